From an optimization exercise on the open Yosys and OpenROAD flow, aimed at small area, a short achievable clock period and few clock cycles per item; shortcuts taken in it are not production practice. RTL that was checked went through simulation tests only; none was proved equivalent to the original. Order is by start time. A run may have started before the one above it ended, and the first run may already hold edits. The series may have gaps, and a smaller design here may also do less where the tests do not look. Only the layout flow was run in run 1; the RTL was not checked for function there.

File: design/flow/config.mk
export PLATFORM = sky130hd
export DESIGN_NAME = gcd
export DESIGN_NICKNAME = gcd
export VERILOG_FILES = /design/flow/design.v
export SDC_FILE = /design/flow/constraint.sdc
export NUM_CORES = 4
export LEC_CHECK = 0
export CAP_MARGIN = 20
export CORE_MARGIN = 2
export CORE_UTILIZATION = 40
export PLACE_DENSITY = 0.6
export SLEW_MARGIN = 20
File: design/flow/constraint.sdc
create_clock -name core_clock -period 4.0 [get_ports {clk}]
set_input_delay 0.8000 -clock core_clock [delete_from_list [all_inputs] [get_ports {clk}]]
set_output_delay 0.8000 -clock core_clock [all_outputs]
set_load 0.01 [all_outputs]
File: design/flow/design.v
module gcd(
      input [31:0]      a_in,      
      input [31:0]      b_in,      
      input             start,     
      input             reset_n,   
      input             clk,       
      output reg [31:0] result,    
      output reg      done        
      );
      reg [31:0] tempA;        
      reg [31:0] tempB;        
      reg [31:0] aIn;          
      reg [31:0] bIn;          
      reg [31:0] tempANext, tempBNext, aInNext, bInNext, resultNext;
      reg        doneNext;
      enum logic [2:0] {       
            IDLE = 3'b00,
            TEST = 3'b01,
            SUBTRACT = 3'b10,
            SWAP = 3'b11
      } presentState, nextState;
      always_ff @(posedge clk, negedge reset_n) begin
            if (!reset_n) begin
                  presentState <= IDLE;
                  done <= 1'b0;
            end
            else begin
                  presentState <= nextState;
                  done <= doneNext;
            end
      end
      always_ff @(posedge clk) begin
            tempA <= tempANext;
            tempB <= tempBNext;
            aIn <= aInNext;
            bIn <= bInNext;
            result <= resultNext;
      end
      always_comb begin
            tempANext = tempA;
            tempBNext = tempB;
            aInNext = aIn;
            bInNext = bIn;
            resultNext = result;
            doneNext = done;
            nextState = presentState;
            case (presentState)
                  IDLE: begin
                        if (start) begin 
                              aInNext = a_in;
                              bInNext = b_in;
                              doneNext = 1'b0;
                              nextState = TEST;
                        end
                        else 
                              nextState = IDLE;
                  end
                  TEST: begin
                        if (aIn < bIn) begin 
                              tempANext = aIn;
                              tempBNext = bIn;
                              nextState = SWAP;
                        end
                        else if (aIn == 32'd0) begin 
                              resultNext = bIn;
                              doneNext = 1'b1;
                              nextState = IDLE;
                        end
                        else if (bIn == 32'd0) begin 
                              resultNext = aIn;
                              doneNext = 1'b1;
                              nextState = IDLE;
                        end
                        else 
                              nextState = SUBTRACT;
                  end
                  SUBTRACT: begin 
                        aInNext = aIn - bIn;
                        nextState = TEST;
                  end
                  SWAP: begin 
                        aInNext = tempB;
                        bInNext = tempA;
                        nextState = SUBTRACT;
                  end
                  default: nextState = IDLE;
            endcase
      end
endmodule
File: design/flow/run.sh
#!/bin/bash
# synth_recipe.tcl (not shown) runs the flow's synth.tcl, then flattens the netlist and writes it again
# the make line also repeats each setting of config.mk as NAME=value (left out here)
make -C /OpenROAD-flow-scripts/flow DESIGN_CONFIG=/design/flow/config.mk WORK_HOME=/design/flow/orfs CLKGATE_MAP_FILE= SYNTH_SCRIPT=/design/flow/synth_recipe.tcl finish
==> results.txt, run 1 <==
share of layout cells above drive strength 1=6.79%; hpwl dp=13900 µm; Synth-to-Final Area Change=22.0%; hold crit path type=register to register; ant diodes=0; Synth Register Bits=163; initial antenna violation count=0; setup bufs post-CTS=0; skew final=0.0101 ns; CP Data Arrival Time=3.62 ns; CTS clk-pin slew, worst paths=0.07 ns; root buffer cell=clkbuf_16; clock sinks=163; GR Util All Layers=20.3%; via count=5908; htree depth=4; RSZ-0062 raised after global routing=no; number of distinct library cells after synthesis=58; vias per inst=5.40; Filler cells=1775; most frequent cells in the layout=160 x edfxtp_1, 130 x nand2_1, 99 x clkdlybuf4s50_1; Final Hold Fails=0; First-pass DRT Iterations=7; Post-Syn Area=8160 µm²; final setup fails=0; global-route wire length before repair=33600 µm; IO buf count=99; CP endpoint kind=register; Core Area=20100 µm²; Die Wd=147 µm; Crit Path Category=register to register; setup TNS=0 ns; count of hold-fix buffers inserted at cts=0; final net count=913; Die Span Y=147 µm; Cells after Synth=714; max-slew violation count=0; largest net degree at the start of global routing=65; RePlAce Congestion=0.921; Worst Max-Slew Pin Slew=0.791 ns; Num CTS Buffers=17; clock latency (worst-skew pair)=0.43 ns; CTS tree=yes; most common cell after layout, fill and taps aside=edfxtp_1; final global-route overflow total=0; worst path required time=4.11 ns; DR WL/cell=19.3 µm; critical path startpoint category=register; met3 GRT Util=4.60%; GRT busiest layer=met2; status=complete, no violations; Row Count=52; Async S/R FF share, synth=1.84%; normalized max-slew margin=47.3%; syn nets=814; f_max=0.285 GHz; R2R Setup Slk=0.49 ns; met2 GRT Util=33.4%; YS warnings=1; syn avg cell area=11.4 µm²; sequential area share after synthesis=59.8%; most common flop cell mapped by yosys=edfxtp_1; Clock Path Buffers=2; Initial Util=40.6%; DRC Markers=0; final period utilization=87.7%; Top Ports=100; Die Footprint=21600 µm²; final WL=21100 µm; worst-path fanout max=32; EDFF count, synth=160; met1 Track Usage GR=27.4%; Initial DRC Count=609; minimum clock period=3.51 ns; vias in the first global route=6051; Antenna Nets Post-Route=0; # Max-Cap Violations=0; Resized cells post-CTS=0
[sequential cells by signal (all words and copies together) (netlist names)]
signal        flops
bIn              32
presentState      2
tempB            32
result           32
done              1
tempA            32
aIn              32
[area by class of cell]
cell class	instances	area [µm²]	area share (%)
clock buffers	21	440	4.42
clock inverters	10	63.8	0.641
inverters	41	154	1.55
multi-input cells	480	2960	29.7
flip-flops and latches	163	4880	49.0
well taps	270	338	3.39
repair buffers	110	1120	11.3
[synth_stat cells (2+ instances only)]
master,n,area [µm²]
nor4_1,16,100
o21ai_0,13,65.1
o2111ai_1,2,17.5
clkbuf_8,4,55.1
inv_1,41,154
a31o_2,3,26.3
a21oi_1,55,275
a22oi_1,2,15.0
a31oi_1,10,62.6
ha_1,32,400
a21o_1,49,368
a221o_1,5,50.1
buf_4,3,22.5
nor2b_1,6,37.5
nand3_1,4,20.0
dfrtp_1,3,75.1
xnor2_1,16,140
a31o_1,2,17.5
o31ai_1,4,30.0
xor2_1,10,87.6
a211oi_1,3,22.5
and3_1,4,25.0
buf_6,2,22.5
clkbuf_1,17,63.8
o21a_1,3,22.5
o21bai_1,3,22.5
nand2_1,130,488
mux2i_1,4,40.0
buf_1,3,11.3
nor2_1,55,206
nand4_1,10,62.6
and2_2,2,15.0
o21ai_1,4,20.0
o311a_1,2,20.0
and2_1,2,12.5
mux2_2,2,22.5
a41oi_1,2,17.5
or3_1,4,25.0
nand2b_1,4,25.0
edfxtp_1,160,4800
[cell families after synthesis]
kind of cell | Yosys count | share of synthesized area (%)
simple gates | 241 | 12.9
buf+inv | 71 | 4.09
compound gates | 174 | 14.5
mux | 6 | 0.767
fa+ha+maj | 33 | 5.15
xor+xnor | 26 | 2.79
flops | 163 | 59.8
[through the flow]
step	setup WS [ns]	hold WS (ns)	cells	cell area, µm²	util (%)
after global placement	0.608	0.472	1064	9450	47.0
final	0.491	0.506	1095	9960	49.5
after detailed placement	0.485	0.495	1064	9450	47.0
after global routing	0.213	0.516	1095	9960	49.5
after CTS	0.463	0.504	1095	9960	49.5
after floorplan	0.238	0.451	714	8160	-
[worst max-delay path, stage by stage, from the launching register on]
cell and delay [ns]:
edfxtp_1 0.38, inv_1 0.08, ha_1 0.23, fa_1 0.41, nand2b_1 0.18, a21oi_1 0.21, o31ai_1 0.15, a2111oi_2 0.44
o21ai_1 0.13, nand2_1 0.14, o2bb2ai_1 0.18, o31a_1 0.19, and3_2 0.22, buf_12 0.24
[worst paths after layout]
kind,start,cells after the start,end
setup / recovery,aIn[0]$_DFFE_PP_,13,result[5]$_DFFE_PP_
hold / removal,aIn[0]$_DFFE_PP_,0,tempA[0]$_DFFE_PP_
setup reg to reg,aIn[0]$_DFFE_PP_,13,result[5]$_DFFE_PP_
hold reg to reg,aIn[0]$_DFFE_PP_,0,tempA[0]$_DFFE_PP_
max in group asynchronous,reset_n,1,presentState[1]$_DFF_PN0_
min in group asynchronous,reset_n,1,done$_DFFE_PN0P_
[layer usage]
metal	wire (µm)	part of all wire, %
met1	9660	46
met2	10300	49
met3	897	4.3
met4	257	1.2
met5	0	0
Power of run 1 is not shown: the default activity estimate is doubtful for this run.
==> inputs of run 2 (changes only) <==
==> design/flow/design.v (replaced) <==
module gcd(
      input [31:0]      a_in,
      input [31:0]      b_in,
      input             start,
      input             reset_n,
      input             clk,
      output [31:0]     result,
      output            done
      );
      reg [31:0] a, b;
      reg        busy;       
      wire [31:0] t  = a ~^ b;         
      wire [31:0] pg = a | ~b;         
      wire [31:0] gg = a & ~b;         
      reg  [31:0] G, P;                
      integer lv, i;
      always @* begin
            G = gg;
            P = pg;
            for (lv = 0; lv < 5; lv = lv + 1)
                  for (i = 0; i < 32; i = i + 1)
                        if (i[lv]) begin
                              G[i] = G[i] | (P[i] & G[((i >> lv) << lv) - 1]);
                              P[i] = P[i] & P[((i >> lv) << lv) - 1];
                        end
      end
      wire [32:0] c0 = {G, 1'b0};         
      wire [32:0] c1 = {G | P, 1'b1};     
      wire [31:0] dab = t ^ c1[31:0];     
      wire [31:0] dba = ~(t ^ c0[31:0]);  
      wire a_gt = c0[32];                 
      wire b_gt = ~c1[32];                
      wire eq = &t;
      assign done = busy & (eq | ~|a | ~|b);
      assign result = a | b;
      wire [31:0] u = a | b;
      reg  [31:0] below;                
      always @* begin
            below = {u[30:0], 1'b0};
            for (lv = 0; lv < 5; lv = lv + 1)
                  for (i = 31; i >= 0; i = i - 1)
                        if (i >= (1 << lv))
                              below[i] = below[i] | below[i - (1 << lv)];
      end
      wire [31:0] lo = u & ~below;
      wire [31:0] x  = a ^ b;
      wire ak = |(a & lo);                           
      wire bk = |(b & lo);                           
      wire x1 = |({1'b0, x[31:1]} & lo);             
      wire x2 = |({2'b0, x[31:2]} & lo);             
      wire sub = ak & bk;
      wire a_step = ~ak | (bk & a_gt);
      wire b_step = ~bk | (ak & b_gt);
      wire [1:0] sh = x1 ? 2'd0 : x2 ? 2'd1 : 2'd2;   
      reg [31:0] a_nx, b_nx;
      always @* begin
            if (!sub)
                  a_nx = {1'b0, a[31:1]};
            else case (sh)
                  2'd0: a_nx = {1'b0, dab[31:1]};
                  2'd1: a_nx = {2'b0, dab[31:2]};
                  default: a_nx = {3'b0, dab[31:3]};
            endcase
            if (!sub)
                  b_nx = {1'b0, b[31:1]};
            else case (sh)
                  2'd0: b_nx = {1'b0, dba[31:1]};
                  2'd1: b_nx = {2'b0, dba[31:2]};
                  default: b_nx = {3'b0, dba[31:3]};
            endcase
      end
      always @(posedge clk, negedge reset_n) begin
            if (!reset_n)
                  busy <= 1'b0;
            else if (start)
                  busy <= 1'b1;
      end
      always @(posedge clk) begin
            if (start) begin
                  a <= a_in;
                  b <= b_in;
            end
            else begin
                  if (a_step) a <= a_nx;
                  if (b_step) b <= b_nx;
            end
      end
endmodule
--- a/design/flow/config.mk
+++ b/design/flow/config.mk
@@ -10,3 +10,4 @@
 export CORE_UTILIZATION = 40
 export PLACE_DENSITY = 0.6
+export SETUP_SLACK_MARGIN = 0.5
 export SLEW_MARGIN = 20
==> results.txt, run 2 <==
status=complete, no violations; Die Wd=159 µm; R2R cell count=15; Synth area leaders=edfxtp_1 20%, ha_1 12%, inv_1 5.0%; most common flop cell mapped by yosys=edfxtp_1; normalized max-slew margin=55.1%; skew final=0.0120 ns; RePlAce Congestion=0.995; GR Util All Layers=32.6%; DRC Markers=0; most common cell after layout, fill and taps aside=buf_4; area leader, netlist=edfxtp_1; Hold Path Origin=busy$_DFFE_PN0P_; # Max-Cap Violations=0; Synth Register Bits=65; EDFF count, synth=64; WHS Path Cells=1; max-slew violation count=0; syn nets=1396; final net count=1634; biggest regs=a: 32 flops, b: 32 flops, busy: 1 flops; clock sinks=65; minimum clock period=3.58 ns; Die Footprint=25400 µm²; count of hold-fix buffers inserted at cts=0; htree depth=3; number of distinct library cells after synthesis=97; CP endpoint kind=register; Synth top cells by count=130 x inv_1, 96 x ha_1, 96 x nand2_1, 79 x nor2_1, 70 x a21oi_1; Yosys top cell area share=19.9%; root buffer cell=clkbuf_16; via count=11293; clock latency (worst-skew pair)=0.36 ns; Initial Util=40.9%; YS warnings=1; Core Area=23600 µm²; Clock Path Buffers=2; global-route wire length before repair=64100 µm; most numerous cell in the Yosys netlist=inv_1; Row Count=56; Num CTS Buffers=9; worst-path fanout max=5; DR WL/cell=24.8 µm; Async S/R FF share, synth=1.54%; RSZ-0062 raised after global routing=yes; Top Ports=100; Synth-to-Final Area Change=41.5%; worst r2r src=b[0]$_DFFE_PP_; CTS clk-pin slew, worst paths=0.07 ns; initial antenna violation count=0; IO buf count=99; Final Hold Fails=0; Antenna Nets Post-Route=0; Crit Path Category=register to register; hold crit path type=register to register; most frequent cells in the layout=154 x buf_4, 110 x inv_1, 98 x clkdlybuf4s50_1; final period utilization=89.5%; f_max=0.279 GHz; vias per inst=6.31; syn avg cell area=7.87 µm²; worst setup path startpoint=b[0]$_DFFE_PP_; worst path required time=4.18 ns; share of layout cells above drive strength 1=26.9%; Die Span Y=159 µm; Cells after Synth=1228; Initial DRC Count=1642; critical path startpoint category=register; Worst Max-Slew Pin Slew=0.666 ns; CP Data Arrival Time=3.76 ns; setup TNS=0 ns; Post-Syn Area=9660 µm²; vias in the first global route=10633; ant diodes=0; final setup fails=0; sequential area share after synthesis=20.1%; hpwl dp=32400 µm; First-pass DRT Iterations=8; CTS tree=yes; largest net degree at the start of global routing=45; final WL=44400 µm; final global-route overflow total=0
==> run 2: critical path, cell delays in order (launching register included) <==
cell and delay [ns]:
edfxtp_1 0.42, inv_2 0.10, ha_4 0.12, inv_2 0.03, fa_2 0.35, or3_4 0.36, a31oi_4 0.18, o31a_1 0.34
buf_6 0.19, nor3_4 0.06, fa_2 0.39, o21ai_2 0.09, xor2_2 0.11, mux2_4 0.29, a211o_1 0.30, o311ai_2 0.06
==> run 2: kinds of logic after synthesis <==
logic type      after synthesis  share of synthesized area, %
compound gates              355                          25.7
xor+xnor                     45                          4.08
fa+ha+maj                   101                          13.5
buf+inv                     197                          8.79
flops                        65                          20.1
mux                          42                          4.43
simple gates                423                          23.4
==> run 2: final timing paths <==
check	endpoint	slack, ns
max	a[14]$_DFFE_PP_	0.42
max reg2reg	a[14]$_DFFE_PP_	0.42
min reg2reg	busy$_DFFE_PN0P_	0.47
max in group asynchronous	busy$_DFFE_PN0P_	3.32
min in group asynchronous	busy$_DFFE_PN0P_	0.59
min	busy$_DFFE_PN0P_	0.47
==> run 2: repair_timing <==
action / 4_1_cts / 5_1_grt
cloned: 1 / 7
pin swaps: 17 / 33
setup buffers: 37 / 42
gates resized for setup: 87 / 139
setup endpoints to repair: 127 / 126
==> run 2: layer usage <==
layer	track usage (%)	share of wire, %
met1	43.0	40
met2	52.2	45
met3	6.77	11
met4	13.2	4.8
met5	0	0
==> run 2: metrics by stage <==
stage	utilization [%]	setup WS [ns]	cell area, µm²	cells	hold slack [ns]
floorplan	-	0.583	9670	1228	0.437
global placement	49.2	0.0313	11600	1687	0.454
detailed placement	49.2	0.121	11600	1687	0.457
CTS	53.3	0.490	12600	1741	0.470
global route	57.9	0.307	13700	1790	0.499
finish	57.9	0.420	13700	1790	0.467
==> run 2: cell type report <==
type,instances,area (µm²)
Fill cell,2204,9940
Sequential cell,65,1950
Clock inverter,6,35.0
Tap cell,319,399
Inverter,131,502
Timing Repair Buffer,293,2830
Multi-Input combinational cell,966,7730
Clock buffer,10,229
Testbench counts for the RTL of run 2, summed over its fixed seeds: cycles 13,892, items 1,600.
Power of run 2 is not shown: default switching activity piles up to over one toggle a cycle in this logic, so the estimate is an artifact.
==> inputs of run 3 (changes only) <==
--- a/design/flow/config.mk
+++ b/design/flow/config.mk
@@ -10,4 +10,3 @@
 export CORE_UTILIZATION = 40
 export PLACE_DENSITY = 0.6
-export SETUP_SLACK_MARGIN = 0.5
 export SLEW_MARGIN = 20
==> results.txt, run 3 <==
status=complete, no violations; area leader, netlist=edfxtp_1; final net count=1584; Post-Syn Area=9660 µm²; Worst path slowest cell=or4b_1; RePlAce Congestion=0.982; setup TNS=0 ns; Crit Path Category=register to register; initial antenna violation count=1; R2R Setup Slk=0.11 ns; critical path startpoint category=register; Top Ports=100; GR Util All Layers=32.0%; CP Data Arrival Time=3.97 ns; WHS Path Cells=1; final critical-path setup slack=0.108 ns; final WL=42100 µm; multi-input logic area=6920 µm²; global-route wire length before repair=63100 µm; largest net degree at the start of global routing=43; Synth Register Bits=65; final global-route overflow total=0; syn avg cell area=7.87 µm²; skew final=0.0131 ns; Setup crit end=a[27]$_DFFE_PP_; clock sinks=65; worst path required time=4.07 ns; EDFF count, synth=64; worst r2r src=a[6]$_DFFE_PP_; count of hold-fix buffers inserted at cts=0; DR WL/cell=24.2 µm; First-pass DRT Iterations=6; vias per inst=6.20; CTS tree=yes; Cell Chain, Critical Path=inv_1, ha_1, or4_1, or4b_1, nand3b_1, nor3_4, o311ai_1, xor2_1, buf_4, nand2_1, o211ai_1, a31oi_1; pre-CTS WS=-0.0714 ns; R2R cell count=12; minimum clock period=3.89 ns; final setup fails=0; max-slew violation count=0; Initial Util=40.9%; share of layout cells above drive strength 1=15.0%; YS warnings=1; Filler cells=2351; Register Area=1950 µm²; DRC Markers=0; IO buf count=99; biggest regs=a: 32 flops, b: 32 flops, busy: 1 flops; hpwl dp=33200 µm; # Max-Cap Violations=0; Synth-to-Final Area Change=26.8%; most numerous cell in the Yosys netlist=inv_1; Final Hold Fails=0; Die Span Y=159 µm; Placed Instances=1724; Worst Max-Slew Pin Slew=0.908 ns; root buffer cell=clkbuf_16; via count=10794; Initial DRC Count=1049; CP endpoint kind=register; syn nets=1396; clock latency (worst-skew pair)=0.36 ns; final period utilization=97.3%; Cells after Synth=1228; Antenna Nets Post-Route=0; Non-Filler Instances=1740; Async S/R FF share, synth=1.54%; sequential area share after synthesis=20.1%; Yosys top cell area share=19.9%; Synth area leaders=edfxtp_1 20%, ha_1 12%, inv_1 5.0%; hold crit path type=register to register; Crit path largest cell delay=0.67 ns; Num CTS Buffers=9; most frequent cells in the layout=134 x buf_4, 130 x inv_1, 98 x clkdlybuf4s50_1; CTS clk-pin slew, worst paths=0.06 ns; ant diodes=0; Die Footprint=25400 µm²; normalized max-slew margin=39.0%; htree depth=3; vias in the first global route=10396; Row Count=56; most common flop cell mapped by yosys=edfxtp_1; Synth top cells by count=130 x inv_1, 96 x ha_1, 96 x nand2_1, 79 x nor2_1, 70 x a21oi_1; worst setup path startpoint=a[6]$_DFFE_PP_; Die Wd=159 µm; worst-path fanout max=7; f_max=0.257 GHz; number of distinct library cells after synthesis=97; Crit Reg-Reg Endpoint=a[27]$_DFFE_PP_; Clock Path Buffers=2; most common cell after layout, fill and taps aside=buf_4; Core Area=23600 µm²
-- run 3: cell counts after synthesis --
Identical to the previous run, type by type.
-- run 3: how the worst min path moves through the flow --
stage	to	from	slack, ns
finish	busy$_DFFE_PN0P_	busy$_DFFE_PN0P_	0.47
global route	busy$_DFFE_PN0P_	busy$_DFFE_PN0P_	0.49
CTS	busy$_DFFE_PN0P_	busy$_DFFE_PN0P_	0.47
detailed placement	busy$_DFFE_PN0P_	busy$_DFFE_PN0P_	0.45
global placement	busy$_DFFE_PN0P_	busy$_DFFE_PN0P_	0.46
floorplan	busy$_DFFE_PN0P_	busy$_DFFE_PN0P_	0.44
-- run 3: timing repair --
action	CTS	global route
endpoints found under the setup margin	5	25
hold endpoints to repair	0	0
resized for setup	1	12
buffers inserted	0	0
-- run 3: logic make-up after synthesis --
| logic type | Yosys count | synth area share (%) |
|---|---|---|
| adders and majority gates | 101 | 13.5 |
| AOI/OAI and AO/OA | 355 | 25.7 |
| buffers and inverters | 197 | 8.79 |
| muxes | 42 | 4.43 |
| xor gates and xnor gates | 45 | 4.08 |
| and+or+nand+nor | 423 | 23.4 |
| DFF | 65 | 20.1 |
-- run 3: through the flow --
step,util [%],hold slack [ns],cell area [µm²]
2_1_floorplan,-,0.437,9660
3_3_place_gp,50.4,0.456,11900
3_5_place_dp,50.4,0.454,11900
4_1_cts,51.7,0.473,12200
5_1_grt,51.9,0.487,12200
6_report,51.9,0.473,12200
-- run 3: layout make-up --
class	count	area share [%]
clock inverters	7	0.582
clock buffers	9	1.84
well taps	319	3.26
repair buffers	243	17.9
flip-flops and latches	65	15.9
inverters	131	4.01
multi-input cells	966	56.5
-- run 3: routing by layer --
metal  wire length, µm  vias up  track usage [%]  part of all wire [%]
met5                 0        -                0                     0
met4              1110        0             11.2                   2.6
met3              3360       79             4.66                   8.0
met2             19500      584             53.1                    46
met1             18100     5183             42.6                    43
li1                  -     4948                -                     -
-- run 3: critical path, delay by kind of cell, from the launching register on --
kind	cells	cell delay, ns
AOI/OAI and AO/OA	3	0.62
adders and majority gates	1	0.24
buffers and inverters	2	0.28
xor gates and xnor gates	1	0.27
and+or+nand+nor	5	1.75
DFF	1	0.43
Power of run 3 is left out for the same reason.
==> inputs of run 4 (changes only) <==
--- a/design/flow/design.v
+++ b/design/flow/design.v
@@ -10,12 +10,13 @@
       reg [31:0] a, b;
       reg        busy;       
-      wire [31:0] t  = a ~^ b;         
-      wire [31:0] pg = a | ~b;         
-      wire [31:0] gg = a & ~b;         
+      wire [31:0] x  = a ^ b;
+      wire [31:0] n  = a & b;
+      wire [31:0] t  = ~x;             
+      wire [31:0] gg = a & x;          
       reg  [31:0] G, P;                
       integer lv, i;
       always @* begin
             G = gg;
-            P = pg;
+            P = t;
             for (lv = 0; lv < 5; lv = lv + 1)
                   for (i = 0; i < 32; i = i + 1)
@@ -34,15 +35,14 @@
       assign done = busy & (eq | ~|a | ~|b);
       assign result = a | b;
-      wire [31:0] u = a | b;
+      wire [31:0] u = x | n;           
       reg  [31:0] below;                
       always @* begin
             below = {u[30:0], 1'b0};
             for (lv = 0; lv < 5; lv = lv + 1)
-                  for (i = 31; i >= 0; i = i - 1)
-                        if (i >= (1 << lv))
-                              below[i] = below[i] | below[i - (1 << lv)];
+                  for (i = 0; i < 32; i = i + 1)
+                        if (i[lv])
+                              below[i] = below[i] | below[((i >> lv) << lv) - 1];
       end
-      wire [31:0] lo = u & ~below;
-      wire [31:0] x  = a ^ b;
+      wire [31:0] lo = ~below;         
       wire ak = |(a & lo);                           
       wire bk = |(b & lo);                           
==> results.txt, run 4 <==
Synth area leaders=edfxtp_1 24%, ha_1 7.6%, a21oi_1 7.2%; Synth top cells by count=121 x nand2_1, 115 x a21oi_1, 107 x inv_1, 75 x o21ai_0, 64 x edfxtp_1; syn avg cell area=7.51 µm²; most common cell after layout, fill and taps aside=nand2_1; top layer in use=met4; vias in the first global route=8668; area leader, netlist=edfxtp_1; Worst Max-Slew Pin Slew=0.844 ns; Design Area, Final=10100 µm²; final period utilization=97.8%; initial antenna violation count=0; critical path's top delay family=compound AO/OA/AOI/OAI gates; worst setup path startpoint=b[11]$_DFFE_PP_; number of distinct library cells after synthesis=75; hpwl dp=25200 µm; DRC Markers=0; most common flop cell mapped by yosys=edfxtp_1; Post-Syn Area=8040 µm²; Initial Util=41.1%; final critical-path setup slack=0.0886 ns; Final Hold Fails=0; R2R Setup Slk=0.09 ns; RePlAce Congestion=0.982; Cells after Synth=1071; clock sinks=65; Crit Reg-Reg Endpoint=a[28]$_DFFE_PP_; Yosys top cell area share=23.9%; share of layout cells above drive strength 1=11.3%; Crit Path Category=register to register; f_max=0.256 GHz; pre-CTS WS=0.155 ns; global-route wire length before repair=51200 µm; EDFF count, synth=64; GR Util All Layers=30.9%; critical path startpoint category=register; Initial DRC Count=1140; Async S/R FF share, synth=1.54%; met3 routed WL=3250 µm; final WL=33100 µm; most frequent cells in the layout=121 x nand2_1, 115 x a21oi_1, 107 x inv_1; Clock Path Buffers=2; worst-path fanout max=11; YS warnings=1; Cell Chain, Critical Path=inv_1, ha_1, buf_4, mux2_2, a221o_1, a211o_4, o2111a_1, or2_0, buf_4, o31ai_4, xnor2_1, o31ai_2, o21ai_1; syn nets=1187; htree depth=3; CTS tree=yes; status=complete, no violations; multi-input logic area=5460 µm²; max-slew violation count=0; Row Count=51; DR WL met2=14400 µm; # Max-Cap Violations=0; Num CTS Buffers=9; Worst path slowest cell=edfxtp_1; final net count=1311; ant diodes=0; skew final=0.00801 ns; final global-route overflow total=0; largest net degree at the start of global routing=54; minimum clock period=3.91 ns; Top Ports=100; clock latency (worst-skew pair)=0.36 ns; most numerous cell in the Yosys netlist=nand2_1; final setup fails=0; biggest regs=a: 32 flops, b: 32 flops, busy: 1 flops; vias per inst=6.23; Core Area=19600 µm²; Hold Path Origin=busy$_DFFE_PN0P_; worst path required time=4.10 ns; hold crit path type=register to register; CTS clk-pin slew, worst paths=0.06 ns; IO buf count=99; Antenna Nets Post-Route=0; WHS Path Cells=1; Die Wd=146 µm; CP endpoint kind=register; normalized max-slew margin=43.5%; Crit path largest cell delay=0.40 ns; R2R cell count=13; RSZ-0062 raised after global routing=yes; Die Footprint=21300 µm²; Register Area=1950 µm²; Filler cells=2009; final core occ=51.8%; root buffer cell=clkbuf_16; DR WL/cell=22.6 µm; Synth-to-Final Area Change=26.1%; DRT met1 WL=14400 µm; final hold slack=0.476 ns; Setup crit end=a[28]$_DFFE_PP_; worst path bufs/invs=3; CP Data Arrival Time=4.01 ns; sequential area share after synthesis=24.2%; Synth Register Bits=65; setup bufs post-CTS=0; via count=9129; Die Span Y=146 µm; First-pass DRT Iterations=6; worst r2r src=b[11]$_DFFE_PP_; placed cell area=9790 µm²; most frequent CP cell=buf_4; Crit path depth=13
run 4: cell types whose count changed in the layout (fill, tap and decap cells not counted), moves of 21 or more:
cell     change
buf_4       -49
a21oi_1     +45
ha_1        -42
nor3_1      -27
nand2_1     +25
inv_1       -23
o21ai_1     -21
run 4: how the worst min path moves through the flow:
stage	to	slack, ns
floorplan	busy$_DFFE_PN0P_	0.44
detailed placement	busy$_DFFE_PN0P_	0.47
finish	busy$_DFFE_PN0P_	0.48
global route	busy$_DFFE_PN0P_	0.50
global placement	busy$_DFFE_PN0P_	0.47
CTS	busy$_DFFE_PN0P_	0.48
run 4: metrics by stage:
| step | instances | TNS, ns |
|---|---|---|
| floorplan | 1071 | 0 |
| global placement | 1449 | 0 |
| detailed placement | 1449 | 0 |
| CTS | 1465 | 0 |
| global route | 1465 | -0.223 |
| finish | 1465 | 0 |
run 4: area by class of cell:
cell class	count	area share, %
inverter	109	4.03
clock inverter	6	0.814
clock buffer	10	2.26
timing repair buffer	187	16.7
sequential	65	19.2
tap	265	3.27
multi-input combinational	823	53.8
run 4: cells by family (layout without fill, tap and decap cells):
kind of cell / count (synthesis) / count (layout) / synth area share, %
AO/OA/AOI/OAI: 383 / 383 / 31.1
AND/OR/NAND/NOR: 297 / 297 / 17.3
buffers and inverters: 183 / 312 / 8.87
flip-flops: 65 / 65 / 24.2
XOR/XNOR: 62 / 62 / 6.75
adder cells (fa/ha/maj): 49 / 49 / 7.62
multiplexers: 32 / 32 / 4.22
run 4: per-layer routing:
layer  vias up  global-route usage [%]
li1       4185                       -
met1      4330                    43.5
met2       546                    47.0
met3        68                    5.96
met4         0                    11.0
met5         -                       0
run 4: what timing repair did:
action,CTS,global route
hold buffers,0,0
gates cloned,0,0
resized for setup,4,4
setup endpoints to repair,1,21
pin swaps,1,3
Testbench counts for the RTL of run 4, summed over its fixed seeds: cycles 13,892, items 1,600.
Power of run 4 is left out for the same reason.
==> inputs of run 5 (changes only) <==
--- a/design/flow/config.mk
+++ b/design/flow/config.mk
@@ -10,3 +10,4 @@
 export CORE_UTILIZATION = 40
 export PLACE_DENSITY = 0.6
+export SETUP_SLACK_MARGIN = 0.3
 export SLEW_MARGIN = 20
==> results.txt, run 5 <==
area leader, netlist=edfxtp_1; RePlAce Congestion=1.01; Die Footprint=21300 µm²; most common flop cell mapped by yosys=edfxtp_1; worst path required time=4.09 ns; syn avg cell area=7.51 µm²; Final Hold Fails=0; Synth area leaders=edfxtp_1 24%, ha_1 7.6%, a21oi_1 7.2%; count of hold-fix buffers inserted at cts=0; vias in the first global route=8704; multi-input logic area=5710 µm²; CTS tree=yes; most frequent cells in the layout=121 x nand2_1, 115 x buf_4, 113 x a21oi_1; Post-Syn Area=8040 µm²; initial antenna violation count=1; max-slew violation count=0; Initial Util=41.1%; share of layout cells above drive strength 1=18.1%; YS warnings=1; global-route wire length before repair=51700 µm; ant diodes=0; status=complete, no violations; root buffer cell=clkbuf_16; Die Wd=146 µm; Yosys top cell area share=23.9%; number of distinct library cells after synthesis=75; minimum clock period=3.83 ns; # Max-Cap Violations=0; Initial DRC Count=1219; Synth top cells by count=121 x nand2_1, 115 x a21oi_1, 107 x inv_1, 75 x o21ai_0, 64 x edfxtp_1; Top Ports=100; htree depth=3; RSZ-0062 raised after global routing=yes; clock sinks=65; IO buf count=99; setup TNS=0 ns; DR WL/cell=23.0 µm; Placed Instances=1450; DRC Markers=0; final setup fails=0; worst r2r src=b[3]$_DFFE_PP_; critical path's top delay family=buffers and inverters; Synth-to-Final Area Change=34.7%; Async S/R FF share, synth=1.54%; Hold Path Origin=busy$_DFFE_PN0P_; Register Area=1950 µm²; f_max=0.261 GHz; Clock Path Buffers=2; Cells after Synth=1071; Filler cells=1852; worst setup path startpoint=b[3]$_DFFE_PP_; R2R cell count=22; biggest regs=a: 32 flops, b: 32 flops, busy: 1 flops; critical path startpoint category=register; Non-Filler Instances=1512; most numerous cell in the Yosys netlist=nand2_1; Core Area=19600 µm²; hold crit path type=register to register; Hold Path End=busy$_DFFE_PN0P_; vias per inst=6.18; Synth Register Bits=65; Worst Max-Slew Pin Slew=0.760 ns; Row Count=51; final net count=1358; Cell Chain, Critical Path=inv_1, ha_4, nor4_4, and3_4, or3b_4, nor3_4, buf_4, buf_6, buf_6, buf_6, buf_6, buf_6, buf_6, buf_6, buf_6, buf_6, buf_6, buf_6, o31ai_4, xnor2_2, a221oi_2, a21oi_1; First-pass DRT Iterations=6; WHS Path Cells=1; Worst path slowest cell=edfxtp_1; final global-route overflow total=0; GR Util All Layers=31.4%; Die Span Y=146 µm; hpwl dp=25300 µm; largest net degree at the start of global routing=36; worst path bufs/invs=13; via count=9339; final period utilization=95.7%; EDFF count, synth=64; most frequent CP cell=buf_6; Num CTS Buffers=9; R2R Setup Slk=0.17 ns; Crit Reg-Reg Endpoint=a[29]$_DFFE_PP_; CP endpoint kind=register; final WL=34800 µm; most common cell after layout, fill and taps aside=nand2_1; clock latency (worst-skew pair)=0.36 ns; sequential area share after synthesis=24.2%; normalized max-slew margin=48.9%; worst-path fanout max=4; CTS clk-pin slew, worst paths=0.06 ns; Antenna Nets Post-Route=0; skew final=0.0130 ns; Crit Path Category=register to register; syn nets=1187; Crit path largest cell delay=0.45 ns; CP Data Arrival Time=3.92 ns
## run 5: cell counts after synthesis
Identical to the previous run, type by type.
## run 5: logic make-up (layout without fill, tap and decap cells)
logic type,Yosys count,count (layout),share of synthesized area (%)
fa+ha+maj,49,49,7.62
xor+xnor,62,62,6.75
mux,32,32,4.22
buf+inv,183,358,8.87
flops,65,65,24.2
compound gates,383,383,31.1
simple gates,297,298,17.3
## run 5: layout make-up
class	instances	share of cell area, %
sequential	65	18.0
timing repair buffer	233	19.7
inverter	109	3.78
clock buffer	14	2.44
multi-input combinational	824	52.7
clock inverter	2	0.346
tap	265	3.06
## run 5: layer usage
layer	GRT usage [%]	vias to the layer above	part of all wire, %	wire, µm
li1	-	4286	-	-
met1	45.2	4413	44	15500
met2	47.5	564	44	15300
met3	5.71	74	8.8	3080
met4	9.90	2	2.7	936
met5	0	-	0.037	13
## run 5: repair_timing
action / 4_1_cts / 5_1_grt
pin swaps: 14 / 18
gates resized for setup: 36 / 39
buffers inserted: 23 / 21
endpoints found under the setup margin: 36 / 125
cloned: 0 / 2
## run 5: how the worst max path moves through the flow
stage,to,slack [ns],depth (start not counted)
6_report,a[29]$_DFFE_PP_,0.17,22
5_1_grt,a[29]$_DFFE_PP_,0.07,22
4_1_cts,a[29]$_DFFE_PP_,0.23,23
3_5_place_dp,done,0.13,10
3_3_place_gp,done,0.18,10
2_1_floorplan,b[0]$_DFFE_PP_,0.33,12
## run 5: per-stage QoR
stage	utilization [%]	hold slack (ns)	instance area, µm²	setup slack, ns
finish	55.3	0.471	10800	0.170
global route	55.3	0.500	10800	0.0705
CTS	53.4	0.472	10500	0.225
detailed placement	50.2	0.461	9830	0.134
global placement	50.2	0.454	9830	0.178
floorplan	-	0.437	8060	0.330
Power of run 5 is left out for the same reason.
==> inputs of run 6 (changes only) <==
==> design/flow/flow/run.sh (new file) <==
#!/bin/bash
cp standard.sh standard_sh.log
export BUFFER_PORTS_ARGS="-buffer_cell sky130_fd_sc_hd__buf_1"
bash standard.sh > standard.log 2>&1
==> design/flow/standard.sh (new file) <==
#!/bin/bash
# synth_recipe.tcl (not shown) runs the flow's synth.tcl, then flattens the netlist and writes it again
# the make line also repeats each setting of config.mk as NAME=value (left out here)
make -C /OpenROAD-flow-scripts/flow DESIGN_CONFIG=/design/flow/config.mk WORK_HOME=/design/flow/orfs CLKGATE_MAP_FILE= SYNTH_SCRIPT=/design/flow/synth_recipe.tcl "${@:-finish}"
--- a/design/flow/config.mk
+++ b/design/flow/config.mk
@@ -10,4 +10,3 @@
 export CORE_UTILIZATION = 40
 export PLACE_DENSITY = 0.6
-export SETUP_SLACK_MARGIN = 0.3
 export SLEW_MARGIN = 20
removed: design/flow/run.sh
==> results.txt, run 6 <==
IO buf count=99; worst path bufs/invs=2; syn nets=1187; worst-path fanout max=9; Antenna Nets Post-Route=0; Initial Util=41.1%; largest net degree at the start of global routing=48; Synth Area in XOR/XNOR=6.75%; count of hold-fix buffers inserted at cts=0; Row Count=51; CTS clk-pin slew, worst paths=0.06 ns; RePlAce Congestion=1.02; Num CTS Buffers=9; hpwl dp=24600 µm; hold crit path type=input pin to asynchronous set/reset pin; CP endpoint kind=register; final WL=32400 µm; vias per inst=6.26; final net count=1297; Die Footprint=21300 µm²; biggest regs=a: 32 flops, b: 32 flops, busy: 1 flops; Crit Path Category=register to register; main combinational cell family by area after synthesis=compound AO/OA/AOI/OAI gates; area leader, netlist=edfxtp_1; mux cell area share after synthesis=4.22%; status=complete, no violations; Placed Instances=1434; compound-cell area share of the yosys netlist=31.1%; Clock Path Buffers=2; placed cell area=9090 µm²; CP Data Arrival Time=4.00 ns; simple-gate share of the synthesized area=17.3%; # Max-Cap Violations=0; Cell Chain, Critical Path=inv_1, ha_1, mux2_2, a221o_1, a211o_4, o2111a_1, or2_0, buf_4, o31ai_4, xnor2_1, o31ai_2, o21ai_1; CTS tree=yes; Yosys top cell area share=23.9%; minimum clock period=3.90 ns; root buffer cell=clkbuf_16; ant diodes=0; share of layout cells above drive strength 1=10.5%; Synth area leaders=edfxtp_1 24%, ha_1 7.6%, a21oi_1 7.2%; YS warnings=1; Worst Max-Slew Pin Slew=0.809 ns; GR Util All Layers=29.8%; Async S/R FF share, synth=1.54%; f_max=0.256 GHz; htree depth=3; global-route wire length before repair=49500 µm; DR WL/cell=22.3 µm; via count=9078; Non-Filler Instances=1451; worst setup path startpoint=a[11]$_DFFE_PP_; worst r2r src=a[11]$_DFFE_PP_; max-slew violation count=0; DRC Markers=0; met3 routed WL=3050 µm; final setup fails=0; Top Ports=100; normalized max-slew margin=45.9%; Synth top cells by count=121 x nand2_1, 115 x a21oi_1, 107 x inv_1, 75 x o21ai_0, 64 x edfxtp_1; vias in the first global route=8395; top layer in use=met4; initial antenna violation count=0; DRT met1 WL=14200 µm; First-pass DRT Iterations=5; most frequent cells in the layout=121 x nand2_1, 115 x a21oi_1, 107 x inv_1; clock latency (worst-skew pair)=0.36 ns; Final Hold Fails=0; EDFF count, synth=64; number of distinct library cells after synthesis=75; final critical-path setup slack=0.0963 ns; DR WL met2=14000 µm; Core Area=19600 µm²; most common flop cell mapped by yosys=edfxtp_1; final hold slack=0.189 ns; critical path's top delay family=compound AO/OA/AOI/OAI gates; Die Span Y=146 µm; final global-route overflow total=0; Crit path largest cell delay=0.43 ns; final period utilization=97.6%; critical path startpoint category=register; Synth-to-Final Area Change=17.0%; Post-Syn Area=8040 µm²; Cells after Synth=1071; clock sinks=65; worst path required time=4.10 ns; most numerous cell in the Yosys netlist=nand2_1; Design Area, Final=9410 µm²; Initial DRC Count=1229; post-synthesis adder-cell area fraction=7.62%; pre-CTS WS=0.158 ns; most common cell after layout, fill and taps aside=nand2_1; Worst path slowest cell=edfxtp_1; skew final=0.00825 ns; sequential area share after synthesis=24.2%; Synth Register Bits=65; syn avg cell area=7.51 µm²; Die Wd=146 µm; RSZ-0062 raised after global routing=yes
[run 6: cell counts after synthesis]
Identical to the previous run, type by type.
[run 6: stage by stage]
step | util, % | TNS (ns)
floorplan | - | 0
global placement | 46.4 | 0
detailed placement | 46.4 | 0
CTS | 47.9 | 0
global route | 48.0 | -0.0434
finish | 48.0 | 0
[run 6: kinds of logic after synthesis]
family / after synthesis
buf+inv: 183
xor+xnor: 62
mux: 32
compound gates: 383
flops: 65
fa+ha+maj: 49
simple gates: 297
[run 6: timing repair]
item	4_1_cts	5_1_grt
setup endpoints to repair	1	2
pin swaps	0	1
gates resized for setup	2	7
buffers inserted	1	0
[run 6: area by class of cell]
cell class,instances,area (µm²)
tap,265,332
inverter,109,409
multi-input combinational,823,5470
timing repair buffer,173,993
sequential,65,1950
clock buffer,10,229
clock inverter,6,35.0
fill,2061,10200
[run 6: layer usage]
| metal | track usage (%) | up-vias |
|---|---|---|
| met2 | 44.5 | 525 |
| met4 | 12.2 | 0 |
| met5 | 0 | - |
| met3 | 4.67 | 75 |
| met1 | 42.8 | 4316 |
| li1 | - | 4162 |
[run 6: worst paths after layout]
| kind | to | slack [ns] | depth (start not counted) |
|---|---|---|---|
| worst min-delay path | busy$_DFFE_PN0P_ | 0.19 | 1 |
| min in group core_clock | busy$_DFFE_PN0P_ | 0.47 | 1 |
| worst max register to register | a[28]$_DFFE_PP_ | 0.1 | 12 |
| max in group asynchronous | busy$_DFFE_PN0P_ | 3.72 | 1 |
| worst min register to register | busy$_DFFE_PN0P_ | 0.47 | 1 |
| worst max-delay path | a[28]$_DFFE_PP_ | 0.1 | 12 |
Power of run 6 is left out for the same reason.
==> inputs of run 7 (changes only) <==
--- a/design/flow/config.mk
+++ b/design/flow/config.mk
@@ -9,4 +9,5 @@
 export CORE_MARGIN = 2
 export CORE_UTILIZATION = 40
+export CTS_BUF_LIST = sky130_fd_sc_hd__clkbuf_8
 export PLACE_DENSITY = 0.6
 export SLEW_MARGIN = 20
==> results.txt, run 7 <==
Worst Max-Slew Pin Slew=0.811 ns; area leader, netlist=edfxtp_1; DRC Markers=0; biggest regs=a: 32 flops, b: 32 flops, busy: 1 flops; Die Wd=146 µm; final period utilization=97.3%; Num CTS Buffers=9; Initial DRC Count=1247; Die Span Y=146 µm; CP Data Arrival Time=4.02 ns; Register Area=1950 µm²; status=complete, no violations; Setup crit end=a[28]$_DFFE_PP_; final WL=32500 µm; hpwl dp=24600 µm; worst setup path startpoint=a[11]$_DFFE_PP_; syn avg cell area=7.51 µm²; # Max-Cap Violations=0; R2R Setup Slk=0.11 ns; skew final=0.00995 ns; vias in the first global route=8414; Core Area=19600 µm²; final net count=1302; via count=9017; IO buf count=99; Yosys top cell area share=23.9%; most common flop cell mapped by yosys=edfxtp_1; Row Count=51; clock sinks=65; placed cell area=9090 µm²; minimum clock period=3.89 ns; EDFF count, synth=64; critical path startpoint category=register; Crit Reg-Reg Endpoint=a[28]$_DFFE_PP_; Design Area, Final=9370 µm²; Die Footprint=21300 µm²; Antenna Nets Post-Route=0; sequential area share after synthesis=24.2%; Clock Path Buffers=2; Synth top cells by count=121 x nand2_1, 115 x a21oi_1, 107 x inv_1, 75 x o21ai_0, 64 x edfxtp_1; vias per inst=6.19; setup TNS=0 ns; Placed Instances=1434; most common cell after layout, fill and taps aside=nand2_1; Post-Syn Area=8040 µm²; global-route wire length before repair=49400 µm; Cells after Synth=1071; CTS clk-pin slew, worst paths=0.09 ns; Top Ports=100; GR Util All Layers=29.8%; number of distinct library cells after synthesis=75; CTS tree=yes; worst path required time=4.13 ns; worst r2r src=a[11]$_DFFE_PP_; most numerous cell in the Yosys netlist=nand2_1; Synth area leaders=edfxtp_1 24%, ha_1 7.6%, a21oi_1 7.2%; DR WL/cell=22.3 µm; largest net degree at the start of global routing=48; f_max=0.257 GHz; multi-input logic area=5490 µm²; Filler cells=2079; hold crit path type=input pin to asynchronous set/reset pin; Non-Filler Instances=1456; most frequent cells in the layout=121 x nand2_1, 115 x a21oi_1, 108 x inv_1; final global-route overflow total=0; final setup fails=0; root buffer cell=clkbuf_8; clock latency (worst-skew pair)=0.39 ns; worst-path fanout max=9; Initial Util=41.1%; syn nets=1187; CP endpoint kind=register; Synth Register Bits=65; normalized max-slew margin=45.4%; RePlAce Congestion=1.02; Synth-to-Final Area Change=16.5%; share of layout cells above drive strength 1=11.3%; initial antenna violation count=0; First-pass DRT Iterations=6; Async S/R FF share, synth=1.54%; R2R cell count=12; Crit Path Category=register to register; max-slew violation count=0; ant diodes=0; YS warnings=1; htree depth=3; Final Hold Fails=0
## run 7: cell counts after synthesis
Identical to the previous run, type by type.
## run 7: repair_timing
action | 4_1_cts | 5_1_grt
endpoints found under the setup margin | 1 | 2
gates resized for setup | 2 | 12
setup buffers | 1 | 5
pin swaps | 0 | 1
hold buffers | 0 | 0
## run 7: cell type report
type / instances / share of cell area (%)
Inverter: 109 / 4.37
Timing Repair Buffer: 178 / 11.0
Tap cell: 265 / 3.54
Clock inverter: 7 / 0.414
Multi-Input combinational cell: 823 / 58.6
Clock buffer: 9 / 1.32
Sequential cell: 65 / 20.8
## run 7: worst min path at each step
stage / depth (start not counted) / slack, ns / endpoint
after floorplan: 1 / 0.44 / busy$_DFFE_PN0P_
after global placement: 1 / 0.46 / busy$_DFFE_PN0P_
after detailed placement: 1 / 0.46 / busy$_DFFE_PN0P_
after CTS: 1 / 0.15 / busy$_DFFE_PN0P_
after global routing: 1 / 0.16 / busy$_DFFE_PN0P_
final: 1 / 0.16 / busy$_DFFE_PN0P_
## run 7: metrics by stage
stage                     util, %  hold slack, ns  setup slack, ns
after floorplan                 -           0.437            0.108
after global placement       46.4           0.457            0.144
final                        47.8           0.156            0.109
after detailed placement     46.4           0.459            0.158
after global routing         47.8           0.157          -0.0102
after CTS                    47.4           0.149          0.00885
## run 7: routing by layer
| metal | GRT usage [%] | vias to the layer above | wire length, µm |
|---|---|---|---|
| met2 | 44.2 | 538 | 13700 |
| met5 | 0 | - | 0 |
| met3 | 5.11 | 89 | 3270 |
| li1 | - | 4175 | - |
| met4 | 13.0 | 0 | 1290 |
| met1 | 42.2 | 4215 | 14200 |
## run 7: logic make-up after synthesis
family                   Yosys count  share of synthesized area (%)
AO/OA/AOI/OAI                    383                           31.1
AND/OR/NAND/NOR                  297                           17.3
buffers and inverters            183                           8.87
flip-flops                        65                           24.2
XOR/XNOR                          62                           6.75
adder cells (fa/ha/maj)           49                           7.62
multiplexers                      32                           4.22
## run 7: worst max-delay path, cell delays in order (launching register included)
cell and delay, ns:
edfxtp_1 0.42, inv_1 0.09, ha_2 0.41, mux2_2 0.37, a221o_1 0.40, a211o_4 0.40, o2111a_1 0.28, or2_0 0.24
buf_4 0.18, o31ai_4 0.17, xnor2_1 0.17, o31ai_2 0.37, o21ai_1 0.12
Power of run 7 is left out for the same reason.
==> inputs of run 8 (changes only) <==
==> design/flow/flow/run.sh (replaced) <==
#!/bin/bash
cp standard.sh standard_sh.log
export BUFFER_PORTS_ARGS="-buffer_cell sky130_fd_sc_hd__buf_1"
export RECOVER_POWER=100
bash standard.sh > standard.log 2>&1
==> results.txt, run 8 <==
Num CTS Buffers=9; DR WL met2=13800 µm; Synth Register Bits=65; IO buf count=99; root buffer cell=clkbuf_8; Top Ports=100; max-slew violation count=43; normalized max-slew margin=-39.3%; Design Area, Final=9320 µm²; SO Viols=capacitance limit, slew limit; clock sinks=65; hpwl dp=24600 µm; syn avg cell area=7.51 µm²; CTS clk-pin slew, worst paths=0.09 ns; Worst Max-Slew Pin Slew=2.09 ns; number of distinct library cells after synthesis=75; R2R Setup Slk=0.1 ns; GR Util All Layers=29.8%; share of layout cells above drive strength 1=10.4%; Synth area leaders=edfxtp_1 24%, ha_1 7.6%, a21oi_1 7.2%; Crit Reg-Reg Endpoint=a[28]$_DFFE_PP_; most common cell after layout, fill and taps aside=nand2_1; final global-route overflow total=0; skew final=0.0119 ns; Antenna Nets Post-Route=0; ant diodes=0; final net count=1302; global-route wire length before repair=49400 µm; critical path startpoint category=register; Yosys top cell area share=23.9%; # Max-Cap Violations=1; syn nets=1187; minimum clock period=3.90 ns; vias in the first global route=8414; Placed Instances=1434; final WL=32400 µm; First-pass DRT Iterations=7; Initial DRC Count=1098; Core Area=19600 µm²; Final Hold Fails=0; CP endpoint kind=register; worst setup path startpoint=a[11]$_DFFE_PP_; R2R cell count=12; placed cell area=9090 µm²; worst-path fanout max=9; Row Count=51; CTS tree=yes; status=failed layout checks; htree depth=3; Filler cells=2089; DR WL/cell=22.3 µm; multi-input logic area=5490 µm²; most numerous cell in the Yosys netlist=nand2_1; worst r2r src=a[11]$_DFFE_PP_; EDFF count, synth=64; worst path required time=4.13 ns; Non-Filler Instances=1456; YS warnings=1; Die Footprint=21300 µm²; Die Wd=146 µm; final core occ=47.6%; Post-Syn Area=8040 µm²; f_max=0.256 GHz; Cells after Synth=1071; RePlAce Congestion=1.02; area leader, netlist=edfxtp_1; final period utilization=97.6%; top layer in use=met4; final setup fails=0; largest net degree at the start of global routing=48; DRT met1 WL=14200 µm; final hold slack=0.158 ns; vias per inst=6.25; Async S/R FF share, synth=1.54%; most frequent cells in the layout=121 x nand2_1, 115 x a21oi_1, 108 x inv_1; DRC Markers=0; Synth-to-Final Area Change=15.9%; clock latency (worst-skew pair)=0.39 ns; met3 routed WL=3160 µm; Die Span Y=146 µm; Setup crit end=a[28]$_DFFE_PP_; biggest regs=a: 32 flops, b: 32 flops, busy: 1 flops; CP Data Arrival Time=4.03 ns; sequential area share after synthesis=24.2%; Initial Util=41.1%; Register Area=1950 µm²; via count=9095; most common flop cell mapped by yosys=edfxtp_1; Clock Path Buffers=2; Synth top cells by count=121 x nand2_1, 115 x a21oi_1, 107 x inv_1, 75 x o21ai_0, 64 x edfxtp_1; hold crit path type=input pin to asynchronous set/reset pin; initial antenna violation count=0; Crit Path Category=register to register
## run 8: worst min path at each step
stage | cells after the start | start | to | slack, ns
2_1_floorplan | 1 | busy$_DFFE_PN0P_ | busy$_DFFE_PN0P_ | 0.44
3_3_place_gp | 1 | busy$_DFFE_PN0P_ | busy$_DFFE_PN0P_ | 0.46
3_5_place_dp | 1 | busy$_DFFE_PN0P_ | busy$_DFFE_PN0P_ | 0.46
4_1_cts | 1 | reset_n | busy$_DFFE_PN0P_ | 0.15
5_1_grt | 1 | reset_n | busy$_DFFE_PN0P_ | 0.16
6_report | 1 | reset_n | busy$_DFFE_PN0P_ | 0.16
## run 8: kinds of logic after synthesis
logic type / count (synthesis) / synth area share (%)
xor gates and xnor gates: 62 / 6.75
and+or+nand+nor: 297 / 17.3
adders and majority gates: 49 / 7.62
buffers and inverters: 183 / 8.87
DFF: 65 / 24.2
muxes: 32 / 4.22
AOI/OAI and AO/OA: 383 / 31.1
## run 8: through the flow
step,setup TNS [ns],worst slack (ns)
3_5_place_dp,0,0.158
4_1_cts,0,0.00885
6_report,0,0.0968
3_3_place_gp,0,0.144
5_1_grt,-0.0531,-0.0147
2_1_floorplan,0,0.108
## run 8: final cells by class
class	count	share of cell area [%]
Inverter	109	4.39
Tap cell	265	3.56
Sequential cell	65	20.9
Multi-Input combinational cell	823	58.9
Timing Repair Buffer	178	10.6
Clock inverter	7	0.416
Clock buffer	9	1.33
## run 8: timing repair
action,4_1_cts,5_1_grt
hold endpoints to repair,0,0
hold buffers,0,0
pin swaps,0,1
setup endpoints to repair,1,2
setup buffers,1,5
resized for setup,2,12
## run 8: critical path: stages (launching register included)
cell	delay, ns
edfxtp_1	0.42
inv_1	0.09
ha_2	0.41
mux2_1	0.37
a221o_1	0.40
a211o_4	0.40
o2111a_1	0.29
or2_0	0.24
buf_4	0.17
o31ai_4	0.17
xnor2_1	0.17
o31ai_2	0.38
o21ai_1	0.12
## run 8: routing by layer
| metal | vias up | track usage [%] |
|---|---|---|
| met5 | - | 0 |
| met4 | 0 | 13.0 |
| met3 | 90 | 5.11 |
| met2 | 555 | 44.2 |
| met1 | 4278 | 42.2 |
| li1 | 4172 | - |
Power of run 8 is left out for the same reason.
==> inputs of run 9 (changes only) <==
==> design/flow/flow/run.sh (replaced) <==
#!/bin/bash
cp standard.sh standard_sh.log
export BUFFER_PORTS_ARGS="-buffer_cell sky130_fd_sc_hd__buf_1"
bash standard.sh > standard.log 2>&1
--- a/design/flow/config.mk
+++ b/design/flow/config.mk
@@ -8,6 +8,6 @@
 export CAP_MARGIN = 20
 export CORE_MARGIN = 2
-export CORE_UTILIZATION = 40
+export CORE_UTILIZATION = 65
 export CTS_BUF_LIST = sky130_fd_sc_hd__clkbuf_8
-export PLACE_DENSITY = 0.6
+export PLACE_DENSITY = 0.75
 export SLEW_MARGIN = 20
==> results.txt, run 9 <==
First-pass DRT Iterations=8; skew final=0.0153 ns; most common cell after layout, fill and taps aside=nand2_1; sequential area share after synthesis=24.2%; number of distinct library cells after synthesis=75; worst-path fanout max=6; met2 GRT Util=68.6%; root buffer cell=clkbuf_8; final net count=1287; CTS tree=yes; f_max=0.254 GHz; vias in the first global route=8615; count of hold-fix buffers inserted at cts=0; final critical-path setup slack=0.0643 ns; GR Util All Layers=46.6%; Crit path largest cell delay=0.52 ns; Final Hold Fails=0; # Max-Cap Violations=0; syn nets=1187; Post-Syn Area=8040 µm²; Synth area leaders=edfxtp_1 24%, ha_1 7.6%, a21oi_1 7.2%; DRC Markers=0; Yosys top cell area share=23.9%; final hold slack=0.170 ns; worst path required time=3.20 ns; CP endpoint kind=output port; status=complete, no violations; R2R Setup Slk=0.12 ns; share of layout cells above drive strength 1=10.1%; CP Data Arrival Time=3.14 ns; Worst path slowest cell=or3b_2; Core Area=12100 µm²; Cells after Synth=1071; Async S/R FF share, synth=1.54%; syn avg cell area=7.51 µm²; Synth-to-Final Area Change=13.5%; IO buf count=99; max-slew violation count=0; final WL=31000 µm; Synth top cells by count=121 x nand2_1, 115 x a21oi_1, 107 x inv_1, 75 x o21ai_0, 64 x edfxtp_1; Antenna Nets Post-Route=0; final period utilization=98.4%; CTS clk-pin slew, worst paths=0.09 ns; Crit Reg-Reg Endpoint=b[15]$_DFFE_PP_; via count=9458; hpwl dp=23100 µm; YS warnings=1; Worst Max-Slew Pin Slew=0.881 ns; worst r2r src=b[8]$_DFFE_PP_; GRT busiest layer=met2; EDFF count, synth=64; biggest regs=a: 32 flops, b: 32 flops, busy: 1 flops; RePlAce Congestion=1.10; pre-CTS WS=0.159 ns; critical path startpoint category=register; Die Span Y=115 µm; clock sinks=65; Filler cells=918; clock latency (worst-skew pair)=0.39 ns; htree depth=3; global-route wire length before repair=47100 µm; Initial DRC Count=1907; Die Footprint=13300 µm²; RSZ-0062 raised after global routing=yes; most numerous cell in the Yosys netlist=nand2_1; Initial Util=66.7%; final core occ=75.7%; minimum clock period=3.94 ns; largest net degree at the start of global routing=59; met3 GRT Util=13.4%; most frequent cells in the layout=121 x nand2_1, 115 x a21oi_1, 109 x inv_1; vias per inst=7.04; initial antenna violation count=0; setup TNS=0 ns; Top Ports=100; Synth Register Bits=65; Crit Path Category=register to output port; Row Count=40; area leader, netlist=edfxtp_1; ant diodes=0; Clock Path Buffers=2; Die Wd=115 µm; most common flop cell mapped by yosys=edfxtp_1; Cell Chain, Critical Path=inv_1, ha_2, nor4_2, buf_4, and3_1, or3b_2, nor3_2, and3_4, o21a_1, clkbuf_2; normalized max-slew margin=40.9%; Num CTS Buffers=9; met1 Track Usage GR=62.2%; hold crit path type=input pin to asynchronous set/reset pin; final global-route overflow total=0; R2R cell count=11; final setup fails=0; DR WL/cell=23.0 µm
-- run 9: what timing repair did --
item                                    4_1_cts  5_1_grt
cloned                                        0        0
endpoints found under the setup margin        1       48
buffers inserted                              1        6
hold endpoints to repair                      0        0
resized for setup                             4       10
pin swaps                                     0        2
-- run 9: how the worst max path moves through the flow --
stage | startpoint | end | slack [ns] | cells after the start
final | b[10]$_DFFE_PP_ | done | 0.06 | 10
after global routing | b[10]$_DFFE_PP_ | done | -0.02 | 10
after CTS | a[11]$_DFFE_PP_ | done | 0.0002 | 10
after detailed placement | a[13]$_DFFE_PP_ | b[14]$_DFFE_PP_ | 0.16 | 12
after global placement | a[13]$_DFFE_PP_ | a[28]$_DFFE_PP_ | 0.21 | 12
after floorplan | a[9]$_DFFE_PP_ | b[0]$_DFFE_PP_ | 0.11 | 12
-- run 9: per-stage QoR --
stage                     cell area [µm²]  cells
after CTS                            9050   1338
after global placement               8850   1321
after detailed placement             8850   1321
after floorplan                      8050   1071
after global routing                 9130   1344
final                                9130   1344
-- run 9: final cells by class --
type | instances | area (µm²) | share of cell area, %
clock inverters | 5 | 22.5 | 0.247
inverters | 109 | 409 | 4.48
clock buffers | 11 | 151 | 1.66
multi-input cells | 823 | 5470 | 59.9
flip-flops and latches | 65 | 1950 | 21.3
repair buffers | 163 | 917 | 10.0
well taps | 168 | 210 | 2.30
-- run 9: layer usage --
| layer | vias up | wire length (µm) |
|---|---|---|
| li1 | 4152 | - |
| met1 | 4231 | 11500 |
| met2 | 897 | 13000 |
| met3 | 178 | 4690 |
| met4 | 0 | 1780 |
| met5 | - | 0 |
-- run 9: logic make-up after synthesis --
logic type | count (synthesis) | share of synthesized area, %
AOI/OAI and AO/OA | 383 | 31.1
xor gates and xnor gates | 62 | 6.75
buffers and inverters | 183 | 8.87
adders and majority gates | 49 | 7.62
DFF | 65 | 24.2
and+or+nand+nor | 297 | 17.3
muxes | 32 | 4.22
-- run 9: worst max-delay path, delay by kind of cell, from the launching register on --
kind                     cells  cell delay (ns)
adder cells (fa/ha/maj)      1             0.34
AO/OA/AOI/OAI                1             0.14
buffers and inverters        3             0.42
flip-flops                   1             0.42
AND/OR/NAND/NOR              5             1.42
Power of run 9 is left out for the same reason.
==> inputs of run 10 (changes only) <==
--- a/design/flow/config.mk
+++ b/design/flow/config.mk
@@ -8,6 +8,6 @@
 export CAP_MARGIN = 20
 export CORE_MARGIN = 2
-export CORE_UTILIZATION = 65
+export CORE_UTILIZATION = 55
 export CTS_BUF_LIST = sky130_fd_sc_hd__clkbuf_8
-export PLACE_DENSITY = 0.75
+export PLACE_DENSITY = 0.65
 export SLEW_MARGIN = 20
==> results.txt, run 10 <==
simple-gate share of the synthesized area=17.3%; main combinational cell family by area after synthesis=compound AO/OA/AOI/OAI gates; CTS tree=yes; # Max-Cap Violations=0; most numerous cell in the Yosys netlist=nand2_1; DR WL/cell=23.3 µm; final net count=1297; CP endpoint kind=output port; syn nets=1187; initial antenna violation count=1; share of layout cells above drive strength 1=10.5%; YS warnings=1; Cells after Synth=1071; worst r2r src=a[1]$_DFFE_PP_; clock sinks=65; Synth Register Bits=65; hpwl dp=23700 µm; IO buf count=99; mux cell area share after synthesis=4.22%; f_max=0.257 GHz; Final Hold Fails=0; Initial DRC Count=1169; final core occ=63.9%; EDFF count, synth=64; Die Wd=125 µm; DRC Markers=0; Initial Util=55.8%; most frequent cells in the layout=121 x nand2_1, 115 x a21oi_1, 110 x inv_1; count of hold-fix buffers inserted at cts=0; post-synthesis adder-cell area fraction=7.62%; pre-CTS WS=0.0620 ns; vias in the first global route=8430; minimum clock period=3.88 ns; Synth top cells by count=121 x nand2_1, 115 x a21oi_1, 107 x inv_1, 75 x o21ai_0, 64 x edfxtp_1; final period utilization=97.1%; sequential area share after synthesis=24.2%; global-route wire length before repair=48100 µm; Synth area leaders=edfxtp_1 24%, ha_1 7.6%, a21oi_1 7.2%; CTS clk-pin slew, worst paths=0.08 ns; final global-route overflow total=0; Filler cells=1345; Antenna Nets Post-Route=0; Die Footprint=15600 µm²; clock latency (worst-skew pair)=0.39 ns; number of distinct library cells after synthesis=75; worst setup path startpoint=a[11]$_DFFE_PP_; Synth Area in XOR/XNOR=6.75%; Core Area=14400 µm²; via count=9261; biggest regs=a: 32 flops, b: 32 flops, busy: 1 flops; max-slew violation count=0; Yosys top cell area share=23.9%; Synth-to-Final Area Change=14.7%; CP Data Arrival Time=3.08 ns; Crit Reg-Reg Endpoint=b[14]$_DFFE_PP_; RePlAce Congestion=1.02; root buffer cell=clkbuf_8; normalized max-slew margin=34.5%; status=complete, no violations; Die Span Y=125 µm; final critical-path setup slack=0.116 ns; R2R Setup Slk=0.14 ns; R2R cell count=13; htree depth=3; Crit Path Category=register to output port; Row Count=44; compound-cell area share of the yosys netlist=31.1%; critical path startpoint category=register; syn avg cell area=7.51 µm²; GR Util All Layers=39.4%; setup TNS=0 ns; Async S/R FF share, synth=1.54%; final WL=31900 µm; Num CTS Buffers=9; final setup fails=0; First-pass DRT Iterations=6; most common flop cell mapped by yosys=edfxtp_1; hold crit path type=input pin to asynchronous set/reset pin; Worst Max-Slew Pin Slew=0.983 ns; Setup crit end=done; area leader, netlist=edfxtp_1; ant diodes=0; worst-path fanout max=11; largest net degree at the start of global routing=57; Clock Path Buffers=2; Top Ports=100; most common cell after layout, fill and taps aside=nand2_1; vias per inst=6.76; Post-Syn Area=8040 µm²; worst path required time=3.20 ns; skew final=0.0168 ns
-- run 10: cell counts after synthesis --
Identical to the previous run, type by type.
-- run 10: final cells by class --
| class | count | area [µm²] | share of cell area (%) |
|---|---|---|---|
| multi-input cells | 824 | 5490 | 59.5 |
| well taps | 184 | 230 | 2.50 |
| inverters | 109 | 409 | 4.44 |
| clock buffers | 10 | 138 | 1.49 |
| clock inverters | 6 | 51.3 | 0.556 |
| repair buffers | 172 | 961 | 10.4 |
| flip-flops and latches | 65 | 1950 | 21.1 |
-- run 10: metrics by stage --
stage / area [µm²] / cells / hold WS [ns]
3_3_place_gp: 8910 / 1345 / 0.452
3_5_place_dp: 8910 / 1345 / 0.464
2_1_floorplan: 8050 / 1071 / 0.437
4_1_cts: 9160 / 1365 / 0.172
6_report: 9220 / 1370 / 0.174
5_1_grt: 9220 / 1370 / 0.174
-- run 10: worst max-delay path, cell delays in order, from the launching register on --
cell      delay, ns
edfxtp_1       0.44
inv_1          0.10
ha_1           0.25
buf_4          0.19
nor4_2         0.26
buf_4          0.16
and3_1         0.21
or3b_4         0.43
nor3_4         0.15
and3_4         0.23
o21a_1         0.12
buf_1          0.15
-- run 10: layer usage --
| layer | global-route usage (%) | routed length [µm] | up-vias |
|---|---|---|---|
| met5 | 0 | 7 | - |
| met4 | 18.2 | 1580 | 2 |
| met3 | 8.52 | 3940 | 140 |
| met2 | 59.0 | 13500 | 674 |
| met1 | 54.4 | 12800 | 4278 |
| li1 | - | - | 4167 |
-- run 10: cells by family after synthesis --
| kind of cell | count (synthesis) |
|---|---|
| xor+xnor | 62 |
| simple gates | 297 |
| buf+inv | 183 |
| mux | 32 |
| compound gates | 383 |
| fa+ha+maj | 49 |
| flops | 65 |
-- run 10: worst min path at each step --
stage / startpoint / endpoint / slack (ns) / cells past startpoint
after floorplan: busy$_DFFE_PN0P_ / busy$_DFFE_PN0P_ / 0.44 / 1
after CTS: reset_n / busy$_DFFE_PN0P_ / 0.17 / 1
final: reset_n / busy$_DFFE_PN0P_ / 0.17 / 1
after global routing: reset_n / busy$_DFFE_PN0P_ / 0.17 / 1
after global placement: busy$_DFFE_PN0P_ / busy$_DFFE_PN0P_ / 0.45 / 1
after detailed placement: busy$_DFFE_PN0P_ / busy$_DFFE_PN0P_ / 0.46 / 1
-- run 10: timing repair --
action	4_1_cts	5_1_grt
buffers inserted	4	4
gates cloned	0	1
pin swaps	1	4
gates resized for setup	5	9
endpoints found under the setup margin	1	54
Power of run 10 is left out for the same reason.
==> inputs of run 11 (changes only) <==
==> design/flow/flow/run.sh (replaced) <==
#!/bin/bash
set -e
cp standard.sh standard_sh.log
rm -rf scripts
cp -r "$FLOW_HOME/scripts" scripts
cp flow/abc_speed.script scripts/abc_speed.script
export BUFFER_PORTS_ARGS="-buffer_cell sky130_fd_sc_hd__buf_1"
bash standard.sh SCRIPTS_DIR="$PWD/scripts" finish > standard.log 2>&1
==> design/flow/flow/abc_speed.script (new file) <==
&get -n
&st
&dch
&nf
&st
&syn2
&if -g -K 6
&synch2
&nf
&st
&dch
&nf -R 1000
&put
buffer -c
topo
stime -c
upsize -c
dnsize -c
--- a/design/flow/config.mk
+++ b/design/flow/config.mk
@@ -8,6 +8,6 @@
 export CAP_MARGIN = 20
 export CORE_MARGIN = 2
-export CORE_UTILIZATION = 55
+export CORE_UTILIZATION = 65
 export CTS_BUF_LIST = sky130_fd_sc_hd__clkbuf_8
-export PLACE_DENSITY = 0.65
+export PLACE_DENSITY = 0.75
 export SLEW_MARGIN = 20
==> results.txt, run 11 <==
skew final=0.0177 ns; syn avg cell area=7.70 µm²; CTS tree=yes; DRC Markers=0; CTS clk-pin slew, worst paths=0.08 ns; max-slew violation count=0; global-route wire length before repair=44400 µm; RePlAce Congestion=1.08; number of distinct library cells after synthesis=66; EDFF count, synth=64; largest net degree at the start of global routing=105; final setup fails=11; main combinational cell family by area after synthesis=compound AO/OA/AOI/OAI gates; status=failed layout checks; critical path's top delay family=compound AO/OA/AOI/OAI gates; htree depth=3; Crit Path Category=register to register; # Max-Cap Violations=0; most frequent CP cell=a21oi_2; Worst Max-Slew Pin Slew=1.06 ns; CP Data Arrival Time=4.11 ns; Core Area=11300 µm²; Die Wd=111 µm; worst-path fanout max=6; Worst path slowest cell=edfxtp_1; count of hold-fix buffers inserted at cts=0; Row Count=39; Synth area leaders=edfxtp_1 26%, ha_1 8.3%, a21oi_1 7.4%; First-pass DRT Iterations=9; DR WL/cell=22.9 µm; final critical-path setup slack=-0.00941 ns; Num CTS Buffers=9; hpwl dp=20900 µm; f_max=0.249 GHz; Filler cells=770; Cells after Synth=964; Clock Path Buffers=2; Register Area=1950 µm²; final period utilization=100%; Die Span Y=111 µm; CP endpoint kind=register; GR Util All Layers=45.2%; Synth Register Bits=65; Synth top cells by count=110 x a21oi_1, 95 x inv_1, 79 x nand2_1, 68 x nor2_1, 64 x edfxtp_1; minimum clock period=4.01 ns; Yosys top cell area share=25.9%; Post-Syn Area=7420 µm²; IO buf count=99; most frequent cells in the layout=107 x a21oi_1, 104 x buf_4, 98 x buf_1; most numerous cell in the Yosys netlist=a21oi_1; R2R Setup Slk=-0.009 ns; critical path startpoint category=register; via count=8941; Synth-to-Final Area Change=23.4%; Initial Util=65.9%; share of layout cells above drive strength 1=18.2%; worst path bufs/invs=3; Synth Area in XOR/XNOR=6.71%; most common flop cell mapped by yosys=edfxtp_1; biggest regs=a: 32 flops, b: 32 flops, busy: 1 flops; compound-cell area share of the yosys netlist=31.9%; final net count=1233; vias per inst=7.07; root buffer cell=clkbuf_8; Final Hold Fails=0; hold crit path type=input pin to asynchronous set/reset pin; syn nets=1080; Initial DRC Count=1437; SO Viols=setup timing; worst path required time=4.10 ns; final global-route overflow total=0; multi-input logic area=5100 µm²; Cell Chain, Critical Path=inv_2, ha_4, mux2i_4, o31ai_1, a21oi_4, o21ai_2, a21oi_2, nor2_2, or3_4, nand4_4, nand3_4, a221o_1, a211oi_2, a21oi_2, o311ai_4, buf_6, clkbuf_16; normalized max-slew margin=29.4%; Antenna Nets Post-Route=0; Async S/R FF share, synth=1.54%; simple-gate share of the synthesized area=14.8%; clock latency (worst-skew pair)=0.39 ns; RSZ-0062 raised after global routing=yes; post-synthesis adder-cell area fraction=8.26%; vias in the first global route=8408; Die Footprint=12300 µm²; final core occ=81.3%; Top Ports=100; clock sinks=65; final WL=28900 µm; most common cell after layout, fill and taps aside=a21oi_1; area leader, netlist=edfxtp_1; Crit path largest cell delay=0.41 ns; mux cell area share after synthesis=2.86%; sequential area share after synthesis=26.2%; initial antenna violation count=0; YS warnings=1
-- run 11: changes by cell type in the layout (fill, tap and decap cells not counted), sizes merged, moves of 9 or more --
cell,change
buf,+42
nand2,-41
a221oi,+17
a31oi,-16
o21ai,+11
a22o,+10
nand3,-10
o22ai,+10
mux2,-9
-- run 11: cell families (layout without fill, tap and decap cells) --
| family | Yosys count | in the layout |
|---|---|---|
| AO/OA/AOI/OAI | 366 | 366 |
| buffers and inverters | 175 | 332 |
| flip-flops | 65 | 65 |
| AND/OR/NAND/NOR | 233 | 233 |
| other | 0 | 1 |
| XOR/XNOR | 56 | 56 |
| adder cells (fa/ha/maj) | 49 | 49 |
| multiplexers | 20 | 20 |
-- run 11: repair_timing --
action,CTS,global route
buffers inserted,7,19
endpoints found under the setup margin,46,95
pin swaps,5,16
gates cloned,1,1
gates resized for setup,17,54
-- run 11: routing by layer --
metal	global-route usage [%]	vias to the layer above	wire length [µm]
li1	-	3843	-
met1	58.9	4041	10500
met2	69.7	864	12400
met3	11.6	193	4180
met4	23.1	0	1910
met5	0	-	0
-- run 11: area by class of cell --
type / instances / area share [%]
flip-flops and latches: 65 / 21.2
clock inverters: 6 / 0.560
diodes: 1 / 0.0273
repair buffers: 215 / 15.0
clock buffers: 9 / 1.35
inverters: 102 / 4.18
multi-input cells: 724 / 55.7
well taps: 143 / 1.95
-- run 11: worst paths after layout --
check,startpoint,to,depth (start not counted)
setup / recovery,b[5]$_DFFE_PP_,b[6]$_DFFE_PP_,17
hold / removal,reset_n,busy$_DFFE_PN0P_,1
max in group asynchronous,reset_n,busy$_DFFE_PN0P_,1
min in group core_clock,busy$_DFFE_PN0P_,busy$_DFFE_PN0P_,1
hold reg to reg,busy$_DFFE_PN0P_,busy$_DFFE_PN0P_,1
setup reg to reg,b[5]$_DFFE_PP_,b[6]$_DFFE_PP_,17
-- run 11: through the flow --
step / setup TNS [ns] / worst slack, ns / cells / hold slack [ns] / cell area, µm²
4_1_cts: 0 / 0.0163 / 1244 / 0.166 / 8760
2_1_floorplan: -8.30 / -0.259 / 964 / 0.437 / 7460
6_report: -0.0389 / -0.00941 / 1265 / 0.174 / 9170
3_3_place_gp: -6.10 / -0.218 / 1221 / 0.453 / 8440
5_1_grt: -3.00 / -0.111 / 1264 / 0.185 / 9160
3_5_place_dp: -6.46 / -0.209 / 1221 / 0.470 / 8440
Power of run 11 is left out for the same reason.
==> inputs of run 12 (changes only) <==
==> design/flow/flow/abc_speed.script (replaced) <==
&get -n
&st
&dch
&nf -R 1000
&put
buffer -c
topo
stime -c
upsize -c
dnsize -c
==> results.txt, run 12 <==
status=complete, no violations; global-route wire length before repair=42800 µm; GR Util All Layers=43.3%; vias in the first global route=8122; Die Footprint=12600 µm²; worst-path fanout max=13; Antenna Nets Post-Route=0; Crit path largest cell delay=0.46 ns; First-pass DRT Iterations=9; final WL=27900 µm; initial antenna violation count=0; compound-cell area share of the yosys netlist=29.0%; Cells after Synth=994; Initial Util=66.6%; CTS tree=yes; Top Ports=100; Initial DRC Count=1510; DR WL/cell=22.3 µm; mux cell area share after synthesis=2.14%; biggest regs=a: 32 flops, b: 32 flops, busy: 1 flops; via count=8651; final period utilization=97.4%; main combinational cell family by area after synthesis=compound AO/OA/AOI/OAI gates; largest net degree at the start of global routing=69; Worst Max-Slew Pin Slew=1.10 ns; clock sinks=65; area leader, netlist=edfxtp_1; Core Area=11400 µm²; share of layout cells above drive strength 1=13.1%; f_max=0.257 GHz; skew final=0.0132 ns; worst path bufs/invs=3; Worst path slowest cell=ha_1; most common flop cell mapped by yosys=edfxtp_1; final net count=1222; Async S/R FF share, synth=1.54%; Die Wd=112 µm; sequential area share after synthesis=25.6%; CTS clk-pin slew, worst paths=0.08 ns; ant diodes=0; Row Count=39; max-slew violation count=0; Post-Syn Area=7600 µm²; post-synthesis adder-cell area fraction=8.06%; Filler cells=842; number of distinct library cells after synthesis=70; root buffer cell=clkbuf_8; Crit Path Category=register to output port; normalized max-slew margin=26.0%; hold crit path type=input pin to asynchronous set/reset pin; hpwl dp=20700 µm; EDFF count, synth=64; final global-route overflow total=0; simple-gate share of the synthesized area=17.7%; Synth area leaders=edfxtp_1 25%, ha_1 8.1%, o22ai_1 6.9%; Synth top cells by count=110 x inv_1, 101 x nand2_1, 84 x o22ai_1, 82 x o21ai_1, 64 x edfxtp_1; Die Span Y=112 µm; minimum clock period=3.89 ns; multi-input logic area=4970 µm²; Synth Area in XOR/XNOR=6.45%; syn nets=1110; final core occ=78.0%; most numerous cell in the Yosys netlist=inv_1; Register Area=1950 µm²; most common cell after layout, fill and taps aside=inv_1; vias per inst=6.90; Final Hold Fails=0; Synth-to-Final Area Change=17.1%; clock latency (worst-skew pair)=0.38 ns; most frequent cells in the layout=107 x inv_1, 100 x nand2_1, 98 x buf_1; final setup fails=0; RePlAce Congestion=1.09; htree depth=3; IO buf count=99; CP Data Arrival Time=3.09 ns; YS warnings=1; # Max-Cap Violations=0; syn avg cell area=7.65 µm²; worst path required time=3.20 ns; critical path startpoint category=register; Yosys top cell area share=25.3%; critical path's top delay family=simple AND/OR/NAND/NOR gates; Clock Path Buffers=2; DRC Markers=0; Synth Register Bits=65; CP endpoint kind=output port; Num CTS Buffers=9; Cell Chain, Critical Path=inv_1, ha_1, nor4_4, nand2_2, or3_1, nor2_1, buf_6, and3_1, o31a_1, buf_1
-- run 12: changes by cell type in the layout (fill, tap and decap cells not counted), sizes merged, moves of 11 or more --
cell and change:
nor2 -15, o21ai +39, inv +12, o22ai +67, a221oi -16, nand2 +22, a2bb2oi -11, a21oi -79
buf -31
-- run 12: kinds of logic after synthesis --
group	Yosys count
compound gates	347
mux	16
simple gates	265
buf+inv	196
xor+xnor	56
flops	65
fa+ha+maj	49
-- run 12: worst paths after layout --
check	endpoint	slack, ns	startpoint	cells after the start
max	done	0.11	a[7]$_DFFE_PP_	10
min	busy$_DFFE_PN0P_	0.18	reset_n	1
max reg2reg	b[17]$_DFFE_PP_	0.12	b[0]$_DFFE_PP_	17
min reg2reg	busy$_DFFE_PN0P_	0.54	busy$_DFFE_PN0P_	1
max in group asynchronous	busy$_DFFE_PN0P_	3.72	reset_n	1
min in group core_clock	busy$_DFFE_PN0P_	0.54	busy$_DFFE_PN0P_	1
-- run 12: layout make-up --
type	count	area share (%)
sequential	65	21.9
clock buffer	9	1.39
inverter	113	4.82
clock inverter	7	1.50
timing repair buffer	183	12.6
multi-input combinational	734	55.8
tap	143	2.01
-- run 12: metrics by stage --
| step | TNS (ns) | hold WS, ns | cell area [µm²] | std cells | worst slack (ns) |
|---|---|---|---|---|---|
| floorplan | 0 | 0.437 | 7670 | 994 | 0.00570 |
| global placement | 0 | 0.483 | 8440 | 1224 | 0.156 |
| detailed placement | 0 | 0.506 | 8440 | 1224 | 0.140 |
| CTS | 0 | 0.178 | 8730 | 1241 | 0.00345 |
| global route | -0.00796 | 0.181 | 8910 | 1254 | -0.00457 |
| finish | 0 | 0.180 | 8910 | 1254 | 0.105 |
-- run 12: worst reg2reg max path, cell delays in order (launching register included) --
cell      delay (ns)
edfxtp_1        0.42
inv_2           0.08
ha_4            0.19
inv_4           0.09
nor3_4          0.05
buf_4           0.14
a32oi_1         0.17
nand2_1         0.11
a221oi_2        0.25
nand3_1         0.14
a221oi_1        0.38
nand4_1         0.26
or3b_4          0.47
or2_4           0.29
buf_12          0.18
o221ai_1        0.20
o22ai_1         0.10
o21ai_1         0.19
-- run 12: repair_timing --
item,in CTS,in global routing
pin swaps,1,7
gates cloned,0,1
resized for setup,3,16
setup buffers,1,12
endpoints found under the setup margin,1,71
hold buffers,0,0
-- run 12: metal layers --
layer  global-route usage, %  routed length, µm  vias to the layer above
met5                       0                  0                        -
met4                    17.6               1120                        0
met3                    9.40               3920                      108
met2                    66.5              12300                      738
met1                    59.6              10600                     3925
li1                        -                  -                     3880
Power of run 12 is left out for the same reason.
==> inputs of run 13 (changes only) <==
--- a/design/flow/config.mk
+++ b/design/flow/config.mk
@@ -10,4 +10,6 @@
 export CORE_UTILIZATION = 65
 export CTS_BUF_LIST = sky130_fd_sc_hd__clkbuf_8
+export CTS_CLUSTER_DIAMETER = 100
+export CTS_CLUSTER_SIZE = 40
 export PLACE_DENSITY = 0.75
 export SLEW_MARGIN = 20
==> results.txt, run 13 <==
share of layout cells above drive strength 1=13.1%; CP Data Arrival Time=3.09 ns; status=complete, no violations; met3 GRT Util=9.40%; Die Footprint=12600 µm²; Worst Max-Slew Pin Slew=1.10 ns; simple-gate share of the synthesized area=17.7%; First-pass DRT Iterations=9; sequential area share after synthesis=25.6%; ant diodes=0; syn nets=1110; Post-Syn Area=7600 µm²; most common cell after layout, fill and taps aside=inv_1; most numerous cell in the Yosys netlist=inv_1; RePlAce Congestion=1.09; most common flop cell mapped by yosys=edfxtp_1; root buffer cell=clkbuf_8; max-slew violation count=0; clock sinks=65; clock latency (worst-skew pair)=0.38 ns; syn avg cell area=7.65 µm²; skew final=0.0132 ns; Design Area, Final=8910 µm²; final setup fails=0; CTS clk-pin slew, worst paths=0.08 ns; Cells after Synth=994; # Max-Cap Violations=0; IO buf count=99; worst-path fanout max=13; post-synthesis adder-cell area fraction=8.06%; via count=8651; worst path required time=3.20 ns; Synth Area in XOR/XNOR=6.45%; Row Count=39; biggest regs=a: 32 flops, b: 32 flops, busy: 1 flops; compound-cell area share of the yosys netlist=29.0%; R2R Setup Slk=0.12 ns; Synth top cells by count=110 x inv_1, 101 x nand2_1, 84 x o22ai_1, 82 x o21ai_1, 64 x edfxtp_1; global-route wire length before repair=42800 µm; mux cell area share after synthesis=2.14%; Synth Register Bits=65; Initial Util=66.6%; Die Span Y=112 µm; hold crit path type=input pin to asynchronous set/reset pin; CTS tree=yes; DRC Markers=0; hpwl dp=20700 µm; DR WL/cell=22.3 µm; YS warnings=1; final global-route overflow total=0; minimum clock period=3.89 ns; most frequent cells in the layout=107 x inv_1, 100 x nand2_1, 98 x buf_1; main combinational cell family by area after synthesis=compound AO/OA/AOI/OAI gates; critical path startpoint category=register; Core Area=11400 µm²; GR Util All Layers=43.3%; Filler cells=842; met1 Track Usage GR=59.6%; placed cell area=8440 µm²; area leader, netlist=edfxtp_1; Initial DRC Count=1510; Register Area=1950 µm²; Die Wd=112 µm; Clock Path Buffers=2; Final Hold Fails=0; Async S/R FF share, synth=1.54%; GRT busiest layer=met2; met2 GRT Util=66.5%; count of hold-fix buffers inserted at cts=0; Antenna Nets Post-Route=0; largest net degree at the start of global routing=69; multi-input logic area=4970 µm²; final net count=1222; f_max=0.257 GHz; CP endpoint kind=output port; vias in the first global route=8122; Top Ports=100; vias per inst=6.90; number of distinct library cells after synthesis=70; Synth area leaders=edfxtp_1 25%, ha_1 8.1%, o22ai_1 6.9%; Num CTS Buffers=9; normalized max-slew margin=26.0%; final WL=27900 µm; htree depth=3; final period utilization=97.4%; Crit Path Category=register to output port; Yosys top cell area share=25.3%; initial antenna violation count=0; Synth-to-Final Area Change=17.1%; EDFF count, synth=64
run 13: metal layers:
| metal | vias to the layer above | wire length, µm |
|---|---|---|
| li1 | 3880 | - |
| met1 | 3925 | 10600 |
| met2 | 738 | 12300 |
| met3 | 108 | 3920 |
| met4 | 0 | 1120 |
| met5 | - | 0 |
run 13: worst paths after layout:
path                                    endpoint  depth (start not counted)             start
worst max-delay path                        done                         10    a[7]$_DFFE_PP_
worst min-delay path            busy$_DFFE_PN0P_                          1           reset_n
worst max register to register   b[17]$_DFFE_PP_                         17    b[0]$_DFFE_PP_
worst min register to register  busy$_DFFE_PN0P_                          1  busy$_DFFE_PN0P_
max in group asynchronous       busy$_DFFE_PN0P_                          1           reset_n
min in group core_clock         busy$_DFFE_PN0P_                          1  busy$_DFFE_PN0P_
run 13: logic make-up (layout without fill, tap and decap cells):
family	after synthesis	after routing
AND/OR/NAND/NOR	265	266
XOR/XNOR	56	56
AO/OA/AOI/OAI	347	347
multiplexers	16	16
adder cells (fa/ha/maj)	49	49
flip-flops	65	65
buffers and inverters	196	312
run 13: timing repair:
item,in CTS,in global routing
endpoints found under the hold margin,0,0
pin swaps,1,7
gates cloned,0,1
gates resized for setup,3,16
setup buffers,1,12
endpoints found under the setup margin,1,71
run 13: metrics by stage:
step	util [%]	setup WS [ns]	hold WS (ns)	TNS, ns	cells
2_1_floorplan	-	0.00570	0.437	0	994
3_3_place_gp	74.0	0.156	0.483	0	1224
3_5_place_dp	74.0	0.140	0.506	0	1224
4_1_cts	76.5	0.00345	0.178	0	1241
5_1_grt	78.0	-0.00457	0.181	-0.00796	1254
6_report	78.0	0.105	0.180	0	1254
run 13: final cells by class:
| class | count | area share (%) |
|---|---|---|
| clock inverters | 7 | 1.50 |
| repair buffers | 183 | 12.6 |
| multi-input cells | 734 | 55.8 |
| well taps | 143 | 2.01 |
| inverters | 113 | 4.82 |
| clock buffers | 9 | 1.39 |
| flip-flops and latches | 65 | 21.9 |
run 13: worst max-delay path: stages, from the launching register on:
cell,delay (ns)
edfxtp_1,0.45
inv_1,0.07
ha_1,0.46
nor4_4,0.30
nand2_2,0.13
or3_1,0.42
nor2_1,0.15
buf_6,0.20
and3_1,0.20
o31a_1,0.17
buf_1,0.17
Power of run 13 is left out for the same reason.
==> inputs of run 14 (changes only) <==
--- a/design/flow/design.v
+++ b/design/flow/design.v
@@ -8,5 +8,7 @@
       output            done
       );
-      reg [31:0] a, b;
+      reg [31:0] na, nb;     
+      wire [31:0] a = ~na;
+      wire [31:0] b = ~nb;
       reg        busy;       
       wire [31:0] x  = a ^ b;
@@ -78,10 +80,10 @@
       always @(posedge clk) begin
             if (start) begin
-                  a <= a_in;
-                  b <= b_in;
+                  na <= ~a_in;
+                  nb <= ~b_in;
             end
             else begin
-                  if (a_step) a <= a_nx;
-                  if (b_step) b <= b_nx;
+                  if (a_step) na <= ~a_nx;
+                  if (b_step) nb <= ~b_nx;
             end
       end
==> design/flow/flow/run.sh (replaced) <==
#!/bin/bash
cp standard.sh standard_sh.log
export BUFFER_PORTS_ARGS="-buffer_cell sky130_fd_sc_hd__buf_1"
bash standard.sh > standard.log 2>&1
--- a/design/flow/config.mk
+++ b/design/flow/config.mk
@@ -10,6 +10,4 @@
 export CORE_UTILIZATION = 65
 export CTS_BUF_LIST = sky130_fd_sc_hd__clkbuf_8
-export CTS_CLUSTER_DIAMETER = 100
-export CTS_CLUSTER_SIZE = 40
 export PLACE_DENSITY = 0.75
 export SLEW_MARGIN = 20
removed: design/flow/flow/abc_speed.script
==> results.txt, run 14 <==
status=complete, no violations; YS warnings=1; Crit Path Category=register to output port; initial antenna violation count=0; final WL=32400 µm; Final Hold Fails=0; Post-Syn Area=8520 µm²; critical path's top delay family=simple AND/OR/NAND/NOR gates; vias per inst=7.21; htree depth=3; DR WL/cell=23.3 µm; worst path bufs/invs=2; final hold slack=0.160 ns; Synth top cells by count=103 x nand2_1, 83 x o21ai_0, 82 x nor2_1, 65 x inv_1, 64 x edfxtp_1; max-slew violation count=0; final period utilization=96.6%; critical path startpoint category=register; Synth area leaders=edfxtp_1 23%, ha_1 7.2%, o21ai_0 4.9%; final setup fails=0; Worst Max-Slew Pin Slew=0.783 ns; normalized max-slew margin=47.6%; CP endpoint kind=output port; setup bufs post-CTS=0; root buffer cell=clkbuf_8; RePlAce Congestion=1.03; Num CTS Buffers=9; final core occ=75.3%; sequential area share after synthesis=22.8%; Die Footprint=14000 µm²; DRC Markers=0; # Max-Cap Violations=0; final net count=1332; minimum clock period=3.87 ns; Cells after Synth=1109; First-pass DRT Iterations=7; syn nets=1225; Synth-to-Final Area Change=12.4%; ant diodes=0; Async S/R FF share, synth=1.54%; most numerous cell in the Yosys netlist=nand2_1; worst-path fanout max=9; number of distinct library cells after synthesis=90; hold crit path type=input pin to asynchronous set/reset pin; CP Data Arrival Time=3.07 ns; Synth Register Bits=65; Worst path slowest cell=edfxtp_1; clock sinks=65; share of layout cells above drive strength 1=11.1%; post-synthesis adder-cell area fraction=7.19%; most common cell after layout, fill and taps aside=nand2_1; mux cell area share after synthesis=2.51%; most common flop cell mapped by yosys=edfxtp_1; EDFF count, synth=64; GR Util All Layers=45.8%; Die Wd=119 µm; main combinational cell family by area after synthesis=compound AO/OA/AOI/OAI gates; Cell Chain, Critical Path=ha_1, buf_4, nor4bb_2, and3_1, and2_1, and3b_1, nand4b_1, a21boi_0, buf_1; compound-cell area share of the yosys netlist=31.5%; Synth Area in XOR/XNOR=5.04%; Initial Util=67.0%; simple-gate share of the synthesized area=23.7%; CTS tree=yes; count of hold-fix buffers inserted at cts=0; syn avg cell area=7.68 µm²; most frequent cells in the layout=103 x nand2_1, 98 x buf_1, 82 x o21ai_0; setup TNS=0 ns; largest net degree at the start of global routing=55; global-route wire length before repair=50600 µm; clock latency (worst-skew pair)=0.40 ns; Initial DRC Count=1639; Antenna Nets Post-Route=0; final critical-path setup slack=0.134 ns; area leader, netlist=edfxtp_1; worst path required time=3.20 ns; hpwl dp=24200 µm; Core Area=12700 µm²; vias in the first global route=9327; RSZ-0062 raised after global routing=no; IO buf count=99; CTS clk-pin slew, worst paths=0.09 ns; skew final=0.0124 ns; Clock Path Buffers=2; via count=10049; final global-route overflow total=0; Row Count=41; f_max=0.259 GHz; Resized cells post-CTS=0; Die Span Y=119 µm; Top Ports=100; Yosys top cell area share=22.6%; pre-CTS WS=0.0573 ns; Crit path largest cell delay=0.51 ns; biggest regs=na: 32 flops, nb: 32 flops, busy: 1 flops
==> run 14: cell count changes in the layout (fill, tap and decap cells not counted), sizes merged, moves of 16 or more <==
cell,previous run,this run
a211oi,0,25
a21oi,35,59
a31oi,5,31
inv,114,67
nand2b,2,24
nand3,21,37
nor2,53,85
o211ai,4,21
o21ai,129,91
o22ai,84,18
xor2,35,19
==> run 14: per-layer routing <==
metal | track usage, % | share of wire (%) | vias up
met5 | 0 | 0 | -
met4 | 26.4 | 6.3 | 0
met3 | 8.78 | 14 | 183
met2 | 71.6 | 44 | 854
met1 | 59.2 | 36 | 4582
li1 | - | - | 4430
==> run 14: cell type report <==
| type | instances | area, µm² |
|---|---|---|
| inverter | 66 | 248 |
| timing repair buffer | 170 | 976 |
| clock inverter | 5 | 22.5 |
| fill | 1069 | 3150 |
| multi-input combinational | 904 | 6020 |
| sequential | 65 | 1950 |
| tap | 172 | 215 |
| clock buffer | 11 | 151 |
==> run 14: final timing paths <==
path	startpoint	endpoint	slack, ns	cells after the start
setup / recovery	na[17]$_DFFE_PP_	done	0.13	9
hold / removal	reset_n	busy$_DFFE_PN0P_	0.16	1
setup reg to reg	nb[22]$_DFFE_PP_	nb[16]$_DFFE_PP_	0.15	11
hold reg to reg	busy$_DFFE_PN0P_	busy$_DFFE_PN0P_	0.48	1
max in group asynchronous	reset_n	busy$_DFFE_PN0P_	3.74	1
min in group core_clock	busy$_DFFE_PN0P_	busy$_DFFE_PN0P_	0.48	1
==> run 14: worst register-to-register path: stages, from the launching register on <==
cell	delay (ns)
edfxtp_1	0.55
ha_1	0.34
nor2b_1	0.19
o21ai_0	0.09
a2111oi_0	0.53
a21oi_1	0.20
a211oi_1	0.44
or3_1	0.28
buf_12	0.28
nor2_1	0.20
a221oi_1	0.37
o22ai_1	0.13
==> run 14: kinds of logic after synthesis <==
| kind of cell | after synthesis |
|---|---|
| compound gates | 394 |
| flops | 65 |
| xor+xnor | 49 |
| simple gates | 392 |
| buf+inv | 140 |
| mux | 20 |
| fa+ha+maj | 49 |
==> run 14: metrics by stage <==
step / cell area [µm²] / std cells
finish: 9580 / 1393
global route: 9580 / 1393
CTS: 9540 / 1393
detailed placement: 9370 / 1377
global placement: 9340 / 1376
floorplan: 8530 / 1109
Testbench counts for the RTL of run 14, summed over its fixed seeds: cycles 13,892, items 1,600.
Power of run 14 is left out for the same reason.
==> inputs of run 15 (changes only) <==
==> design/flow/flow/run.sh (replaced) <==
#!/bin/bash
set -e
cp standard.sh standard_sh.log
rm -rf scripts
cp -r "$FLOW_HOME/scripts" scripts
cp flow/abc_speed.script scripts/abc_speed.script
export BUFFER_PORTS_ARGS="-buffer_cell sky130_fd_sc_hd__buf_1"
bash standard.sh SCRIPTS_DIR="$PWD/scripts" finish > standard.log 2>&1
==> design/flow/flow/abc_speed.script (new file) <==
&get -n
&st
&dch
&nf -R 1000
&put
buffer -c
topo
stime -c
upsize -c
dnsize -c
--- a/design/flow/config.mk
+++ b/design/flow/config.mk
@@ -11,3 +11,4 @@
 export CTS_BUF_LIST = sky130_fd_sc_hd__clkbuf_8
 export PLACE_DENSITY = 0.75
+export SETUP_SLACK_MARGIN = 0.05
 export SLEW_MARGIN = 20
==> results.txt, run 15 <==
YS warnings=1; sequential area share after synthesis=25.9%; clock sinks=65; Yosys top cell area share=25.6%; IO buf count=99; Final Hold Fails=0; minimum clock period=3.91 ns; Filler cells=852; Worst path slowest cell=edfxtp_1; vias per inst=7.22; worst-path fanout max=7; final core occ=75.4%; final WL=27800 µm; Async S/R FF share, synth=1.54%; final period utilization=97.9%; Synth top cells by count=87 x nand2_1, 87 x o22ai_1, 64 x edfxtp_1, 58 x o21ai_1, 56 x o21ai_0; Crit Path Category=register to output port; most frequent cells in the layout=99 x buf_1, 87 x o22ai_1, 86 x nand2_1; syn nets=1049; worst path required time=3.20 ns; Synth-to-Final Area Change=14.0%; critical path's top delay family=simple AND/OR/NAND/NOR gates; hold crit path type=input pin to asynchronous set/reset pin; most common cell after layout, fill and taps aside=buf_1; final net count=1152; First-pass DRT Iterations=8; number of distinct library cells after synthesis=75; biggest regs=na: 32 flops, nb: 32 flops, busy: 1 flops; vias in the first global route=7997; Placed Instances=1143; Worst Max-Slew Pin Slew=0.661 ns; EDFF count, synth=64; status=complete, no violations; Cells after Synth=933; f_max=0.255 GHz; Synth area leaders=edfxtp_1 26%, ha_1 8.2%, o22ai_1 7.2%; count of hold-fix buffers inserted at cts=0; worst path bufs/invs=2; root buffer cell=clkbuf_8; Die Wd=112 µm; CP endpoint kind=output port; final hold slack=0.174 ns; via count=8546; Top Ports=100; most common flop cell mapped by yosys=edfxtp_1; setup TNS=0 ns; Antenna Nets Post-Route=0; Cell Chain, Critical Path=inv_1, ha_2, nand2b_1, nor2_1, and3_1, and3_2, nand2_1, or3_1, a21boi_1, buf_1; RSZ-0062 raised after global routing=yes; CTS tree=yes; Core Area=11400 µm²; final global-route overflow total=0; normalized max-slew margin=55.9%; final setup fails=0; Die Span Y=112 µm; RePlAce Congestion=1.05; syn avg cell area=8.06 µm²; skew final=0.00980 ns; share of layout cells above drive strength 1=14.0%; critical path startpoint category=register; Post-Syn Area=7520 µm²; Initial Util=66.1%; Num CTS Buffers=9; htree depth=3; DR WL/cell=23.5 µm; Crit path largest cell delay=0.47 ns; DRC Markers=0; CP Data Arrival Time=3.11 ns; # Max-Cap Violations=0; GR Util All Layers=42.1%; Synth Register Bits=65; clock latency (worst-skew pair)=0.38 ns; initial antenna violation count=1; Row Count=39; Initial DRC Count=1227; Die Footprint=12400 µm²; max-slew violation count=0; Non-Filler Instances=1183; area leader, netlist=edfxtp_1; CTS clk-pin slew, worst paths=0.08 ns; hpwl dp=19900 µm; global-route wire length before repair=41500 µm; largest net degree at the start of global routing=58; Clock Path Buffers=2; ant diodes=0
run 15: changes by cell type in the layout (fill, tap and decap cells not counted), sizes merged, moves of 12 or more:
cell    previous run  this run
a211oi            25        13
a21boi            14         2
a21oi             59        46
a31oi             31        10
nand2            105        89
nand2b            24         7
nor2              85        52
nor3              24         9
o21ai             91       115
o22ai             18        87
o31ai             19         1
run 15: path summary, 6_finish.rpt:
path / from / endpoint / slack [ns] / depth (start not counted)
max: na[8]$_DFFE_PP_ / done / 0.09 / 10
min: reset_n / busy$_DFFE_PN0P_ / 0.17 / 1
max reg2reg: na[0]$_DFFE_PP_ / na[17]$_DFFE_PP_ / 0.12 / 18
min reg2reg: busy$_DFFE_PN0P_ / busy$_DFFE_PN0P_ / 0.49 / 1
max in group asynchronous: reset_n / busy$_DFFE_PN0P_ / 3.72 / 1
min in group core_clock: busy$_DFFE_PN0P_ / busy$_DFFE_PN0P_ / 0.49 / 1
run 15: stage by stage:
step	cell area, µm²	setup WS, ns
after CTS	8340	0.0665
after global placement	8120	0.175
after detailed placement	8120	0.133
final	8570	0.0852
after floorplan	7660	-0.232
after global routing	8570	0.0174
run 15: timing repair:
item	4_1_cts	5_1_grt
endpoints found under the setup margin	1	60
resized for setup	3	22
pin swaps	0	7
cloned	0	2
setup buffers	5	18
run 15: logic make-up (layout without fill, tap and decap cells):
logic type	Yosys count	count (layout)	share of synthesized area (%)
xor gates and xnor gates	50	50	5.83
muxes	28	28	3.76
buffers and inverters	130	235	8.67
and+or+nand+nor	259	261	18.3
adders and majority gates	49	49	8.16
AOI/OAI and AO/OA	352	352	29.4
DFF	65	65	25.9
run 15: area by class of cell:
type / count / area [µm²] / share of cell area (%)
timing repair buffer: 160 / 905 / 10.6
tap: 143 / 179 / 2.09
clock buffer: 9 / 124 / 1.45
inverter: 60 / 228 / 2.66
multi-input combinational: 740 / 5140 / 59.9
sequential: 65 / 1950 / 22.7
clock inverter: 6 / 51.3 / 0.599
run 15: metal layers:
metal	GRT usage (%)	wire, µm
met1	55.3	10500
met2	66.8	12100
met3	8.27	3710
met4	20.6	1490
met5	0	0
run 15: worst reg2reg max path: cells and delay by family (launching register included):
family / cells / cell delay [ns]
adder cells (fa/ha/maj): 1 / 0.18
AO/OA/AOI/OAI: 5 / 0.86
AND/OR/NAND/NOR: 10 / 1.78
buffers and inverters: 2 / 0.39
flip-flops: 1 / 0.40
Power of run 15 is left out for the same reason.
==> inputs of run 16 (changes only) <==
--- a/design/flow/config.mk
+++ b/design/flow/config.mk
@@ -11,4 +11,4 @@
 export CTS_BUF_LIST = sky130_fd_sc_hd__clkbuf_8
 export PLACE_DENSITY = 0.75
-export SETUP_SLACK_MARGIN = 0.05
+export SETUP_SLACK_MARGIN = 0.1
 export SLEW_MARGIN = 20
==> results.txt, run 16 <==
Post-Syn Area=7520 µm²; worst r2r src=na[16]$_DFFE_PP_; Cells after Synth=933; Initial DRC Count=1319; largest net degree at the start of global routing=58; Final Hold Fails=0; DR WL/cell=23.5 µm; f_max=0.260 GHz; final net count=1154; share of layout cells above drive strength 1=14.6%; Num CTS Buffers=9; status=complete, no violations; hpwl dp=19900 µm; area leader, netlist=edfxtp_1; Synth Register Bits=65; CP Data Arrival Time=3.96 ns; Clock Path Buffers=2; Cell Chain, Critical Path=ha_2, inv_2, nor4_4, and3_4, and3_4, nand4_1, nor2_4, buf_4, nand2b_1, o221ai_1, nor4_1, nand3_1, and2_4, inv_2, a21oi_1, o211ai_1, o211ai_1, o21ai_1; number of distinct library cells after synthesis=75; vias per inst=7.22; # Max-Cap Violations=0; Crit path largest cell delay=0.48 ns; count of hold-fix buffers inserted at cts=0; Synth top cells by count=87 x nand2_1, 87 x o22ai_1, 64 x edfxtp_1, 58 x o21ai_1, 56 x o21ai_0; Row Count=39; most common flop cell mapped by yosys=edfxtp_1; most common cell after layout, fill and taps aside=buf_1; hold crit path type=input pin to asynchronous set/reset pin; biggest regs=na: 32 flops, nb: 32 flops, busy: 1 flops; Synth area leaders=edfxtp_1 26%, ha_1 8.2%, o22ai_1 7.2%; RSZ-0062 raised after global routing=yes; Synth-to-Final Area Change=14.6%; EDFF count, synth=64; CP endpoint kind=register; Non-Filler Instances=1185; Die Span Y=112 µm; most frequent cells in the layout=99 x buf_1, 86 x nand2_1, 85 x o22ai_1; Initial Util=66.1%; Die Wd=112 µm; max-slew violation count=0; Crit Path Category=register to register; Filler cells=852; Core Area=11400 µm²; minimum clock period=3.85 ns; final critical-path setup slack=0.151 ns; Placed Instances=1143; syn avg cell area=8.06 µm²; Worst Max-Slew Pin Slew=0.677 ns; GR Util All Layers=42.3%; CTS clk-pin slew, worst paths=0.07 ns; ant diodes=0; skew final=0.00788 ns; syn nets=1049; final WL=27900 µm; R2R Setup Slk=0.15 ns; final core occ=75.8%; normalized max-slew margin=54.9%; R2R cell count=18; YS warnings=1; final setup fails=0; vias in the first global route=8009; sequential area share after synthesis=25.9%; Antenna Nets Post-Route=0; Yosys top cell area share=25.6%; worst path required time=4.11 ns; Die Footprint=12400 µm²; DRC Markers=0; clock latency (worst-skew pair)=0.37 ns; Async S/R FF share, synth=1.54%; RePlAce Congestion=1.05; Worst path slowest cell=edfxtp_1; htree depth=3; root buffer cell=clkbuf_8; final period utilization=96.2%; initial antenna violation count=1; Crit Reg-Reg Endpoint=na[17]$_DFFE_PP_; global-route wire length before repair=41600 µm; critical path startpoint category=register; pre-CTS WS=0.133 ns; final global-route overflow total=0; CTS tree=yes; via count=8561; IO buf count=99; worst-path fanout max=16; First-pass DRT Iterations=6; clock sinks=65; Top Ports=100
[run 16: cell types whose count changed in the layout (fill, tap and decap cells not counted), sizes merged]
cell	before	now
buf	160	162
[run 16: logic make-up (layout without fill, tap and decap cells)]
family                   after synthesis  count (layout)  synth area share (%)
AO/OA/AOI/OAI                        352             352                  29.4
AND/OR/NAND/NOR                      259             261                  18.3
buffers and inverters                130             237                  8.67
flip-flops                            65              65                  25.9
XOR/XNOR                              50              50                  5.83
adder cells (fa/ha/maj)               49              49                  8.16
multiplexers                          28              28                  3.76
[run 16: layout make-up]
cell class              instances  area, µm²  area share [%]
flip-flops and latches         65       1950            22.6
well taps                     143        179            2.08
repair buffers                162        920            10.7
inverters                      60        228            2.64
multi-input cells             740       5170            60.0
clock buffers                   9        124            1.44
clock inverters                 6       51.3           0.595
[run 16: repair_timing]
item	in CTS	in global routing
endpoints found under the setup margin	1	83
gates resized for setup	5	25
gates cloned	0	2
pin swaps	0	8
buffers inserted	6	19
[run 16: worst max path at each step]
stage / start / to
2_1_floorplan: nb[2]$_DFFE_PP_ / nb[0]$_DFFE_PP_
3_3_place_gp: na[16]$_DFFE_PP_ / nb[6]$_DFFE_PP_
3_5_place_dp: na[16]$_DFFE_PP_ / nb[6]$_DFFE_PP_
4_1_cts: na[16]$_DFFE_PP_ / nb[6]$_DFFE_PP_
5_1_grt: na[16]$_DFFE_PP_ / na[12]$_DFFE_PP_
6_report: na[16]$_DFFE_PP_ / na[17]$_DFFE_PP_
[run 16: per-layer routing]
layer  global-route usage (%)  vias up  wire (µm)
met5                        0        -          0
li1                         -     3756          -
met1                     55.6     3887      10500
met4                     20.6        0       1530
met2                     67.1      744      12200
met3                     8.22      174       3590
[run 16: critical path, delay by kind of cell, from the launching register on]
| family | cells | cell delay (ns) |
|---|---|---|
| AOI/OAI and AO/OA | 5 | 0.65 |
| adders and majority gates | 1 | 0.26 |
| buffers and inverters | 3 | 0.43 |
| DFF | 1 | 0.48 |
| and+or+nand+nor | 9 | 1.75 |
[run 16: through the flow]
step | setup TNS [ns] | hold WS (ns) | instance area [µm²]
final | 0 | 0.180 | 8610
after global routing | 0 | 0.184 | 8610
after CTS | 0 | 0.177 | 8350
after detailed placement | 0 | 0.472 | 8120
after global placement | 0 | 0.443 | 8120
after floorplan | -7.42 | 0.429 | 7660
Power of run 16 is left out for the same reason.
==> inputs of run 17 (changes only) <==
==> design/flow/flow/abc_speed.script (replaced) <==
&get -n
&st
&dch
&nf -R 1000
&st
&dch
&nf -R 1000
&put
buffer -c
topo
stime -c
upsize -c
dnsize -c
==> results.txt, run 17 <==
clock latency (worst-skew pair)=0.37 ns; Synth area leaders=edfxtp_1 26%, ha_1 8.3%, o22ai_1 7.7%; max-slew violation count=0; htree depth=3; largest net degree at the start of global routing=62; Synth Register Bits=65; Synth top cells by count=92 x o21ai_0, 90 x o22ai_1, 67 x nand2_1, 64 x edfxtp_1, 62 x inv_1; hold crit path type=input pin to asynchronous set/reset pin; Die Span Y=110 µm; CTS clk-pin slew, worst paths=0.08 ns; IO buf count=99; First-pass DRT Iterations=7; Post-Syn Area=7360 µm²; final net count=1173; global-route wire length before repair=43100 µm; clock sinks=65; Final Hold Fails=0; RSZ-0062 raised after global routing=yes; Synth-to-Final Area Change=18.6%; final core occ=79.8%; met2 GRT Util=65.8%; RePlAce Congestion=1.11; share of layout cells above drive strength 1=15.6%; Clock Path Buffers=2; syn avg cell area=7.94 µm²; final global-route overflow total=0; worst path required time=3.20 ns; status=failed layout checks; minimum clock period=4.09 ns; number of distinct library cells after synthesis=80; pre-CTS WS=-0.0470 ns; Die Wd=110 µm; vias per inst=7.50; final setup fails=1; Num CTS Buffers=9; final critical-path setup slack=-0.0906 ns; biggest regs=na: 32 flops, nb: 32 flops, busy: 1 flops; final period utilization=102%; DR WL/cell=23.5 µm; Register Area=1950 µm²; f_max=0.244 GHz; most frequent CP cell=nand2_1; most common cell after layout, fill and taps aside=buf_1; Crit Path Category=register to output port; worst-path fanout max=5; GR Util All Layers=43.5%; Core Area=10900 µm²; Initial Util=67.3%; CP endpoint kind=output port; sequential area share after synthesis=26.5%; CTS tree=yes; met1 Track Usage GR=59.0%; root buffer cell=clkbuf_8; placed cell area=8160 µm²; Initial DRC Count=1828; Worst path slowest cell=edfxtp_1; vias in the first global route=8177; Cell Chain, Critical Path=buf_4, ha_1, nor2b_4, nand2_1, nor2_4, nand2_1, nor2_2, nand3_2, nor4_4, buf_4, nand2_1, or3_1, a21boi_1, buf_2; DRC Markers=0; Cells after Synth=927; SO Viols=setup timing; Crit path largest cell delay=0.41 ns; Row Count=38; syn nets=1043; Design Area, Final=8730 µm²; hpwl dp=19700 µm; # Max-Cap Violations=0; Die Footprint=12200 µm²; EDFF count, synth=64; Yosys top cell area share=26.1%; Worst Max-Slew Pin Slew=0.911 ns; Antenna Nets Post-Route=0; area leader, netlist=edfxtp_1; ant diodes=0; normalized max-slew margin=39.3%; CP Data Arrival Time=3.29 ns; Async S/R FF share, synth=1.54%; most common flop cell mapped by yosys=edfxtp_1; initial antenna violation count=0; skew final=0.0137 ns; multi-input logic area=5080 µm²; final WL=28200 µm; Filler cells=773; most numerous cell in the Yosys netlist=o21ai_0; most frequent cells in the layout=98 x buf_1, 89 x o22ai_1, 89 x o21ai_0; met3 GRT Util=9.71%; critical path startpoint category=register; via count=9018; Top Ports=100; YS warnings=1; R2R cell count=13; GRT busiest layer=met2
[run 17: changes by cell type after synthesis, moves of 8 or more]
cell	delta
a211oi_1	+14
nor2_1	+17
buf_2	-8
o211ai_1	-14
nand3_1	-9
nand2_1	-20
o21ai_0	+36
a22oi_1	-10
mux2i_1	-19
o221ai_1	+15
clkbuf_1	+12
o21ai_1	-30
xnor2_1	-10
[run 17: final cells by class]
type	instances	area share, %
flip-flops and latches	65	22.3
well taps	140	2.01
clock buffers	9	1.42
inverters	67	2.88
multi-input cells	736	58.2
clock inverters	7	0.616
repair buffers	178	12.6
[run 17: final timing paths]
kind	startpoint	end	slack, ns
worst max-delay path	nb[16]$_DFFE_PP_	done	-0.09
max in group asynchronous	reset_n	busy$_DFFE_PN0P_	3.73
min in group core_clock	busy$_DFFE_PN0P_	busy$_DFFE_PN0P_	0.50
worst min-delay path	reset_n	busy$_DFFE_PN0P_	0.18
worst max register to register	na[15]$_DFFE_PP_	nb[20]$_DFFE_PP_	0.15
worst min register to register	busy$_DFFE_PN0P_	busy$_DFFE_PN0P_	0.50
[run 17: repair_timing]
item | in CTS | in global routing
setup buffers | 5 | 10
cloned | 2 | 2
pin swaps | 6 | 10
gates resized for setup | 12 | 30
hold buffers | 0 | 0
setup endpoints to repair | 46 | 126
[run 17: through the flow]
step                      TNS (ns)  instances  hold WS, ns
after floorplan                  0        927        0.429
after global placement     -0.0445       1166        0.446
after detailed placement    -0.111       1167        0.474
after CTS                        0       1190        0.183
after global routing        -0.211       1202        0.190
final                      -0.0906       1202        0.176
[run 17: kinds of logic after synthesis]
kind of cell	synth area share, %
AOI/OAI and AO/OA	33.3
and+or+nand+nor	18.8
buffers and inverters	7.67
DFF	26.5
adders and majority gates	8.33
xor gates and xnor gates	4.40
muxes	1.11
[run 17: worst max-delay path, delay by kind of cell (launching register included)]
kind            cells  cell delay [ns]
fa+ha+maj           1             0.29
buf+inv             3             0.50
flops               1             0.41
simple gates        9             1.54
compound gates      1             0.17
[run 17: metal layers]
metal	share of wire (%)	vias up
li1	-	3841
met1	36	4083
met2	42	893
met3	16	201
met4	6.0	0
met5	0	-
Power of run 17 is left out for the same reason.
==> inputs of run 18 (changes only) <==
--- a/design/flow/design.v
+++ b/design/flow/design.v
@@ -38,17 +38,27 @@
       assign result = a | b;
       wire [31:0] u = x | n;           
-      reg  [31:0] below;                
+      reg  [31:0] any, va, vb, v1, v2;
+      integer w;
       always @* begin
-            below = {u[30:0], 1'b0};
-            for (lv = 0; lv < 5; lv = lv + 1)
-                  for (i = 0; i < 32; i = i + 1)
-                        if (i[lv])
-                              below[i] = below[i] | below[((i >> lv) << lv) - 1];
+            any = u;
+            va = a;
+            vb = b;
+            v1 = {1'b0, x[31:1]};
+            v2 = {2'b0, x[31:2]};
+            for (lv = 0; lv < 5; lv = lv + 1) begin
+                  w = 1 << lv;
+                  for (i = 0; i < 32; i = i + 2 * (1 << lv)) begin
+                        va[i] = va[i] | (~any[i] & va[i + w]);
+                        vb[i] = vb[i] | (~any[i] & vb[i + w]);
+                        v1[i] = v1[i] | (~any[i] & v1[i + w]);
+                        v2[i] = v2[i] | (~any[i] & v2[i + w]);
+                        any[i] = any[i] | any[i + w];
+                  end
+            end
       end
-      wire [31:0] lo = ~below;         
-      wire ak = |(a & lo);                           
-      wire bk = |(b & lo);                           
-      wire x1 = |({1'b0, x[31:1]} & lo);             
-      wire x2 = |({2'b0, x[31:2]} & lo);             
+      wire ak = va[0];                 
+      wire bk = vb[0];                 
+      wire x1 = v1[0];                 
+      wire x2 = v2[0];                 
       wire sub = ak & bk;
       wire a_step = ~ak | (bk & a_gt);
==> design/flow/flow/abc_speed.script (replaced) <==
&get -n
&st
&dch
&nf -R 1000
&put
buffer -c
topo
stime -c
upsize -c
dnsize -c
==> results.txt, run 18 <==
status=complete, no violations; count of hold-fix buffers inserted at cts=0; Synth Register Bits=65; GR Util All Layers=38.3%; critical path startpoint category=register; syn nets=1097; CTS tree=yes; root buffer cell=clkbuf_8; f_max=0.260 GHz; Worst Max-Slew Pin Slew=0.931 ns; vias in the first global route=7460; normalized max-slew margin=38.0%; most common flop cell mapped by yosys=edfxtp_1; max-slew violation count=0; syn avg cell area=8.07 µm²; IO buf count=99; final net count=1194; minimum clock period=3.85 ns; Yosys top cell area share=24.8%; Initial Util=67.2%; sequential area share after synthesis=25.1%; Post-Syn Area=7740 µm²; number of distinct library cells after synthesis=67; share of layout cells above drive strength 1=10.4%; biggest regs=na: 32 flops, nb: 32 flops, busy: 1 flops; Synth-to-Final Area Change=12.4%; worst-path fanout max=6; Die Span Y=113 µm; Core Area=11500 µm²; final hold slack=0.170 ns; DRC Markers=0; most numerous cell in the Yosys netlist=nand2_1; clock sinks=65; Die Wd=113 µm; DR WL/cell=20.3 µm; global-route wire length before repair=38700 µm; most common cell after layout, fill and taps aside=buf_1; worst path required time=3.20 ns; via count=8004; final critical-path setup slack=0.153 ns; Filler cells=913; ant diodes=0; Crit Path Category=register to output port; vias per inst=6.65; Top Ports=100; multi-input logic area=5260 µm²; Die Footprint=12800 µm²; pre-CTS WS=0.177 ns; First-pass DRT Iterations=16; final period utilization=96.2%; final global-route overflow total=0; Clock Path Buffers=2; RePlAce Congestion=1.07; Register Area=1950 µm²; RSZ-0062 raised after global routing=yes; Cells after Synth=959; Final Hold Fails=0; EDFF count, synth=64; Synth area leaders=edfxtp_1 25%, ha_1 11%, mux2i_1 9.4%; hpwl dp=18100 µm; # Max-Cap Violations=0; final WL=24500 µm; CTS clk-pin slew, worst paths=0.08 ns; skew final=0.0126 ns; largest net degree at the start of global routing=54; Synth top cells by count=93 x nand2_1, 73 x mux2i_1, 71 x ha_1, 69 x inv_1; area leader, netlist=edfxtp_1; htree depth=3; initial antenna violation count=0; clock latency (worst-skew pair)=0.39 ns; Num CTS Buffers=9; CP Data Arrival Time=3.05 ns; most frequent cells in the layout=98 x buf_1, 93 x nand2_1, 73 x mux2i_1; CP endpoint kind=output port; final setup fails=0; hold crit path type=input pin to asynchronous set/reset pin; Row Count=39; YS warnings=1; Initial DRC Count=980; Async S/R FF share, synth=1.54%; Antenna Nets Post-Route=0
run 18: stage by stage:
step	setup TNS (ns)	utilization (%)	cell area, µm²	std cells
2_1_floorplan	0	-	7740	959
3_3_place_gp	0	72.0	8290	1173
3_5_place_dp	0	72.0	8290	1173
4_1_cts	0	74.4	8570	1194
5_1_grt	-0.00255	75.6	8700	1204
6_report	0	75.6	8700	1204
run 18: critical path, cell delays in order, from the launching register on:
cell	delay, ns
edfxtp_1	0.52
ha_1	0.33
nor2b_1	0.20
nand2_1	0.10
nor2_1	0.16
buf_4	0.16
nand3_1	0.15
nor2_2	0.20
nand2_1	0.14
nor3_4	0.16
nand3b_1	0.14
a21boi_0	0.20
buf_1	0.17
run 18: final timing paths:
check	from	end	slack [ns]	cells past startpoint
setup / recovery	nb[0]$_DFFE_PP_	done	0.15	12
setup reg to reg	na[2]$_DFFE_PP_	na[24]$_DFFE_PP_	0.22	16
hold reg to reg	busy$_DFFE_PN0P_	busy$_DFFE_PN0P_	0.48	1
max in group asynchronous	reset_n	busy$_DFFE_PN0P_	3.73	1
min in group core_clock	busy$_DFFE_PN0P_	busy$_DFFE_PN0P_	0.48	1
hold / removal	reset_n	busy$_DFFE_PN0P_	0.17	1
run 18: cell families (layout without fill, tap and decap cells):
| logic type | after synthesis | count (layout) | synth area share, % |
|---|---|---|---|
| multiplexers | 73 | 73 | 9.44 |
| AND/OR/NAND/NOR | 256 | 256 | 16.1 |
| adder cells (fa/ha/maj) | 71 | 71 | 11.5 |
| AO/OA/AOI/OAI | 305 | 305 | 24.0 |
| XOR/XNOR | 51 | 51 | 5.77 |
| buffers and inverters | 138 | 240 | 8.05 |
| flip-flops | 65 | 65 | 25.1 |
run 18: per-layer routing:
layer,global-route usage [%],up-vias,part of all wire (%)
met1,49.2,3667,39
met5,1.57,-,0
met3,5.03,113,9.7
met4,17.6,0,4.1
met2,64.1,512,47
li1,-,3712,-
run 18: final cells by class:
type                    instances  share of cell area [%]
clock buffers                  13                    2.06
flip-flops and latches         65                    22.4
inverters                      72                    3.11
well taps                     143                    2.06
repair buffers                152                    9.50
multi-input cells             756                    60.5
clock inverters                 3                   0.446
run 18: what timing repair did:
action,in CTS,in global routing
resized for setup,6,14
endpoints found under the setup margin,1,105
pin swaps,2,2
setup buffers,5,10
Testbench counts for the RTL of run 18, summed over its fixed seeds: cycles 13,892, items 1,600.
Power of run 18 is left out for the same reason.
==> inputs of run 19 (changes only) <==
==> design/flow/flow/abc_speed.script (replaced) <==
&get -n
&st
&dch
&nf -R 1000
&st
&dch
&nf -R 1000
&put
buffer -c
topo
stime -c
upsize -c
dnsize -c
==> results.txt, run 19 <==
sequential area share after synthesis=26.0%; Initial Util=66.2%; clock latency (worst-skew pair)=0.38 ns; Non-Filler Instances=1181; status=complete, no violations; vias per inst=6.99; CP Data Arrival Time=3.04 ns; Die Footprint=12400 µm²; Core Area=11300 µm²; Die Wd=111 µm; area leader, netlist=edfxtp_1; most common flop cell mapped by yosys=edfxtp_1; worst path required time=3.20 ns; largest net degree at the start of global routing=71; EDFF count, synth=64; Synth-to-Final Area Change=14.2%; ant diodes=0; Cells after Synth=931; Worst path slowest cell=edfxtp_1; root buffer cell=clkbuf_8; most numerous cell in the Yosys netlist=o21ai_0; GR Util All Layers=41.1%; Synth top cells by count=126 x o21ai_0, 77 x inv_1, 74 x a21oi_1, 71 x ha_1; Worst Max-Slew Pin Slew=0.912 ns; global-route wire length before repair=41200 µm; syn avg cell area=8.06 µm²; max-slew violation count=0; clock sinks=65; First-pass DRT Iterations=8; minimum clock period=3.84 ns; syn nets=1069; Clock Path Buffers=2; final net count=1171; share of layout cells above drive strength 1=11.7%; final WL=25700 µm; Crit Reg-Reg Endpoint=na[18]$_DFFE_PP_; RSZ-0062 raised after global routing=yes; hold crit path type=input pin to asynchronous set/reset pin; CP endpoint kind=output port; most frequent cells in the layout=126 x o21ai_0, 98 x buf_1, 77 x inv_1; biggest regs=na: 32 flops, nb: 32 flops, busy: 1 flops; Placed Instances=1157; critical path startpoint category=register; final period utilization=96.1%; Top Ports=100; Crit path largest cell delay=0.41 ns; CTS tree=yes; via count=8254; htree depth=3; Synth Register Bits=65; IO buf count=99; Antenna Nets Post-Route=0; DR WL/cell=21.8 µm; normalized max-slew margin=39.2%; R2R Setup Slk=0.25 ns; Post-Syn Area=7500 µm²; YS warnings=1; worst-path fanout max=5; count of hold-fix buffers inserted at cts=0; most common cell after layout, fill and taps aside=o21ai_0; # Max-Cap Violations=0; Yosys top cell area share=25.6%; f_max=0.260 GHz; Row Count=39; Cell Chain, Critical Path=ha_1, nor2b_2, nand2_2, nor2_4, nand2_1, nor2_4, and3_4, nand2_4, nor4_4, and3_4, nand3b_1, a21boi_0, buf_2; skew final=0.0114 ns; worst r2r src=nb[16]$_DFFE_PP_; Crit Path Category=register to output port; final setup fails=0; RePlAce Congestion=1.04; Final Hold Fails=0; final global-route overflow total=0; initial antenna violation count=0; Filler cells=826; R2R cell count=13; Async S/R FF share, synth=1.54%; CTS clk-pin slew, worst paths=0.07 ns; Synth area leaders=edfxtp_1 26%, ha_1 12%, o21ai_0 8.4%; Initial DRC Count=1337; number of distinct library cells after synthesis=75; hpwl dp=18900 µm; Die Span Y=111 µm; vias in the first global route=7945; Num CTS Buffers=9; DRC Markers=0
run 19: cell count changes after synthesis, moves of 10 or more:
cell	before	now
a21oi_1	60	74
a22oi_1	26	3
a31oi_1	18	8
clkbuf_1	30	40
mux2i_1	73	16
nand2_1	93	64
nand3_1	40	12
o21ai_0	64	126
o21ai_1	40	3
o221ai_1	3	55
run 19: final cells by class:
| cell class | instances | area, µm² | share of cell area, % |
|---|---|---|---|
| clock buffers | 9 | 124 | 1.45 |
| clock inverters | 7 | 30.0 | 0.351 |
| inverters | 80 | 300 | 3.51 |
| multi-input cells | 724 | 5150 | 60.2 |
| flip-flops and latches | 65 | 1950 | 22.7 |
| well taps | 143 | 179 | 2.09 |
| repair buffers | 153 | 828 | 9.67 |
run 19: cell families (layout without fill, tap and decap cells):
kind of cell	Yosys count	count (layout)	share of synthesized area (%)
AOI/OAI and AO/OA	383	384	32.4
xor gates and xnor gates	44	44	5.44
buffers and inverters	143	249	7.66
DFF	65	65	26.0
muxes	19	19	2.74
adders and majority gates	71	71	11.8
and+or+nand+nor	206	206	14.0
run 19: worst max-delay path, delay by kind of cell, from the launching register on:
family	cells	cell delay, ns
and+or+nand+nor	10	1.57
DFF	1	0.41
adders and majority gates	1	0.35
AOI/OAI and AO/OA	1	0.17
buffers and inverters	1	0.15
run 19: worst max path at each step:
| stage | from | end | slack, ns |
|---|---|---|---|
| final | na[1]$_DFFE_PP_ | done | 0.16 |
| after global routing | na[1]$_DFFE_PP_ | done | 0.03 |
| after CTS | na[1]$_DFFE_PP_ | done | 0.11 |
| after detailed placement | nb[0]$_DFFE_PP_ | done | 0.15 |
| after global placement | na[1]$_DFFE_PP_ | done | 0.32 |
| after floorplan | nb[19]$_DFFE_PP_ | na[0]$_DFFE_PP_ | -0.45 |
run 19: per-stage QoR:
stage / TNS (ns) / util (%) / instance area (µm²) / worst slack (ns) / hold slack, ns
final: 0 / 75.6 / 8560 / 0.157 / 0.185
after global routing: 0 / 75.6 / 8560 / 0.0259 / 0.188
after CTS: 0 / 75.3 / 8530 / 0.108 / 0.184
after detailed placement: 0 / 73.2 / 8290 / 0.152 / 0.473
after global placement: 0 / 73.2 / 8290 / 0.320 / 0.444
after floorplan: -14.42 / - / 7600 / -0.451 / 0.429
run 19: timing repair:
action / 4_1_cts / 5_1_grt
buffers inserted: 5 / 2
pin swaps: 3 / 1
cloned: 0 / 1
endpoints found under the setup margin: 1 / 69
resized for setup: 11 / 2
run 19: per-layer routing:
layer | track usage, % | share of wire, % | up-vias
li1 | - | - | 3719
met1 | 57.3 | 41 | 3755
met2 | 64.2 | 44 | 664
met3 | 6.04 | 11 | 116
met4 | 18.1 | 4.2 | 0
met5 | 0 | 0 | -
Power of run 19 is left out for the same reason.
==> inputs of run 20 (changes only) <==
--- a/design/flow/config.mk
+++ b/design/flow/config.mk
@@ -11,4 +11,4 @@
 export CTS_BUF_LIST = sky130_fd_sc_hd__clkbuf_8
 export PLACE_DENSITY = 0.75
-export SETUP_SLACK_MARGIN = 0.1
+export SETUP_SLACK_MARGIN = 0.3
 export SLEW_MARGIN = 20
==> results.txt, run 20 <==
placed cell area=8290 µm²; pre-CTS WS=0.152 ns; largest net degree at the start of global routing=71; ant diodes=0; Crit Path Category=register to output port; Initial DRC Count=1454; worst-path fanout max=2; hold crit path type=input pin to asynchronous set/reset pin; global-route wire length before repair=42000 µm; biggest regs=na: 32 flops, nb: 32 flops, busy: 1 flops; most numerous cell in the Yosys netlist=o21ai_0; Yosys top cell area share=25.6%; normalized max-slew margin=34.8%; Synth top cells by count=126 x o21ai_0, 77 x inv_1, 74 x a21oi_1, 71 x ha_1; Clock Path Buffers=2; Post-Syn Area=7500 µm²; DRC Markers=0; Placed Instances=1157; Die Span Y=111 µm; final critical-path setup slack=0.292 ns; Top Ports=100; Row Count=39; f_max=0.270 GHz; First-pass DRT Iterations=7; most common flop cell mapped by yosys=edfxtp_1; final setup fails=0; Async S/R FF share, synth=1.54%; initial antenna violation count=0; Non-Filler Instances=1204; minimum clock period=3.71 ns; worst path required time=3.20 ns; main combinational cell family by area after synthesis=compound AO/OA/AOI/OAI gates; Initial Util=66.2%; Worst Max-Slew Pin Slew=0.967 ns; sequential area share after synthesis=26.0%; R2R cell count=12; hpwl dp=18900 µm; CTS clk-pin slew, worst paths=0.07 ns; area leader, netlist=edfxtp_1; Crit Reg-Reg Endpoint=na[0]$_DFFE_PP_; Design Area, Final=8900 µm²; critical path startpoint category=register; Final Hold Fails=0; Synth-to-Final Area Change=18.7%; most frequent cells in the layout=124 x o21ai_0, 98 x buf_1, 77 x inv_1; final period utilization=92.7%; EDFF count, synth=64; Core Area=11300 µm²; status=complete, no violations; mux cell area share after synthesis=2.74%; worst r2r src=nb[28]$_DFFE_PP_; clock sinks=65; RSZ-0062 raised after global routing=yes; Synth Register Bits=65; share of layout cells above drive strength 1=15.9%; Synth Area in XOR/XNOR=5.44%; number of distinct library cells after synthesis=75; IO buf count=99; most common cell after layout, fill and taps aside=o21ai_0; root buffer cell=clkbuf_8; CP Data Arrival Time=2.91 ns; syn avg cell area=8.06 µm²; simple-gate share of the synthesized area=14.0%; R2R Setup Slk=0.30 ns; skew final=0.0130 ns; syn nets=1069; max-slew violation count=0; Num CTS Buffers=9; Filler cells=776; RePlAce Congestion=1.04; Antenna Nets Post-Route=0; final net count=1194; CP endpoint kind=output port; YS warnings=1; # Max-Cap Violations=0; final global-route overflow total=0; vias in the first global route=8047; DR WL/cell=22.8 µm; htree depth=3; via count=8607; Synth area leaders=edfxtp_1 26%, ha_1 12%, o21ai_0 8.4%; compound-cell area share of the yosys netlist=32.4%; CTS tree=yes; GR Util All Layers=42.2%; Die Wd=111 µm; Die Footprint=12400 µm²; Cells after Synth=931; count of hold-fix buffers inserted at cts=0; final WL=27400 µm; vias per inst=7.15; post-synthesis adder-cell area fraction=11.8%; clock latency (worst-skew pair)=0.38 ns
run 20: metal layers:
layer	up-vias	wire length [µm]	GRT usage, %	share of wire (%)
met4	0	1300	19.0	4.8
met1	3911	10500	57.9	38
met2	780	12300	66.2	45
met5	-	0	0	0
met3	150	3270	6.59	12
li1	3766	-	-	-
run 20: cell type report:
type                    count  area [µm²]  area share [%]
multi-input cells         724        5270            59.2
flip-flops and latches     65        1950            21.9
repair buffers            176        1050            11.8
inverters                  80         303            3.40
well taps                 143         179            2.01
clock buffers               9         124            1.39
clock inverters             7        30.0           0.337
run 20: repair_timing:
item	CTS	global route
cloned	0	2
setup endpoints to repair	21	110
pin swaps	7	9
hold endpoints to repair	0	0
resized for setup	18	31
buffers inserted	14	15
run 20: cells by family (layout without fill, tap and decap cells):
group                      count (synthesis)  count (layout)
muxes                                     19              19
DFF                                       65              65
xor gates and xnor gates                  44              44
buffers and inverters                    143             272
and+or+nand+nor                          206             206
AOI/OAI and AO/OA                        383             384
adders and majority gates                 71              71
run 20: critical path, cell delays in order (launching register included):
cell and delay, ns:
edfxtp_1 0.36, inv_1 0.07, ha_1 0.28, nor2b_2 0.18, nand2_2 0.10, nor2_4 0.15, nand2_2 0.09, nor2_4 0.15
and3_4 0.22, nand2_4 0.07, nor4_4 0.19, and3_4 0.25, nand3b_1 0.11, a21boi_1 0.16, buf_2 0.14
run 20: through the flow:
| step | utilization [%] | hold WS [ns] | setup TNS, ns |
|---|---|---|---|
| final | 78.6 | 0.181 | 0 |
| after floorplan | - | 0.429 | -14.42 |
| after global placement | 73.2 | 0.444 | 0 |
| after CTS | 76.1 | 0.184 | 0 |
| after detailed placement | 73.2 | 0.473 | 0 |
| after global routing | 78.6 | 0.185 | 0 |
run 20: worst max-delay path by stage:
stage                           from              end  slack [ns]  depth (start not counted)
finish               na[0]$_DFFE_PP_             done        0.29                         14
global route         nb[0]$_DFFE_PP_             done        0.21                         13
CTS                  nb[1]$_DFFE_PP_             done        0.30                         13
detailed placement   nb[0]$_DFFE_PP_             done        0.15                         13
global placement     na[1]$_DFFE_PP_             done        0.32                         13
floorplan           nb[19]$_DFFE_PP_  na[0]$_DFFE_PP_       -0.45                         10
Power of run 20 is left out for the same reason.
==> inputs of run 21 (changes only) <==
--- a/design/flow/config.mk
+++ b/design/flow/config.mk
@@ -11,4 +11,4 @@
 export CTS_BUF_LIST = sky130_fd_sc_hd__clkbuf_8
 export PLACE_DENSITY = 0.75
-export SETUP_SLACK_MARGIN = 0.3
+export SETUP_SLACK_MARGIN = 0.0
 export SLEW_MARGIN = 20
==> results.txt, run 21 <==
worst path bufs/invs=1; Crit Reg-Reg Endpoint=na[18]$_DFFE_PP_; Core Area=11300 µm²; vias in the first global route=7911; number of distinct library cells after synthesis=75; most common cell after layout, fill and taps aside=o21ai_0; f_max=0.254 GHz; final period utilization=98.3%; final global-route overflow total=0; RePlAce Congestion=1.04; htree depth=3; Synth top cells by count=126 x o21ai_0, 77 x inv_1, 74 x a21oi_1, 71 x ha_1; Crit Path Category=register to output port; Synth Register Bits=65; max-slew violation count=0; ant diodes=0; Worst path slowest cell=edfxtp_1; minimum clock period=3.93 ns; area leader, netlist=edfxtp_1; Register Area=1950 µm²; Cell Chain, Critical Path=ha_1, nor2b_4, nand2_2, nor2_4, nand2_2, nor2_4, and3_4, nand2_2, nor4_4, and3_4, nand3b_1, a21boi_1, clkbuf_2; via count=8286; worst r2r src=na[9]$_DFFE_PP_; Design Area, Final=8560 µm²; Yosys top cell area share=25.6%; clock latency (worst-skew pair)=0.38 ns; vias per inst=7.02; GR Util All Layers=40.9%; multi-input logic area=5160 µm²; Die Span Y=111 µm; worst-path fanout max=5; skew final=0.0127 ns; CP endpoint kind=output port; Clock Path Buffers=2; IO buf count=99; sequential area share after synthesis=26.0%; count of hold-fix buffers inserted at cts=0; most numerous cell in the Yosys netlist=o21ai_0; final setup fails=0; root buffer cell=clkbuf_8; final net count=1170; EDFF count, synth=64; CTS clk-pin slew, worst paths=0.07 ns; global-route wire length before repair=41000 µm; Initial Util=66.2%; Top Ports=100; Num CTS Buffers=9; Synth-to-Final Area Change=14.2%; R2R cell count=14; Filler cells=824; Post-Syn Area=7500 µm²; Initial DRC Count=1278; final critical-path setup slack=0.0679 ns; DR WL/cell=22.0 µm; most frequent CP cell=nand2_2; biggest regs=na: 32 flops, nb: 32 flops, busy: 1 flops; syn avg cell area=8.06 µm²; initial antenna violation count=0; Antenna Nets Post-Route=0; largest net degree at the start of global routing=71; most common flop cell mapped by yosys=edfxtp_1; hpwl dp=18900 µm; clock sinks=65; pre-CTS WS=0.152 ns; Cells after Synth=931; critical path startpoint category=register; most frequent cells in the layout=126 x o21ai_0, 98 x buf_1, 77 x inv_1; share of layout cells above drive strength 1=12.0%; Async S/R FF share, synth=1.54%; Crit path largest cell delay=0.41 ns; Die Footprint=12400 µm²; status=complete, no violations; Row Count=39; normalized max-slew margin=39.7%; YS warnings=1; Synth area leaders=edfxtp_1 26%, ha_1 12%, o21ai_0 8.4%; final WL=25900 µm; Final Hold Fails=0; worst path required time=3.20 ns; critical path's top delay family=simple AND/OR/NAND/NOR gates; hold crit path type=input pin to asynchronous set/reset pin; Worst Max-Slew Pin Slew=0.905 ns; placed cell area=8290 µm²; # Max-Cap Violations=0; DRC Markers=0; CTS tree=yes; syn nets=1069; First-pass DRT Iterations=8; Die Wd=111 µm; CP Data Arrival Time=3.13 ns; R2R Setup Slk=0.24 ns
run 21: through the flow:
| step | setup TNS [ns] | util (%) | hold WS [ns] | cells |
|---|---|---|---|---|
| 4_1_cts | 0 | 75.0 | 0.184 | 1176 |
| 5_1_grt | -0.0503 | 75.7 | 0.188 | 1180 |
| 3_3_place_gp | 0 | 73.2 | 0.444 | 1157 |
| 2_1_floorplan | -14.42 | - | 0.429 | 931 |
| 3_5_place_dp | 0 | 73.2 | 0.473 | 1157 |
| 6_report | 0 | 75.7 | 0.189 | 1180 |
run 21: what timing repair did:
| action | CTS | global route |
|---|---|---|
| resized for setup | 5 | 12 |
| endpoints found under the hold margin | 0 | 0 |
| pin swaps | 1 | 3 |
| setup endpoints to repair | 1 | 28 |
| buffers inserted | 3 | 4 |
run 21: worst reg2reg max path: cells and delay by family, from the launching register on:
family | cells | cell delay (ns)
AOI/OAI and AO/OA | 10 | 2.18
xor gates and xnor gates | 1 | 0.15
adders and majority gates | 1 | 0.42
DFF | 1 | 0.48
and+or+nand+nor | 2 | 0.24
run 21: area by class of cell:
cell class / count / share of cell area [%]
Inverter: 80 / 3.51
Tap cell: 143 / 2.09
Clock inverter: 7 / 0.351
Sequential cell: 65 / 22.7
Clock buffer: 9 / 1.45
Multi-Input combinational cell: 723 / 60.2
Timing Repair Buffer: 153 / 9.67
run 21: worst max path at each step:
stage | start | endpoint | slack, ns | cells after the start
floorplan | nb[19]$_DFFE_PP_ | na[0]$_DFFE_PP_ | -0.45 | 10
global placement | na[1]$_DFFE_PP_ | done | 0.32 | 13
detailed placement | nb[0]$_DFFE_PP_ | done | 0.15 | 13
CTS | nb[1]$_DFFE_PP_ | done | 0.003 | 13
global route | nb[0]$_DFFE_PP_ | done | -0.05 | 13
finish | nb[0]$_DFFE_PP_ | done | 0.07 | 13
run 21: per-layer routing:
metal / global-route usage, % / vias up / wire length [µm]
met5: 0 / - / 0
met2: 63.9 / 688 / 11600
met4: 17.8 / 0 / 1010
li1: - / 3714 / -
met1: 57.1 / 3768 / 10400
met3: 5.93 / 116 / 2870
run 21: logic make-up after synthesis:
kind of cell | after synthesis | share of synthesized area [%]
flip-flops | 65 | 26.0
XOR/XNOR | 44 | 5.44
AO/OA/AOI/OAI | 383 | 32.4
adder cells (fa/ha/maj) | 71 | 11.8
AND/OR/NAND/NOR | 206 | 14.0
buffers and inverters | 143 | 7.66
multiplexers | 19 | 2.74
Power of run 21 is left out for the same reason.
==> inputs of run 22 (changes only) <==
--- a/design/flow/design.v
+++ b/design/flow/design.v
@@ -23,7 +23,13 @@
             for (lv = 0; lv < 5; lv = lv + 1)
                   for (i = 0; i < 32; i = i + 1)
-                        if (i[lv]) begin
-                              G[i] = G[i] | (P[i] & G[((i >> lv) << lv) - 1]);
-                              P[i] = P[i] & P[((i >> lv) << lv) - 1];
+                        if ((i % (2 << lv)) == (2 << lv) - 1) begin
+                              G[i] = G[i] | (P[i] & G[i - (1 << lv)]);
+                              P[i] = P[i] & P[i - (1 << lv)];
+                        end
+            for (lv = 3; lv >= 0; lv = lv - 1)
+                  for (i = 0; i < 32; i = i + 1)
+                        if ((i % (2 << lv)) == (1 << lv) - 1 && i >= (2 << lv)) begin
+                              G[i] = G[i] | (P[i] & G[i - (1 << lv)]);
+                              P[i] = P[i] & P[i - (1 << lv)];
                         end
       end
--- a/design/flow/config.mk
+++ b/design/flow/config.mk
@@ -11,4 +11,4 @@
 export CTS_BUF_LIST = sky130_fd_sc_hd__clkbuf_8
 export PLACE_DENSITY = 0.75
-export SETUP_SLACK_MARGIN = 0.0
+export SETUP_SLACK_MARGIN = 0.1
 export SLEW_MARGIN = 20
==> results.txt, run 22 <==
Num CTS Buffers=9; DR WL met2=11200 µm; Die Footprint=12000 µm²; final global-route overflow total=0; global-route wire length before repair=37400 µm; CP Data Arrival Time=3.06 ns; Die Span Y=110 µm; YS warnings=1; critical path startpoint category=register; Antenna Nets Post-Route=0; hold crit path type=input pin to asynchronous set/reset pin; root buffer cell=clkbuf_8; syn avg cell area=8.03 µm²; CP endpoint kind=output port; most frequent cells in the layout=106 x o21ai_0, 98 x buf_1, 82 x inv_1; IO buf count=99; Synth top cells by count=106 x o21ai_0, 80 x inv_1, 71 x ha_1, 68 x a21oi_1, 68 x o22ai_1; R2R cell count=14; Placed Instances=1128; skew final=0.0110 ns; max-slew violation count=0; worst path required time=3.20 ns; final hold slack=0.189 ns; Async S/R FF share, synth=1.54%; # Max-Cap Violations=0; clock latency (worst-skew pair)=0.36 ns; CTS tree=yes; multi-input logic area=4870 µm²; most numerous cell in the Yosys netlist=o21ai_0; Yosys top cell area share=26.4%; Row Count=38; Filler cells=838; Synth Register Bits=65; most common flop cell mapped by yosys=edfxtp_1; final net count=1151; count of hold-fix buffers inserted at cts=0; biggest regs=na: 32 flops, nb: 32 flops, busy: 1 flops; EDFF count, synth=64; final period utilization=96.5%; Final Hold Fails=0; Cells after Synth=905; worst r2r src=na[9]$_DFFE_PP_; vias per inst=6.97; f_max=0.259 GHz; clock sinks=65; Crit Reg-Reg Endpoint=nb[29]$_DFFE_PP_; ant diodes=0; via count=8069; Crit Path Category=register to output port; DRC Markers=0; worst-path fanout max=8; Top Ports=100; hpwl dp=18300 µm; initial antenna violation count=0; largest net degree at the start of global routing=49; RSZ-0062 raised after global routing=yes; share of layout cells above drive strength 1=10.7%; area leader, netlist=edfxtp_1; syn nets=1043; First-pass DRT Iterations=7; met3 routed WL=2630 µm; Register Area=1950 µm²; sequential area share after synthesis=26.8%; R2R Setup Slk=0.18 ns; Non-Filler Instances=1158; minimum clock period=3.86 ns; htree depth=3; Worst Max-Slew Pin Slew=0.580 ns; most common cell after layout, fill and taps aside=o21ai_0; DR WL/cell=21.4 µm; Initial Util=66.7%; normalized max-slew margin=61.0%; Synth-to-Final Area Change=13.9%; Die Wd=110 µm; GR Util All Layers=40.6%; Core Area=10900 µm²; final WL=24700 µm; Initial DRC Count=1041; vias in the first global route=7472; top layer in use=met4; CTS clk-pin slew, worst paths=0.08 ns; final setup fails=0; number of distinct library cells after synthesis=69; DRT met1 WL=9210 µm; Clock Path Buffers=2; status=complete, no violations; RePlAce Congestion=1.06; Synth area leaders=edfxtp_1 26%, ha_1 12%, o21ai_0 7.3%; Post-Syn Area=7270 µm²
[run 22: how the worst max path moves through the flow]
stage | from | slack (ns) | end | depth (start not counted)
after floorplan | na[1]$_DFFE_PP_ | -0.35 | na[0]$_DFFE_PP_ | 13
after global placement | na[18]$_DFFE_PP_ | 0.25 | nb[24]$_DFFE_PP_ | 13
after detailed placement | na[2]$_DFFE_PP_ | 0.15 | na[26]$_DFFE_PP_ | 16
after CTS | na[19]$_DFFE_PP_ | 0.12 | done | 10
after global routing | na[9]$_DFFE_PP_ | 0.04 | na[26]$_DFFE_PP_ | 15
final | na[16]$_DFFE_PP_ | 0.14 | done | 9
[run 22: cell type report]
cell class	count	share of cell area [%]
Clock buffer	9	1.50
Clock inverter	7	0.363
Inverter	82	3.75
Multi-Input combinational cell	702	58.9
Sequential cell	65	23.5
Tap cell	140	2.12
Timing Repair Buffer	153	9.86
[run 22: cell families (layout without fill, tap and decap cells)]
| kind of cell | Yosys count | count (layout) | share of synthesized area (%) |
|---|---|---|---|
| and+or+nand+nor | 208 | 208 | 13.7 |
| adders and majority gates | 71 | 71 | 12.2 |
| buffers and inverters | 138 | 251 | 7.92 |
| AOI/OAI and AO/OA | 364 | 364 | 31.8 |
| DFF | 65 | 65 | 26.8 |
| muxes | 27 | 27 | 3.74 |
| xor gates and xnor gates | 32 | 32 | 3.86 |
[run 22: metrics by stage]
stage / setup TNS (ns) / util [%] / worst slack [ns] / area (µm²)
floorplan: -11.08 / - / -0.346 / 7290
global placement: 0 / 72.6 / 0.250 / 7900
detailed placement: 0 / 72.6 / 0.150 / 7900
CTS: 0 / 74.3 / 0.116 / 8090
global route: 0 / 76.0 / 0.0404 / 8280
finish: 0 / 76.0 / 0.139 / 8280
[run 22: repair_timing]
| item | CTS | global route |
|---|---|---|
| pin swaps | 0 | 4 |
| setup buffers | 3 | 11 |
| setup endpoints to repair | 1 | 76 |
| resized for setup | 3 | 18 |
[run 22: per-layer routing]
layer | global-route usage [%] | vias to the layer above
li1 | - | 3625
met1 | 49.8 | 3675
met2 | 66.4 | 623
met3 | 6.99 | 146
met4 | 24.9 | 0
met5 | 0 | -
[run 22: critical path: stages, from the launching register on]
cell and delay (ns):
edfxtp_1 0.45, inv_1 0.11, ha_2 0.42, nor3b_2 0.23, nand3b_1 0.16, or3_2 0.50
nor4_2 0.27, nand2_1 0.14, a31oi_1 0.23, clkbuf_2 0.18
Testbench counts for the RTL of run 22, summed over its fixed seeds: cycles 13,892, items 1,600.
Power of run 22 is left out for the same reason.
==> inputs of run 23 (changes only) <==
--- a/design/flow/config.mk
+++ b/design/flow/config.mk
@@ -8,7 +8,7 @@
 export CAP_MARGIN = 20
 export CORE_MARGIN = 2
-export CORE_UTILIZATION = 65
+export CORE_UTILIZATION = 72
 export CTS_BUF_LIST = sky130_fd_sc_hd__clkbuf_8
-export PLACE_DENSITY = 0.75
+export PLACE_DENSITY = 0.8
 export SETUP_SLACK_MARGIN = 0.1
 export SLEW_MARGIN = 20
==> results.txt, run 23 <==
syn nets=1043; worst path required time=4.12 ns; Clock Path Buffers=2; most frequent CP cell=o21ai_0; Post-Syn Area=7270 µm²; share of layout cells above drive strength 1=11.9%; Top Ports=100; Synth top cells by count=106 x o21ai_0, 80 x inv_1, 71 x ha_1, 68 x a21oi_1, 68 x o22ai_1; Crit path largest cell delay=0.46 ns; area leader, netlist=edfxtp_1; Crit Path Category=register to register; max-slew violation count=0; # Max-Cap Violations=0; normalized max-slew margin=65.0%; vias per inst=7.17; most frequent cells in the layout=105 x o21ai_0, 99 x buf_1, 83 x inv_1; Synth-to-Final Area Change=15.7%; skew final=0.0210 ns; final hold slack=0.188 ns; final net count=1159; CTS clk-pin slew, worst paths=0.09 ns; RePlAce Congestion=1.07; f_max=0.259 GHz; final period utilization=96.4%; Initial DRC Count=1183; ant diodes=0; CP Data Arrival Time=3.97 ns; root buffer cell=clkbuf_8; Register Area=1950 µm²; sequential area share after synthesis=26.8%; Worst path slowest cell=edfxtp_1; Initial Util=74.3%; worst path bufs/invs=1; Synth Register Bits=65; R2R Setup Slk=0.15 ns; Non-Filler Instances=1159; Worst Max-Slew Pin Slew=0.525 ns; DR WL/cell=21.8 µm; R2R cell count=14; IO buf count=99; CTS tree=yes; Synth area leaders=edfxtp_1 26%, ha_1 12%, o21ai_0 7.3%; GR Util All Layers=43.8%; Cell Chain, Critical Path=ha_1, nand2b_1, a311oi_1, o21ai_0, a31oi_1, nor3_1, o31ai_1, and2_2, and2_1, buf_4, a222oi_1, nand2_1, o211ai_1, o21ai_0; global-route wire length before repair=38000 µm; minimum clock period=3.85 ns; critical path's top delay family=compound AO/OA/AOI/OAI gates; Die Wd=104 µm; EDFF count, synth=64; final WL=25200 µm; number of distinct library cells after synthesis=69; hold crit path type=input pin to asynchronous set/reset pin; CP endpoint kind=register; critical path startpoint category=register; hpwl dp=17700 µm; Final Hold Fails=0; worst r2r src=na[29]$_DFFE_PP_; RSZ-0062 raised after global routing=yes; Row Count=36; Filler cells=575; biggest regs=na: 32 flops, nb: 32 flops, busy: 1 flops; largest net degree at the start of global routing=58; Core Area=9770 µm²; clock sinks=65; DRC Markers=0; vias in the first global route=7385; Yosys top cell area share=26.4%; Async S/R FF share, synth=1.54%; status=complete, no violations; syn avg cell area=8.03 µm²; Die Footprint=10900 µm²; Antenna Nets Post-Route=0; multi-input logic area=4930 µm²; via count=8310; initial antenna violation count=1; most common cell after layout, fill and taps aside=o21ai_0; Crit Reg-Reg Endpoint=nb[19]$_DFFE_PP_; worst-path fanout max=9; most common flop cell mapped by yosys=edfxtp_1; Placed Instances=1117; final global-route overflow total=0; clock latency (worst-skew pair)=0.38 ns; Cells after Synth=905; final setup fails=0; most numerous cell in the Yosys netlist=o21ai_0; First-pass DRT Iterations=8; htree depth=3; Die Span Y=104 µm; Num CTS Buffers=9; YS warnings=1
[run 23: area by class of cell]
cell class                      count  share of cell area (%)
Clock buffer                       10                    1.64
Clock inverter                      6                   0.908
Inverter                           82                    3.69
Multi-Input combinational cell    702                    58.6
Sequential cell                    65                    23.2
Tap cell                          133                    1.98
Timing Repair Buffer              161                    10.0
[run 23: worst max path at each step]
stage / endpoint / cells after the start / from
2_1_floorplan: na[0]$_DFFE_PP_ / 13 / na[1]$_DFFE_PP_
3_3_place_gp: na[26]$_DFFE_PP_ / 16 / na[2]$_DFFE_PP_
3_5_place_dp: na[26]$_DFFE_PP_ / 16 / na[2]$_DFFE_PP_
4_1_cts: na[27]$_DFFE_PP_ / 16 / na[6]$_DFFE_PP_
5_1_grt: na[13]$_DFFE_PP_ / 13 / na[29]$_DFFE_PP_
6_report: nb[19]$_DFFE_PP_ / 14 / na[29]$_DFFE_PP_
[run 23: what timing repair did]
action	CTS	global route
endpoints found under the setup margin	3	63
resized for setup	6	27
pin swaps	0	2
setup buffers	2	24
endpoints found under the hold margin	0	0
hold buffers	0	0
[run 23: routing by layer]
metal,global-route usage (%),wire [µm],vias to the layer above
li1,-,-,3638
met1,59.1,9020,3727
met2,67.1,10800,772
met3,9.46,3860,173
met4,20.0,1500,0
met5,0,0,-
[run 23: kinds of logic after synthesis]
logic type	count (synthesis)	share of synthesized area [%]
compound gates	364	31.8
buf+inv	138	7.92
fa+ha+maj	71	12.2
xor+xnor	32	3.86
simple gates	208	13.7
mux	27	3.74
flops	65	26.8
[run 23: stage by stage]
step                worst slack [ns]  util [%]  instance area [µm²]  TNS, ns
detailed placement             0.153      80.2                 7840        0
CTS                            0.102      82.9                 8100        0
finish                         0.145      86.0                 8410        0
global route                 0.00631      86.0                 8410        0
floorplan                     -0.346         -                 7290   -11.08
global placement               0.182      80.2                 7840        0
[run 23: worst reg2reg max path: stages, from the launching register on]
cell and delay, ns:
edfxtp_1 0.46, ha_1 0.43, nand2b_1 0.30, a311oi_1 0.09, o21ai_0 0.28, a31oi_1 0.17, nor3_1 0.24, o31ai_1 0.14
and2_2 0.25, and2_1 0.21, buf_4 0.21, a222oi_1 0.46, nand2_1 0.10, o211ai_1 0.13, o21ai_0 0.11
Power of run 23 is left out for the same reason.

re-timing with driven ports:
In the flow no input, the clock included, has a driving cell. The finished layouts below were timed again as built, in two steps. Step 1: set_driving_cell puts a clkbuf_16 on clk and a buf_2 on each other input, an assumption about the parent block. Step 2 times the ports against the registers' clock, not the clock port: input delays grow and output delays shrink by t, the midpoint of the rising clock arrivals with the driver on. Slacks: ideal / step 1 / step 2; pairs: ideal / step 1.
| run | t (ns) | slack for setup (ns) | hold WS [ns] | worst setup path after step 2 | slew at the worst register clock pin (ns) |
|---|---|---|---|---|---|
| run 1 | 0.467 | 0.491 / 0.491 / 0.491 | 0.506 / 0.506 / 0.506 | register to register | 0.07 / 0.07 |
| run 2 | 0.402 | 0.420 / 0.391 / 0.420 | 0.467 / 0.467 / 0.467 | register to register | 0.07 / 0.07 |
| run 3 | 0.402 | 0.108 / 0.108 / 0.108 | 0.473 / 0.473 / 0.473 | register to register | 0.07 / 0.07 |
| run 4 | 0.399 | 0.089 / 0.089 / 0.089 | 0.476 / 0.476 / 0.476 | register to register | 0.06 / 0.06 |
| run 5 | 0.395 | 0.170 / 0.170 / 0.170 | 0.471 / 0.471 / 0.471 | register to register | 0.07 / 0.07 |
| run 6 | 0.398 | 0.096 / 0.070 / 0.096 | 0.189 / 0.178 / 0.474 | register to register | 0.06 / 0.06 |
| run 7 | 0.425 | 0.109 / 0.070 / 0.109 | 0.156 / 0.149 / 0.481 | register to register | 0.09 / 0.09 |
| run 8 | 0.423 | 0.097 / 0.076 / 0.018 | 0.158 / 0.152 / 0.480 | input to register | 0.09 / 0.09 |
| run 9 | 0.415 | 0.064 / 0.028 / 0.125 | 0.170 / 0.160 / 0.510 | register to register | 0.09 / 0.09 |
| run 10 | 0.418 | 0.116 / 0.074 / 0.143 | 0.174 / 0.155 / 0.470 | register to register | 0.09 / 0.09 |
| run 11 | 0.417 | -0.009 / -0.009 / -0.009 | 0.174 / 0.159 / 0.522 | register to register | 0.09 / 0.09 |
| run 12 | 0.409 | 0.105 / 0.070 / 0.116 | 0.180 / 0.171 / 0.543 | register to register | 0.09 / 0.09 |
| run 13 | 0.409 | 0.105 / 0.070 / 0.116 | 0.180 / 0.171 / 0.543 | register to register | 0.09 / 0.09 |
| run 14 | 0.429 | 0.134 / 0.096 / 0.148 | 0.160 / 0.148 / 0.478 | register to register | 0.09 / 0.09 |
| run 15 | 0.412 | 0.085 / 0.046 / 0.123 | 0.174 / 0.158 / 0.490 | register to register | 0.08 / 0.08 |
| run 16 | 0.409 | 0.151 / 0.119 / 0.151 | 0.180 / 0.165 / 0.478 | register to register | 0.07 / 0.07 |
| run 17 | 0.405 | -0.091 / -0.131 / 0.149 | 0.176 / 0.160 / 0.499 | register to register | 0.08 / 0.08 |
| run 18 | 0.419 | 0.153 / 0.113 / 0.223 | 0.170 / 0.158 / 0.478 | register to register | 0.08 / 0.08 |
| run 19 | 0.407 | 0.157 / 0.122 / 0.252 | 0.185 / 0.175 / 0.486 | register to register | 0.08 / 0.08 |
| run 20 | 0.413 | 0.292 / 0.256 / 0.298 | 0.181 / 0.170 / 0.482 | register to register | 0.08 / 0.08 |
| run 21 | 0.405 | 0.068 / 0.032 / 0.236 | 0.189 / 0.179 / 0.485 | register to register | 0.08 / 0.08 |
| run 22 | 0.393 | 0.139 / 0.104 / 0.184 | 0.189 / 0.182 / 0.496 | register to register | 0.08 / 0.08 |
| run 23 | 0.408 | 0.145 / 0.145 / 0.145 | 0.188 / 0.176 / 0.460 | register to register | 0.09 / 0.09 |
For run 8, which loses most, drivers alone change the setup slack by -0.021 ns; drivers and shift together by -0.079 ns.
